What follows belongs to an exercise in optimizing a design on an open flow for small area; a production flow would make more cautious choices.
RTL that was checked went through simulation tests only; none was proved equivalent to the original.
Order is by start time. A run may have started before the one above it ended, and the first run may already hold edits.
Not every run is shown, and edits may drop behaviour that the tests do not exercise.
Only the layout flow was run in run 1; the RTL was not checked for function there.
Power and IR drop assume default switching activity.

==> design.v <==
module filter_delay#(
	parameter DELAY = 20
)(
    input wire sys_clk, sam_clk_en, reset,
    input wire signed [17:0] sig_in,
    input wire [3:0] delay_change,
    output reg signed [17:0] sig_out
);
reg signed [17:0] delay[DELAY:0];
integer i;
always @ (posedge sys_clk)
	if(sam_clk_en)
		delay[0] <= sig_in;
	else
		delay[0] <= delay[0];
always @ (posedge sys_clk)
	if(sam_clk_en)
		for (i = 1; i <= DELAY; i = i+1)
			delay[i] <= delay[i-1];
	else
		for(i = 1; i <= DELAY; i = i+1)
			delay[i] <= delay[i];
always @ *
    case(delay_change)
    4'd0: sig_out = delay[DELAY-10];
    4'd1: sig_out = delay[DELAY-9];
    4'd2: sig_out = delay[DELAY-8];
    4'd3: sig_out = delay[DELAY-7];
	 4'd4: sig_out = delay[DELAY-6];
	 4'd5: sig_out = delay[DELAY-5];
	 4'd6: sig_out = delay[DELAY-4];
	 4'd7: sig_out = delay[DELAY-3];
	 4'd8: sig_out = delay[DELAY-2];
	 4'd9: sig_out = delay[DELAY-1];
	 4'd10: sig_out = delay[DELAY];
    default: sig_out = delay[DELAY-10];
    endcase
endmodule
module downsampler(
    input sym_clk_en, sam_clk_en, sys_clk, reset,
    input wire signed [17:0] sig_in,
    output reg signed [17:0] sym_out
);
always @ (posedge sys_clk or posedge reset)
    if(reset)
        sym_out <= 18'sd0;
    else if(sym_clk_en)
        sym_out <= sig_in;
    else
        sym_out <= sym_out;
endmodule
module halfband_filter_decim_poly(
    input clk, reset, sym_clk_en, sam_clk_en, bit_rate_en,
							input [1:0] sw,
                    input signed [17:0] x_in,  
                    output reg signed [17:0] y,  
						  output reg signed [35:0] y2
);
reg signed [17:0] y1, y2_acc_delay, y2_acc_delay2;
reg signed [35:0]  y2_acc; 
reg counter, counter_lpf;
reg signed [17:0] x1[2:0];  
reg signed [17:0] x2[3:0];  
reg signed [17:0] x1_delay, x2_delay, x1_delay2, x2_delay2;
integer i;
reg signed [17:0] h_mult, x_mult;  
wire signed [17:0] h3, h1;  
reg signed [17:0] h3_in, h1_in;  
reg signed [35:0] h3_out, h1_out;  
assign h3 = 18'sd 74920;  
assign h1 = -18'sd 9220;  
always @ (posedge clk)
    if(counter == 1'b0)
        x1_delay <= x_in;
    else 
        x1_delay <= x1_delay;
always @ (posedge clk)
	x1_delay2 <= x1_delay;
always @ (posedge clk)
    if(counter == 1'b1)
        x2_delay <= x_in;
    else 
        x2_delay <= x2_delay;
always @ (posedge clk)
	x2_delay2 <= x2_delay;
always @ (posedge clk)
    if(bit_rate_en)
        x1[0] <= x1_delay2;
    else 
        x1[0] <= x1[0];
always @ (posedge clk)
    if(bit_rate_en)
        x2[0] <= x2_delay2;
    else 
        x2[0] <= x2[0];
always @ (posedge clk or posedge reset)
    if(reset)
        for(i=1; i < 3; i = i+1)
            x1[i] <= 18'sd0;
    else if (bit_rate_en)
        for(i=1; i < 3; i = i+1)
            x1[i] <= x1[i-1];
    else
        for(i = 1; i < 3; i = i+1)
            x1[i] <= x1[i];   
always @ (posedge clk or posedge reset)
    if(reset)
        for(i=1; i < 4; i = i+1)
            x2[i] <= 18'sd0;
    else if (bit_rate_en)
        for(i=1; i < 4; i = i+1)
            x2[i] <= x2[i-1];
    else
        for(i = 1; i < 4; i = i+1)
            x2[i] <= x2[i];   
always @ (posedge clk)
    y1 <= x1[2] >>> 1;
always @ *
    h3_in = {x2[1][17], x2[1][17:1]} + {x2[2][17], x2[2][17:1]};  
always @ *
    h1_in = {x2[0][17], x2[0][17:1]} + {x2[3][17], x2[3][17:1]};  
always @ *
    h3_out = h3 * h3_in;  
always @ *
    h1_out = h1 * h1_in;  
always @ *
    y2 = h1_out + h3_out;  
always @ (posedge clk or posedge reset)
    if (reset)
        y <= 18'sd0;
    else if (bit_rate_en)
        y <= y2[34:17] + y1;
    else
        y <= y;
always @ (posedge clk or posedge reset)
    if(reset)
        counter <= 1'b1;
	else if (bit_rate_en)
		counter <= 1'b1;
    else  
        counter <= counter + 1'b1;
endmodule
module halfband_filter_decim(
    input clk, reset, sym_clk_en, sam_clk_en, bit_rate_en,
							input [1:0] sw,
                    input signed [17:0] x_in,  
						  output reg signed [35:0] y2,
                    output reg signed [17:0] y  
);
reg signed [17:0] y1, y1_delay, y2_acc_delay, y2_acc_delay2;
(* noprune *) reg signed [35:0]  y2_acc; 
reg counter, counter_lpf;
reg signed [17:0] x1[2:0];  
reg signed [17:0] x2[3:0];  
reg signed [17:0] x1_delay, x2_delay;
integer i;
reg signed [17:0] h_mult, x_mult;  
wire signed [17:0] h3, h1;  
reg signed [17:0] h3_in, h1_in;  
reg signed [35:0] h3_out, h1_out;  
assign h3 = 18'sd 74920;  
assign h1 = -18'sd 9220;  
always @ (posedge clk)
    if(counter == 1'b0 && bit_rate_en)
        x1_delay <= x_in;
    else 
        x1_delay <= x1_delay;
always @ (posedge clk)
    if(counter == 1'b1 && bit_rate_en)
        x2_delay <= x_in;
    else 
        x2_delay <= x2_delay;
always @ (posedge clk)
    if(sam_clk_en)
        x1[0] <= x1_delay;
    else 
        x1[0] <= x1[0];
always @ (posedge clk)
    if(sam_clk_en)
        x2[0] <= x2_delay;
    else 
        x2[0] <= x2[0];
always @ (posedge clk or posedge reset)
    if(reset)
        for(i=1; i < 3; i = i+1)
            x1[i] <= 18'sd0;
    else if (sam_clk_en)
        for(i=1; i < 3; i = i+1)
            x1[i] <= x1[i-1];
    else
        for(i = 1; i < 3; i = i+1)
            x1[i] <= x1[i];   
always @ (posedge clk or posedge reset)
    if(reset)
        for(i=1; i < 4; i = i+1)
            x2[i] <= 18'sd0;
    else if (sam_clk_en)
        for(i=1; i < 4; i = i+1)
            x2[i] <= x2[i-1];
    else
        for(i = 1; i < 4; i = i+1)
            x2[i] <= x2[i];   
always @ (posedge clk)
    if( sam_clk_en)
        y1 <= x1[2] >>> 1;
    else
        y1 <= y1;
always @ *
    h3_in = {x2[1][17], x2[1][17:1]} + {x2[2][17], x2[2][17:1]};  
always @ *
    h1_in = {x2[0][17], x2[0][17:1]} + {x2[3][17], x2[3][17:1]};  
always @ * 
    y2 <= h_mult*x_mult;
always @ (posedge clk or posedge reset)
    if (reset)
        y <= 18'sd0;
    else if (sam_clk_en)
        y <= y2_acc_delay + y1;
    else
        y <= y;
always @ (posedge clk)
    if(reset)
        y2_acc <= y2;
    else if (counter == 1'b0 && bit_rate_en)  
        y2_acc <= y2;
    else if (bit_rate_en)
        y2_acc <= y2_acc + y2;
    else
        y2_acc <= y2_acc;
always @ (posedge clk)
    if(bit_rate_en)
        y2_acc_delay <= y2_acc[34:17];
always @ (posedge clk or posedge reset)
    if(reset)
        counter <= 1'b0;
    else if (sam_clk_en)
        counter <= 1'b0;
    else if(bit_rate_en)
        counter <= counter + 1'b1;
    else
        counter <= counter;
always @ *
    begin
        case(counter)
        1'b0: h_mult = h1;
        1'b1: h_mult = h3;
        default: h_mult = h1;
    endcase
    end
always @ *
    begin
        case(counter)
        1'b0: x_mult = h1_in;
        1'b1: x_mult = h3_in;
        default: x_mult = h1_in;
    endcase
    end
endmodule
module rx_gs_filter #(
    parameter COEFF_LEN = 65,
    parameter HALF_COEFF_LEN = (COEFF_LEN-1)/2
)
( input clk, reset, sym_clk_en, sam_clk_en,
							input [1:0] sw,
                    input signed [17:0] x_in,  
                    output reg signed [17:0] y,  
					output reg [1:0] counter);
integer  i;
reg signed [17:0] xd[COEFF_LEN-1:0];  
reg signed [17:0] x[HALF_COEFF_LEN:0];  
reg signed [17:0] xm[7:0];  
reg signed [17:0] h[7:0];  
reg signed [35:0] m[7:0];  
reg signed [35:0] m_acc[7:0];  
reg signed [35:0] m_acc_reg[7:0];  
reg signed [35:0] sum_level_1[3:0];  
reg signed [35:0] sum_level_2[1:0];  
reg signed [35:0] sum_level_3;  
reg signed [35:0] y_temp;  
reg signed [35:0] mout9, mout9_reg, mout9_reg2;
always @ (posedge clk or posedge reset)
	if (reset)
		counter <= 2'd0;
	else if (sam_clk_en)
		counter <= 2'd0;
	else
		counter <= counter + 2'd1;
always @ (posedge clk or posedge reset)
    if(reset)
        xd[0] <= 18'sd0;
    else if (sam_clk_en)
        xd[0] <= x_in;
	else
		xd[0] <= xd[0];
always @ (posedge clk or posedge reset)
    if(reset) 
    begin
        for(i=1; i<COEFF_LEN; i=i+1)
            xd[i] <= 18'sd0;
    end
    else if (sam_clk_en)
    begin
        for(i=1; i<COEFF_LEN; i=i+1)
            xd[i] <= xd[i-1];
    end
	else
    begin
        for(i=1; i<COEFF_LEN; i=i+1)
            xd[i] <= xd[i];
    end
always @ *
begin
    for(i=0; i<=HALF_COEFF_LEN-1; i= i+1)
    x[i] <= {xd[i][17], xd[i][17:1]} + {xd[COEFF_LEN-1-i][17], xd[COEFF_LEN-1-i][17:1]};  
end
always @ *
	x[HALF_COEFF_LEN] = {xd[HALF_COEFF_LEN][17], xd[HALF_COEFF_LEN][17:1]};
always @ * 
	if(reset)
		for(i=0; i<4; i = i+1)
			sum_level_1[i] = 36'sd0;
	else
		for(i=0; i<4; i = i+1)
			sum_level_1[i] = m_acc_reg[2*i] + m_acc_reg[2*i+1];
always @ * 
	if(reset)
		for(i=0; i<2; i = i + 1)
			sum_level_2[i] = 36'sd0;
	else
		for(i=0; i<2; i = i+1)
			sum_level_2[i] = sum_level_1[2*i] + sum_level_1[2*i+1];
always @ * 
	if(reset)
			sum_level_3 = 36'sd0;
	else
		sum_level_3 = sum_level_2[0] + sum_level_2[1];
always @ *
	if(reset)
		y_temp = 36'sd0;
	else
		y_temp = sum_level_3 + mout9_reg2;
always @ (posedge clk or posedge reset)
	if(reset)
		y <= 18'sd0;
	else if (sam_clk_en)
		y <= y_temp[34:17];
	else
		y <= y;
wire signed [17:0] h32;
assign h32 = 18'sd 36468;
always @ *
	mout9 = x[32] * h32;
always @ (posedge clk or posedge reset)
	if (reset)
		mout9_reg <= 18'sd0;
	else if (sam_clk_en)
		mout9_reg <= mout9;
	else
		mout9_reg <= mout9_reg;
always @ (posedge clk or posedge reset)
	if (reset)
		mout9_reg2 <= 18'sd0;
	else if (sam_clk_en)
		mout9_reg2 <= mout9_reg;
	else
		mout9_reg2 <= mout9_reg2;
always @ *
	if(reset)
		m[0] = 36'sd0;
	else
		m[0] = xm[0] * h[0];
always @ (posedge clk or posedge reset)
	if(reset)
		m_acc[0] <= 36'sd0;
	else if (counter == 2'd0)
		m_acc[0] <= m[0];
	else
		m_acc[0] <= m_acc[0] + m[0];
reg signed [35:0] m0_acc_delay[2:0];
always @ (posedge clk)
		begin
		m0_acc_delay[0] <= m_acc[0];
		m0_acc_delay[1] <= m0_acc_delay[0];
		m0_acc_delay[2] <= m0_acc_delay[1];
		end
always @ (posedge clk or posedge reset)
	if(reset)
		m_acc_reg[0] <= 36'sd0;
	else if (sam_clk_en)
		m_acc_reg[0] <= m0_acc_delay[2];
	else
		m_acc_reg[0] <= m_acc_reg[0];
always @ *
	if(reset)
		m[1] = 36'sd0;
	else
		m[1] = xm[1] * h[1];
always @ (posedge clk or posedge reset)
	if(reset)
		m_acc[1] <= 36'sd0;
	else if (counter == 2'd0)
		m_acc[1] <= m[1];
	else
		m_acc[1] <= m_acc[1] + m[1];
reg signed [35:0] m1_acc_delay[2:0];
always @ (posedge clk)
		begin
		m1_acc_delay[0] <= m_acc[1];
		m1_acc_delay[1] <= m1_acc_delay[0];
		m1_acc_delay[2] <= m1_acc_delay[1];
		end
always @ (posedge clk or posedge reset)
	if(reset)
		m_acc_reg[1] <= 36'sd0;
	else if (sam_clk_en)
		m_acc_reg[1] <= m1_acc_delay[2];
	else
		m_acc_reg[1] <= m_acc_reg[1];
always @ *
	if(reset)
		m[2] = 36'sd0;
	else
		m[2] = xm[2] * h[2];
always @ (posedge clk or posedge reset)
	if(reset)
		m_acc[2] <= 36'sd0;
	else if (counter == 2'd0)
		m_acc[2] <= m[2];
	else
		m_acc[2] <= m_acc[2] + m[2];
reg signed [35:0] m2_acc_delay[2:0];
always @ (posedge clk)
		begin
		m2_acc_delay[0] <= m_acc[2];
		m2_acc_delay[1] <= m2_acc_delay[0];
		m2_acc_delay[2] <= m2_acc_delay[1];
		end
always @ (posedge clk or posedge reset)
	if(reset)
		m_acc_reg[2] <= 36'sd0;
	else if (sam_clk_en)
		m_acc_reg[2] <= m2_acc_delay[2];
	else
		m_acc_reg[2] <= m_acc_reg[2];
always @ *
	if(reset)
		m[3] = 36'sd0;
	else
		m[3] = xm[3] * h[3];
always @ (posedge clk or posedge reset)
	if(reset)
		m_acc[3] <= 36'sd0;
	else if (counter == 2'd0)
		m_acc[3] <= m[3];
	else
		m_acc[3] <= m_acc[3] + m[3];
reg signed [35:0] m3_acc_delay[2:0];
always @ (posedge clk)
		begin
		m3_acc_delay[0] <= m_acc[3];
		m3_acc_delay[1] <= m3_acc_delay[0];
		m3_acc_delay[2] <= m3_acc_delay[1];
		end
always @ (posedge clk or posedge reset)
	if(reset)
		m_acc_reg[3] <= 36'sd0;
	else if (sam_clk_en)
		m_acc_reg[3] <= m3_acc_delay[2];
	else
		m_acc_reg[3] <= m_acc_reg[3];
always @ *
	if(reset)
		m[4] = 36'sd0;
	else
		m[4] = xm[4] * h[4];
always @ (posedge clk or posedge reset)
	if(reset)
		m_acc[4] <= 36'sd0;
	else if (counter == 2'd0)
		m_acc[4] <= m[4];
	else
		m_acc[4] <= m_acc[4] + m[4];
reg signed [35:0] m4_acc_delay[2:0];
always @ (posedge clk)
		begin
		m4_acc_delay[0] <= m_acc[4];
		m4_acc_delay[1] <= m4_acc_delay[0];
		m4_acc_delay[2] <= m4_acc_delay[1];
		end
always @ (posedge clk or posedge reset)
	if(reset)
		m_acc_reg[4] <= 36'sd0;
	else if (sam_clk_en)
		m_acc_reg[4] <= m4_acc_delay[2];
	else
		m_acc_reg[4] <= m_acc_reg[4];
always @ *
	if(reset)
		m[5] = 36'sd0;
	else
		m[5] = xm[5] * h[5];
always @ (posedge clk or posedge reset)
	if(reset)
		m_acc[5] <= 36'sd0;
	else if (counter == 2'd0)
		m_acc[5] <= m[5];
	else
		m_acc[5] <= m_acc[5] + m[5];
reg signed [35:0] m5_acc_delay[2:0];
always @ (posedge clk)
		begin
		m5_acc_delay[0] <= m_acc[5];
		m5_acc_delay[1] <= m5_acc_delay[0];
		m5_acc_delay[2] <= m5_acc_delay[1];
		end
always @ (posedge clk or posedge reset)
	if(reset)
		m_acc_reg[5] <= 36'sd0;
	else if (sam_clk_en)
		m_acc_reg[5] <= m5_acc_delay[2];
	else
		m_acc_reg[5] <= m_acc_reg[5];
always @ *
	if(reset)
		m[6] = 36'sd0;
	else
		m[6] = xm[6] * h[6];
always @ (posedge clk or posedge reset)
	if(reset)
		m_acc[6] <= 36'sd0;
	else if (counter == 2'd0)
		m_acc[6] <= m[6];
	else
		m_acc[6] <= m_acc[6] + m[6];
reg signed [35:0] m6_acc_delay[2:0];
always @ (posedge clk)
		begin
		m6_acc_delay[0] <= m_acc[6];
		m6_acc_delay[1] <= m6_acc_delay[0];
		m6_acc_delay[2] <= m6_acc_delay[1];
		end
always @ (posedge clk or posedge reset)
	if(reset)
		m_acc_reg[6] <= 36'sd0;
	else if (sam_clk_en)
		m_acc_reg[6] <= m6_acc_delay[2];
	else
		m_acc_reg[6] <= m_acc_reg[6];
always @ *
	if(reset)
		m[7] = 36'sd0;
	else
		m[7] = xm[7] * h[7];
always @ (posedge clk or posedge reset)
	if(reset)
		m_acc[7] <= 36'sd0;
	else if (counter == 2'd0)
		m_acc[7] <= m[7];
	else
		m_acc[7] <= m_acc[7] + m[7];
reg signed [35:0] m7_acc_delay[2:0];
always @ (posedge clk)
		begin
		m7_acc_delay[0] <= m_acc[7];
		m7_acc_delay[1] <= m7_acc_delay[0];
		m7_acc_delay[2] <= m7_acc_delay[1];
		end
always @ (posedge clk or posedge reset)
	if(reset)
		m_acc_reg[7] <= 36'sd0;
	else if (sam_clk_en)
		m_acc_reg[7] <= m7_acc_delay[2];
	else
		m_acc_reg[7] <= m_acc_reg[7];
always @ *
begin
	case(counter)
		2'd0 : h[0] = 18'sd 402;
		2'd1 : h[0] = 18'sd 165;
		2'd2 : h[0] = -18'sd 259;
		2'd3 : h[0] = -18'sd 581;
		default: h[0] = 18'sd 402;
	endcase
end
always @ *
begin
	case(counter)
		2'd0 : h[1] = -18'sd 535;
		2'd1 : h[1] = -18'sd 74;
		2'd2 : h[1] = 18'sd 546;
		2'd3 : h[1] = 18'sd 899;
		default: h[1] = -18'sd 535;
	endcase
end
always @ *
begin
	case(counter)
		2'd0 : h[2] = 18'sd 669;
		2'd1 : h[2] = -18'sd 97;
		2'd2 : h[2] = -18'sd 957;
		2'd3 : h[2] = -18'sd 1310;
		default: h[2] = 18'sd 669;
	endcase
end
always @ *
begin
	case(counter)
		2'd0 : h[3] = -18'sd 799;
		2'd1 : h[3] = 18'sd 387;
		2'd2 : h[3] = 18'sd 1546;
		2'd3 : h[3] = 18'sd 1854;
		default: h[3] = -18'sd 799;
	endcase
end
always @ *
begin
	case(counter)
		2'd0 : h[4] = 18'sd 918;
		2'd1 : h[4] = -18'sd 866;
		2'd2 : h[4] = -18'sd 2429;
		2'd3 : h[4] = -18'sd 2629;
		default: h[4] = 18'sd 918;
	endcase
end
always @ *
begin
	case(counter)
		2'd0 : h[5] = -18'sd 1018;
		2'd1 : h[5] = 18'sd 1706;
		2'd2 : h[5] = 18'sd 3914;
		2'd3 : h[5] = 18'sd 3921;
		default: h[5] = -18'sd 1018;
	endcase
end
always @ *
begin
	case(counter)
		2'd0 : h[6] = 18'sd 1094;
		2'd1 : h[6] = -18'sd 3463;
		2'd2 : h[6] = -18'sd 7134;
		2'd3 : h[6] = -18'sd 6946;
		default: h[6] = 18'sd 1094;
	endcase
end
always @ *
begin
	case(counter)
		2'd0 : h[7] = -18'sd 1142;
		2'd1 : h[7] = 18'sd 9656;
		2'd2 : h[7] = 18'sd 22358;
		2'd3 : h[7] = 18'sd 32565;
		default: h[7] = -18'sd 1142;
	endcase
end
always @ *
begin
	case(counter)
		2'd0 : xm[0] = x[0];
		2'd1 : xm[0] = x[1];
		2'd2 : xm[0] = x[2];
		2'd3 : xm[0] = x[3];
		default: xm[0] = x[0];
	endcase
end
always @ *
begin
	case(counter)
		2'd0 : xm[1] = x[4];
		2'd1 : xm[1] = x[5];
		2'd2 : xm[1] = x[6];
		2'd3 : xm[1] = x[7];
		default: xm[1] = x[4];
	endcase
end
always @ *
begin
	case(counter)
		2'd0 : xm[2] = x[8];
		2'd1 : xm[2] = x[9];
		2'd2 : xm[2] = x[10];
		2'd3 : xm[2] = x[11];
		default: xm[2] = x[8];
	endcase
end
always @ *
begin
	case(counter)
		2'd0 : xm[3] = x[12];
		2'd1 : xm[3] = x[13];
		2'd2 : xm[3] = x[14];
		2'd3 : xm[3] = x[15];
		default: xm[3] = x[12];
	endcase
end
always @ *
begin
	case(counter)
		2'd0 : xm[4] = x[16];
		2'd1 : xm[4] = x[17];
		2'd2 : xm[4] = x[18];
		2'd3 : xm[4] = x[19];
		default: xm[4] = x[16];
	endcase
end
always @ *
begin
	case(counter)
		2'd0 : xm[5] = x[20];
		2'd1 : xm[5] = x[21];
		2'd2 : xm[5] = x[22];
		2'd3 : xm[5] = x[23];
		default: xm[5] = x[20];
	endcase
end
always @ *
begin
	case(counter)
		2'd0 : xm[6] = x[24];
		2'd1 : xm[6] = x[25];
		2'd2 : xm[6] = x[26];
		2'd3 : xm[6] = x[27];
		default: xm[6] = x[24];
	endcase
end
always @ *
begin
	case(counter)
		2'd0 : xm[7] = x[28];
		2'd1 : xm[7] = x[29];
		2'd2 : xm[7] = x[30];
		2'd3 : xm[7] = x[31];
		default: xm[7] = x[28];
	endcase
end
endmodule
module RF_Channel_RX(
    input wire sys_clk, sam_clk_ena, sym_clk_ena, clock_12_5_ena, reset,
    input wire [3:0] delay_chain1, delay_chain2, delay_chain3,
    input wire signed [17:0] sig_in,  
    output wire signed [17:0] decision_variable,   
	 output reg signed [17:0] test_point3a, test_point3b
);
wire signed [17:0] hb_decim1_out,hb_decim1_down, hb_decim2_out, hb_decim2_down, y_into_delay, y_into_down_sam;
halfband_filter_decim_poly decim1(
	.clk(sys_clk),
	.reset(reset),
	.sym_clk_en(sym_clk_ena),
	.sam_clk_en(sam_clk_ena),
	.bit_rate_en(clock_12_5_ena),
	.x_in(sig_in),
	.y(hb_decim1_out)
);
filter_delay #(.DELAY(10)) hb1_decim_delay(
	.sys_clk(sys_clk),
	.reset(reset),
	.sam_clk_en(clock_12_5_ena),
	.sig_in(hb_decim1_out),
	.sig_out(hb_decim1_down),
	.delay_change(delay_chain1)
);
always @ *
	test_point3a = hb_decim1_down;
halfband_filter_decim decim2(
	.clk(sys_clk),
	.reset(reset),
	.sym_clk_en(sym_clk_ena),
	.sam_clk_en(sam_clk_ena),
	.bit_rate_en(clock_12_5_ena),
	.x_in(hb_decim1_down),
	.y(hb_decim2_out)
);
filter_delay #(.DELAY(10)) hb2_decim_delay(
	.sys_clk(sys_clk),
	.reset(reset),
	.sam_clk_en(sam_clk_ena),
	.sig_in(hb_decim2_out),
	.sig_out(hb_decim2_down),
	.delay_change(delay_chain2)
);
always @ *
	test_point3b = hb_decim2_down;
rx_gs_filter filt2(
	.clk(sys_clk),
	.reset(reset),
	.sym_clk_en(sym_clk_ena),
	.sam_clk_en(sam_clk_ena),
	.x_in(hb_decim2_down),
	.y(y_into_delay)
);
filter_delay #(.DELAY(10)) filt_delay(
	.sys_clk(sys_clk),
	.reset(reset),
	.sam_clk_en(sam_clk_ena),
	.sig_in(y_into_delay),
	.sig_out(y_into_down_sam),
	.delay_change(delay_chain3)
);
downsampler downsam(
	.sys_clk(sys_clk),
	.sym_clk_en(sym_clk_ena),
	.sam_clk_en(sam_clk_ena),
	.reset(reset),
	.sig_in(y_into_down_sam),
	.sym_out(decision_variable)
);
endmodule
module rx_chain(
    input wire clk, reset,
    input wire signed [17:0] sig_in,  
    input wire [3:0] delay_chain1, delay_chain2, delay_chain3,
    output wire signed [17:0] decision_variable,  
    output wire signed [17:0] test_point3a, test_point3b
);
reg [3:0] clk_phase;
reg clock_12_5_ena, sam_clk_ena, sym_clk_ena;
always @ (posedge clk or posedge reset)
    if(reset)
        clk_phase <= 4'd0;
    else if(clk_phase == 4'd15)
        clk_phase <= 4'd0;
    else
        clk_phase <= clk_phase + 4'd1;
always @ *
    clock_12_5_ena = (clk_phase[0] == 1'b1);
always @ *
    sam_clk_ena = (clk_phase[1:0] == 2'b11);
always @ *
    sym_clk_ena = (clk_phase == 4'hf);
RF_Channel_RX rx(
    .sys_clk(clk),
    .sam_clk_ena(sam_clk_ena),
    .sym_clk_ena(sym_clk_ena),
    .clock_12_5_ena(clock_12_5_ena),
    .reset(reset),
    .sig_in(sig_in),
    .delay_chain1(delay_chain1),
    .delay_chain2(delay_chain2),
    .delay_chain3(delay_chain3),
    .decision_variable(decision_variable),
    .test_point3a(test_point3a),
    .test_point3b(test_point3b)
);
endmodule
==> run.sh <==
#!/bin/bash
# synth_recipe.tcl (not shown) runs the flow's synth.tcl, then flattens the netlist and writes it again
# the make line also repeats each setting of config.mk as NAME=value (left out here)
make -C /OpenROAD-flow-scripts/flow DESIGN_CONFIG=/design/flow/config.mk WORK_HOME=/design/flow/orfs CLKGATE_MAP_FILE= SYNTH_SCRIPT=/design/flow/synth_recipe.tcl finish
==> config.mk <==
export PLATFORM = sky130hd
export DESIGN_NAME = rx_chain
export DESIGN_NICKNAME = rx_chain
export VERILOG_FILES = /design/flow/design.v
export SDC_FILE = /design/flow/constraint.sdc
export NUM_CORES = 4
export LEC_CHECK = 0
export CAP_MARGIN = 20
export CORE_MARGIN = 2
export CORE_UTILIZATION = 45
export SLEW_MARGIN = 20
==> constraint.sdc <==
create_clock -name core_clock -period 17.0 [get_ports {clk}]
set_input_delay 3.4000 -clock core_clock [delete_from_list [all_inputs] [get_ports {clk}]]
set_output_delay 3.4000 -clock core_clock [all_outputs]
set_load 0.01 [all_outputs]
==> results.cfg, run 1 <==
[sta]
post-route-period-util = 0.779
setup_tns_ns = 0
worst_slack_ns = 3.76
clock.fmax_ghz = 0.0755
worst_slew_pin_slew_ns = 1.30
finalMaxSlewViolations = 0
rsz0062_at_grt = false
setup_viol = 0
hold_viol = 0
relSlewSlack = 0.128
finalClockSkew_ns = 0.0735
period_needed_ns = 13.24

[worst_setup_path]
r2r_end = rx.filt2.m_acc[5][34]
critPathLaunchType = flop
crit_required_ns = 17.87
endpoint_kind = flop
reg2reg_from = rx.filt2.xd[22][1]
reg2reg_slack_ns = 3.76
crit_type = reg -> reg
cpPeakStageDelay_ns = 0.82
path_max_fanout = 5
arrival_ns = 14.12
rr_worst_depth = 47
cp_slowest_cell = o31ai_1
crit_path_frequent_cell = fa_1

[floorplan]
start_util = 0.451
die_y_um = 800
dieArea_sq_mm = 0.640
ios = 86
die_w_um = 800
rows = 292
coreArea_sq_mm = 0.632

[clock_network]
cts.path.max_buffers = 4
cts_buffers = 400
cts_sinks = 3664
cts_tree = done
cts_max_level = 5
root_buffer = clkbuf_16
post_cts_buffers = 0
hold_buffers = 0
cts_resized = 0
clkSlewWorstSetupHoldPaths_ns = 0.07
clk_latency_ns = 1.05

[synthesis]
synth-main-ff-cell = dfrtp_1
synthCells = 26900
synth_edf_count = 798
syn_nets = 32500
ys_seq_area_frac = 0.320
syn_area_sq_mm = 0.285
syn_avg_cell_area_sq_um = 10.6
ys_types = 99
ys_warn_count = 29
async_flop_share = 0.539
synth_seq_cells = 3664

[layout]
nets = 32500
final_common_cell = inv_1
drive_above_1_share = 0.102
area_growth_pct = 8.96
multi_input_comb_area_sq_mm = 0.174
mostFrequentLayoutCells = inv_1, fa_1, ha_1
largest_reg_flops = 1105
fill_cells = 57200
utilization = 0.492
regArea_sq_mm = 0.0912
stdcell_count = 35700

[pwr]
p_per_area_mw_per_mm2 = 166
irDropWorstVdd_uv = 828
p_leak_nw = 153

[place]
dp_hpwl_um = 583000
routabilityCongestion = 0.906
io_buffers = 84
pre_cts_slack_ns = 3.98
dp.cells = 34900

[global_routing]
grt_use_total = 0.230
grt-ovfl-total = 0
grt_max_degree = 178
grt_pass1_vias = 194000
grt_first_pass_wirelength_um = 1150000
antenna_found_initial = 38

[worst_hold_path]
worst_hold_path_type = reg -> reg
hold_end = rx.filt2.m4_acc_delay[1][11]
min_path_cells = 0
hp-start = rx.filt2.m4_acc_delay[0][11]

[status]
status = complete, no violations

[detailed_routing]
dr.pass1.iters = 6
wl_per_cell_um = 20.6
drt-vias-per-instance = 5.32
vias = 190000
drtIter0Drc = 13500
postRouteWirelength_um = 736000
ant_nets = 0
drc = 0

[flow_run]
drv_cap = 0
==> per-layer routing <==
metal | vias up | global-route usage | share of wire
met5 | - | 0 | 0.000035
met3 | 830 | 0.0383 | 0.063
met4 | 4 | 0.0553 | 0.026
met1 | 95700 | 0.330 | 0.46
met2 | 4499 | 0.363 | 0.45
li1 | 89100 | - | -
==> worst max-delay path: cells and delay by family, from the launching register on <==
| family | cells | cell delay (ns) |
|---|---|---|
| adders and majority gates | 10 | 4.39 |
| xor gates and xnor gates | 4 | 0.96 |
| AOI/OAI and AO/OA | 21 | 5.87 |
| buffers and inverters | 4 | 0.23 |
| DFF | 1 | 0.40 |
| and+or+nand+nor | 8 | 1.24 |
==> report_power, final <==
part	switching (W)	internal (W)	total, W	leakage [nW]
combinational	0.0186	0.0134	0.0320	105
sequential	0.000381	0.00990	0.0103	41.3
clock	0.00388	0.00543	0.00931	6.92
==> synth_stat cells, types with 90 or more instances <==
cell type | count | area [sq um]
xor2_1 | 492 | 4310
nand2_1 | 1485 | 5570
edfxtp_1 | 798 | 24000
nand2b_1 | 247 | 1550
dfxtp_1 | 891 | 17800
and2_1 | 222 | 1390
fa_1 | 3033 | 60700
or2_2 | 103 | 644
dfrtp_1 | 1974 | 49400
o21ai_1 | 97 | 485
a221oi_1 | 90 | 788
inv_1 | 4722 | 17700
a22oi_1 | 180 | 1350
ha_1 | 2492 | 31200
o21bai_1 | 234 | 1760
o21a_1 | 166 | 1250
xnor2_1 | 882 | 7720
a21oi_1 | 1277 | 6390
a211oi_1 | 126 | 946
nand3_1 | 272 | 1360
a31oi_1 | 118 | 738
o21ai_0 | 799 | 4000
clkbuf_1 | 554 | 2080
and3_1 | 133 | 832
or3_1 | 120 | 751
mux2_2 | 1662 | 18700
nor2b_1 | 212 | 1330
nor3_1 | 328 | 1640
nor2_1 | 1569 | 5890
a21o_1 | 430 | 3230
==> cells by family (layout without fill, tap and decap cells) <==
kind of cell             Yosys count  in the layout  share of synthesized area
AND/OR/NAND/NOR                 4918           4918                     0.0793
XOR/XNOR                        1378           1378                     0.0425
adder cells (fa/ha/maj)         5525           5525                      0.322
flip-flops                      3664           3664                      0.320
multiplexers                    1699           1699                     0.0669
other                              0             10                          0
buffers and inverters           5370           5802                     0.0707
AO/OA/AOI/OAI                   4340           4340                     0.0984
==> layout make-up <==
type,instances,share of cell area
inverter,4733,0.0573
sequential,3664,0.294
tap,8379,0.0337
antenna,10,0.0000805
clock inverter,225,0.00966
clock buffer,527,0.0362
timing repair buffer,317,0.00920
multi-input combinational,17900,0.560
==> stage by stage <==
| step | hold slack (ns) | power [W] | cell area (sq um) |
|---|---|---|---|
| CTS | 0.260 | 0.0518 | 311000 |
| detailed placement | 0.312 | 0.0422 | 296000 |
| global route | 0.256 | 0.0568 | 311000 |
| finish | 0.254 | 0.0516 | 311000 |
| global placement | 0.310 | 0.0416 | 296000 |
| floorplan | 0.310 | 0.0353 | 285000 |
==> how the worst max path moves through the flow <==
| stage | cells past startpoint | slack (ns) | from | end |
|---|---|---|---|---|
| after floorplan | 5 | -0.58 | clk_phase[0] | rx.filt2.xd[2][10] |
| after global routing | 50 | 2.97 | rx.filt2.xd[22][1] | rx.filt2.m_acc[5][34] |
| after global placement | 47 | 4.08 | rx.filt2.xd[22][1] | rx.filt2.m_acc[5][34] |
| after CTS | 47 | 3.93 | rx.filt2.xd[22][1] | rx.filt2.m_acc[5][34] |
| final | 47 | 3.76 | rx.filt2.xd[22][1] | rx.filt2.m_acc[5][34] |
| after detailed placement | 47 | 3.98 | rx.filt2.xd[22][1] | rx.filt2.m_acc[5][34] |
==> run 2: too many edits to list; what changed since run 1 <==
design.v: 843 -> 3492 lines; modules unchanged: 0
  downsampler: edited, 13 -> 37 lines
  hb1_stage: new, 470 lines, not shown
  hb2_stage: new, 507 lines, not shown
  srrc_stage: new, 2436 lines, shown in part
  RF_Channel_RX: edited, 71 -> 17 lines
  rx_chain: edited, 37 -> 25 lines
  removed: filter_delay, halfband_filter_decim_poly, halfband_filter_decim, rx_gs_filter
==> module downsampler as of run 2 <==
module downsampler(
    input wire sys_clk,
    input wire [3:0] clk_phase,
    input wire [17:0] sig_in,
    input wire [3:0] delay_change,
    output reg [17:0] sym_out
);
reg [17:0] r [0:10];
reg [17:0] pick;
integer i;
always @(posedge sys_clk) begin
    r[0] <= (clk_phase[1:0] == 2'd0) ? sig_in : r[10];
    for (i = 1; i < 11; i = i + 1) r[i] <= r[i-1];
    if (clk_phase == 4'd15) sym_out <= pick;
end
always @* begin
    case (delay_change)
    4'd0: pick = r[2];
    4'd1: pick = r[6];
    4'd2: pick = r[10];
    4'd3: pick = r[3];
    4'd4: pick = r[7];
    4'd5: pick = r[0];
    4'd6: pick = r[4];
    4'd7: pick = r[8];
    4'd8: pick = r[1];
    4'd9: pick = r[5];
    4'd10: pick = r[9];
    4'd11: pick = r[2];
    4'd12: pick = r[2];
    4'd13: pick = r[2];
    4'd14: pick = r[2];
    4'd15: pick = r[2];
    default: pick = 18'd0;
    endcase
end
endmodule
==> module srrc_stage as of run 2, first 48 of 2436 lines <==
module srrc_stage(
    input wire clk,
    input wire [1:0] ph,
    input wire [17:0] x_in,
    output wire [17:0] y        
);
wire ph0 = (ph == 2'd0);
wire ph3 = (ph == 2'd3);
wire [16:0] w = x_in[17:1];
reg [3:0] ln [0:268];
reg [11:0] hold;
reg sg [0:68];
integer i;
always @(posedge clk) begin
    ln[0] <= ph3 ? w[3:0] : hold[3:0];
    hold[3:0] <= ph3 ? w[7:4] : hold[7:4];
    hold[7:4] <= ph3 ? w[11:8] : hold[11:8];
    hold[11:8] <= w[15:12];
    for (i = 1; i < 269; i = i + 1) ln[i] <= ln[i-1];
    sg[0] <= ph3 ? w[16] : sg[68];
    for (i = 1; i < 69; i = i + 1) sg[i] <= sg[i-1];
end
reg [31:0] cf;
wire [31:0] cout;
wire [3:0] na0 = ln[12], nb0 = ln[268];
wire ci0 = cf[0] & ~ph0;
wire pp0_s0 = na0[0] ^ nb0[0] ^ ci0;
wire pp0_c0 = (na0[0] & nb0[0]) | (na0[0] & ci0) | (nb0[0] & ci0);
wire pp0_s1 = na0[1] ^ nb0[1] ^ pp0_c0;
wire pp0_c1 = (na0[1] & nb0[1]) | (na0[1] & pp0_c0) | (nb0[1] & pp0_c0);
wire pp0_s2 = na0[2] ^ nb0[2] ^ pp0_c1;
wire pp0_c2 = (na0[2] & nb0[2]) | (na0[2] & pp0_c1) | (nb0[2] & pp0_c1);
wire pp0_s3 = na0[3] ^ nb0[3] ^ pp0_c2;
wire pp0_c3 = (na0[3] & nb0[3]) | (na0[3] & pp0_c2) | (nb0[3] & pp0_c2);
wire [3:0] ps0 = {pp0_s3, pp0_s2, pp0_s1, pp0_s0};
assign cout[0] = pp0_c3;
wire t0_s = cout[0] ^ ~sg[15] ^ ~sg[64];
wire t0_c = (cout[0] & ~sg[15]) | (cout[0] & ~sg[64]) | (~sg[15] & ~sg[64]);
wire x16_0 = t0_s & ph3;
wire x17_0 = ~t0_c & ph3;
wire [3:0] na1 = ln[16], nb1 = ln[264];
wire ci1 = cf[1] & ~ph0;
wire pp1_s0 = na1[0] ^ nb1[0] ^ ci1;
wire pp1_c0 = (na1[0] & nb1[0]) | (na1[0] & ci1) | (nb1[0] & ci1);
wire pp1_s1 = na1[1] ^ nb1[1] ^ pp1_c0;
wire pp1_c1 = (na1[1] & nb1[1]) | (na1[1] & pp1_c0) | (nb1[1] & pp1_c0);
wire pp1_s2 = na1[2] ^ nb1[2] ^ pp1_c1;
wire pp1_c2 = (na1[2] & nb1[2]) | (na1[2] & pp1_c1) | (nb1[2] & pp1_c1);
==> module RF_Channel_RX as of run 2 <==
module RF_Channel_RX(
    input wire sys_clk,
    input wire [3:0] clk_phase,
    input wire [3:0] delay_chain1, delay_chain2, delay_chain3,
    input wire signed [17:0] sig_in,
    output wire signed [17:0] decision_variable,
    output wire signed [17:0] test_point3a, test_point3b
);
wire [17:0] srrc_y;
hb1_stage decim1(.clk(sys_clk), .odd(clk_phase[0]), .ph0b(clk_phase[0]),
    .w_in(sig_in[17:1]), .sel(delay_chain1), .tp(test_point3a));
hb2_stage decim2(.clk(sys_clk), .ph(clk_phase[1:0]), .x_in(test_point3a),
    .sel(delay_chain2), .tp(test_point3b));
srrc_stage filt2(.clk(sys_clk), .ph(clk_phase[1:0]), .x_in(test_point3b), .y(srrc_y));
downsampler downsam(.sys_clk(sys_clk), .clk_phase(clk_phase), .sig_in(srrc_y),
    .delay_change(delay_chain3), .sym_out(decision_variable));
endmodule
==> module rx_chain as of run 2 <==
module rx_chain(
    input wire clk, reset,
    input wire signed [17:0] sig_in,  
    input wire [3:0] delay_chain1, delay_chain2, delay_chain3,
    output wire signed [17:0] decision_variable,  
    output wire signed [17:0] test_point3a, test_point3b
);
reg [3:0] clk_phase;
always @ (posedge clk or posedge reset)
    if(reset)
        clk_phase <= 4'd0;
    else
        clk_phase <= clk_phase + 4'd1;
RF_Channel_RX rx(
    .sys_clk(clk),
    .clk_phase(clk_phase),
    .sig_in(sig_in),
    .delay_chain1(delay_chain1),
    .delay_chain2(delay_chain2),
    .delay_chain3(delay_chain3),
    .decision_variable(decision_variable),
    .test_point3a(test_point3a),
    .test_point3b(test_point3b)
);
endmodule
==> results.cfg, run 2 <==
[status]
status = complete, no violations

[worst_setup_path]
crit_type = in -> out
endpoint_kind = primary output
critPathLaunchType = input port
arrival_ns = 8.46
crit_required_ns = 13.60
path_max_fanout = 30

[synthesis]
synth_most_common_cell = dfxtp_1
synth_edf_count = 52
synth_top_family_by_area = adder cells
synthAdderAreaFrac = 0.323
syn_area_sq_mm = 0.0895
synth.area.mux_share = 0.0107
synth-main-ff-cell = dfxtp_1
synth_top_cells_by_area = dfxtp_1, fa_1, inv_1, edfxtp_1, ha_1
synth_common_cells = dfxtp_1, inv_1, fa_1
synthXorXnorAreaFrac = 0.000783
ys_seq_area_frac = 0.519
synth_compound_area_frac = 0.0384
syn_avg_cell_area_sq_um = 13.4
yosysTopAreaCell = dfxtp_1
synth_seq_cells = 2294
async_flop_share = 0.00174
synthCells = 6692
syn_nets = 8208
ys_warn_count = 11
synth_simple_gate_area_frac = 0.0286
ys_types = 74
synth_top_area_frac = 0.500

[clock_network]
hold_buffers = 0
post_cts_buffers = 0
cts_tree = done
clkSlewWorstSetupHoldPaths_ns = 0.06
cts_sinks = 2294
clk_latency_ns = 0.88
cts_max_level = 4
cts_buffers = 212
cts_resized = 0
cts.path.max_buffers = 3
root_buffer = clkbuf_16

[layout]
final_common_cell = dfxtp_1
stdcell_count = 9746
mostFrequentLayoutCells = dfxtp_1, inv_1, fa_1
area_growth_pct = 12.9
stdcell_area_sq_mm = 0.101
utilization = 0.511
reg_top3 = rx.filt2.ln x1076, rx.decim2.r x270, rx.decim1.r x234
top_register = rx.filt2.ln
nets = 8441
drive_above_1_share = 0.0698
largest_reg_flops = 1076
fill_cells = 16900

[sta]
finalMaxSlewViolations = 0
post-route-period-util = 0.698
finalClockSkew_ns = 0.0583
period_needed_ns = 11.86
setup_tns_ns = 0
worst_slew_pin_slew_ns = 1.08
setup_viol = 0
hold_viol = 0
rsz0062_at_grt = false
relSlewSlack = 0.276
clock.fmax_ghz = 0.0843

[detailed_routing]
drc = 0
dr.pass1.iters = 8
postRouteWirelength_um = 214000
drt-vias-per-instance = 4.71
ant_nets = 0
vias = 45900
wl_per_cell_um = 21.9
drtIter0Drc = 3583

[global_routing]
grt_use_total = 0.216
antenna_found_initial = 9
grt_first_pass_wirelength_um = 321000
grt_pass1_vias = 49900
grt_max_degree = 60
grt-ovfl-total = 0

[floorplan]
die_w_um = 450
coreArea_sq_mm = 0.198
start_util = 0.453
dieArea_sq_mm = 0.203
ios = 86
rows = 163
die_y_um = 450

[place]
routabilityCongestion = 0.999
dp.cells = 9351
io_buffers = 84
dp_hpwl_um = 169000
postPlaceCellArea_sq_mm = 0.0937

[worst_hold_path]
worst_hold_path_type = reg -> reg

[flow_run]
drv_cap = 0
## run 2: cells by family (layout without fill, tap and decap cells)
group / Yosys count / in the layout
buffers and inverters: 1887 / 2299
other: 0 / 2
AO/OA/AOI/OAI: 433 / 433
adder cells (fa/ha/maj): 1488 / 1488
XOR/XNOR: 8 / 8
multiplexers: 85 / 85
AND/OR/NAND/NOR: 497 / 497
flip-flops: 2294 / 2294
## run 2: layout make-up
class,count,area (sq um),share of cell area
Sequential cell,2294,46500,0.460
Multi-Input combinational cell,2511,36100,0.357
Inverter,1783,6690,0.0662
Clock buffer,290,5940,0.0588
Tap cell,2640,3300,0.0327
Clock inverter,103,1440,0.0142
Timing Repair Buffer,123,1130,0.0112
Antenna cell,2,5.00,0.0000495
## run 2: worst paths after layout
path | start | endpoint | slack, ns | cells past startpoint
hold reg to reg | rx.filt2.ln[165][0] | rx.filt2.ln[166][0] | 0.28 | 0
hold / removal | rx.filt2.ln[165][0] | rx.filt2.ln[166][0] | 0.28 | 0
max in group asynchronous | reset | clk_phase[3] | 14.03 | 2
min in group asynchronous | reset | clk_phase[0] | 2.82 | 2
setup / recovery | delay_chain2[0] | test_point3b[3] | 5.14 | 9
setup reg to reg | rx.decim1.p3[7] | rx.decim1.r[0][17] | 6.40 | 30
## run 2: per-layer routing
metal	part of all wire	global-route usage	vias up
met5	0.00013	0	-
met3	0.062	0.0384	324
met4	0.036	0.0794	4
met1	0.45	0.308	23700
met2	0.45	0.329	1385
li1	-	-	20400
## run 2: critical path, stage by stage
cell             delay, ns
clkdlybuf4s50_1       1.08
and3b_1               0.31
and3b_1               0.39
or2_0                 0.64
or4_1                 0.71
or3_4                 0.60
nor3b_1               0.26
a21oi_1               0.41
clkdlybuf4s50_1       0.63
## run 2: per-stage QoR
step,hold slack [ns],worst slack (ns)
finish,0.280,5.14
global route,0.291,5.06
CTS,0.274,5.17
detailed placement,0.312,5.19
global placement,0.310,5.23
floorplan,0.310,7.29
Power of run 2 is left out: the tool's default activity adds up to more than one toggle a clock period on the data nets, which glitch-free logic cannot reach.
## Run 3: large edit since run 2, in outline
design.v: 3492 -> 3513 lines; modules unchanged: 3
  csa_fa: new, 4 lines
  hb1_stage: edited, 470 -> 465 lines, not shown
  hb2_stage: edited, 507 -> 502 lines, not shown
  srrc_stage: edited, 2436 -> 2463 lines, shown in part
==> module csa_fa as of run 3 <==
module csa_fa(input wire a, b, c, output wire s, co);
assign s = a ^ b ^ c;
assign co = (a & b) | (a & c) | (b & c);
endmodule
==> module srrc_stage, changes in run 3, first 38 of 4546 lines <==
@@ -24,14 +24,14 @@
 wire [31:0] cout;
 wire [3:0] na0 = ln[12], nb0 = ln[268];
 wire ci0 = cf[0] & ~ph0;
-wire pp0_s0 = na0[0] ^ nb0[0] ^ ci0;
-wire pp0_c0 = (na0[0] & nb0[0]) | (na0[0] & ci0) | (nb0[0] & ci0);
-wire pp0_s1 = na0[1] ^ nb0[1] ^ pp0_c0;
-wire pp0_c1 = (na0[1] & nb0[1]) | (na0[1] & pp0_c0) | (nb0[1] & pp0_c0);
-wire pp0_s2 = na0[2] ^ nb0[2] ^ pp0_c1;
-wire pp0_c2 = (na0[2] & nb0[2]) | (na0[2] & pp0_c1) | (nb0[2] & pp0_c1);
-wire pp0_s3 = na0[3] ^ nb0[3] ^ pp0_c2;
-wire pp0_c3 = (na0[3] & nb0[3]) | (na0[3] & pp0_c2) | (nb0[3] & pp0_c2);
+wire pp0_s0, pp0_c0;
+csa_fa u_pp0_s0 (.a(na0[0]), .b(nb0[0]), .c(ci0), .s(pp0_s0), .co(pp0_c0));
+wire pp0_s1, pp0_c1;
+csa_fa u_pp0_s1 (.a(na0[1]), .b(nb0[1]), .c(pp0_c0), .s(pp0_s1), .co(pp0_c1));
+wire pp0_s2, pp0_c2;
+csa_fa u_pp0_s2 (.a(na0[2]), .b(nb0[2]), .c(pp0_c1), .s(pp0_s2), .co(pp0_c2));
+wire pp0_s3, pp0_c3;
+csa_fa u_pp0_s3 (.a(na0[3]), .b(nb0[3]), .c(pp0_c2), .s(pp0_s3), .co(pp0_c3));
 wire [3:0] ps0 = {pp0_s3, pp0_s2, pp0_s1, pp0_s0};
 assign cout[0] = pp0_c3;
 wire t0_s = cout[0] ^ ~sg[15] ^ ~sg[64];
@@ -40,14 +40,14 @@
 wire x17_0 = ~t0_c & ph3;
 wire [3:0] na1 = ln[16], nb1 = ln[264];
 wire ci1 = cf[1] & ~ph0;
-wire pp1_s0 = na1[0] ^ nb1[0] ^ ci1;
-wire pp1_c0 = (na1[0] & nb1[0]) | (na1[0] & ci1) | (nb1[0] & ci1);
-wire pp1_s1 = na1[1] ^ nb1[1] ^ pp1_c0;
-wire pp1_c1 = (na1[1] & nb1[1]) | (na1[1] & pp1_c0) | (nb1[1] & pp1_c0);
-wire pp1_s2 = na1[2] ^ nb1[2] ^ pp1_c1;
-wire pp1_c2 = (na1[2] & nb1[2]) | (na1[2] & pp1_c1) | (nb1[2] & pp1_c1);
-wire pp1_s3 = na1[3] ^ nb1[3] ^ pp1_c2;
-wire pp1_c3 = (na1[3] & nb1[3]) | (na1[3] & pp1_c2) | (nb1[3] & pp1_c2);
+wire pp1_s0, pp1_c0;
+csa_fa u_pp1_s0 (.a(na1[0]), .b(nb1[0]), .c(ci1), .s(pp1_s0), .co(pp1_c0));
+wire pp1_s1, pp1_c1;
--- a/config.mk
+++ b/config.mk
@@ -5,7 +5,10 @@
 export SDC_FILE = /design/flow/constraint.sdc
 export NUM_CORES = 4
 export LEC_CHECK = 0
+export ABC_AREA = 1
 export CAP_MARGIN = 20
 export CORE_MARGIN = 2
 export CORE_UTILIZATION = 45
 export SLEW_MARGIN = 20
+export SYNTH_HIERARCHICAL = 1
+export SYNTH_MINIMUM_KEEP_SIZE = 0
==> results.cfg, run 3 <==
[detailed_routing]
ant_nets = 0
drtIter0Drc = 3203
dr.pass1.iters = 6
drt-vias-per-instance = 4.81
drc = 0
wl_per_cell_um = 23.2
vias = 43500
postRouteWirelength_um = 210000

[layout]
mostFrequentLayoutCells = dfxtp_1, fa_1, nand2_1
drive_above_1_share = 0.0811
stdcell_area_sq_mm = 0.0967
regArea_sq_mm = 0.0464
fill_cells = 15800
top_register = rx.filt2.ln
nets = 7875
area_growth_pct = 13.4
reg_top3 = rx.filt2.ln x1076, rx.decim2.r x270, rx.decim1.r x234
final_common_cell = dfxtp_1
largest_reg_flops = 1076
multi_input_comb_area_sq_mm = 0.0362

[synthesis]
synth_top_cells_by_area = dfxtp_1, fa_1, nand2_1, inv_1, edfxtp_1
synth_top_area_frac = 0.524
syn_area_sq_mm = 0.0853
synth_seq_cells = 2289
ys_types = 45
syn_nets = 7599
syn_avg_cell_area_sq_um = 14.0
async_flop_share = 0.00175
synthCells = 6093
synth_edf_count = 52
synth-main-ff-cell = dfxtp_1
synth_most_common_cell = dfxtp_1
ys_seq_area_frac = 0.544
yosysTopAreaCell = dfxtp_1
synth_common_cells = dfxtp_1, fa_1, nand2_1
ys_warn_count = 17

[worst_hold_path]
worst_hold_path_type = reg -> reg

[global_routing]
grt_max_degree = 54
grt_use_total = 0.225
antenna_found_initial = 2
grt_first_pass_wirelength_um = 313000
grt_pass1_vias = 47500
grt-ovfl-total = 0

[sta]
worst_slew_pin_slew_ns = 1.19
setup_viol = 0
post-route-period-util = 0.625
rsz0062_at_grt = false
finalMaxSlewViolations = 0
relSlewSlack = 0.205
period_needed_ns = 10.63
hold_viol = 0
finalClockSkew_ns = 0.0556
setup_tns_ns = 0
clock.fmax_ghz = 0.0941

[floorplan]
ios = 86
die_y_um = 439
rows = 159
die_w_um = 439
start_util = 0.454
dieArea_sq_mm = 0.193
coreArea_sq_mm = 0.188

[worst_setup_path]
crit_required_ns = 13.60
crit_type = in -> out
startpoint = delay_chain1[3]
endpoint_kind = primary output
arrival_ns = 7.23
reg2reg_slack_ns = 6.53
path_max_fanout = 18
r2r_end = rx.decim2.r[0][17]
reg2reg_from = rx.decim2.p3[6]
endpoint = test_point3a[17]
critPathLaunchType = input port
rr_worst_depth = 30

[clock_network]
hold_buffers = 0
cts.path.max_buffers = 3
post_cts_buffers = 0
cts_sinks = 2289
cts_resized = 0
cts_tree = done
clk_latency_ns = 0.88
cts_buffers = 212
root_buffer = clkbuf_16
cts_max_level = 4
clkSlewWorstSetupHoldPaths_ns = 0.06

[status]
status = complete, no violations

[place]
dp_hpwl_um = 159000
postPlaceCellArea_sq_mm = 0.0893
routabilityCongestion = 1.01
io_buffers = 84

[flow_run]
drv_cap = 0
==> run 3: changes by cell type in the layout (fill, tap and decap cells not counted), moves of 74 or more <==
cell      change
nand3_1     +140
nand2_1     +807
a22oi_1      -87
nor2_1      +207
nor2b_1      -87
a222oi_1     -74
inv_1      -1220
==> run 3: layout make-up <==
type / instances / area share
Multi-Input combinational cell: 3125 / 0.374
Inverter: 583 / 0.0227
Clock buffer: 303 / 0.0641
Clock inverter: 88 / 0.0128
Tap cell: 2495 / 0.0323
Sequential cell: 2289 / 0.479
Timing Repair Buffer: 158 / 0.0145
Antenna cell: 2 / 0.0000517
==> run 3: cells by family after synthesis <==
group           share of synthesized area
xor+xnor                          0.00103
mux                               0.00475
buf+inv                            0.0320
compound gates                    0.00832
fa+ha+maj                           0.338
flops                               0.544
simple gates                       0.0725
==> run 3: worst min-delay path by stage <==
stage,startpoint,endpoint,depth (start not counted)
after global routing,rx.filt2.ln[177][3],rx.filt2.ln[178][3],0
after floorplan,rx.decim1.sl1[0],rx.decim1.sl2[0],0
final,rx.filt2.ln[95][1],rx.filt2.ln[96][1],0
after global placement,rx.decim2.q[1][14],rx.decim2.q[2][14],0
after detailed placement,rx.filt2.ln[198][0],rx.filt2.ln[199][0],0
after CTS,rx.decim1.sl3[1],rx.decim1.sl4[1],0
==> run 3: critical path: stages <==
cell and delay (ns):
clkdlybuf4s50_1 0.53, nor2_1 0.09, inv_2 0.06, nor3_1 0.05, o21ai_2 0.68, nand4_1 0.28
nor3_4 0.92, nand2_1 0.11, nand3_1 0.43, clkdlybuf4s50_1 0.67
==> run 3: stage by stage <==
stage | cells | util | hold slack, ns | setup WS [ns]
final | 9043 | 0.514 | 0.301 | 6.37
after global routing | 9041 | 0.514 | 0.305 | 6.03
after CTS | 9041 | 0.514 | 0.295 | 6.38
after detailed placement | 8650 | 0.475 | 0.312 | 6.37
after global placement | 8649 | 0.475 | 0.310 | 6.38
after floorplan | 6093 | - | 0.310 | 6.98
==> run 3: modules after synthesis (local to each module, per instance), a selection <==
module       times used  flip-flops and latches  cells inside
csa_fa             1346                       0             1
downsampler           1                     216           678
hb1_stage             1                     406           972
hb2_stage             1                     425          1285
rx_chain              1                       4            13
srrc_stage            1                    1238          1799
==> run 3: layer usage <==
| layer | vias up | wire length, um | track usage |
|---|---|---|---|
| met4 | 2 | 7910 | 0.0804 |
| met1 | 22500 | 90600 | 0.307 |
| met5 | - | 7 | 0 |
| li1 | 19100 | - | - |
| met3 | 400 | 16800 | 0.0587 |
| met2 | 1449 | 94800 | 0.349 |
Power of run 3 is left out for the same reason.
==> run 4: changes to the inputs <==
--- a/config.mk
+++ b/config.mk
@@ -9,6 +9,8 @@
 export CAP_MARGIN = 20
 export CORE_MARGIN = 2
 export CORE_UTILIZATION = 45
+export CTS_BUF_LIST = sky130_fd_sc_hd__clkbuf_4
+export CTS_CLUSTER_SIZE = 30
 export SLEW_MARGIN = 20
 export SYNTH_HIERARCHICAL = 1
 export SYNTH_MINIMUM_KEEP_SIZE = 0
==> results.cfg, run 4 <==
[sta]
hold_viol = 0
worst_slew_pin_slew_ns = 1.23
clock.fmax_ghz = 0.0938
post-route-period-util = 0.627
rsz0062_at_grt = false
setup_tns_ns = 0
relSlewSlack = 0.174
setup_viol = 0
finalClockSkew_ns = 0.147
finalMaxSlewViolations = 0
period_needed_ns = 10.66

[place]
io_buffers = 84
dp_hpwl_um = 159000
routabilityCongestion = 1.01

[layout]
area_growth_pct = 12.9
largest_reg_flops = 1076
nets = 8235
mostFrequentLayoutCells = dfxtp_1, fa_1, nand2_1
top_register = rx.filt2.ln
drive_above_1_share = 0.145
reg_top3 = rx.filt2.ln x1076, rx.decim2.r x270, rx.decim1.r x234
final_common_cell = dfxtp_1

[clock_network]
clk_latency_ns = 1.41
cts_buffers = 572
post_cts_buffers = 0
cts_tree = done
cts_resized = 0
hold_buffers = 0
cts_max_level = 6
root_buffer = clkbuf_4
cts_sinks = 2289
clkSlewWorstSetupHoldPaths_ns = 0.06
cts.path.max_buffers = 4

[synthesis]
synth_common_cells = dfxtp_1, fa_1, nand2_1
async_flop_share = 0.00175
syn_nets = 7599
ys_warn_count = 17
synth_most_common_cell = dfxtp_1
syn_area_sq_mm = 0.0853
synth_top_cells_by_area = dfxtp_1, fa_1, nand2_1, inv_1, edfxtp_1
ys_seq_area_frac = 0.544
syn_avg_cell_area_sq_um = 14.0
synth_seq_cells = 2289
ys_types = 45
synth_edf_count = 52
synthCells = 6093
synth-main-ff-cell = dfxtp_1
yosysTopAreaCell = dfxtp_1
synth_top_area_frac = 0.524

[detailed_routing]
vias = 45500
drt-vias-per-instance = 4.74
drtIter0Drc = 3005
ant_nets = 0
postRouteWirelength_um = 213000
wl_per_cell_um = 22.2
dr.pass1.iters = 5
drc = 0

[worst_setup_path]
arrival_ns = 7.26
cpPeakStageDelay_ns = 0.93
path_cells = clkdlybuf4s50_1 > nor2_1 > inv_2 > nor3_1 > o21ai_2 > nand4_1 > nor3_4 > nand2_1 > nand3_1 > clkdlybuf4s50_1
endpoint_kind = primary output
cp_slowest_cell = nor3_4
crit_type = in -> out
path_max_fanout = 18
crit_path_frequent_cell = clkdlybuf4s50_1
cp_num_buf_inv = 3
critPathLaunchType = input port
crit_required_ns = 13.60
critical_path.top_delay_family = simple AND/OR/NAND/NOR gates

[floorplan]
rows = 159
ios = 86
coreArea_sq_mm = 0.188
die_y_um = 439
start_util = 0.454
die_w_um = 439
dieArea_sq_mm = 0.193

[global_routing]
grt_max_degree = 54
grt_first_pass_wirelength_um = 319000
antenna_found_initial = 4
grt_pass1_vias = 50700
grt_use_total = 0.229
grt-ovfl-total = 0

[flow_run]
drv_cap = 0

[status]
status = complete, no violations

[worst_hold_path]
worst_hold_path_type = reg -> reg
[run 4: worst paths after layout]
check                           cells after the start  slack (ns)                   to                start
min in group asynchronous                           2        2.41         clk_phase[2]                reset
max in group asynchronous                           2       14.42         clk_phase[0]                reset
worst max-delay path                               10        6.34     test_point3a[17]      delay_chain1[3]
worst min-delay path                                0        0.23  rx.downsam.r[5][12]  rx.downsam.r[4][12]
worst min register to register                      0        0.23  rx.downsam.r[5][12]  rx.downsam.r[4][12]
worst max register to register                     30        6.53   rx.decim2.r[0][17]      rx.decim2.p3[6]
[run 4: cell type report]
cell class | count | area [sq um]
Tap cell | 2495 | 3120
Antenna cell | 10 | 25.0
Clock inverter | 147 | 995
Clock buffer | 793 | 5950
Sequential cell | 2289 | 46400
Inverter | 583 | 2190
Timing Repair Buffer | 158 | 1400
Multi-Input combinational cell | 3125 | 36200
Fill cell | 16200 | 91700
[run 4: cells by family (layout without fill, tap and decap cells)]
| kind of cell | after synthesis | after routing | share of synthesized area |
|---|---|---|---|
| other | 0 | 10 | 0 |
| DFF | 2289 | 2289 | 0.544 |
| buffers and inverters | 679 | 1681 | 0.0320 |
| and+or+nand+nor | 1510 | 1510 | 0.0725 |
| muxes | 36 | 36 | 0.00475 |
| adders and majority gates | 1474 | 1474 | 0.338 |
| AOI/OAI and AO/OA | 95 | 95 | 0.00832 |
| xor gates and xnor gates | 10 | 10 | 0.00103 |
[run 4: worst reg2reg max path: cells and delay by family (launching register included)]
| family | cells | cell delay, ns |
|---|---|---|
| flip-flops | 1 | 0.63 |
| AND/OR/NAND/NOR | 5 | 0.38 |
| AO/OA/AOI/OAI | 2 | 0.16 |
| buffers and inverters | 1 | 0.08 |
| adder cells (fa/ha/maj) | 22 | 9.16 |
[run 4: per-layer routing]
metal	vias to the layer above	GRT usage	wire length, um	share of wire
li1	20200	-	-	-
met1	23300	0.303	91200	0.43
met2	1619	0.349	96000	0.45
met3	429	0.0706	17400	0.082
met4	2	0.0969	8360	0.039
met5	-	0	13	0.000061
[run 4: metrics by stage]
| step | utilization | instances | instance area, sq um | hold WS (ns) | setup slack (ns) |
|---|---|---|---|---|---|
| finish | 0.512 | 9600 | 96200 | 0.226 | 6.34 |
| CTS | 0.512 | 9590 | 96200 | 0.209 | 6.37 |
| global route | 0.512 | 9599 | 96200 | 0.209 | 6.02 |
| floorplan | - | 6093 | 85300 | 0.310 | 6.98 |
| global placement | 0.475 | 8649 | 89300 | 0.310 | 6.38 |
| detailed placement | 0.475 | 8650 | 89300 | 0.312 | 6.37 |
[run 4: modules after synthesis, one instance, submodules excluded, a selection]
module / flip-flops and latches / cell area [sq um] / copies in the design / cells
srrc_stage: 1238 / 27900 / 1 / 1799
hb2_stage: 425 / 12700 / 1 / 1285
hb1_stage: 406 / 11000 / 1 / 972
downsampler: 216 / 6660 / 1 / 678
rx_chain: 4 / 151 / 1 / 13
csa_fa: 0 / 20.0 / 1346 / 1
Power of run 4 is left out for the same reason.
==> run 5: changes to the inputs <==
--- a/config.mk
+++ b/config.mk
@@ -9,8 +9,9 @@
 export CAP_MARGIN = 20
 export CORE_MARGIN = 2
 export CORE_UTILIZATION = 45
-export CTS_BUF_LIST = sky130_fd_sc_hd__clkbuf_4
-export CTS_CLUSTER_SIZE = 30
+export CTS_BUF_LIST = sky130_fd_sc_hd__clkbuf_16
+export CTS_CLUSTER_DIAMETER = 80
+export CTS_CLUSTER_SIZE = 28
 export SLEW_MARGIN = 20
 export SYNTH_HIERARCHICAL = 1
 export SYNTH_MINIMUM_KEEP_SIZE = 0
==> results.cfg, run 5 <==
[worst_setup_path]
critPathLaunchType = input port
crit_path_frequent_cell = clkdlybuf4s50_1
crit_type = in -> out
crit_required_ns = 13.60
path_max_fanout = 18
cp_slowest_cell = nor3_4
r2r_end = rx.decim2.r[0][17]
arrival_ns = 7.20
reg2reg_slack_ns = 6.53
cpPeakStageDelay_ns = 0.91
reg2reg_from = rx.decim2.p3[6]
endpoint_kind = primary output
path_cells = clkdlybuf4s50_1 > nor2_1 > inv_2 > nor3_1 > o21ai_2 > nand4_1 > nor3_4 > nand2_1 > nand3_1 > clkdlybuf4s50_1
rr_worst_depth = 30

[detailed_routing]
met1Wirelength_um = 90800
ant_nets = 0
dr.pass1.iters = 5
drt-vias-per-instance = 4.82
route.met3.wl_um = 15100
drc = 0
drtIter0Drc = 3275
top_layer = met4
vias = 42500
wl_per_cell_um = 23.4
met2WireLength_um = 92300
postRouteWirelength_um = 206000

[global_routing]
grt_max_degree = 54
grt-ovfl-total = 0
grt_pass1_vias = 46100
antenna_found_initial = 1
grt_use_total = 0.220
grt_first_pass_wirelength_um = 306000

[synthesis]
syn_area_sq_mm = 0.0853
synth-main-ff-cell = dfxtp_1
ys_types = 45
async_flop_share = 0.00175
synth_top_cells_by_area = dfxtp_1, fa_1, nand2_1, inv_1, edfxtp_1
ys_warn_count = 17
synth_most_common_cell = dfxtp_1
synthCells = 6093
syn_nets = 7599
yosysTopAreaCell = dfxtp_1
synth_seq_cells = 2289
syn_avg_cell_area_sq_um = 14.0
ys_seq_area_frac = 0.544
synth_edf_count = 52
synth_top_area_frac = 0.524
synth_common_cells = dfxtp_1, fa_1, nand2_1

[clock_network]
clkSlewWorstSetupHoldPaths_ns = 0.10
clk_latency_ns = 0.81
cts_sinks = 2289
hold_buffers = 0
cts_resized = 0
cts_max_level = 3
root_buffer = clkbuf_16
post_cts_buffers = 0
cts_tree = done
cts_buffers = 104
cts.path.max_buffers = 3

[floorplan]
start_util = 0.454
die_y_um = 439
die_w_um = 439
ios = 86
dieArea_sq_mm = 0.193
rows = 159
coreArea_sq_mm = 0.188

[worst_hold_path]
hp-start = rx.filt2.ln[261][1]
worst_hold_path_type = reg -> reg
min_path_cells = 0
hold_end = rx.filt2.ln[262][1]

[sta]
setup_tns_ns = 0
relSlewSlack = 0.203
worst_slew_pin_slew_ns = 1.19
post-route-period-util = 0.624
hold_viol = 0
clock.fmax_ghz = 0.0943
period_needed_ns = 10.60
finalClockSkew_ns = 0.0601
finalMaxSlewViolations = 0
timing.hold.ws_ns = 0.303
setup_viol = 0
rsz0062_at_grt = false

[layout]
final_common_cell = dfxtp_1
reg_top3 = rx.filt2.ln x1076, rx.decim2.r x270, rx.decim1.r x234
top_register = rx.filt2.ln
num_antenna_cells = 0
area_growth_pct = 8.59
stdcell_count = 8807
drive_above_1_share = 0.0509
stdcell_area_sq_mm = 0.0926
fill_cells = 16200
nets = 7767
largest_reg_flops = 1076
mostFrequentLayoutCells = dfxtp_1, fa_1, nand2_1

[flow_run]
drv_cap = 0

[place]
io_buffers = 84
dp_hpwl_um = 159000
routabilityCongestion = 1.01
dp.cells = 8650
postPlaceCellArea_sq_mm = 0.0893

[status]
status = complete, no violations
==> run 5: cell types whose count changed in the layout (fill, tap and decap cells not counted), sizes merged <==
cell / change
diode: -10
inv: +10
clkbuf: -688
bufinv: -12
clkinv: -91
clkinvlp: -2
==> run 5: logic make-up (layout without fill, tap and decap cells) <==
logic type	after synthesis	count (layout)	share of synthesized area
AND/OR/NAND/NOR	1510	1510	0.0725
adder cells (fa/ha/maj)	1474	1474	0.338
buffers and inverters	679	898	0.0320
AO/OA/AOI/OAI	95	95	0.00832
XOR/XNOR	10	10	0.00103
flip-flops	2289	2289	0.544
multiplexers	36	36	0.00475
==> run 5: critical path, delay by kind of cell <==
family                 cells  cell delay, ns
and+or+nand+nor            6            1.84
buffers and inverters      3            1.25
AOI/OAI and AO/OA          1            0.69
==> run 5: final cells by class <==
class	count	area [sq um]	area share
Clock buffer	105	2630	0.0284
Clock inverter	52	684	0.00739
Inverter	583	2190	0.0237
Multi-Input combinational cell	3125	36200	0.391
Sequential cell	2289	46400	0.501
Tap cell	2495	3120	0.0337
Timing Repair Buffer	158	1400	0.0152
==> run 5: metal layers <==
metal	GRT usage	up-vias
li1	-	18800
met4	0.0778	0
met1	0.305	22000
met5	0	-
met2	0.341	1281
met3	0.0512	370
==> run 5: worst max-delay path by stage <==
| stage | from | endpoint | slack, ns | cells past startpoint |
|---|---|---|---|---|
| 4_1_cts | delay_chain1[3] | test_point3a[17] | 6.35 | 10 |
| 2_1_floorplan | rx.decim1.p3[14] | rx.decim1.r[0][17] | 6.98 | 24 |
| 5_1_grt | rx.decim2.p3[6] | rx.decim2.r[0][17] | 6.01 | 30 |
| 3_5_place_dp | delay_chain1[3] | test_point3a[17] | 6.37 | 10 |
| 6_report | delay_chain1[3] | test_point3a[17] | 6.40 | 10 |
| 3_3_place_gp | delay_chain1[3] | test_point3a[17] | 6.38 | 10 |
==> run 5: modules after synthesis (local to each module, per instance), excerpt <==
module | cell area [sq um] | flip-flops and latches
downsampler | 6660 | 216
rx_chain | 151 | 4
csa_fa | 20.0 | 0
hb1_stage | 11000 | 406
srrc_stage | 27900 | 1238
hb2_stage | 12700 | 425
==> run 5: stage by stage <==
stage | util | setup slack, ns
3_3_place_gp | 0.475 | 6.38
5_1_grt | 0.493 | 6.01
6_report | 0.493 | 6.40
3_5_place_dp | 0.475 | 6.37
2_1_floorplan | - | 6.98
4_1_cts | 0.492 | 6.35
Power of run 5 is left out for the same reason.
==> run 6: changes to the inputs <==
--- a/config.mk
+++ b/config.mk
@@ -9,9 +9,9 @@
 export CAP_MARGIN = 20
 export CORE_MARGIN = 2
 export CORE_UTILIZATION = 45
-export CTS_BUF_LIST = sky130_fd_sc_hd__clkbuf_16
-export CTS_CLUSTER_DIAMETER = 80
-export CTS_CLUSTER_SIZE = 28
+export CTS_BUF_LIST = sky130_fd_sc_hd__clkbuf_8
+export CTS_CLUSTER_DIAMETER = 60
+export CTS_CLUSTER_SIZE = 20
 export SLEW_MARGIN = 20
 export SYNTH_HIERARCHICAL = 1
 export SYNTH_MINIMUM_KEEP_SIZE = 0
==> results.cfg, run 6 <==
[status]
status = complete, no violations

[synthesis]
synthAdderAreaFrac = 0.338
syn_area_sq_mm = 0.0853
synth.area.mux_share = 0.00475
ys_warn_count = 17
synthCells = 6093
synth-main-ff-cell = dfxtp_1
synth_top_area_frac = 0.524
syn_avg_cell_area_sq_um = 14.0
synth_seq_cells = 2289
synth_top_family_by_area = adder cells
async_flop_share = 0.00175
synth_common_cells = dfxtp_1, fa_1, nand2_1
synthXorXnorAreaFrac = 0.00103
synth_most_common_cell = dfxtp_1
synth_top_cells_by_area = dfxtp_1, fa_1, nand2_1, inv_1, edfxtp_1
synth_edf_count = 52
ys_types = 45
ys_seq_area_frac = 0.544
syn_nets = 7599
synth_simple_gate_area_frac = 0.0725
yosysTopAreaCell = dfxtp_1
synth_compound_area_frac = 0.00832

[clock_network]
cts_sinks = 2289
cts_resized = 0
cts_max_level = 4
clk_latency_ns = 0.99
cts.path.max_buffers = 3
clkSlewWorstSetupHoldPaths_ns = 0.11
cts_tree = done
cts_buffers = 149
root_buffer = clkbuf_8
post_cts_buffers = 0
hold_buffers = 0

[worst_hold_path]
min_path_cells = 0
worst_hold_path_type = reg -> reg

[layout]
final_common_cell = dfxtp_1
reg_top3 = rx.filt2.ln x1076, rx.decim2.r x270, rx.decim1.r x234
largest_reg_flops = 1076
mostFrequentLayoutCells = dfxtp_1, fa_1, nand2_1
fill_cells = 16300
nets = 7812
top_register = rx.filt2.ln
area_growth_pct = 8.05
drive_above_1_share = 0.0604

[floorplan]
die_y_um = 439
ios = 86
die_w_um = 439
rows = 159
dieArea_sq_mm = 0.193
start_util = 0.454
coreArea_sq_mm = 0.188

[detailed_routing]
ant_nets = 0
drc = 0
dr.pass1.iters = 5
postRouteWirelength_um = 207000
drt-vias-per-instance = 4.83
wl_per_cell_um = 23.3
vias = 42900
drtIter0Drc = 3143

[global_routing]
grt_max_degree = 54
grt-ovfl-total = 0
grt_use_total = 0.222
grt_pass1_vias = 46600
grt_first_pass_wirelength_um = 308000
antenna_found_initial = 3

[sta]
setup_tns_ns = 0
period_needed_ns = 10.64
rsz0062_at_grt = false
clock.fmax_ghz = 0.0940
setup_viol = 0
hold_viol = 0
relSlewSlack = 0.214
finalMaxSlewViolations = 0
finalClockSkew_ns = 0.0514
post-route-period-util = 0.626
worst_slew_pin_slew_ns = 1.17

[place]
io_buffers = 84
dp_hpwl_um = 159000
routabilityCongestion = 1.01

[worst_setup_path]
critPathLaunchType = input port
cp_num_buf_inv = 3
arrival_ns = 7.24
path_cells = clkdlybuf4s50_1 > nor2_1 > inv_2 > nor3_1 > o21ai_2 > nand4_1 > nor3_4 > nand2_1 > nand3_1 > clkdlybuf4s50_1
path_depth = 10
crit_type = in -> out
cpPeakStageDelay_ns = 0.93
endpoint_kind = primary output
rr_worst_depth = 29
cp_slowest_cell = nor3_4
crit_path_frequent_cell = clkdlybuf4s50_1
critical_path.top_delay_family = simple AND/OR/NAND/NOR gates
crit_required_ns = 13.60
path_max_fanout = 18

[flow_run]
drv_cap = 0
-- run 6: cell types whose count changed in the layout (fill, tap and decap cells not counted), sizes merged --
| cell | before | now |
|---|---|---|
| clkbuf | 105 | 156 |
| inv | 605 | 623 |
| clkinv | 25 | 16 |
| diode | 0 | 5 |
| bufinv | 2 | 4 |
| clkinvlp | 3 | 5 |
-- run 6: through the flow --
stage | util | hold slack (ns) | setup slack [ns] | cells | instance area, sq um
detailed placement | 0.475 | 0.312 | 6.37 | 8650 | 89300
floorplan | - | 0.310 | 6.98 | 6093 | 85300
finish | 0.490 | 0.301 | 6.36 | 8876 | 92100
global placement | 0.475 | 0.310 | 6.38 | 8649 | 89300
CTS | 0.490 | 0.299 | 6.37 | 8871 | 92100
global route | 0.490 | 0.301 | 6.02 | 8876 | 92100
-- run 6: modules after synthesis, one instance, submodules excluded, excerpt --
module       cells inside  area [sq um]
downsampler           678          6660
rx_chain               13           151
hb1_stage             972         11000
csa_fa                  1          20.0
srrc_stage           1799         27900
hb2_stage            1285         12700
-- run 6: logic make-up (layout without fill, tap and decap cells) --
group	count (synthesis)	after routing
xor+xnor	10	10
compound gates	95	95
other cells	0	5
fa+ha+maj	1474	1474
mux	36	36
simple gates	1510	1510
flops	2289	2289
buf+inv	679	962
-- run 6: worst paths after layout --
path / startpoint / end / slack [ns]
worst max-delay path: delay_chain1[3] / test_point3a[17] / 6.36
worst min-delay path: rx.filt2.ln[249][3] / rx.filt2.ln[250][3] / 0.30
worst max register to register: rx.decim1.p3[8] / rx.decim1.r[0][17] / 6.52
worst min register to register: rx.filt2.ln[249][3] / rx.filt2.ln[250][3] / 0.30
max in group asynchronous: reset / clk_phase[0] / 14.14
min in group asynchronous: reset / clk_phase[1] / 2.70
-- run 6: final cells by class --
class / instances / area [sq um] / area share
Sequential cell: 2289 / 46400 / 0.503
Multi-Input combinational cell: 3125 / 36200 / 0.393
Tap cell: 2495 / 3120 / 0.0339
Inverter: 583 / 2190 / 0.0238
Clock buffer: 156 / 2150 / 0.0233
Timing Repair Buffer: 158 / 1400 / 0.0152
Clock inverter: 65 / 697 / 0.00756
Antenna cell: 5 / 12.5 / 0.000136
-- run 6: metal layers --
layer  global-route usage  wire [um]  share of wire
met5                    0          0              0
met2                0.342      92300           0.45
met3               0.0556      16300          0.079
met1                0.304      90000           0.44
met4               0.0813       8180          0.040
Power of run 6 is left out for the same reason.
==> run 7: too many edits to list; what changed since run 6 <==
design.v: 3513 -> 3645 lines; modules unchanged: 2
  mx_aoi3: new, 3 lines
  mx_aoi2: new, 3 lines
  mx_nand2: new, 3 lines
  mx_nand3: new, 3 lines
  mx_nand4: new, 3 lines
  mx_and4: new, 3 lines
  downsampler: edited, 37 -> 202 lines
  hb_stages: new, 1037 lines, not shown
  srrc_stage: edited, 2463 -> 2344 lines, shown in part
  RF_Channel_RX: edited, 17 -> 15 lines
  removed: hb1_stage, hb2_stage
==> module mx_aoi3 as of run 7 <==
module mx_aoi3(input wire a0, s0, a1, s1, a2, s2, output wire y);
assign y = ~((a0 & s0) | (a1 & s1) | (a2 & s2));
endmodule
==> module mx_aoi2 as of run 7 <==
module mx_aoi2(input wire a0, s0, a1, s1, output wire y);
assign y = ~((a0 & s0) | (a1 & s1));
endmodule
==> module mx_nand2 as of run 7 <==
module mx_nand2(input wire a, b, output wire y);
assign y = ~(a & b);
endmodule
==> module mx_nand3 as of run 7 <==
module mx_nand3(input wire a, b, c, output wire y);
assign y = ~(a & b & c);
endmodule
==> module mx_nand4 as of run 7 <==
module mx_nand4(input wire a, b, c, d, output wire y);
assign y = ~(a & b & c & d);
endmodule
==> module mx_and4 as of run 7 <==
module mx_and4(input wire a, b, c, d, output wire y);
assign y = a & b & c & d;
endmodule
==> module downsampler as of run 7 <==
module downsampler(
    input wire sys_clk,
    input wire [3:0] clk_phase,
    input wire [17:0] sig_in,
    input wire [3:0] delay_change,
    output reg [17:0] sym_out
);
reg [17:0] r [0:10];
reg [17:0] pick;
integer i;
always @(posedge sys_clk) begin
    r[0] <= (clk_phase[1:0] == 2'd0) ? sig_in : r[10];
    for (i = 1; i < 11; i = i + 1) r[i] <= r[i-1];
    if (clk_phase == 4'd15) sym_out <= pick;
end
wire pick_oh0 = (delay_change == 4'd5);
wire [17:0] pick_src0 = r[0];
wire pick_oh1 = (delay_change == 4'd8);
wire [17:0] pick_src1 = r[1];
wire pick_oh2 = (delay_change == 4'd0) || (delay_change == 4'd11) || (delay_change == 4'd12) || (delay_change == 4'd13) || (delay_change == 4'd14) || (delay_change == 4'd15);
wire [17:0] pick_src2 = r[2];
wire pick_oh3 = (delay_change == 4'd3);
wire [17:0] pick_src3 = r[3];
wire pick_oh4 = (delay_change == 4'd6);
wire [17:0] pick_src4 = r[4];
wire pick_oh5 = (delay_change == 4'd9);
wire [17:0] pick_src5 = r[5];
wire pick_oh6 = (delay_change == 4'd1);
wire [17:0] pick_src6 = r[6];
wire pick_oh7 = (delay_change == 4'd4);
wire [17:0] pick_src7 = r[7];
wire pick_oh8 = (delay_change == 4'd7);
wire [17:0] pick_src8 = r[8];
wire pick_oh9 = (delay_change == 4'd10);
wire [17:0] pick_src9 = r[9];
wire pick_oh10 = (delay_change == 4'd2);
wire [17:0] pick_src10 = r[10];
wire [17:0] pick_w;
wire gm3_0_0;
mx_aoi3 u_gm3_0_0 (.a0(pick_src0[0]), .s0(pick_oh0), .a1(pick_src1[0]), .s1(pick_oh1), .a2(pick_src2[0]), .s2(pick_oh2), .y(gm3_0_0));
wire gm3_0_1;
mx_aoi3 u_gm3_0_1 (.a0(pick_src3[0]), .s0(pick_oh3), .a1(pick_src4[0]), .s1(pick_oh4), .a2(pick_src5[0]), .s2(pick_oh5), .y(gm3_0_1));
wire gm3_0_2;
mx_aoi3 u_gm3_0_2 (.a0(pick_src6[0]), .s0(pick_oh6), .a1(pick_src7[0]), .s1(pick_oh7), .a2(pick_src8[0]), .s2(pick_oh8), .y(gm3_0_2));
wire gm3_0_3;
mx_aoi2 u_gm3_0_3 (.a0(pick_src9[0]), .s0(pick_oh9), .a1(pick_src10[0]), .s1(pick_oh10), .y(gm3_0_3));
mx_nand4 u_gm3_0_o (.a(gm3_0_0), .b(gm3_0_1), .c(gm3_0_2), .d(gm3_0_3), .y(pick_w[0]));
wire gm3_1_0;
mx_aoi3 u_gm3_1_0 (.a0(pick_src0[1]), .s0(pick_oh0), .a1(pick_src1[1]), .s1(pick_oh1), .a2(pick_src2[1]), .s2(pick_oh2), .y(gm3_1_0));
wire gm3_1_1;
mx_aoi3 u_gm3_1_1 (.a0(pick_src3[1]), .s0(pick_oh3), .a1(pick_src4[1]), .s1(pick_oh4), .a2(pick_src5[1]), .s2(pick_oh5), .y(gm3_1_1));
wire gm3_1_2;
mx_aoi3 u_gm3_1_2 (.a0(pick_src6[1]), .s0(pick_oh6), .a1(pick_src7[1]), .s1(pick_oh7), .a2(pick_src8[1]), .s2(pick_oh8), .y(gm3_1_2));
wire gm3_1_3;
mx_aoi2 u_gm3_1_3 (.a0(pick_src9[1]), .s0(pick_oh9), .a1(pick_src10[1]), .s1(pick_oh10), .y(gm3_1_3));
mx_nand4 u_gm3_1_o (.a(gm3_1_0), .b(gm3_1_1), .c(gm3_1_2), .d(gm3_1_3), .y(pick_w[1]));
wire gm3_2_0;
mx_aoi3 u_gm3_2_0 (.a0(pick_src0[2]), .s0(pick_oh0), .a1(pick_src1[2]), .s1(pick_oh1), .a2(pick_src2[2]), .s2(pick_oh2), .y(gm3_2_0));
wire gm3_2_1;
mx_aoi3 u_gm3_2_1 (.a0(pick_src3[2]), .s0(pick_oh3), .a1(pick_src4[2]), .s1(pick_oh4), .a2(pick_src5[2]), .s2(pick_oh5), .y(gm3_2_1));
wire gm3_2_2;
mx_aoi3 u_gm3_2_2 (.a0(pick_src6[2]), .s0(pick_oh6), .a1(pick_src7[2]), .s1(pick_oh7), .a2(pick_src8[2]), .s2(pick_oh8), .y(gm3_2_2));
wire gm3_2_3;
mx_aoi2 u_gm3_2_3 (.a0(pick_src9[2]), .s0(pick_oh9), .a1(pick_src10[2]), .s1(pick_oh10), .y(gm3_2_3));
mx_nand4 u_gm3_2_o (.a(gm3_2_0), .b(gm3_2_1), .c(gm3_2_2), .d(gm3_2_3), .y(pick_w[2]));
wire gm3_3_0;
mx_aoi3 u_gm3_3_0 (.a0(pick_src0[3]), .s0(pick_oh0), .a1(pick_src1[3]), .s1(pick_oh1), .a2(pick_src2[3]), .s2(pick_oh2), .y(gm3_3_0));
wire gm3_3_1;
mx_aoi3 u_gm3_3_1 (.a0(pick_src3[3]), .s0(pick_oh3), .a1(pick_src4[3]), .s1(pick_oh4), .a2(pick_src5[3]), .s2(pick_oh5), .y(gm3_3_1));
wire gm3_3_2;
mx_aoi3 u_gm3_3_2 (.a0(pick_src6[3]), .s0(pick_oh6), .a1(pick_src7[3]), .s1(pick_oh7), .a2(pick_src8[3]), .s2(pick_oh8), .y(gm3_3_2));
wire gm3_3_3;
mx_aoi2 u_gm3_3_3 (.a0(pick_src9[3]), .s0(pick_oh9), .a1(pick_src10[3]), .s1(pick_oh10), .y(gm3_3_3));
mx_nand4 u_gm3_3_o (.a(gm3_3_0), .b(gm3_3_1), .c(gm3_3_2), .d(gm3_3_3), .y(pick_w[3]));
wire gm3_4_0;
mx_aoi3 u_gm3_4_0 (.a0(pick_src0[4]), .s0(pick_oh0), .a1(pick_src1[4]), .s1(pick_oh1), .a2(pick_src2[4]), .s2(pick_oh2), .y(gm3_4_0));
wire gm3_4_1;
mx_aoi3 u_gm3_4_1 (.a0(pick_src3[4]), .s0(pick_oh3), .a1(pick_src4[4]), .s1(pick_oh4), .a2(pick_src5[4]), .s2(pick_oh5), .y(gm3_4_1));
wire gm3_4_2;
mx_aoi3 u_gm3_4_2 (.a0(pick_src6[4]), .s0(pick_oh6), .a1(pick_src7[4]), .s1(pick_oh7), .a2(pick_src8[4]), .s2(pick_oh8), .y(gm3_4_2));
wire gm3_4_3;
mx_aoi2 u_gm3_4_3 (.a0(pick_src9[4]), .s0(pick_oh9), .a1(pick_src10[4]), .s1(pick_oh10), .y(gm3_4_3));
mx_nand4 u_gm3_4_o (.a(gm3_4_0), .b(gm3_4_1), .c(gm3_4_2), .d(gm3_4_3), .y(pick_w[4]));
wire gm3_5_0;
mx_aoi3 u_gm3_5_0 (.a0(pick_src0[5]), .s0(pick_oh0), .a1(pick_src1[5]), .s1(pick_oh1), .a2(pick_src2[5]), .s2(pick_oh2), .y(gm3_5_0));
wire gm3_5_1;
mx_aoi3 u_gm3_5_1 (.a0(pick_src3[5]), .s0(pick_oh3), .a1(pick_src4[5]), .s1(pick_oh4), .a2(pick_src5[5]), .s2(pick_oh5), .y(gm3_5_1));
wire gm3_5_2;
mx_aoi3 u_gm3_5_2 (.a0(pick_src6[5]), .s0(pick_oh6), .a1(pick_src7[5]), .s1(pick_oh7), .a2(pick_src8[5]), .s2(pick_oh8), .y(gm3_5_2));
wire gm3_5_3;
mx_aoi2 u_gm3_5_3 (.a0(pick_src9[5]), .s0(pick_oh9), .a1(pick_src10[5]), .s1(pick_oh10), .y(gm3_5_3));
mx_nand4 u_gm3_5_o (.a(gm3_5_0), .b(gm3_5_1), .c(gm3_5_2), .d(gm3_5_3), .y(pick_w[5]));
wire gm3_6_0;
mx_aoi3 u_gm3_6_0 (.a0(pick_src0[6]), .s0(pick_oh0), .a1(pick_src1[6]), .s1(pick_oh1), .a2(pick_src2[6]), .s2(pick_oh2), .y(gm3_6_0));
wire gm3_6_1;
mx_aoi3 u_gm3_6_1 (.a0(pick_src3[6]), .s0(pick_oh3), .a1(pick_src4[6]), .s1(pick_oh4), .a2(pick_src5[6]), .s2(pick_oh5), .y(gm3_6_1));
wire gm3_6_2;
mx_aoi3 u_gm3_6_2 (.a0(pick_src6[6]), .s0(pick_oh6), .a1(pick_src7[6]), .s1(pick_oh7), .a2(pick_src8[6]), .s2(pick_oh8), .y(gm3_6_2));
wire gm3_6_3;
mx_aoi2 u_gm3_6_3 (.a0(pick_src9[6]), .s0(pick_oh9), .a1(pick_src10[6]), .s1(pick_oh10), .y(gm3_6_3));
mx_nand4 u_gm3_6_o (.a(gm3_6_0), .b(gm3_6_1), .c(gm3_6_2), .d(gm3_6_3), .y(pick_w[6]));
wire gm3_7_0;
mx_aoi3 u_gm3_7_0 (.a0(pick_src0[7]), .s0(pick_oh0), .a1(pick_src1[7]), .s1(pick_oh1), .a2(pick_src2[7]), .s2(pick_oh2), .y(gm3_7_0));
wire gm3_7_1;
mx_aoi3 u_gm3_7_1 (.a0(pick_src3[7]), .s0(pick_oh3), .a1(pick_src4[7]), .s1(pick_oh4), .a2(pick_src5[7]), .s2(pick_oh5), .y(gm3_7_1));
wire gm3_7_2;
mx_aoi3 u_gm3_7_2 (.a0(pick_src6[7]), .s0(pick_oh6), .a1(pick_src7[7]), .s1(pick_oh7), .a2(pick_src8[7]), .s2(pick_oh8), .y(gm3_7_2));
wire gm3_7_3;
mx_aoi2 u_gm3_7_3 (.a0(pick_src9[7]), .s0(pick_oh9), .a1(pick_src10[7]), .s1(pick_oh10), .y(gm3_7_3));
mx_nand4 u_gm3_7_o (.a(gm3_7_0), .b(gm3_7_1), .c(gm3_7_2), .d(gm3_7_3), .y(pick_w[7]));
wire gm3_8_0;
mx_aoi3 u_gm3_8_0 (.a0(pick_src0[8]), .s0(pick_oh0), .a1(pick_src1[8]), .s1(pick_oh1), .a2(pick_src2[8]), .s2(pick_oh2), .y(gm3_8_0));
wire gm3_8_1;
mx_aoi3 u_gm3_8_1 (.a0(pick_src3[8]), .s0(pick_oh3), .a1(pick_src4[8]), .s1(pick_oh4), .a2(pick_src5[8]), .s2(pick_oh5), .y(gm3_8_1));
wire gm3_8_2;
mx_aoi3 u_gm3_8_2 (.a0(pick_src6[8]), .s0(pick_oh6), .a1(pick_src7[8]), .s1(pick_oh7), .a2(pick_src8[8]), .s2(pick_oh8), .y(gm3_8_2));
wire gm3_8_3;
mx_aoi2 u_gm3_8_3 (.a0(pick_src9[8]), .s0(pick_oh9), .a1(pick_src10[8]), .s1(pick_oh10), .y(gm3_8_3));
mx_nand4 u_gm3_8_o (.a(gm3_8_0), .b(gm3_8_1), .c(gm3_8_2), .d(gm3_8_3), .y(pick_w[8]));
wire gm3_9_0;
mx_aoi3 u_gm3_9_0 (.a0(pick_src0[9]), .s0(pick_oh0), .a1(pick_src1[9]), .s1(pick_oh1), .a2(pick_src2[9]), .s2(pick_oh2), .y(gm3_9_0));
wire gm3_9_1;
mx_aoi3 u_gm3_9_1 (.a0(pick_src3[9]), .s0(pick_oh3), .a1(pick_src4[9]), .s1(pick_oh4), .a2(pick_src5[9]), .s2(pick_oh5), .y(gm3_9_1));
wire gm3_9_2;
mx_aoi3 u_gm3_9_2 (.a0(pick_src6[9]), .s0(pick_oh6), .a1(pick_src7[9]), .s1(pick_oh7), .a2(pick_src8[9]), .s2(pick_oh8), .y(gm3_9_2));
wire gm3_9_3;
mx_aoi2 u_gm3_9_3 (.a0(pick_src9[9]), .s0(pick_oh9), .a1(pick_src10[9]), .s1(pick_oh10), .y(gm3_9_3));
mx_nand4 u_gm3_9_o (.a(gm3_9_0), .b(gm3_9_1), .c(gm3_9_2), .d(gm3_9_3), .y(pick_w[9]));
wire gm3_10_0;
mx_aoi3 u_gm3_10_0 (.a0(pick_src0[10]), .s0(pick_oh0), .a1(pick_src1[10]), .s1(pick_oh1), .a2(pick_src2[10]), .s2(pick_oh2), .y(gm3_10_0));
wire gm3_10_1;
mx_aoi3 u_gm3_10_1 (.a0(pick_src3[10]), .s0(pick_oh3), .a1(pick_src4[10]), .s1(pick_oh4), .a2(pick_src5[10]), .s2(pick_oh5), .y(gm3_10_1));
wire gm3_10_2;
mx_aoi3 u_gm3_10_2 (.a0(pick_src6[10]), .s0(pick_oh6), .a1(pick_src7[10]), .s1(pick_oh7), .a2(pick_src8[10]), .s2(pick_oh8), .y(gm3_10_2));
wire gm3_10_3;
mx_aoi2 u_gm3_10_3 (.a0(pick_src9[10]), .s0(pick_oh9), .a1(pick_src10[10]), .s1(pick_oh10), .y(gm3_10_3));
mx_nand4 u_gm3_10_o (.a(gm3_10_0), .b(gm3_10_1), .c(gm3_10_2), .d(gm3_10_3), .y(pick_w[10]));
wire gm3_11_0;
mx_aoi3 u_gm3_11_0 (.a0(pick_src0[11]), .s0(pick_oh0), .a1(pick_src1[11]), .s1(pick_oh1), .a2(pick_src2[11]), .s2(pick_oh2), .y(gm3_11_0));
wire gm3_11_1;
mx_aoi3 u_gm3_11_1 (.a0(pick_src3[11]), .s0(pick_oh3), .a1(pick_src4[11]), .s1(pick_oh4), .a2(pick_src5[11]), .s2(pick_oh5), .y(gm3_11_1));
wire gm3_11_2;
mx_aoi3 u_gm3_11_2 (.a0(pick_src6[11]), .s0(pick_oh6), .a1(pick_src7[11]), .s1(pick_oh7), .a2(pick_src8[11]), .s2(pick_oh8), .y(gm3_11_2));
wire gm3_11_3;
mx_aoi2 u_gm3_11_3 (.a0(pick_src9[11]), .s0(pick_oh9), .a1(pick_src10[11]), .s1(pick_oh10), .y(gm3_11_3));
mx_nand4 u_gm3_11_o (.a(gm3_11_0), .b(gm3_11_1), .c(gm3_11_2), .d(gm3_11_3), .y(pick_w[11]));
wire gm3_12_0;
mx_aoi3 u_gm3_12_0 (.a0(pick_src0[12]), .s0(pick_oh0), .a1(pick_src1[12]), .s1(pick_oh1), .a2(pick_src2[12]), .s2(pick_oh2), .y(gm3_12_0));
wire gm3_12_1;
mx_aoi3 u_gm3_12_1 (.a0(pick_src3[12]), .s0(pick_oh3), .a1(pick_src4[12]), .s1(pick_oh4), .a2(pick_src5[12]), .s2(pick_oh5), .y(gm3_12_1));
wire gm3_12_2;
mx_aoi3 u_gm3_12_2 (.a0(pick_src6[12]), .s0(pick_oh6), .a1(pick_src7[12]), .s1(pick_oh7), .a2(pick_src8[12]), .s2(pick_oh8), .y(gm3_12_2));
wire gm3_12_3;
mx_aoi2 u_gm3_12_3 (.a0(pick_src9[12]), .s0(pick_oh9), .a1(pick_src10[12]), .s1(pick_oh10), .y(gm3_12_3));
mx_nand4 u_gm3_12_o (.a(gm3_12_0), .b(gm3_12_1), .c(gm3_12_2), .d(gm3_12_3), .y(pick_w[12]));
wire gm3_13_0;
mx_aoi3 u_gm3_13_0 (.a0(pick_src0[13]), .s0(pick_oh0), .a1(pick_src1[13]), .s1(pick_oh1), .a2(pick_src2[13]), .s2(pick_oh2), .y(gm3_13_0));
wire gm3_13_1;
mx_aoi3 u_gm3_13_1 (.a0(pick_src3[13]), .s0(pick_oh3), .a1(pick_src4[13]), .s1(pick_oh4), .a2(pick_src5[13]), .s2(pick_oh5), .y(gm3_13_1));
wire gm3_13_2;
mx_aoi3 u_gm3_13_2 (.a0(pick_src6[13]), .s0(pick_oh6), .a1(pick_src7[13]), .s1(pick_oh7), .a2(pick_src8[13]), .s2(pick_oh8), .y(gm3_13_2));
wire gm3_13_3;
mx_aoi2 u_gm3_13_3 (.a0(pick_src9[13]), .s0(pick_oh9), .a1(pick_src10[13]), .s1(pick_oh10), .y(gm3_13_3));
mx_nand4 u_gm3_13_o (.a(gm3_13_0), .b(gm3_13_1), .c(gm3_13_2), .d(gm3_13_3), .y(pick_w[13]));
wire gm3_14_0;
mx_aoi3 u_gm3_14_0 (.a0(pick_src0[14]), .s0(pick_oh0), .a1(pick_src1[14]), .s1(pick_oh1), .a2(pick_src2[14]), .s2(pick_oh2), .y(gm3_14_0));
wire gm3_14_1;
mx_aoi3 u_gm3_14_1 (.a0(pick_src3[14]), .s0(pick_oh3), .a1(pick_src4[14]), .s1(pick_oh4), .a2(pick_src5[14]), .s2(pick_oh5), .y(gm3_14_1));
wire gm3_14_2;
mx_aoi3 u_gm3_14_2 (.a0(pick_src6[14]), .s0(pick_oh6), .a1(pick_src7[14]), .s1(pick_oh7), .a2(pick_src8[14]), .s2(pick_oh8), .y(gm3_14_2));
wire gm3_14_3;
mx_aoi2 u_gm3_14_3 (.a0(pick_src9[14]), .s0(pick_oh9), .a1(pick_src10[14]), .s1(pick_oh10), .y(gm3_14_3));
mx_nand4 u_gm3_14_o (.a(gm3_14_0), .b(gm3_14_1), .c(gm3_14_2), .d(gm3_14_3), .y(pick_w[14]));
wire gm3_15_0;
mx_aoi3 u_gm3_15_0 (.a0(pick_src0[15]), .s0(pick_oh0), .a1(pick_src1[15]), .s1(pick_oh1), .a2(pick_src2[15]), .s2(pick_oh2), .y(gm3_15_0));
wire gm3_15_1;
mx_aoi3 u_gm3_15_1 (.a0(pick_src3[15]), .s0(pick_oh3), .a1(pick_src4[15]), .s1(pick_oh4), .a2(pick_src5[15]), .s2(pick_oh5), .y(gm3_15_1));
wire gm3_15_2;
mx_aoi3 u_gm3_15_2 (.a0(pick_src6[15]), .s0(pick_oh6), .a1(pick_src7[15]), .s1(pick_oh7), .a2(pick_src8[15]), .s2(pick_oh8), .y(gm3_15_2));
wire gm3_15_3;
mx_aoi2 u_gm3_15_3 (.a0(pick_src9[15]), .s0(pick_oh9), .a1(pick_src10[15]), .s1(pick_oh10), .y(gm3_15_3));
mx_nand4 u_gm3_15_o (.a(gm3_15_0), .b(gm3_15_1), .c(gm3_15_2), .d(gm3_15_3), .y(pick_w[15]));
wire gm3_16_0;
mx_aoi3 u_gm3_16_0 (.a0(pick_src0[16]), .s0(pick_oh0), .a1(pick_src1[16]), .s1(pick_oh1), .a2(pick_src2[16]), .s2(pick_oh2), .y(gm3_16_0));
wire gm3_16_1;
mx_aoi3 u_gm3_16_1 (.a0(pick_src3[16]), .s0(pick_oh3), .a1(pick_src4[16]), .s1(pick_oh4), .a2(pick_src5[16]), .s2(pick_oh5), .y(gm3_16_1));
wire gm3_16_2;
mx_aoi3 u_gm3_16_2 (.a0(pick_src6[16]), .s0(pick_oh6), .a1(pick_src7[16]), .s1(pick_oh7), .a2(pick_src8[16]), .s2(pick_oh8), .y(gm3_16_2));
wire gm3_16_3;
mx_aoi2 u_gm3_16_3 (.a0(pick_src9[16]), .s0(pick_oh9), .a1(pick_src10[16]), .s1(pick_oh10), .y(gm3_16_3));
mx_nand4 u_gm3_16_o (.a(gm3_16_0), .b(gm3_16_1), .c(gm3_16_2), .d(gm3_16_3), .y(pick_w[16]));
wire gm3_17_0;
mx_aoi3 u_gm3_17_0 (.a0(pick_src0[17]), .s0(pick_oh0), .a1(pick_src1[17]), .s1(pick_oh1), .a2(pick_src2[17]), .s2(pick_oh2), .y(gm3_17_0));
wire gm3_17_1;
mx_aoi3 u_gm3_17_1 (.a0(pick_src3[17]), .s0(pick_oh3), .a1(pick_src4[17]), .s1(pick_oh4), .a2(pick_src5[17]), .s2(pick_oh5), .y(gm3_17_1));
wire gm3_17_2;
mx_aoi3 u_gm3_17_2 (.a0(pick_src6[17]), .s0(pick_oh6), .a1(pick_src7[17]), .s1(pick_oh7), .a2(pick_src8[17]), .s2(pick_oh8), .y(gm3_17_2));
wire gm3_17_3;
mx_aoi2 u_gm3_17_3 (.a0(pick_src9[17]), .s0(pick_oh9), .a1(pick_src10[17]), .s1(pick_oh10), .y(gm3_17_3));
mx_nand4 u_gm3_17_o (.a(gm3_17_0), .b(gm3_17_1), .c(gm3_17_2), .d(gm3_17_3), .y(pick_w[17]));
always @* pick = pick_w;
endmodule
==> module srrc_stage, changes in run 7, first 39 of 2953 lines <==
@@ -537,1890 +537,1771 @@
 always @(posedge clk) cf <= cout;
 wire [3:0] nc = ln[140];
 wire sc = sg[5] & ph3;
+wire mg0_s0 = ps3[0] ^ ps19[0];
+wire mg0_c0 = ps3[0] & ps19[0];
+wire mg0_s1, mg0_c1;
+csa_fa u_mg0_s1 (.a(ps3[1]), .b(ps19[1]), .c(mg0_c0), .s(mg0_s1), .co(mg0_c1));
+wire mg0_s2, mg0_c2;
+csa_fa u_mg0_s2 (.a(ps3[2]), .b(ps19[2]), .c(mg0_c1), .s(mg0_s2), .co(mg0_c2));
+wire mg0_s3, mg0_c3;
+csa_fa u_mg0_s3 (.a(ps3[3]), .b(ps19[3]), .c(mg0_c2), .s(mg0_s3), .co(mg0_c3));
+wire [4:0] mg0 = {mg0_c3, mg0_s3, mg0_s2, mg0_s1, mg0_s0};
+wire mg1_s0 = ps14[0] ^ ps21[0];
+wire mg1_c0 = ps14[0] & ps21[0];
+wire mg1_s1, mg1_c1;
+csa_fa u_mg1_s1 (.a(ps14[1]), .b(ps21[1]), .c(mg1_c0), .s(mg1_s1), .co(mg1_c1));
+wire mg1_s2, mg1_c2;
+csa_fa u_mg1_s2 (.a(ps14[2]), .b(ps21[2]), .c(mg1_c1), .s(mg1_s2), .co(mg1_c2));
+wire mg1_s3, mg1_c3;
+csa_fa u_mg1_s3 (.a(ps14[3]), .b(ps21[3]), .c(mg1_c2), .s(mg1_s3), .co(mg1_c3));
+wire [4:0] mg1 = {mg1_c3, mg1_s3, mg1_s2, mg1_s1, mg1_s0};
+wire mg2_s0 = ps1[0] ^ ps8[0];
+wire mg2_c0 = ps1[0] & ps8[0];
+wire mg2_s1, mg2_c1;
+csa_fa u_mg2_s1 (.a(ps1[1]), .b(ps8[1]), .c(mg2_c0), .s(mg2_s1), .co(mg2_c1));
+wire mg2_s2, mg2_c2;
+csa_fa u_mg2_s2 (.a(ps1[2]), .b(ps8[2]), .c(mg2_c1), .s(mg2_s2), .co(mg2_c2));
+wire mg2_s3, mg2_c3;
+csa_fa u_mg2_s3 (.a(ps1[3]), .b(ps8[3]), .c(mg2_c2), .s(mg2_s3), .co(mg2_c3));
+wire [4:0] mg2 = {mg2_c3, mg2_s3, mg2_s2, mg2_s1, mg2_s0};
+wire mg3_s0 = ps7[0] ^ ps13[0];
+wire mg3_c0 = ps7[0] & ps13[0];
+wire mg3_s1, mg3_c1;
+csa_fa u_mg3_s1 (.a(ps7[1]), .b(ps13[1]), .c(mg3_c0), .s(mg3_s1), .co(mg3_c1));
+wire mg3_s2, mg3_c2;
+csa_fa u_mg3_s2 (.a(ps7[2]), .b(ps13[2]), .c(mg3_c1), .s(mg3_s2), .co(mg3_c2));
+wire mg3_s3, mg3_c3;
+csa_fa u_mg3_s3 (.a(ps7[3]), .b(ps13[3]), .c(mg3_c2), .s(mg3_s3), .co(mg3_c3));
==> module RF_Channel_RX as of run 7 <==
module RF_Channel_RX(
    input wire sys_clk,
    input wire [3:0] clk_phase,
    input wire [3:0] delay_chain1, delay_chain2, delay_chain3,
    input wire signed [17:0] sig_in,
    output wire signed [17:0] decision_variable,
    output wire signed [17:0] test_point3a, test_point3b
);
wire [17:0] srrc_y;
hb_stages decim(.clk(sys_clk), .ph(clk_phase[1:0]), .w_in(sig_in[17:1]),
    .sel1(delay_chain1), .sel2(delay_chain2), .tp1(test_point3a), .tp2(test_point3b));
srrc_stage filt2(.clk(sys_clk), .ph(clk_phase[1:0]), .x_in(test_point3b), .y(srrc_y));
downsampler downsam(.sys_clk(sys_clk), .clk_phase(clk_phase), .sig_in(srrc_y),
    .delay_change(delay_chain3), .sym_out(decision_variable));
endmodule
--- a/config.mk
+++ b/config.mk
@@ -5,7 +5,6 @@
 export SDC_FILE = /design/flow/constraint.sdc
 export NUM_CORES = 4
 export LEC_CHECK = 0
-export ABC_AREA = 1
 export CAP_MARGIN = 20
 export CORE_MARGIN = 2
 export CORE_UTILIZATION = 45
==> results.cfg, run 7 <==
[global_routing]
grt_pass1_vias = 40200
grt-ovfl-total = 0
antenna_found_initial = 3
grt_first_pass_wirelength_um = 281000
grt_max_degree = 53
grt_use_total = 0.227

[sta]
post-route-period-util = 0.662
clock.fmax_ghz = 0.0889
hold_viol = 0
relSlewSlack = 0.218
timing.hold.ws_ns = 0.308
worst_slew_pin_slew_ns = 1.17
period_needed_ns = 11.25
setup_tns_ns = 0
setup_viol = 0
finalClockSkew_ns = 0.0657
finalMaxSlewViolations = 0
rsz0062_at_grt = false

[floorplan]
dieArea_sq_mm = 0.175
die_y_um = 418
start_util = 0.454
coreArea_sq_mm = 0.170
die_w_um = 418
rows = 151
ios = 86

[clock_network]
hold_buffers = 0
cts.path.max_buffers = 3
cts_resized = 0
clk_latency_ns = 0.93
cts_tree = done
cts_max_level = 4
root_buffer = clkbuf_8
cts_buffers = 143
cts_sinks = 2253
clkSlewWorstSetupHoldPaths_ns = 0.11
post_cts_buffers = 0

[detailed_routing]
dr.pass1.iters = 10
wl_per_cell_um = 27.0
drt-vias-per-instance = 5.10
drtIter0Drc = 3471
ant_nets = 0
postRouteWirelength_um = 192000
drc = 0
vias = 36300

[worst_setup_path]
crit_path_frequent_cell = fa_1
crit_type = reg -> reg
endpoint_kind = flop
critPathLaunchType = flop
cp_slowest_cell = dfxtp_1
cp_num_buf_inv = 0
path_max_fanout = 6
startpoint = rx.decim.p3[6]
crit_required_ns = 17.83
reg2reg_from = rx.decim.p3[6]
arrival_ns = 12.07
cpPeakStageDelay_ns = 0.67
critical_path.top_delay_family = adder cells

[layout]
area_growth_pct = 8.38
stdcell_area_sq_mm = 0.0836
final_common_cell = dfxtp_1
reg_top3 = rx.filt2.ln x1076, rx.decim.r2 x270, rx.decim.r1 x234
nets = 6116
largest_reg_flops = 1076
drive_above_1_share = 0.0801
top_register = rx.filt2.ln
mostFrequentLayoutCells = dfxtp_1, fa_1, inv_1

[synthesis]
synth_top_area_frac = 0.579
synth_most_common_cell = dfxtp_1
syn_area_sq_mm = 0.0771
syn_nets = 5906
async_flop_share = 0.00178
synth_seq_cells = 2253
ys_warn_count = 16
ys_seq_area_frac = 0.587
yosysTopAreaCell = dfxtp_1
synth_edf_count = 18
ys_types = 63
synth_common_cells = dfxtp_1, fa_1, inv_1
syn_avg_cell_area_sq_um = 16.7
synthCells = 4629
synth-main-ff-cell = dfxtp_1
synth_top_cells_by_area = dfxtp_1, fa_1, a222oi_1, mux2_2, ha_1

[place]
postPlaceCellArea_sq_mm = 0.0809
routabilityCongestion = 1.01
dp_hpwl_um = 151000
io_buffers = 84

[status]
status = complete, no violations

[worst_hold_path]
hp-start = rx.filt2.ln[142][3]
worst_hold_path_type = reg -> reg

[pwr]
p_per_area_mw_per_mm2 = 179
p_leak_nw = 36.0
irDropWorstVdd_uv = 569

[flow_run]
drv_cap = 0
run 7: cell families after synthesis:
kind of cell	synth area share
DFF	0.587
adders and majority gates	0.315
and+or+nand+nor	0.0297
AOI/OAI and AO/OA	0.0354
buffers and inverters	0.0158
muxes	0.0152
xor gates and xnor gates	0.00136
run 7: metrics by stage:
step           total power (W)   util  worst slack, ns  instances
2_1_floorplan           0.0105      -             6.32       4629
3_3_place_gp            0.0126  0.476             5.74       6910
3_5_place_dp            0.0128  0.476             5.62       6910
6_report                0.0150  0.492             5.75       7118
5_1_grt                 0.0163  0.492             5.24       7118
4_1_cts                 0.0154  0.492             5.61       7112
run 7: final cells by class:
class / instances / area, sq um
fillers: 14300 / 86200
well taps: 2218 / 2780
clock buffers: 147 / 2020
diodes: 4 / 10.0
repair buffers: 130 / 1190
multi-input cells: 2091 / 30800
inverters: 220 / 826
clock inverters: 55 / 666
flip-flops and latches: 2253 / 45300
run 7: where the power goes:
group	total, W	switching, W	internal [W]	leakage [nW]
Combinational	0.00568	0.00299	0.00269	15.9
Sequential	0.00674	0.000471	0.00627	18.6
Clock	0.00257	0.00164	0.000928	1.41
run 7: modules after synthesis (local to each module, per instance), a selection:
module	area [sq um]	flops+latches	cells	copies in the design
downsampler	4840	216	256	1
mx_nand4	6.26	0	1	18
rx_chain	143	4	10	1
mx_aoi3	10.0	0	1	216
mx_and4	8.76	0	1	36
mx_nand2	3.75	0	1	54
mx_aoi2	12.5	0	1	18
csa_fa	20.0	0	1	1128
hb_stages	18600	795	1183	1
run 7: path summary, 6_finish.rpt:
| kind | slack (ns) | depth (start not counted) | end |
|---|---|---|---|
| worst max-delay path | 5.75 | 29 | rx.decim.r1[0][17] |
| worst min-delay path | 0.31 | 0 | rx.filt2.ln[143][3] |
| worst max register to register | 5.75 | 29 | rx.decim.r1[0][17] |
| worst min register to register | 0.31 | 0 | rx.filt2.ln[143][3] |
| max in group asynchronous | 14.13 | 2 | clk_phase[0] |
| min in group asynchronous | 2.70 | 2 | clk_phase[0] |
run 7: layer usage:
| layer | part of all wire | track usage | vias to the layer above |
|---|---|---|---|
| li1 | - | - | 15600 |
| met1 | 0.42 | 0.307 | 19200 |
| met5 | 0 | 0 | - |
| met3 | 0.064 | 0.0471 | 335 |
| met4 | 0.047 | 0.0955 | 0 |
| met2 | 0.47 | 0.359 | 1176 |
--- run 8: outline of the changes from run 7 ---
design.v: 3645 -> 3576 lines; modules unchanged: 10
  hb_stages: edited, 1037 -> 967 lines
  srrc_stage: edited, 2344 -> 2345 lines, shown in part
==> module hb_stages, changes in run 8 <==
@@ -10,158 +10,88 @@
 reg [17:0] p1, p3;
 integer i;
 wire [16:0] q1 = q[1], q2 = q[2], q5 = q[5], q6 = q[6];
-wire sa1_s0 = sl2[0] ^ sl8[0];
-wire sa1_c0 = sl2[0] & sl8[0];
+wire [16:0] oa = ph[0] ? q1 : sl2, ob = ph[0] ? q6 : sl8;
+wire [16:0] oc = ph[0] ? q5 : sl4, od = ph[0] ? q2 : sl6;
+wire sa1_s0 = oa[0] ^ ob[0];
+wire sa1_c0 = oa[0] & ob[0];
 wire sa1_s1, sa1_c1;
-csa_fa u_sa1_s1 (.a(sl2[1]), .b(sl8[1]), .c(sa1_c0), .s(sa1_s1), .co(sa1_c1));
+csa_fa u_sa1_s1 (.a(oa[1]), .b(ob[1]), .c(sa1_c0), .s(sa1_s1), .co(sa1_c1));
 wire sa1_s2, sa1_c2;
-csa_fa u_sa1_s2 (.a(sl2[2]), .b(sl8[2]), .c(sa1_c1), .s(sa1_s2), .co(sa1_c2));
+csa_fa u_sa1_s2 (.a(oa[2]), .b(ob[2]), .c(sa1_c1), .s(sa1_s2), .co(sa1_c2));
 wire sa1_s3, sa1_c3;
-csa_fa u_sa1_s3 (.a(sl2[3]), .b(sl8[3]), .c(sa1_c2), .s(sa1_s3), .co(sa1_c3));
+csa_fa u_sa1_s3 (.a(oa[3]), .b(ob[3]), .c(sa1_c2), .s(sa1_s3), .co(sa1_c3));
 wire sa1_s4, sa1_c4;
-csa_fa u_sa1_s4 (.a(sl2[4]), .b(sl8[4]), .c(sa1_c3), .s(sa1_s4), .co(sa1_c4));
+csa_fa u_sa1_s4 (.a(oa[4]), .b(ob[4]), .c(sa1_c3), .s(sa1_s4), .co(sa1_c4));
 wire sa1_s5, sa1_c5;
-csa_fa u_sa1_s5 (.a(sl2[5]), .b(sl8[5]), .c(sa1_c4), .s(sa1_s5), .co(sa1_c5));
+csa_fa u_sa1_s5 (.a(oa[5]), .b(ob[5]), .c(sa1_c4), .s(sa1_s5), .co(sa1_c5));
 wire sa1_s6, sa1_c6;
-csa_fa u_sa1_s6 (.a(sl2[6]), .b(sl8[6]), .c(sa1_c5), .s(sa1_s6), .co(sa1_c6));
+csa_fa u_sa1_s6 (.a(oa[6]), .b(ob[6]), .c(sa1_c5), .s(sa1_s6), .co(sa1_c6));
 wire sa1_s7, sa1_c7;
-csa_fa u_sa1_s7 (.a(sl2[7]), .b(sl8[7]), .c(sa1_c6), .s(sa1_s7), .co(sa1_c7));
+csa_fa u_sa1_s7 (.a(oa[7]), .b(ob[7]), .c(sa1_c6), .s(sa1_s7), .co(sa1_c7));
 wire sa1_s8, sa1_c8;
-csa_fa u_sa1_s8 (.a(sl2[8]), .b(sl8[8]), .c(sa1_c7), .s(sa1_s8), .co(sa1_c8));
+csa_fa u_sa1_s8 (.a(oa[8]), .b(ob[8]), .c(sa1_c7), .s(sa1_s8), .co(sa1_c8));
 wire sa1_s9, sa1_c9;
-csa_fa u_sa1_s9 (.a(sl2[9]), .b(sl8[9]), .c(sa1_c8), .s(sa1_s9), .co(sa1_c9));
+csa_fa u_sa1_s9 (.a(oa[9]), .b(ob[9]), .c(sa1_c8), .s(sa1_s9), .co(sa1_c9));
 wire sa1_s10, sa1_c10;
-csa_fa u_sa1_s10 (.a(sl2[10]), .b(sl8[10]), .c(sa1_c9), .s(sa1_s10), .co(sa1_c10));
+csa_fa u_sa1_s10 (.a(oa[10]), .b(ob[10]), .c(sa1_c9), .s(sa1_s10), .co(sa1_c10));
 wire sa1_s11, sa1_c11;
-csa_fa u_sa1_s11 (.a(sl2[11]), .b(sl8[11]), .c(sa1_c10), .s(sa1_s11), .co(sa1_c11));
+csa_fa u_sa1_s11 (.a(oa[11]), .b(ob[11]), .c(sa1_c10), .s(sa1_s11), .co(sa1_c11));
 wire sa1_s12, sa1_c12;
-csa_fa u_sa1_s12 (.a(sl2[12]), .b(sl8[12]), .c(sa1_c11), .s(sa1_s12), .co(sa1_c12));
+csa_fa u_sa1_s12 (.a(oa[12]), .b(ob[12]), .c(sa1_c11), .s(sa1_s12), .co(sa1_c12));
 wire sa1_s13, sa1_c13;
-csa_fa u_sa1_s13 (.a(sl2[13]), .b(sl8[13]), .c(sa1_c12), .s(sa1_s13), .co(sa1_c13));
+csa_fa u_sa1_s13 (.a(oa[13]), .b(ob[13]), .c(sa1_c12), .s(sa1_s13), .co(sa1_c13));
 wire sa1_s14, sa1_c14;
-csa_fa u_sa1_s14 (.a(sl2[14]), .b(sl8[14]), .c(sa1_c13), .s(sa1_s14), .co(sa1_c14));
+csa_fa u_sa1_s14 (.a(oa[14]), .b(ob[14]), .c(sa1_c13), .s(sa1_s14), .co(sa1_c14));
 wire sa1_s15, sa1_c15;
-csa_fa u_sa1_s15 (.a(sl2[15]), .b(sl8[15]), .c(sa1_c14), .s(sa1_s15), .co(sa1_c15));
+csa_fa u_sa1_s15 (.a(oa[15]), .b(ob[15]), .c(sa1_c14), .s(sa1_s15), .co(sa1_c15));
 wire sa1_s16, sa1_c16;
-csa_fa u_sa1_s16 (.a(sl2[16]), .b(sl8[16]), .c(sa1_c15), .s(sa1_s16), .co(sa1_c16));
-wire sa1_top = sl2[16] ^ sl8[16] ^ sa1_c16;
+csa_fa u_sa1_s16 (.a(oa[16]), .b(ob[16]), .c(sa1_c15), .s(sa1_s16), .co(sa1_c16));
+wire sa1_top = oa[16] ^ ob[16] ^ sa1_c16;
 wire [17:0] pa1 = {sa1_top, sa1_s16, sa1_s15, sa1_s14, sa1_s13, sa1_s12, sa1_s11, sa1_s10, sa1_s9, sa1_s8, sa1_s7, sa1_s6, sa1_s5, sa1_s4, sa1_s3, sa1_s2, sa1_s1, sa1_s0};
-wire sa3_s0 = sl4[0] ^ sl6[0];
-wire sa3_c0 = sl4[0] & sl6[0];
+wire sa3_s0 = oc[0] ^ od[0];
+wire sa3_c0 = oc[0] & od[0];
 wire sa3_s1, sa3_c1;
-csa_fa u_sa3_s1 (.a(sl4[1]), .b(sl6[1]), .c(sa3_c0), .s(sa3_s1), .co(sa3_c1));
+csa_fa u_sa3_s1 (.a(oc[1]), .b(od[1]), .c(sa3_c0), .s(sa3_s1), .co(sa3_c1));
 wire sa3_s2, sa3_c2;
-csa_fa u_sa3_s2 (.a(sl4[2]), .b(sl6[2]), .c(sa3_c1), .s(sa3_s2), .co(sa3_c2));
+csa_fa u_sa3_s2 (.a(oc[2]), .b(od[2]), .c(sa3_c1), .s(sa3_s2), .co(sa3_c2));
 wire sa3_s3, sa3_c3;
-csa_fa u_sa3_s3 (.a(sl4[3]), .b(sl6[3]), .c(sa3_c2), .s(sa3_s3), .co(sa3_c3));
+csa_fa u_sa3_s3 (.a(oc[3]), .b(od[3]), .c(sa3_c2), .s(sa3_s3), .co(sa3_c3));
 wire sa3_s4, sa3_c4;
-csa_fa u_sa3_s4 (.a(sl4[4]), .b(sl6[4]), .c(sa3_c3), .s(sa3_s4), .co(sa3_c4));
+csa_fa u_sa3_s4 (.a(oc[4]), .b(od[4]), .c(sa3_c3), .s(sa3_s4), .co(sa3_c4));
 wire sa3_s5, sa3_c5;
-csa_fa u_sa3_s5 (.a(sl4[5]), .b(sl6[5]), .c(sa3_c4), .s(sa3_s5), .co(sa3_c5));
+csa_fa u_sa3_s5 (.a(oc[5]), .b(od[5]), .c(sa3_c4), .s(sa3_s5), .co(sa3_c5));
 wire sa3_s6, sa3_c6;
-csa_fa u_sa3_s6 (.a(sl4[6]), .b(sl6[6]), .c(sa3_c5), .s(sa3_s6), .co(sa3_c6));
+csa_fa u_sa3_s6 (.a(oc[6]), .b(od[6]), .c(sa3_c5), .s(sa3_s6), .co(sa3_c6));
 wire sa3_s7, sa3_c7;
-csa_fa u_sa3_s7 (.a(sl4[7]), .b(sl6[7]), .c(sa3_c6), .s(sa3_s7), .co(sa3_c7));
+csa_fa u_sa3_s7 (.a(oc[7]), .b(od[7]), .c(sa3_c6), .s(sa3_s7), .co(sa3_c7));
 wire sa3_s8, sa3_c8;
-csa_fa u_sa3_s8 (.a(sl4[8]), .b(sl6[8]), .c(sa3_c7), .s(sa3_s8), .co(sa3_c8));
+csa_fa u_sa3_s8 (.a(oc[8]), .b(od[8]), .c(sa3_c7), .s(sa3_s8), .co(sa3_c8));
 wire sa3_s9, sa3_c9;
-csa_fa u_sa3_s9 (.a(sl4[9]), .b(sl6[9]), .c(sa3_c8), .s(sa3_s9), .co(sa3_c9));
+csa_fa u_sa3_s9 (.a(oc[9]), .b(od[9]), .c(sa3_c8), .s(sa3_s9), .co(sa3_c9));
 wire sa3_s10, sa3_c10;
-csa_fa u_sa3_s10 (.a(sl4[10]), .b(sl6[10]), .c(sa3_c9), .s(sa3_s10), .co(sa3_c10));
+csa_fa u_sa3_s10 (.a(oc[10]), .b(od[10]), .c(sa3_c9), .s(sa3_s10), .co(sa3_c10));
 wire sa3_s11, sa3_c11;
-csa_fa u_sa3_s11 (.a(sl4[11]), .b(sl6[11]), .c(sa3_c10), .s(sa3_s11), .co(sa3_c11));
+csa_fa u_sa3_s11 (.a(oc[11]), .b(od[11]), .c(sa3_c10), .s(sa3_s11), .co(sa3_c11));
 wire sa3_s12, sa3_c12;
-csa_fa u_sa3_s12 (.a(sl4[12]), .b(sl6[12]), .c(sa3_c11), .s(sa3_s12), .co(sa3_c12));
+csa_fa u_sa3_s12 (.a(oc[12]), .b(od[12]), .c(sa3_c11), .s(sa3_s12), .co(sa3_c12));
 wire sa3_s13, sa3_c13;
-csa_fa u_sa3_s13 (.a(sl4[13]), .b(sl6[13]), .c(sa3_c12), .s(sa3_s13), .co(sa3_c13));
+csa_fa u_sa3_s13 (.a(oc[13]), .b(od[13]), .c(sa3_c12), .s(sa3_s13), .co(sa3_c13));
 wire sa3_s14, sa3_c14;
-csa_fa u_sa3_s14 (.a(sl4[14]), .b(sl6[14]), .c(sa3_c13), .s(sa3_s14), .co(sa3_c14));
+csa_fa u_sa3_s14 (.a(oc[14]), .b(od[14]), .c(sa3_c13), .s(sa3_s14), .co(sa3_c14));
 wire sa3_s15, sa3_c15;
-csa_fa u_sa3_s15 (.a(sl4[15]), .b(sl6[15]), .c(sa3_c14), .s(sa3_s15), .co(sa3_c15));
+csa_fa u_sa3_s15 (.a(oc[15]), .b(od[15]), .c(sa3_c14), .s(sa3_s15), .co(sa3_c15));
 wire sa3_s16, sa3_c16;
-csa_fa u_sa3_s16 (.a(sl4[16]), .b(sl6[16]), .c(sa3_c15), .s(sa3_s16), .co(sa3_c16));
-wire sa3_top = sl4[16] ^ sl6[16] ^ sa3_c16;
+csa_fa u_sa3_s16 (.a(oc[16]), .b(od[16]), .c(sa3_c15), .s(sa3_s16), .co(sa3_c16));
+wire sa3_top = oc[16] ^ od[16] ^ sa3_c16;
 wire [17:0] pa3 = {sa3_top, sa3_s16, sa3_s15, sa3_s14, sa3_s13, sa3_s12, sa3_s11, sa3_s10, sa3_s9, sa3_s8, sa3_s7, sa3_s6, sa3_s5, sa3_s4, sa3_s3, sa3_s2, sa3_s1, sa3_s0};
-wire sb1_s0 = q1[0] ^ q6[0];
-wire sb1_c0 = q1[0] & q6[0];
-wire sb1_s1, sb1_c1;
-csa_fa u_sb1_s1 (.a(q1[1]), .b(q6[1]), .c(sb1_c0), .s(sb1_s1), .co(sb1_c1));
-wire sb1_s2, sb1_c2;
-csa_fa u_sb1_s2 (.a(q1[2]), .b(q6[2]), .c(sb1_c1), .s(sb1_s2), .co(sb1_c2));
-wire sb1_s3, sb1_c3;
-csa_fa u_sb1_s3 (.a(q1[3]), .b(q6[3]), .c(sb1_c2), .s(sb1_s3), .co(sb1_c3));
-wire sb1_s4, sb1_c4;
-csa_fa u_sb1_s4 (.a(q1[4]), .b(q6[4]), .c(sb1_c3), .s(sb1_s4), .co(sb1_c4));
-wire sb1_s5, sb1_c5;
-csa_fa u_sb1_s5 (.a(q1[5]), .b(q6[5]), .c(sb1_c4), .s(sb1_s5), .co(sb1_c5));
-wire sb1_s6, sb1_c6;
-csa_fa u_sb1_s6 (.a(q1[6]), .b(q6[6]), .c(sb1_c5), .s(sb1_s6), .co(sb1_c6));
-wire sb1_s7, sb1_c7;
-csa_fa u_sb1_s7 (.a(q1[7]), .b(q6[7]), .c(sb1_c6), .s(sb1_s7), .co(sb1_c7));
-wire sb1_s8, sb1_c8;
-csa_fa u_sb1_s8 (.a(q1[8]), .b(q6[8]), .c(sb1_c7), .s(sb1_s8), .co(sb1_c8));
-wire sb1_s9, sb1_c9;
-csa_fa u_sb1_s9 (.a(q1[9]), .b(q6[9]), .c(sb1_c8), .s(sb1_s9), .co(sb1_c9));
-wire sb1_s10, sb1_c10;
-csa_fa u_sb1_s10 (.a(q1[10]), .b(q6[10]), .c(sb1_c9), .s(sb1_s10), .co(sb1_c10));
-wire sb1_s11, sb1_c11;
-csa_fa u_sb1_s11 (.a(q1[11]), .b(q6[11]), .c(sb1_c10), .s(sb1_s11), .co(sb1_c11));
-wire sb1_s12, sb1_c12;
-csa_fa u_sb1_s12 (.a(q1[12]), .b(q6[12]), .c(sb1_c11), .s(sb1_s12), .co(sb1_c12));
-wire sb1_s13, sb1_c13;
-csa_fa u_sb1_s13 (.a(q1[13]), .b(q6[13]), .c(sb1_c12), .s(sb1_s13), .co(sb1_c13));
-wire sb1_s14, sb1_c14;
-csa_fa u_sb1_s14 (.a(q1[14]), .b(q6[14]), .c(sb1_c13), .s(sb1_s14), .co(sb1_c14));
-wire sb1_s15, sb1_c15;
-csa_fa u_sb1_s15 (.a(q1[15]), .b(q6[15]), .c(sb1_c14), .s(sb1_s15), .co(sb1_c15));
-wire sb1_s16, sb1_c16;
-csa_fa u_sb1_s16 (.a(q1[16]), .b(q6[16]), .c(sb1_c15), .s(sb1_s16), .co(sb1_c16));
-wire sb1_top = q1[16] ^ q6[16] ^ sb1_c16;
-wire [17:0] pb1 = {sb1_top, sb1_s16, sb1_s15, sb1_s14, sb1_s13, sb1_s12, sb1_s11, sb1_s10, sb1_s9, sb1_s8, sb1_s7, sb1_s6, sb1_s5, sb1_s4, sb1_s3, sb1_s2, sb1_s1, sb1_s0};
-wire sb3_s0 = q5[0] ^ q2[0];
-wire sb3_c0 = q5[0] & q2[0];
-wire sb3_s1, sb3_c1;
-csa_fa u_sb3_s1 (.a(q5[1]), .b(q2[1]), .c(sb3_c0), .s(sb3_s1), .co(sb3_c1));
-wire sb3_s2, sb3_c2;
-csa_fa u_sb3_s2 (.a(q5[2]), .b(q2[2]), .c(sb3_c1), .s(sb3_s2), .co(sb3_c2));
-wire sb3_s3, sb3_c3;
-csa_fa u_sb3_s3 (.a(q5[3]), .b(q2[3]), .c(sb3_c2), .s(sb3_s3), .co(sb3_c3));
-wire sb3_s4, sb3_c4;
-csa_fa u_sb3_s4 (.a(q5[4]), .b(q2[4]), .c(sb3_c3), .s(sb3_s4), .co(sb3_c4));
-wire sb3_s5, sb3_c5;
-csa_fa u_sb3_s5 (.a(q5[5]), .b(q2[5]), .c(sb3_c4), .s(sb3_s5), .co(sb3_c5));
-wire sb3_s6, sb3_c6;
-csa_fa u_sb3_s6 (.a(q5[6]), .b(q2[6]), .c(sb3_c5), .s(sb3_s6), .co(sb3_c6));
-wire sb3_s7, sb3_c7;
-csa_fa u_sb3_s7 (.a(q5[7]), .b(q2[7]), .c(sb3_c6), .s(sb3_s7), .co(sb3_c7));
-wire sb3_s8, sb3_c8;
-csa_fa u_sb3_s8 (.a(q5[8]), .b(q2[8]), .c(sb3_c7), .s(sb3_s8), .co(sb3_c8));
-wire sb3_s9, sb3_c9;
-csa_fa u_sb3_s9 (.a(q5[9]), .b(q2[9]), .c(sb3_c8), .s(sb3_s9), .co(sb3_c9));
-wire sb3_s10, sb3_c10;
-csa_fa u_sb3_s10 (.a(q5[10]), .b(q2[10]), .c(sb3_c9), .s(sb3_s10), .co(sb3_c10));
-wire sb3_s11, sb3_c11;
-csa_fa u_sb3_s11 (.a(q5[11]), .b(q2[11]), .c(sb3_c10), .s(sb3_s11), .co(sb3_c11));
-wire sb3_s12, sb3_c12;
-csa_fa u_sb3_s12 (.a(q5[12]), .b(q2[12]), .c(sb3_c11), .s(sb3_s12), .co(sb3_c12));
-wire sb3_s13, sb3_c13;
-csa_fa u_sb3_s13 (.a(q5[13]), .b(q2[13]), .c(sb3_c12), .s(sb3_s13), .co(sb3_c13));
-wire sb3_s14, sb3_c14;
-csa_fa u_sb3_s14 (.a(q5[14]), .b(q2[14]), .c(sb3_c13), .s(sb3_s14), .co(sb3_c14));
-wire sb3_s15, sb3_c15;
-csa_fa u_sb3_s15 (.a(q5[15]), .b(q2[15]), .c(sb3_c14), .s(sb3_s15), .co(sb3_c15));
-wire sb3_s16, sb3_c16;
-csa_fa u_sb3_s16 (.a(q5[16]), .b(q2[16]), .c(sb3_c15), .s(sb3_s16), .co(sb3_c16));
-wire sb3_top = q5[16] ^ q2[16] ^ sb3_c16;
-wire [17:0] pb3 = {sb3_top, sb3_s16, sb3_s15, sb3_s14, sb3_s13, sb3_s12, sb3_s11, sb3_s10, sb3_s9, sb3_s8, sb3_s7, sb3_s6, sb3_s5, sb3_s4, sb3_s3, sb3_s2, sb3_s1, sb3_s0};
 wire [16:0] cen = ph[0] ? sl6 : q1;
 always @(posedge clk) begin
     sl1 <= w_in; sl2 <= sl1; sl3 <= sl2; sl4 <= sl3;
     sl5 <= sl4; sl6 <= sl5; sl7 <= sl6; sl8 <= sl7;
     q[0] <= ph[0] ? tp1[17:1] : q[6];
     for (i = 1; i < 7; i = i + 1) q[i] <= q[i-1];
-    p1 <= ph[0] ? pb1 : pa1;
-    p3 <= ph[0] ? pb3 : pa3;
+    p1 <= pa1;
+    p3 <= pa3;
 end
 wire a_1 = p3[14] ^ p3[12];
 wire a_2 = p3[14] & p3[12];
==> module srrc_stage, changes in run 8, first 49 of 1830 lines <==
@@ -6,6 +6,7 @@
 );
 wire ph0 = (ph == 2'd0);
 wire ph3 = (ph == 2'd3);
+wire nph3 = ~ph3;
 wire [16:0] w = x_in[17:1];
 reg [3:0] ln [0:268];
 reg [11:0] hold;
@@ -17,7 +18,7 @@
     hold[7:4] <= ph3 ? w[11:8] : hold[11:8];
     hold[11:8] <= w[15:12];
     for (i = 1; i < 269; i = i + 1) ln[i] <= ln[i-1];
-    sg[0] <= ph3 ? w[16] : sg[68];
+    sg[0] <= ph3 ? ~w[16] : sg[68];     
     for (i = 1; i < 69; i = i + 1) sg[i] <= sg[i-1];
 end
 reg [31:0] cf;
@@ -34,10 +35,10 @@
 csa_fa u_pp0_s3 (.a(na0[3]), .b(nb0[3]), .c(pp0_c2), .s(pp0_s3), .co(pp0_c3));
 wire [3:0] ps0 = {pp0_s3, pp0_s2, pp0_s1, pp0_s0};
 assign cout[0] = pp0_c3;
-wire t0_s = cout[0] ^ ~sg[15] ^ ~sg[64];
-wire t0_c = (cout[0] & ~sg[15]) | (cout[0] & ~sg[64]) | (~sg[15] & ~sg[64]);
+wire t0_s, t0_c;
+csa_fa u_t0_s (.a(cout[0]), .b(sg[15]), .c(sg[64]), .s(t0_s), .co(t0_c));
 wire x16_0 = t0_s & ph3;
-wire x17_0 = ~t0_c & ph3;
+wire y17_0 = t0_c | nph3;     
 wire [3:0] na1 = ln[16], nb1 = ln[264];
 wire ci1 = cf[1] & ~ph0;
 wire pp1_s0, pp1_c0;
@@ -50,10 +51,10 @@
 csa_fa u_pp1_s3 (.a(na1[3]), .b(nb1[3]), .c(pp1_c2), .s(pp1_s3), .co(pp1_c3));
 wire [3:0] ps1 = {pp1_s3, pp1_s2, pp1_s1, pp1_s0};
 assign cout[1] = pp1_c3;
-wire t1_s = cout[1] ^ ~sg[19] ^ ~sg[60];
-wire t1_c = (cout[1] & ~sg[19]) | (cout[1] & ~sg[60]) | (~sg[19] & ~sg[60]);
+wire t1_s, t1_c;
+csa_fa u_t1_s (.a(cout[1]), .b(sg[19]), .c(sg[60]), .s(t1_s), .co(t1_c));
 wire x16_1 = t1_s & ph3;
-wire x17_1 = ~t1_c & ph3;
+wire y17_1 = t1_c | nph3;     
 wire [3:0] na2 = ln[20], nb2 = ln[260];
 wire ci2 = cf[2] & ~ph0;
 wire pp2_s0, pp2_c0;
@@ -66,10 +67,10 @@
 csa_fa u_pp2_s3 (.a(na2[3]), .b(nb2[3]), .c(pp2_c2), .s(pp2_s3), .co(pp2_c3));
 wire [3:0] ps2 = {pp2_s3, pp2_s2, pp2_s1, pp2_s0};
 assign cout[2] = pp2_c3;
==> results.cfg, run 8 <==
[status]
status = complete, no violations

[place]
io_buffers = 84
postPlaceCellArea_sq_mm = 0.0804
pre_cts_slack_ns = 5.60
dp_hpwl_um = 154000
routabilityCongestion = 1.03

[global_routing]
grt_max_degree = 55
grt_pass1_vias = 39100
grt_first_pass_wirelength_um = 281000
grt-ovfl-total = 0
grt_use_total = 0.231
antenna_found_initial = 7

[synthesis]
synthCells = 4565
syn_avg_cell_area_sq_um = 16.8
ys_warn_count = 18
syn_nets = 5808
synth_edf_count = 18
synth-main-ff-cell = dfxtp_1
synth_top_area_frac = 0.582
synth_most_common_cell = dfxtp_1
synth_seq_cells = 2253
ys_types = 63
yosysTopAreaCell = dfxtp_1
synth_common_cells = dfxtp_1, fa_1, a222oi_1
synth_top_cells_by_area = dfxtp_1, fa_1, a222oi_1, mux2_2, ha_1
async_flop_share = 0.00178
syn_area_sq_mm = 0.0768
ys_seq_area_frac = 0.590

[worst_setup_path]
crit_path_frequent_cell = fa_1
arrival_ns = 12.05
crit_type = reg -> reg
critPathLaunchType = flop
crit_required_ns = 17.81
endpoint_kind = flop
reg2reg_slack_ns = 5.76
cpPeakStageDelay_ns = 0.62
path_max_fanout = 6
reg2reg_from = rx.decim.p3[10]
startpoint = rx.decim.p3[10]
cp_slowest_cell = dfxtp_1

[clock_network]
post_cts_buffers = 0
cts_sinks = 2253
hold_buffers = 0
cts_resized = 0
cts_max_level = 4
root_buffer = clkbuf_8
clk_latency_ns = 0.92
clkSlewWorstSetupHoldPaths_ns = 0.11
cts_buffers = 141
cts_tree = done
cts.path.max_buffers = 3

[layout]
drive_above_1_share = 0.0848
area_growth_pct = 8.04
stdcell_area_sq_mm = 0.0830
multi_input_comb_area_sq_mm = 0.0306
top_register = rx.filt2.ln
fill_cells = 14400
reg_top3 = rx.filt2.ln x1076, rx.decim.r2 x270, rx.decim.r1 x234
mostFrequentLayoutCells = dfxtp_1, fa_1, a222oi_1
regArea_sq_mm = 0.0453
final_common_cell = dfxtp_1
nets = 5992
largest_reg_flops = 1076

[sta]
worst_slack_ns = 5.76
clock.fmax_ghz = 0.0890
hold_viol = 0
finalClockSkew_ns = 0.0556
post-route-period-util = 0.661
finalMaxSlewViolations = 0
period_needed_ns = 11.24
setup_tns_ns = 0
rsz0062_at_grt = false
worst_slew_pin_slew_ns = 1.16
setup_viol = 0
relSlewSlack = 0.224

[worst_hold_path]
worst_hold_path_type = reg -> reg
hp-start = rx.filt2.ln[139][3]

[detailed_routing]
ant_nets = 0
postRouteWirelength_um = 196000
drtIter0Drc = 3268
drt-vias-per-instance = 5.13
dr.pass1.iters = 9
wl_per_cell_um = 28.0
vias = 36000
drc = 0

[pwr]
p_switching_w = 0.00580
p_leak_nw = 34.5
irDropWorstVdd_uv = 579
seq_power_share = 0.419
pwr-share-comb = 0.427
p_per_area_mw_per_mm2 = 192
clockPowerShare = 0.155
intPower_w = 0.0101
switching_share = 0.365
power_w = 0.0159

[floorplan]
dieArea_sq_mm = 0.174
ios = 86
coreArea_sq_mm = 0.169
rows = 151
start_util = 0.453
die_w_um = 417
die_y_um = 417

[flow_run]
drv_cap = 0
-- run 8: stage by stage --
stage / util / std cells / hold WS (ns)
after CTS: 0.489 / 7018 / 0.308
after global routing: 0.490 / 7020 / 0.299
after detailed placement: 0.475 / 6823 / 0.312
final: 0.490 / 7020 / 0.306
after global placement: 0.474 / 6822 / 0.310
after floorplan: - / 4565 / 0.310
-- run 8: critical path, delay by kind of cell, from the launching register on --
family | cells | cell delay, ns
AO/OA/AOI/OAI | 4 | 0.71
adder cells (fa/ha/maj) | 23 | 9.48
flip-flops | 1 | 0.62
multiplexers | 1 | 0.30
-- run 8: routing by layer --
metal | track usage | vias to the layer above | part of all wire | routed length, um
met5 | 0 | - | 0.00013 | 26
met4 | 0.0954 | 4 | 0.045 | 8920
met3 | 0.0484 | 320 | 0.063 | 12400
met2 | 0.369 | 1211 | 0.47 | 92000
met1 | 0.308 | 19000 | 0.42 | 82900
li1 | - | 15400 | - | -
-- run 8: power groups by stage --
stage,registers (W),logic [W],clock network (W)
finish,0.00665,0.00678,0.00246
global route,0.00675,0.00762,0.00274
CTS,0.00665,0.00716,0.00255
detailed placement,0.00676,0.00714,0
global placement,0.00675,0.00702,0
floorplan,0.00662,0.00424,0
-- run 8: per-module statistics from Yosys, one instance, submodules excluded, a selection --
module / copies in the design / cell area [sq um] / cells inside
srrc_stage: 1 / 27200 / 1620
mx_nand2: 54 / 3.75 / 1
mx_aoi3: 216 / 10.0 / 1
mx_aoi2: 18 / 12.5 / 1
rx_chain: 1 / 143 / 10
hb_stages: 1 / 19000 / 1209
downsampler: 1 / 4840 / 256
-- run 8: logic make-up (layout without fill, tap and decap cells) --
logic type / after synthesis / count (layout) / share of synthesized area
other: 0 / 1 / 0
buffers and inverters: 257 / 493 / 0.0145
adders and majority gates: 1214 / 1214 / 0.308
AOI/OAI and AO/OA: 284 / 284 / 0.0355
and+or+nand+nor: 400 / 400 / 0.0288
xor gates and xnor gates: 6 / 6 / 0.00108
muxes: 151 / 151 / 0.0221
DFF: 2253 / 2253 / 0.590
-- run 8: area by class of cell --
type                    count  share of cell area
well taps                2218              0.0335
clock buffers             146              0.0242
clock inverters            49             0.00603
multi-input cells        2055               0.369
repair buffers            109              0.0125
inverters                 189             0.00855
flip-flops and latches   2253               0.546
diodes                      1           0.0000302
-- run 8: final timing paths --
path | to | depth (start not counted)
worst max-delay path | rx.decim.r1[0][17] | 28
worst min-delay path | rx.filt2.ln[140][3] | 0
worst max register to register | rx.decim.r1[0][17] | 28
worst min register to register | rx.filt2.ln[140][3] | 0
max in group asynchronous | clk_phase[0] | 2
min in group asynchronous | clk_phase[3] | 2
==> run 9: changes to the inputs <==
--- a/config.mk
+++ b/config.mk
@@ -7,7 +7,7 @@
 export LEC_CHECK = 0
 export CAP_MARGIN = 20
 export CORE_MARGIN = 2
-export CORE_UTILIZATION = 45
+export CORE_UTILIZATION = 60
 export CTS_BUF_LIST = sky130_fd_sc_hd__clkbuf_8
 export CTS_CLUSTER_DIAMETER = 60
 export CTS_CLUSTER_SIZE = 20
==> results.cfg, run 9 <==
[status]
status = complete, no violations

[synthesis]
ys_types = 63
synth_common_cells = dfxtp_1, fa_1, a222oi_1
synthCells = 4565
syn_avg_cell_area_sq_um = 16.8
syn_area_sq_mm = 0.0768
yosysTopAreaCell = dfxtp_1
synth-main-ff-cell = dfxtp_1
synth_edf_count = 18
ys_warn_count = 18
synth_top_area_frac = 0.582
async_flop_share = 0.00178
synth_seq_cells = 2253
ys_seq_area_frac = 0.590
synth_top_cells_by_area = dfxtp_1, fa_1, a222oi_1, mux2_2, ha_1
syn_nets = 5808
synth_most_common_cell = dfxtp_1

[floorplan]
start_util = 0.603
dieArea_sq_mm = 0.131
ios = 86
rows = 131
die_w_um = 362
coreArea_sq_mm = 0.127
die_y_um = 362

[place]
routabilityCongestion = 1.07
pre_cts_slack_ns = 5.56
dp_hpwl_um = 147000
io_buffers = 84

[layout]
largest_reg_flops = 1076
area_growth_pct = 7.06
final_common_cell = dfxtp_1
reg_top3 = rx.filt2.ln x1076, rx.decim.r2 x270, rx.decim.r1 x234
mostFrequentLayoutCells = dfxtp_1, fa_1, a222oi_1
top_register = rx.filt2.ln
nets = 5996
drive_above_1_share = 0.0846

[sta]
setup_viol = 0
rsz0062_at_grt = false
post-route-period-util = 0.671
worst_slack_ns = 5.59
finalMaxSlewViolations = 0
period_needed_ns = 11.41
hold_viol = 0
finalClockSkew_ns = 0.0471
relSlewSlack = 0.205
setup_tns_ns = 0
clock.fmax_ghz = 0.0876
worst_slew_pin_slew_ns = 1.19

[clock_network]
post_cts_buffers = 0
cts_buffers = 141
clkSlewWorstSetupHoldPaths_ns = 0.11
clk_latency_ns = 0.88
cts_max_level = 4
cts_tree = done
cts_sinks = 2253
hold_buffers = 0
cts_resized = 0
cts.path.max_buffers = 3
root_buffer = clkbuf_8

[worst_setup_path]
crit_path_frequent_cell = fa_1
endpoint_kind = flop
path_max_fanout = 6
crit_type = reg -> reg
cpPeakStageDelay_ns = 0.63
arrival_ns = 12.19
critPathLaunchType = flop
cp_slowest_cell = dfxtp_1
cp_num_buf_inv = 0
crit_required_ns = 17.78
critical_path.top_delay_family = adder cells

[detailed_routing]
wl_per_cell_um = 29.0
drtIter0Drc = 3543
vias = 36100
drc = 0
postRouteWirelength_um = 187000
drt-vias-per-instance = 5.58
dr.pass1.iters = 9
ant_nets = 0

[global_routing]
grt_util_met2 = 0.467
busiest_layer = met2
grt_use_total = 0.297
grt_util_met1 = 0.389
grt-ovfl-total = 0
grt_max_degree = 50
grt_pass1_vias = 39000
grt_first_pass_wirelength_um = 271000
grt_use_met3 = 0.0669
antenna_found_initial = 7

[worst_hold_path]
worst_hold_path_type = reg -> reg

[pwr]
irDropWorstVdd_uv = 374
p_leak_nw = 34.5
p_per_area_mw_per_mm2 = 189

[flow_run]
drv_cap = 0
## run 9: worst paths after layout
check	start	endpoint	slack [ns]	depth (start not counted)
min in group asynchronous	reset	clk_phase[0]	2.72	2
min reg2reg	rx.filt2.ln[137][0]	rx.filt2.ln[138][0]	0.31	0
min	rx.filt2.ln[137][0]	rx.filt2.ln[138][0]	0.31	0
max reg2reg	rx.decim.p3[10]	rx.decim.r1[0][17]	5.59	28
max in group asynchronous	reset	clk_phase[0]	14.12	2
max	rx.decim.p3[10]	rx.decim.r1[0][17]	5.59	28
## run 9: area by class of cell
type                    count  area, sq um
diodes                      7         17.5
clock inverters            43          445
multi-input cells        2055        30600
repair buffers            113         1080
flip-flops and latches   2253        45300
inverters                 189          709
well taps                1662         2080
fillers                  9188        45200
clock buffers             145         2000
## run 9: metal layers
layer | routed length [um] | vias up
met1 | 74500 | 18800
met2 | 87200 | 1370
li1 | - | 15400
met5 | 14 | -
met4 | 11600 | 2
met3 | 14000 | 436
## run 9: cells by family (layout without fill, tap and decap cells)
group / Yosys count / in the layout / share of synthesized area
other: 0 / 7 / 0
AND/OR/NAND/NOR: 400 / 400 / 0.0288
flip-flops: 2253 / 2253 / 0.590
buffers and inverters: 257 / 490 / 0.0145
XOR/XNOR: 6 / 6 / 0.00108
multiplexers: 151 / 151 / 0.0221
adder cells (fa/ha/maj): 1214 / 1214 / 0.308
AO/OA/AOI/OAI: 284 / 284 / 0.0355
## run 9: per-module statistics from Yosys (local to each module, per instance), a selection
module	flops+latches	area, sq um	cells	times used
mx_nand2	0	3.75	1	54
mx_aoi2	0	12.5	1	18
mx_nand4	0	6.26	1	18
hb_stages	795	19000	1209	1
csa_fa	0	20.0	1	1128
downsampler	216	4840	256	1
mx_aoi3	0	10.0	1	216
srrc_stage	1238	27200	1620	1
mx_and4	0	8.76	1	36
rx_chain	4	143	10	1
## run 9: per-stage QoR
step                      cell area (sq um)  hold WS (ns)  total power [W]  cells  utilization
final                                 82200         0.312           0.0156   6467        0.645
after global routing                  82200         0.326           0.0168   6463        0.645
after CTS                             82200         0.310           0.0160   6458        0.645
after detailed placement              79700         0.312           0.0136   6270        0.626
after global placement                79700         0.310           0.0134   6269        0.626
after floorplan                       76800         0.310           0.0109   4565            -
## run 9: power by group
| group | switching, W | leakage [nW] | internal (W) | total [W] |
|---|---|---|---|---|
| Combinational | 0.00352 | 14.6 | 0.00296 | 0.00648 |
| Clock | 0.00159 | 1.30 | 0.000833 | 0.00242 |
| Sequential | 0.000415 | 18.6 | 0.00624 | 0.00666 |
| Total | 0.00552 | 34.5 | 0.0100 | 0.0156 |
==> run 10: changes to the inputs <==
--- a/config.mk
+++ b/config.mk
@@ -7,10 +7,10 @@
 export LEC_CHECK = 0
 export CAP_MARGIN = 20
 export CORE_MARGIN = 2
-export CORE_UTILIZATION = 60
+export CORE_UTILIZATION = 45
 export CTS_BUF_LIST = sky130_fd_sc_hd__clkbuf_8
-export CTS_CLUSTER_DIAMETER = 60
-export CTS_CLUSTER_SIZE = 20
+export CTS_CLUSTER_DIAMETER = 50
+export CTS_CLUSTER_SIZE = 22
 export SLEW_MARGIN = 20
 export SYNTH_HIERARCHICAL = 1
 export SYNTH_MINIMUM_KEEP_SIZE = 0
==> results.cfg, run 10 <==
[layout]
drive_above_1_share = 0.0960
multi_input_comb_area_sq_mm = 0.0306
top_register = rx.filt2.ln
fill_cells = 14300
regArea_sq_mm = 0.0453
mostFrequentLayoutCells = dfxtp_1, fa_1, a222oi_1
final_common_cell = dfxtp_1
area_growth_pct = 8.92
utilization = 0.493
nets = 5997
stdcell_area_sq_mm = 0.0836
largest_reg_flops = 1076
reg_top3 = rx.filt2.ln x1076, rx.decim.r2 x270, rx.decim.r1 x234

[worst_setup_path]
crit_path_frequent_cell = fa_1
path_max_fanout = 6
r2r_end = rx.decim.r1[0][17]
reg2reg_slack_ns = 5.76
crit_required_ns = 17.81
reg2reg_from = rx.decim.p3[10]
path_depth = 28
arrival_ns = 12.05
cpPeakStageDelay_ns = 0.62
crit_type = reg -> reg
endpoint_kind = flop
cp_slowest_cell = dfxtp_1
critical_path.top_delay_family = adder cells
critPathLaunchType = flop
rr_worst_depth = 28
cp_num_buf_inv = 0

[pwr]
p_per_area_mw_per_mm2 = 194
p_leak_nw = 34.8
irDropWorstVdd_uv = 570
pwr-share-comb = 0.417
p_switching_w = 0.00591
switching_share = 0.365
clockPowerShare = 0.172
intPower_w = 0.0103
seq_power_share = 0.411

[detailed_routing]
dr.pass1.iters = 9
drt-vias-per-instance = 5.11
ant_nets = 0
postRouteWirelength_um = 196000
drc = 0
wl_per_cell_um = 27.8
drtIter0Drc = 3256
vias = 36100

[synthesis]
ys_warn_count = 18
synth_edf_count = 18
synth_top_family_by_area = adder cells
ys_seq_area_frac = 0.590
yosysTopAreaCell = dfxtp_1
syn_avg_cell_area_sq_um = 16.8
synth.area.mux_share = 0.0221
async_flop_share = 0.00178
syn_area_sq_mm = 0.0768
synth_simple_gate_area_frac = 0.0288
synthAdderAreaFrac = 0.308
synth-main-ff-cell = dfxtp_1
synth_compound_area_frac = 0.0355
synth_most_common_cell = dfxtp_1
synth_top_cells_by_area = dfxtp_1, fa_1, a222oi_1, mux2_2, ha_1
synthXorXnorAreaFrac = 0.00108
synth_seq_cells = 2253
synthCells = 4565
synth_top_area_frac = 0.582
syn_nets = 5808
ys_types = 63
synth_common_cells = dfxtp_1, fa_1, a222oi_1

[flow_run]
drv_cap = 0

[clock_network]
cts_max_level = 4
clkSlewWorstSetupHoldPaths_ns = 0.11
cts.path.max_buffers = 3
clk_latency_ns = 0.91
post_cts_buffers = 0
cts_resized = 0
root_buffer = clkbuf_8
cts_sinks = 2253
cts_tree = done
hold_buffers = 0
cts_buffers = 146

[worst_hold_path]
hold_end = rx.filt2.ln[28][1]
hp-start = rx.filt2.ln[27][1]
worst_hold_path_type = reg -> reg
min_path_cells = 0

[sta]
setup_viol = 0
hold_viol = 0
finalMaxSlewViolations = 0
finalClockSkew_ns = 0.0589
setup_tns_ns = 0
clock.fmax_ghz = 0.0890
timing.hold.ws_ns = 0.299
post-route-period-util = 0.661
relSlewSlack = 0.231
period_needed_ns = 11.24
rsz0062_at_grt = false
worst_slew_pin_slew_ns = 1.15

[floorplan]
rows = 151
die_w_um = 417
die_y_um = 417
ios = 86
dieArea_sq_mm = 0.174
start_util = 0.453
coreArea_sq_mm = 0.169

[place]
routabilityCongestion = 1.03
io_buffers = 84
dp_hpwl_um = 154000
postPlaceCellArea_sq_mm = 0.0804

[global_routing]
grt_pass1_vias = 39200
grt_max_degree = 55
grt_first_pass_wirelength_um = 282000
grt-ovfl-total = 0
antenna_found_initial = 8
grt_use_total = 0.232

[status]
status = complete, no violations
## run 10: cell counts after synthesis
Identical to the previous run, type by type.
## run 10: how the worst max path moves through the flow
stage,from,endpoint,slack [ns]
detailed placement,rx.decim.p3[6],rx.decim.r1[0][17],5.60
finish,rx.decim.p3[10],rx.decim.r1[0][17],5.76
floorplan,clk_phase[0],rx.decim.r1[0][17],6.24
global route,rx.decim.p3[10],rx.decim.r1[0][17],5.28
global placement,rx.decim.p3[10],rx.decim.r1[0][17],5.67
CTS,rx.decim.p3[10],rx.decim.r1[0][17],5.61
## run 10: logic make-up (layout without fill, tap and decap cells)
family	after synthesis	after routing
adder cells (fa/ha/maj)	1214	1214
other	0	4
XOR/XNOR	6	6
multiplexers	151	151
buffers and inverters	257	544
AND/OR/NAND/NOR	400	400
flip-flops	2253	2253
AO/OA/AOI/OAI	284	284
## run 10: cell type report
class	instances	area share
multi-input cells	2055	0.366
clock buffers	155	0.0255
well taps	2218	0.0332
clock inverters	91	0.0125
repair buffers	109	0.0124
flip-flops and latches	2253	0.542
inverters	189	0.00848
diodes	4	0.000120
## run 10: per-module statistics from Yosys, one instance, submodules excluded, excerpt
| module | cells inside | times used | flops+latches |
|---|---|---|---|
| csa_fa | 1 | 1128 | 0 |
| downsampler | 256 | 1 | 216 |
| hb_stages | 1209 | 1 | 795 |
| mx_and4 | 1 | 36 | 0 |
| mx_aoi2 | 1 | 18 | 0 |
| mx_aoi3 | 1 | 216 | 0 |
| mx_nand2 | 1 | 54 | 0 |
| mx_nand4 | 1 | 18 | 0 |
| rx_chain | 10 | 1 | 4 |
| srrc_stage | 1620 | 1 | 1238 |
## run 10: layer usage
layer	vias up	part of all wire	global-route usage
met5	-	0.00035	0
met4	4	0.045	0.0921
met3	359	0.067	0.0494
met2	1255	0.47	0.369
met1	19000	0.42	0.310
li1	15500	-	-
## run 10: worst register-to-register path: cells and delay by family (launching register included)
| kind | cells | cell delay, ns |
|---|---|---|
| AO/OA/AOI/OAI | 4 | 0.71 |
| flip-flops | 1 | 0.62 |
| multiplexers | 1 | 0.30 |
| adder cells (fa/ha/maj) | 23 | 9.52 |
## run 10: power groups by stage
| stage | Clock, W | Sequential [W] | Combinational [W] |
|---|---|---|---|
| detailed placement | 0 | 0.00676 | 0.00714 |
| CTS | 0.00287 | 0.00666 | 0.00717 |
| finish | 0.00278 | 0.00666 | 0.00676 |
| global placement | 0 | 0.00675 | 0.00702 |
| global route | 0.00307 | 0.00675 | 0.00762 |
| floorplan | 0 | 0.00662 | 0.00424 |
## run 10: per-stage QoR
stage	cells	power (W)	setup WS, ns
after floorplan	4565	0.0109	6.24
after global placement	6822	0.0138	5.67
after detailed placement	6823	0.0139	5.60
after CTS	7069	0.0167	5.61
after global routing	7072	0.0174	5.28
final	7074	0.0162	5.76
==> run 11: changes to the inputs <==
--- a/config.mk
+++ b/config.mk
@@ -7,10 +7,10 @@
 export LEC_CHECK = 0
 export CAP_MARGIN = 20
 export CORE_MARGIN = 2
-export CORE_UTILIZATION = 45
+export CORE_UTILIZATION = 70
 export CTS_BUF_LIST = sky130_fd_sc_hd__clkbuf_8
-export CTS_CLUSTER_DIAMETER = 50
-export CTS_CLUSTER_SIZE = 22
+export CTS_CLUSTER_DIAMETER = 60
+export CTS_CLUSTER_SIZE = 20
 export SLEW_MARGIN = 20
 export SYNTH_HIERARCHICAL = 1
 export SYNTH_MINIMUM_KEEP_SIZE = 0
==> results.cfg, run 11 <==
[sta]
worst_slew_pin_slew_ns = 1.19
clock.fmax_ghz = 0.0887
finalClockSkew_ns = 0.0540
setup_viol = 0
rsz0062_at_grt = false
hold_viol = 0
post-route-period-util = 0.663
finalMaxSlewViolations = 0
period_needed_ns = 11.27
setup_tns_ns = 0
relSlewSlack = 0.205

[layout]
multi_input_comb_area_sq_mm = 0.0306
stdcell_area_sq_mm = 0.0817
largest_reg_flops = 1076
drive_above_1_share = 0.0809
top_register = rx.filt2.ln
regArea_sq_mm = 0.0453
fill_cells = 6517
nets = 5978
area_growth_pct = 6.42
final_common_cell = dfxtp_1
mostFrequentLayoutCells = dfxtp_1, fa_1, a222oi_1
reg_top3 = rx.filt2.ln x1076, rx.decim.r2 x270, rx.decim.r1 x234

[place]
dp_hpwl_um = 145000
postPlaceCellArea_sq_mm = 0.0793
routabilityCongestion = 1.11
io_buffers = 84

[detailed_routing]
drc = 0
ant_nets = 0
vias = 36500
wl_per_cell_um = 29.9
drt-vias-per-instance = 5.90
dr.pass1.iters = 12
drtIter0Drc = 3875
postRouteWirelength_um = 185000

[global_routing]
antenna_found_initial = 9
grt-ovfl-total = 0
grt_pass1_vias = 40400
grt_use_total = 0.346
grt_first_pass_wirelength_um = 271000
grt_max_degree = 63

[clock_network]
cts_max_level = 4
root_buffer = clkbuf_8
post_cts_buffers = 0
clkSlewWorstSetupHoldPaths_ns = 0.11
cts.path.max_buffers = 3
hold_buffers = 0
clk_latency_ns = 0.89
cts_buffers = 138
cts_resized = 0
cts_sinks = 2253
cts_tree = done

[synthesis]
ys_warn_count = 18
synth_most_common_cell = dfxtp_1
synth_top_area_frac = 0.582
yosysTopAreaCell = dfxtp_1
syn_area_sq_mm = 0.0768
synth_edf_count = 18
syn_nets = 5808
synth_top_cells_by_area = dfxtp_1, fa_1, a222oi_1, mux2_2, ha_1
synthCells = 4565
synth-main-ff-cell = dfxtp_1
synth_seq_cells = 2253
ys_types = 63
ys_seq_area_frac = 0.590
syn_avg_cell_area_sq_um = 16.8
async_flop_share = 0.00178
synth_common_cells = dfxtp_1, fa_1, a222oi_1

[worst_setup_path]
arrival_ns = 12.04
cpPeakStageDelay_ns = 0.62
cp_slowest_cell = dfxtp_1
path_max_fanout = 6
crit_type = reg -> reg
crit_path_frequent_cell = fa_1
crit_required_ns = 17.76
critPathLaunchType = flop
endpoint_kind = flop

[pwr]
p_per_area_mw_per_mm2 = 190
p_leak_nw = 34.4
irDropWorstVdd_uv = 515

[flow_run]
drv_cap = 0

[worst_hold_path]
worst_hold_path_type = reg -> reg

[floorplan]
ios = 86
coreArea_sq_mm = 0.109
die_w_um = 335
rows = 121
die_y_um = 335
start_util = 0.705
dieArea_sq_mm = 0.112

[status]
status = complete, no violations
[run 11: critical path, delay by kind of cell, from the launching register on]
family | cells | cell delay, ns
flops | 1 | 0.62
fa+ha+maj | 23 | 9.50
compound gates | 4 | 0.72
mux | 1 | 0.31
[run 11: area by class of cell]
cell class,instances,area share
well taps,1414,0.0217
clock inverters,37,0.00481
flip-flops and latches,2253,0.555
clock buffers,142,0.0239
repair buffers,98,0.0116
multi-input cells,2055,0.375
diodes,6,0.000184
inverters,189,0.00868
[run 11: path summary, 6_finish.rpt]
path	from	endpoint	slack, ns	depth (start not counted)
min reg2reg	rx.filt2.ln[117][0]	rx.filt2.ln[118][0]	0.29	0
min	rx.filt2.ln[117][0]	rx.filt2.ln[118][0]	0.29	0
min in group asynchronous	reset	clk_phase[0]	2.70	2
max	rx.decim.p3[8]	rx.decim.r1[0][17]	5.73	28
max in group asynchronous	reset	clk_phase[0]	14.13	2
max reg2reg	rx.decim.p3[8]	rx.decim.r1[0][17]	5.73	28
[run 11: Yosys stat by module, one instance, submodules excluded, excerpt]
module | times used | cell area [sq um]
mx_and4 | 36 | 8.76
rx_chain | 1 | 143
hb_stages | 1 | 19000
csa_fa | 1128 | 20.0
mx_aoi2 | 18 | 12.5
mx_nand2 | 54 | 3.75
mx_aoi3 | 216 | 10.0
srrc_stage | 1 | 27200
mx_nand4 | 18 | 6.26
downsampler | 1 | 4840
[run 11: logic make-up after synthesis]
logic type	after synthesis	share of synthesized area
DFF	2253	0.590
xor gates and xnor gates	6	0.00108
and+or+nand+nor	400	0.0288
AOI/OAI and AO/OA	284	0.0355
muxes	151	0.0221
adders and majority gates	1214	0.308
buffers and inverters	257	0.0145
[run 11: report_power, final]
group,internal (W),switching (W)
Clock,0.000807,0.00157
Combinational,0.00297,0.00353
Sequential,0.00624,0.000425
[run 11: layer usage]
metal / track usage / vias up / part of all wire
met1: 0.439 / 19000 / 0.37
met5: 0 / - / 0
met2: 0.547 / 1638 / 0.47
met4: 0.202 / 0 / 0.071
met3: 0.0857 / 541 / 0.087
li1: - / 15400 / -
[run 11: per-stage QoR]
| stage | power, W | hold slack (ns) | setup WS, ns | utilization | instances |
|---|---|---|---|---|---|
| floorplan | 0.0109 | 0.310 | 6.24 | - | 4565 |
| CTS | 0.0159 | 0.282 | 5.59 | 0.750 | 6188 |
| global placement | 0.0132 | 0.310 | 5.76 | 0.729 | 6009 |
| detailed placement | 0.0135 | 0.312 | 5.61 | 0.729 | 6009 |
| global route | 0.0167 | 0.298 | 5.31 | 0.751 | 6190 |
| finish | 0.0155 | 0.295 | 5.73 | 0.751 | 6194 |
==> run 12: changes to the inputs <==
==> flow/run.sh (new file) <==
#!/bin/bash
# The standard layout (standard.sh, its synthesis unchanged) with two
# changes to how it is built: the port buffers use the smallest buffer cell, and
# the clock tree is built without dummy loads (clkbuf_8 buffers, clusters of at
# most 20 sinks within 60 um). make's output goes to standard.log; ORFS keeps
# each step's own log under orfs/logs.
set -euo pipefail
bash standard.sh finish \
  "BUFFER_PORTS_ARGS=-buffer_cell sky130_fd_sc_hd__buf_1" \
  "CTS_ARGS=-sink_clustering_enable -repair_clock_nets -dont_use_dummy_load -buf_list sky130_fd_sc_hd__clkbuf_8 -sink_clustering_size 20 -sink_clustering_max_diameter 60" \
  > standard.log 2>&1
==> standard.sh (new file) <==
#!/bin/bash
# synth_recipe.tcl (not shown) runs the flow's synth.tcl, then flattens the netlist and writes it again
# the make line also repeats each setting of config.mk as NAME=value (left out here)
make -C /OpenROAD-flow-scripts/flow DESIGN_CONFIG=/design/flow/config.mk WORK_HOME=/design/flow/orfs CLKGATE_MAP_FILE= SYNTH_SCRIPT=/design/flow/synth_recipe.tcl "${@:-finish}"
--- a/config.mk
+++ b/config.mk
@@ -7,7 +7,7 @@
 export LEC_CHECK = 0
 export CAP_MARGIN = 20
 export CORE_MARGIN = 2
-export CORE_UTILIZATION = 70
+export CORE_UTILIZATION = 45
 export CTS_BUF_LIST = sky130_fd_sc_hd__clkbuf_8
 export CTS_CLUSTER_DIAMETER = 60
 export CTS_CLUSTER_SIZE = 20
removed: run.sh
==> results.cfg, run 12 <==
[synthesis]
ys_warn_count = 18
async_flop_share = 0.00178
synth_top_area_frac = 0.582
synth-main-ff-cell = dfxtp_1
yosysTopAreaCell = dfxtp_1
synth_most_common_cell = dfxtp_1
synth_top_cells_by_area = dfxtp_1, fa_1, a222oi_1, mux2_2, ha_1
synthCells = 4565
syn_avg_cell_area_sq_um = 16.8
syn_nets = 5808
synth_edf_count = 18
synth_common_cells = dfxtp_1, fa_1, a222oi_1
ys_types = 63
synth_seq_cells = 2253
syn_area_sq_mm = 0.0768
ys_seq_area_frac = 0.590

[worst_hold_path]
min_path_cells = 0
worst_hold_path_type = reg -> reg

[place]
dp_hpwl_um = 155000
routabilityCongestion = 1.03
io_buffers = 84

[worst_setup_path]
path_max_fanout = 6
rr_worst_depth = 28
crit_required_ns = 17.84
endpoint_kind = flop
crit_path_frequent_cell = fa_1
critPathLaunchType = flop
cp_slowest_cell = dfxtp_1
crit_type = reg -> reg
cpPeakStageDelay_ns = 0.63
arrival_ns = 12.06

[global_routing]
busiest_layer = met2
grt_use_total = 0.233
grt_pass1_vias = 39400
grt_use_met3 = 0.0437
grt_max_degree = 51
grt_util_met2 = 0.373
grt_util_met1 = 0.314
grt-ovfl-total = 0
grt_first_pass_wirelength_um = 284000
antenna_found_initial = 9

[layout]
largest_reg_flops = 1076
top_register = rx.filt2.ln
drive_above_1_share = 0.0793
utilization = 0.483
reg_top3 = rx.filt2.ln x1076, rx.decim.r2 x270, rx.decim.r1 x234
nets = 6000
area_growth_pct = 6.68
mostFrequentLayoutCells = dfxtp_1, fa_1, a222oi_1
final_common_cell = dfxtp_1

[floorplan]
die_w_um = 417
start_util = 0.453
dieArea_sq_mm = 0.174
die_y_um = 417
ios = 86
rows = 151
coreArea_sq_mm = 0.169

[sta]
rsz0062_at_grt = false
clock.fmax_ghz = 0.0891
finalClockSkew_ns = 0.121
period_needed_ns = 11.22
hold_viol = 0
worst_slew_pin_slew_ns = 1.15
relSlewSlack = 0.233
setup_viol = 0
post-route-period-util = 0.660
finalMaxSlewViolations = 0
setup_tns_ns = 0

[detailed_routing]
postRouteWirelength_um = 197000
wl_per_cell_um = 28.2
vias = 35700
ant_nets = 0
drtIter0Drc = 3211
drc = 0
drt-vias-per-instance = 5.12
dr.pass1.iters = 7

[clock_network]
root_buffer = clkbuf_8
hold_buffers = 0
cts_resized = 0
post_cts_buffers = 0
cts_buffers = 140
cts_sinks = 2253
cts_tree = done
clk_latency_ns = 0.92
clkSlewWorstSetupHoldPaths_ns = 0.11
cts_max_level = 4
cts.path.max_buffers = 3

[pwr]
irDropWorstVdd_uv = 499
p_per_area_mw_per_mm2 = 190
p_leak_nw = 34.0

[status]
status = complete, no violations

[flow_run]
drv_cap = 0
==> run 12: cell counts after synthesis <==
Identical to the previous run, type by type.
==> run 12: final timing paths <==
path,from,end,slack [ns]
setup / recovery,rx.decim.p3[10],rx.decim.r1[0][17],5.78
hold / removal,rx.filt2.ln[43][3],rx.filt2.ln[44][3],0.25
setup reg to reg,rx.decim.p3[10],rx.decim.r1[0][17],5.78
hold reg to reg,rx.filt2.ln[43][3],rx.filt2.ln[44][3],0.25
max in group asynchronous,reset,clk_phase[0],14.40
min in group asynchronous,reset,clk_phase[3],2.41
==> run 12: Yosys stat by module (local to each module, per instance), excerpt <==
module	copies in the design	area (sq um)
downsampler	1	4840
rx_chain	1	143
csa_fa	1128	20.0
mx_aoi2	18	12.5
mx_nand2	54	3.75
mx_and4	36	8.76
hb_stages	1	19000
mx_nand4	18	6.26
==> run 12: layout make-up <==
| type | count | area, sq um |
|---|---|---|
| fill | 14500 | 87600 |
| sequential | 2253 | 45300 |
| multi-input combinational | 2055 | 30600 |
| tap | 2218 | 2780 |
| clock buffer | 140 | 1930 |
| inverter | 189 | 709 |
| timing repair buffer | 118 | 571 |
| antenna | 4 | 10.0 |
==> run 12: critical path, delay by kind of cell, from the launching register on <==
kind | cells | cell delay [ns]
AOI/OAI and AO/OA | 4 | 0.70
adders and majority gates | 23 | 9.51
muxes | 1 | 0.30
DFF | 1 | 0.63
==> run 12: power by group <==
| group | leakage, nW | internal [W] | switching [W] |
|---|---|---|---|
| Sequential | 18.6 | 0.00624 | 0.000411 |
| Combinational | 14.4 | 0.00295 | 0.00376 |
| Clock | 1.01 | 0.000744 | 0.00147 |
==> run 12: metal layers <==
layer / wire length [um] / vias up
met3: 11200 / 349
met5: 19 / -
li1: - / 15400
met1: 84300 / 18900
met2: 91700 / 1077
met4: 9510 / 4
==> run 12: cells by family after synthesis <==
| group | after synthesis | share of synthesized area |
|---|---|---|
| adders and majority gates | 1214 | 0.308 |
| and+or+nand+nor | 400 | 0.0288 |
| AOI/OAI and AO/OA | 284 | 0.0355 |
| buffers and inverters | 257 | 0.0145 |
| xor gates and xnor gates | 6 | 0.00108 |
| muxes | 151 | 0.0221 |
| DFF | 2253 | 0.590 |
==> run 12: stage by stage <==
stage | hold slack [ns] | total power (W) | instances | setup WS, ns | area [sq um]
global placement | 0.310 | 0.0137 | 6833 | 5.68 | 80000
detailed placement | 0.312 | 0.0138 | 6833 | 5.54 | 80000
global route | 0.245 | 0.0169 | 6977 | 5.32 | 81900
CTS | 0.244 | 0.0160 | 6973 | 5.60 | 81900
floorplan | 0.310 | 0.0109 | 4565 | 6.24 | 76800
finish | 0.246 | 0.0156 | 6977 | 5.78 | 81900
==> run 13: changes to the inputs <==
==> flow/run.sh (replaced) <==
#!/bin/bash
# The standard layout (standard.sh, its synthesis unchanged) with two
# changes to how it is built: the port buffers use the smallest buffer cell, and
# the clock tree is built without dummy loads (clkbuf_16 buffers, clusters of at
# most 30 sinks within 50 um). make's output goes to standard.log; ORFS keeps
# each step's own log under orfs/logs.
set -euo pipefail
bash standard.sh finish \
  "BUFFER_PORTS_ARGS=-buffer_cell sky130_fd_sc_hd__buf_1" \
  "CTS_ARGS=-sink_clustering_enable -repair_clock_nets -dont_use_dummy_load -buf_list sky130_fd_sc_hd__clkbuf_16 -sink_clustering_size 30 -sink_clustering_max_diameter 50" \
  > standard.log 2>&1
==> results.cfg, run 13 <==
[status]
status = complete, no violations

[clock_network]
cts_buffers = 141
post_cts_buffers = 0
root_buffer = clkbuf_16
cts_resized = 0
cts_tree = done
clkSlewWorstSetupHoldPaths_ns = 0.09
clk_latency_ns = 0.82
cts.path.max_buffers = 3
cts_max_level = 4
cts_sinks = 2253
hold_buffers = 0

[place]
routabilityCongestion = 1.03
dp_hpwl_um = 155000
io_buffers = 84
pre_cts_slack_ns = 5.54
postPlaceCellArea_sq_mm = 0.0800

[synthesis]
synth_top_area_frac = 0.582
synth_seq_cells = 2253
synth-main-ff-cell = dfxtp_1
syn_area_sq_mm = 0.0768
syn_nets = 5808
ys_seq_area_frac = 0.590
synth_common_cells = dfxtp_1, fa_1, a222oi_1
yosysTopAreaCell = dfxtp_1
synthCells = 4565
ys_types = 63
synth_edf_count = 18
synth_top_cells_by_area = dfxtp_1, fa_1, a222oi_1, mux2_2, ha_1
syn_avg_cell_area_sq_um = 16.8
ys_warn_count = 18
async_flop_share = 0.00178
synth_most_common_cell = dfxtp_1

[detailed_routing]
top_layer = met5
drt-vias-per-instance = 5.11
postRouteWirelength_um = 197000
wl_per_cell_um = 28.2
route.met3.wl_um = 11200
ant_nets = 0
dr.pass1.iters = 8
drc = 0
met1Wirelength_um = 84000
drtIter0Drc = 3259
met2WireLength_um = 92000
vias = 35700

[floorplan]
rows = 151
start_util = 0.453
ios = 86
die_w_um = 417
die_y_um = 417
coreArea_sq_mm = 0.169
dieArea_sq_mm = 0.174

[global_routing]
grt_first_pass_wirelength_um = 284000
grt-ovfl-total = 0
grt_use_total = 0.234
grt_pass1_vias = 39400
antenna_found_initial = 7
grt_max_degree = 51

[worst_setup_path]
reg2reg_slack_ns = 5.73
cpPeakStageDelay_ns = 0.63
startpoint = rx.decim.p3[10]
crit_path_frequent_cell = fa_1
arrival_ns = 11.94
rr_worst_depth = 28
endpoint_kind = flop
crit_required_ns = 17.67
critPathLaunchType = flop
cp_slowest_cell = dfxtp_1
reg2reg_from = rx.decim.p3[10]
path_max_fanout = 6
r2r_end = rx.decim.r1[0][17]
crit_type = reg -> reg

[pwr]
p_per_area_mw_per_mm2 = 197
p_leak_nw = 34.8
irDropWorstVdd_uv = 490

[layout]
largest_reg_flops = 1076
reg_top3 = rx.filt2.ln x1076, rx.decim.r2 x270, rx.decim.r1 x234
mostFrequentLayoutCells = dfxtp_1, fa_1, a222oi_1
utilization = 0.493
nets = 6001
stdcell_area_sq_mm = 0.0835
top_register = rx.filt2.ln
drive_above_1_share = 0.0795
final_common_cell = dfxtp_1
area_growth_pct = 8.75

[sta]
rsz0062_at_grt = false
worst_slew_pin_slew_ns = 1.17
finalMaxSlewViolations = 0
worst_slack_ns = 5.73
relSlewSlack = 0.221
clock.fmax_ghz = 0.0887
setup_viol = 0
hold_viol = 0
post-route-period-util = 0.663
finalClockSkew_ns = 0.118
setup_tns_ns = 0
period_needed_ns = 11.27

[worst_hold_path]
hold_end = rx.downsam.r[3][15]
hp-start = rx.downsam.r[2][15]
min_path_cells = 0
worst_hold_path_type = reg -> reg

[flow_run]
drv_cap = 0
[run 13: cell count changes in the layout (fill, tap and decap cells not counted)]
cell,previous run,this run
clkbuf_16,0,141
clkbuf_8,140,0
diode_2,4,1
[run 13: cell families after synthesis]
group	count (synthesis)	synth area share
AO/OA/AOI/OAI	284	0.0355
XOR/XNOR	6	0.00108
adder cells (fa/ha/maj)	1214	0.308
buffers and inverters	257	0.0145
flip-flops	2253	0.590
multiplexers	151	0.0221
AND/OR/NAND/NOR	400	0.0288
[run 13: Yosys stat by module (local to each module, per instance), a selection]
module       area (sq um)  times used
mx_nand2             3.75          54
rx_chain              143           1
hb_stages           19000           1
mx_nand4             6.26          18
downsampler          4840           1
mx_aoi3              10.0         216
mx_and4              8.76          36
csa_fa               20.0        1128
mx_aoi2              12.5          18
srrc_stage          27200           1
[run 13: through the flow]
stage	std cells	power, W	hold slack [ns]
global placement	6833	0.0137	0.310
global route	6974	0.0177	0.257
CTS	6974	0.0169	0.257
finish	6975	0.0164	0.257
floorplan	4565	0.0109	0.310
detailed placement	6833	0.0138	0.312
[run 13: worst max-delay path: cells and delay by family (launching register included)]
family / cells / cell delay, ns
adder cells (fa/ha/maj): 23 / 9.51
AO/OA/AOI/OAI: 4 / 0.71
flip-flops: 1 / 0.63
multiplexers: 1 / 0.30
[run 13: per-layer routing]
metal / vias up / track usage
li1: 15400 / -
met5: - / 0
met3: 349 / 0.0463
met1: 18900 / 0.310
met4: 8 / 0.0997
met2: 995 / 0.374
[run 13: worst max-delay path by stage]
stage,end,slack (ns),cells past startpoint
after floorplan,rx.decim.r1[0][17],6.24,28
after detailed placement,rx.decim.r1[0][17],5.54,28
after global routing,rx.decim.r1[0][17],5.28,28
after CTS,rx.decim.r1[0][17],5.56,28
after global placement,rx.decim.r1[0][17],5.68,28
final,rx.decim.r1[0][17],5.73,28
[run 13: where the power goes]
part	internal (W)	switching, W	total [W]
clock network	0.00147	0.00157	0.00304
logic	0.00295	0.00377	0.00672
registers	0.00625	0.000412	0.00666
[run 13: layout make-up]
cell class	count	area (sq um)
Clock buffer	141	3530
Sequential cell	2253	45300
Antenna cell	1	2.50
Tap cell	2218	2780
Timing Repair Buffer	118	571
Multi-Input combinational cell	2055	30600
Inverter	189	709
Fill cell	14300	86000
==> run 14: changes to the inputs <==
==> flow/run.sh (replaced) <==
#!/bin/bash
# The standard layout (standard.sh, its synthesis unchanged) with two
# changes to how it is built: the port buffers use the smallest buffer cell, and
# the clock tree is built without dummy loads (clkbuf_8 buffers, clusters of at
# most 20 sinks within 60 um). make's output goes to standard.log; ORFS keeps
# each step's own log under orfs/logs.
set -euo pipefail
bash standard.sh finish \
  "BUFFER_PORTS_ARGS=-buffer_cell sky130_fd_sc_hd__buf_1" \
  "CTS_ARGS=-sink_clustering_enable -repair_clock_nets -dont_use_dummy_load -buf_list sky130_fd_sc_hd__clkbuf_8 -sink_clustering_size 20 -sink_clustering_max_diameter 60" \
  > standard.log 2>&1
--- a/config.mk
+++ b/config.mk
@@ -7,7 +7,7 @@
 export LEC_CHECK = 0
 export CAP_MARGIN = 20
 export CORE_MARGIN = 2
-export CORE_UTILIZATION = 45
+export CORE_UTILIZATION = 70
 export CTS_BUF_LIST = sky130_fd_sc_hd__clkbuf_8
 export CTS_CLUSTER_DIAMETER = 60
 export CTS_CLUSTER_SIZE = 20
==> results.cfg, run 14 <==
[clock_network]
cts_sinks = 2253
clkSlewWorstSetupHoldPaths_ns = 0.12
root_buffer = clkbuf_8
clk_latency_ns = 0.87
cts.path.max_buffers = 3
cts_buffers = 138
cts_resized = 0
cts_max_level = 4
hold_buffers = 0
cts_tree = done
post_cts_buffers = 0

[synthesis]
ys_seq_area_frac = 0.590
async_flop_share = 0.00178
syn_avg_cell_area_sq_um = 16.8
synth_most_common_cell = dfxtp_1
ys_types = 63
synth_seq_cells = 2253
syn_nets = 5808
synth_common_cells = dfxtp_1, fa_1, a222oi_1
syn_area_sq_mm = 0.0768
synthCells = 4565
synth_top_area_frac = 0.582
ys_warn_count = 18
synth_edf_count = 18
synth_top_cells_by_area = dfxtp_1, fa_1, a222oi_1, mux2_2, ha_1
yosysTopAreaCell = dfxtp_1
synth-main-ff-cell = dfxtp_1

[detailed_routing]
postRouteWirelength_um = 187000
vias = 36700
drc = 0
drtIter0Drc = 3848
dr.pass1.iters = 9
drt-vias-per-instance = 5.96
ant_nets = 0
wl_per_cell_um = 30.5

[global_routing]
grt_pass1_vias = 40500
grt-ovfl-total = 0
grt_use_total = 0.350
antenna_found_initial = 4
grt_max_degree = 94
grt_first_pass_wirelength_um = 274000

[worst_hold_path]
worst_hold_path_type = reg -> reg

[flow_run]
drv_cap = 0

[worst_setup_path]
reg2reg_slack_ns = 5.75
crit_required_ns = 17.78
cpPeakStageDelay_ns = 0.64
path_max_fanout = 6
crit_path_frequent_cell = fa_1
cp_slowest_cell = dfxtp_1
crit_type = reg -> reg
critPathLaunchType = flop
arrival_ns = 12.03
endpoint_kind = flop

[place]
dp_hpwl_um = 146000
dp.cells = 6010
postPlaceCellArea_sq_mm = 0.0788
io_buffers = 84
routabilityCongestion = 1.09

[floorplan]
coreArea_sq_mm = 0.109
start_util = 0.705
dieArea_sq_mm = 0.112
die_y_um = 335
rows = 121
die_w_um = 335
ios = 86

[sta]
hold_viol = 0
post-route-period-util = 0.662
worst_slew_pin_slew_ns = 1.19
finalMaxSlewViolations = 0
clock.fmax_ghz = 0.0889
rsz0062_at_grt = false
period_needed_ns = 11.25
finalClockSkew_ns = 0.124
setup_viol = 0
relSlewSlack = 0.207
setup_tns_ns = 0

[layout]
stdcell_area_sq_mm = 0.0808
stdcell_count = 6155
reg_top3 = rx.filt2.ln x1076, rx.decim.r2 x270, rx.decim.r1 x234
mostFrequentLayoutCells = dfxtp_1, fa_1, a222oi_1
utilization = 0.742
largest_reg_flops = 1076
area_growth_pct = 5.24
nets = 5981
top_register = rx.filt2.ln
drive_above_1_share = 0.0760
final_common_cell = dfxtp_1
fill_cells = 6549

[pwr]
p_leak_nw = 33.9
power_w = 0.0154
irDropWorstVdd_uv = 551
p_per_area_mw_per_mm2 = 190

[status]
status = complete, no violations
run 14: cell counts after synthesis:
Identical to the previous run, type by type.
run 14: cells by family after synthesis:
group | synth area share
flip-flops | 0.590
adder cells (fa/ha/maj) | 0.308
AND/OR/NAND/NOR | 0.0288
AO/OA/AOI/OAI | 0.0355
buffers and inverters | 0.0145
multiplexers | 0.0221
XOR/XNOR | 0.00108
run 14: per-layer routing:
metal | vias up | GRT usage | part of all wire
met5 | - | 0.00174 | 0
met4 | 0 | 0.204 | 0.074
met3 | 563 | 0.102 | 0.093
met2 | 1769 | 0.550 | 0.47
met1 | 19000 | 0.436 | 0.37
li1 | 15300 | - | -
run 14: worst paths after layout:
| path | startpoint | end | cells after the start |
|---|---|---|---|
| worst max-delay path | rx.decim.p3[11] | rx.decim.r1[0][17] | 28 |
| worst min-delay path | rx.decim.q[0][16] | rx.decim.q[1][16] | 0 |
| worst max register to register | rx.decim.p3[11] | rx.decim.r1[0][17] | 28 |
| worst min register to register | rx.decim.q[0][16] | rx.decim.q[1][16] | 0 |
| max in group asynchronous | reset | clk_phase[0] | 2 |
| min in group asynchronous | reset | clk_phase[0] | 2 |
run 14: where the power goes:
group | total, W | internal [W] | switching [W]
clock network | 0.00219 | 0.000734 | 0.00146
logic | 0.00652 | 0.00292 | 0.00360
registers | 0.00667 | 0.00624 | 0.000431
run 14: critical path: cells and delay by family (launching register included):
family / cells / cell delay (ns)
compound gates: 4 / 0.65
fa+ha+maj: 23 / 9.57
flops: 1 / 0.64
mux: 1 / 0.31
run 14: cell type report:
class                           instances  area (sq um)  area share
Timing Repair Buffer                  101           474     0.00587
Clock buffer                          138          1900      0.0235
Sequential cell                      2253         45300       0.561
Multi-Input combinational cell       2055         30600       0.379
Tap cell                             1414          1770      0.0219
Antenna cell                            5          12.5    0.000155
Inverter                              189           709     0.00878
run 14: stage by stage:
step	hold WS (ns)	setup slack, ns
4_1_cts	0.251	5.64
6_report	0.241	5.75
5_1_grt	0.244	5.39
3_5_place_dp	0.312	5.63
2_1_floorplan	0.310	6.24
3_3_place_gp	0.309	5.77
run 14: modules after synthesis, one instance, submodules excluded, excerpt:
module       flip-flops and latches  times used
mx_aoi3                           0         216
downsampler                     216           1
mx_aoi2                           0          18
rx_chain                          4           1
mx_nand4                          0          18
csa_fa                            0        1128
srrc_stage                     1238           1
mx_and4                           0          36
hb_stages                       795           1
mx_nand2                          0          54
==> run 15: changes to the inputs <==
--- a/config.mk
+++ b/config.mk
@@ -7,7 +7,7 @@
 export LEC_CHECK = 0
 export CAP_MARGIN = 20
 export CORE_MARGIN = 2
-export CORE_UTILIZATION = 70
+export CORE_UTILIZATION = 60
 export CTS_BUF_LIST = sky130_fd_sc_hd__clkbuf_8
 export CTS_CLUSTER_DIAMETER = 60
 export CTS_CLUSTER_SIZE = 20
==> results.cfg, run 15 <==
[clock_network]
post_cts_buffers = 0
clkSlewWorstSetupHoldPaths_ns = 0.11
cts.path.max_buffers = 3
cts_resized = 0
cts_sinks = 2253
hold_buffers = 0
cts_buffers = 138
cts_max_level = 4
root_buffer = clkbuf_8
clk_latency_ns = 0.87
cts_tree = done

[detailed_routing]
drt-vias-per-instance = 5.61
drc = 0
vias = 36000
dr.pass1.iters = 10
ant_nets = 0
postRouteWirelength_um = 186000
drtIter0Drc = 3340
wl_per_cell_um = 29.1

[floorplan]
rows = 131
die_y_um = 362
dieArea_sq_mm = 0.131
coreArea_sq_mm = 0.127
die_w_um = 362
start_util = 0.603
ios = 86

[synthesis]
synth_top_cells_by_area = dfxtp_1, fa_1, a222oi_1, mux2_2, ha_1
ys_warn_count = 18
synth_seq_cells = 2253
synth-main-ff-cell = dfxtp_1
synthCells = 4565
synth_common_cells = dfxtp_1, fa_1, a222oi_1
ys_seq_area_frac = 0.590
yosysTopAreaCell = dfxtp_1
synth_edf_count = 18
syn_avg_cell_area_sq_um = 16.8
syn_nets = 5808
ys_types = 63
synth_top_area_frac = 0.582
async_flop_share = 0.00178
synth_most_common_cell = dfxtp_1
syn_area_sq_mm = 0.0768

[global_routing]
antenna_found_initial = 4
grt_pass1_vias = 39000
grt_max_degree = 90
grt_util_met1 = 0.389
grt-ovfl-total = 0
grt_util_met2 = 0.469
grt_use_met3 = 0.0642
busiest_layer = met2
grt_use_total = 0.295
grt_first_pass_wirelength_um = 270000

[layout]
final_common_cell = dfxtp_1
area_growth_pct = 5.63
largest_reg_flops = 1076
drive_above_1_share = 0.0769
utilization = 0.637
reg_top3 = rx.filt2.ln x1076, rx.decim.r2 x270, rx.decim.r1 x234
top_register = rx.filt2.ln
nets = 5991
mostFrequentLayoutCells = dfxtp_1, fa_1, a222oi_1

[worst_setup_path]
critPathLaunchType = flop
cpPeakStageDelay_ns = 0.63
cp_slowest_cell = dfxtp_1
path_max_fanout = 6
crit_path_frequent_cell = fa_1
crit_required_ns = 17.77
cp_num_buf_inv = 0
endpoint_kind = flop
arrival_ns = 12.08
crit_type = reg -> reg
critical_path.top_delay_family = adder cells

[place]
dp_hpwl_um = 146000
io_buffers = 84
routabilityCongestion = 1.05

[flow_run]
drv_cap = 0

[sta]
clock.fmax_ghz = 0.0885
period_needed_ns = 11.30
finalClockSkew_ns = 0.114
hold_viol = 0
post-route-period-util = 0.665
finalMaxSlewViolations = 0
rsz0062_at_grt = false
relSlewSlack = 0.198
setup_tns_ns = 0
worst_slew_pin_slew_ns = 1.20
setup_viol = 0

[pwr]
p_leak_nw = 34.0
irDropWorstVdd_uv = 461
power_w = 0.0153
p_per_area_mw_per_mm2 = 188

[status]
status = complete, no violations

[worst_hold_path]
worst_hold_path_type = reg -> reg
-- run 15: layout make-up --
class | instances | area, sq um
fillers | 9427 | 46200
flip-flops and latches | 2253 | 45300
multi-input cells | 2055 | 30600
well taps | 1662 | 2080
clock buffers | 138 | 1900
inverters | 189 | 709
repair buffers | 111 | 531
diodes | 3 | 7.51
-- run 15: stage by stage --
step | cells | hold slack, ns | setup WS [ns] | instance area, sq um
2_1_floorplan | 4565 | 0.310 | 6.24 | 76800
3_3_place_gp | 6270 | 0.310 | 5.68 | 79200
3_5_place_dp | 6270 | 0.312 | 5.59 | 79200
4_1_cts | 6408 | 0.263 | 5.60 | 81100
5_1_grt | 6409 | 0.262 | 5.36 | 81100
6_report | 6411 | 0.274 | 5.70 | 81100
-- run 15: final timing paths --
kind | start | end | slack, ns | cells after the start
max in group asynchronous | reset | clk_phase[0] | 14.45 | 2
min in group asynchronous | reset | clk_phase[0] | 2.38 | 2
hold reg to reg | rx.filt2.ln[141][1] | rx.filt2.ln[142][1] | 0.27 | 0
setup reg to reg | rx.decim.p3[10] | rx.decim.r1[0][17] | 5.70 | 28
hold / removal | rx.filt2.ln[141][1] | rx.filt2.ln[142][1] | 0.27 | 0
setup / recovery | rx.decim.p3[10] | rx.decim.r1[0][17] | 5.70 | 28
-- run 15: per-module statistics from Yosys, one instance, submodules excluded, excerpt --
module	flops+latches	cell area (sq um)	times used
mx_aoi3	0	10.0	216
mx_aoi2	0	12.5	18
rx_chain	4	143	1
mx_and4	0	8.76	36
csa_fa	0	20.0	1128
hb_stages	795	19000	1
-- run 15: power breakdown --
| part | internal (W) | leakage, nW | switching [W] |
|---|---|---|---|
| clock | 0.000734 | 0.992 | 0.00145 |
| sequential | 0.00624 | 18.6 | 0.000411 |
| combinational | 0.00291 | 14.4 | 0.00351 |
| total | 0.00989 | 34.0 | 0.00537 |
-- run 15: per-layer routing --
| metal | vias up | part of all wire | wire length, um |
|---|---|---|---|
| li1 | 15300 | - | - |
| met1 | 18900 | 0.40 | 75000 |
| met2 | 1305 | 0.47 | 87400 |
| met3 | 416 | 0.071 | 13300 |
| met4 | 2 | 0.058 | 10800 |
| met5 | - | 0.000070 | 13 |
-- run 15: cell families (layout without fill, tap and decap cells) --
logic type	count (synthesis)	after routing	share of synthesized area
DFF	2253	2253	0.590
adders and majority gates	1214	1214	0.308
and+or+nand+nor	400	400	0.0288
AOI/OAI and AO/OA	284	284	0.0355
buffers and inverters	257	438	0.0145
muxes	151	151	0.0221
xor gates and xnor gates	6	6	0.00108
other	0	3	0
==> run 16: changes to the inputs <==
==> flow/run.sh (replaced) <==
#!/bin/bash
# The standard layout (standard.sh, its synthesis unchanged) with two
# changes to how it is built: the port buffers use the smallest buffer cell, and
# the clock tree is built without dummy loads (clkbuf_4 and clkbuf_8 buffers, clusters of at
# most 20 sinks within 60 um). make's output goes to standard.log; ORFS keeps
# each step's own log under orfs/logs.
set -euo pipefail
bash standard.sh finish \
  "BUFFER_PORTS_ARGS=-buffer_cell sky130_fd_sc_hd__buf_1" \
  "CTS_ARGS=-sink_clustering_enable -repair_clock_nets -dont_use_dummy_load -buf_list {sky130_fd_sc_hd__clkbuf_4 sky130_fd_sc_hd__clkbuf_8} -sink_clustering_size 20 -sink_clustering_max_diameter 60" \
  > standard.log 2>&1
==> results.cfg, run 16 <==
[clock_network]
cts.path.max_buffers = 3
cts_buffers = 138
cts_sinks = 2253
cts_tree = done
hold_buffers = 0
clk_latency_ns = 0.87
cts_resized = 0
clkSlewWorstSetupHoldPaths_ns = 0.11
cts_max_level = 4
root_buffer = clkbuf_8
post_cts_buffers = 0

[layout]
nets = 5991
mostFrequentLayoutCells = dfxtp_1, fa_1, a222oi_1
final_common_cell = dfxtp_1
largest_reg_flops = 1076
area_growth_pct = 5.63
top_register = rx.filt2.ln
reg_top3 = rx.filt2.ln x1076, rx.decim.r2 x270, rx.decim.r1 x234
drive_above_1_share = 0.0769
fill_cells = 9427

[floorplan]
dieArea_sq_mm = 0.131
ios = 86
start_util = 0.603
die_y_um = 362
die_w_um = 362
rows = 131
coreArea_sq_mm = 0.127

[sta]
worst_slew_pin_slew_ns = 1.20
clock.fmax_ghz = 0.0885
finalClockSkew_ns = 0.114
worst_slack_ns = 5.70
period_needed_ns = 11.30
post-route-period-util = 0.665
setup_viol = 0
setup_tns_ns = 0
rsz0062_at_grt = false
hold_viol = 0
finalMaxSlewViolations = 0
relSlewSlack = 0.198

[synthesis]
synth_seq_cells = 2253
synthCells = 4565
syn_avg_cell_area_sq_um = 16.8
synth-main-ff-cell = dfxtp_1
ys_types = 63
syn_nets = 5808
syn_area_sq_mm = 0.0768
synth_top_cells_by_area = dfxtp_1, fa_1, a222oi_1, mux2_2, ha_1
yosysTopAreaCell = dfxtp_1
ys_seq_area_frac = 0.590
async_flop_share = 0.00178
synth_edf_count = 18
synth_most_common_cell = dfxtp_1
synth_top_area_frac = 0.582
ys_warn_count = 18
synth_common_cells = dfxtp_1, fa_1, a222oi_1

[pwr]
irDropWorstVdd_uv = 461
p_per_area_mw_per_mm2 = 188
p_leak_nw = 34.0

[detailed_routing]
vias = 36000
drt-vias-per-instance = 5.61
drc = 0
ant_nets = 0
postRouteWirelength_um = 186000
drtIter0Drc = 3340
wl_per_cell_um = 29.1
dr.pass1.iters = 10

[worst_setup_path]
reg2reg_from = rx.decim.p3[10]
path_max_fanout = 6
endpoint_kind = flop
cpPeakStageDelay_ns = 0.63
crit_type = reg -> reg
critPathLaunchType = flop
crit_required_ns = 17.77
crit_path_frequent_cell = fa_1
reg2reg_slack_ns = 5.70
cp_slowest_cell = dfxtp_1
arrival_ns = 12.08
startpoint = rx.decim.p3[10]

[global_routing]
antenna_found_initial = 4
grt_max_degree = 90
grt_pass1_vias = 39000
grt_first_pass_wirelength_um = 270000
grt_use_total = 0.295
grt-ovfl-total = 0

[place]
routabilityCongestion = 1.05
dp_hpwl_um = 146000
pre_cts_slack_ns = 5.59
io_buffers = 84

[flow_run]
drv_cap = 0

[worst_hold_path]
hp-start = rx.filt2.ln[141][1]
worst_hold_path_type = reg -> reg

[status]
status = complete, no violations
run 16: cells by family (layout without fill, tap and decap cells):
group / after synthesis / in the layout / share of synthesized area
AOI/OAI and AO/OA: 284 / 284 / 0.0355
xor gates and xnor gates: 6 / 6 / 0.00108
adders and majority gates: 1214 / 1214 / 0.308
buffers and inverters: 257 / 438 / 0.0145
DFF: 2253 / 2253 / 0.590
muxes: 151 / 151 / 0.0221
other: 0 / 3 / 0
and+or+nand+nor: 400 / 400 / 0.0288
run 16: area by class of cell:
type	count	area, sq um	area share
Inverter	189	709	0.00875
Clock buffer	138	1900	0.0234
Multi-Input combinational cell	2055	30600	0.377
Timing Repair Buffer	111	531	0.00654
Sequential cell	2253	45300	0.559
Tap cell	1662	2080	0.0256
Antenna cell	3	7.51	0.0000926
run 16: final timing paths:
path,to,depth (start not counted)
setup reg to reg,rx.decim.r1[0][17],28
hold reg to reg,rx.filt2.ln[142][1],0
hold / removal,rx.filt2.ln[142][1],0
max in group asynchronous,clk_phase[0],2
min in group asynchronous,clk_phase[0],2
setup / recovery,rx.decim.r1[0][17],28
run 16: per-module statistics from Yosys (local to each module, per instance), excerpt:
| module | cells | times used |
|---|---|---|
| hb_stages | 1209 | 1 |
| mx_nand4 | 1 | 18 |
| mx_nand2 | 1 | 54 |
| mx_and4 | 1 | 36 |
| mx_aoi3 | 1 | 216 |
| mx_aoi2 | 1 | 18 |
| srrc_stage | 1620 | 1 |
| csa_fa | 1 | 1128 |
| rx_chain | 10 | 1 |
| downsampler | 256 | 1 |
run 16: through the flow:
step                hold slack, ns  cell area (sq um)  total power, W  std cells  utilization
global route                 0.262              81100          0.0165       6409        0.637
detailed placement           0.312              79200          0.0135       6270        0.622
finish                       0.274              81100          0.0153       6411        0.637
floorplan                    0.310              76800          0.0109       4565            -
global placement             0.310              79200          0.0133       6270        0.622
CTS                          0.263              81100          0.0157       6408        0.637
run 16: layer usage:
| metal | vias up | wire length (um) | part of all wire | GRT usage |
|---|---|---|---|---|
| met4 | 2 | 10800 | 0.058 | 0.144 |
| met2 | 1305 | 87400 | 0.47 | 0.469 |
| met5 | - | 13 | 0.000070 | 0 |
| met3 | 416 | 13300 | 0.071 | 0.0642 |
| met1 | 18900 | 75000 | 0.40 | 0.389 |
| li1 | 15300 | - | - | - |
run 16: critical path: cells and delay by family (launching register included):
family / cells / cell delay, ns
fa+ha+maj: 23 / 9.58
compound gates: 4 / 0.68
flops: 1 / 0.63
mux: 1 / 0.31
run 16: power breakdown:
part | switching (W) | internal [W]
Sequential | 0.000411 | 0.00624
Clock | 0.00145 | 0.000734
Combinational | 0.00351 | 0.00291

re-timing with driven ports:
The results above use ideal ports. As a check the final layouts listed here were re-extracted and re-timed, cells and wires unchanged.
Step 1 (the two cells are an assumption about what drives the block):
set clk [get_ports {clk}]
set_driving_cell -lib_cell sky130_fd_sc_hd__clkbuf_16 $clk
set_driving_cell -lib_cell sky130_fd_sc_hd__buf_2 [delete_from_list [all_inputs] $clk]
Step 2 also shifts input and output timing later by t, the mid clock arrival at the registers, as if the neighbouring blocks saw the same clock.
a / b / c = ideal ports / drivers / drivers and shift; a / b = the first two.
| run | shift t [ns] | slack for setup (ns) | worst setup path after step 2 | cell pins on the clock port's net |
|---|---|---|---|---|
| run 1 | 1.122 | 3.755 / 3.755 / 3.755 | register to register | 1 |
| run 2 | 0.934 | 5.142 / 5.058 / 5.058 | input to output | 1 |
| run 3 | 0.937 | 6.370 / 6.303 / 6.303 | input to output | 1 |
| run 4 | 1.409 | 6.343 / 6.261 / 6.261 | input to output | 1 |
| run 5 | 0.867 | 6.397 / 6.317 / 6.317 | input to output | 1 |
| run 6 | 1.050 | 6.363 / 6.287 / 6.287 | input to output | 1 |
| run 7 | 0.984 | 5.753 / 5.753 / 5.753 | register to register | 1 |
| run 8 | 0.969 | 5.762 / 5.762 / 5.762 | register to register | 1 |
| run 9 | 0.938 | 5.589 / 5.589 / 5.589 | register to register | 1 |
| run 10 | 0.966 | 5.761 / 5.761 / 5.761 | register to register | 1 |
| run 11 | 0.926 | 5.726 / 5.726 / 5.726 | register to register | 1 |
| run 12 | 0.946 | 5.776 / 5.776 / 5.776 | register to register | 1 |
| run 13 | 0.830 | 5.726 / 5.726 / 5.726 | register to register | 1 |
| run 14 | 0.892 | 5.749 / 5.749 / 5.749 | register to register | 1 |
| run 15 | 0.893 | 5.699 / 5.699 / 5.699 | register to register | 1 |
| run 16 | 0.893 | 5.699 / 5.699 / 5.699 | register to register | 1 |
After both steps setup and hold are still met in every run listed. For run 2, which loses most, drivers alone change the setup slack by -0.084 ns; drivers and shift together by -0.084 ns.
